From an optimization exercise on the open Yosys and OpenROAD flow, aimed at small area and a short achievable clock period; shortcuts taken in it are not production practice. The RTL was checked by simulation tests, not by an equivalence proof against the original design. Order is by start time. A run may have started before the one above it ended, and the first run may already hold edits. Not every run is shown, and edits may drop behaviour that the tests do not exercise.

==> design.v <==
module fifo_mem #(
    parameter int DWIDTH = 8,
    parameter int AWIDTH = 4
) (   
    input  wire              clk, wren,
    input  wire [AWIDTH-1:0] waddr, raddr,
    input  wire [DWIDTH-1:0] wdata,
    output wire [DWIDTH-1:0] rdata
);  
    localparam int DEPTH = 1 << AWIDTH;
    reg [DWIDTH-1:0] mem[DEPTH];
    assign rdata = mem[raddr];
    always @(posedge clk) begin
        if (wren) mem[waddr] <= wdata;
    end
endmodule
module sync_fifo #(
    parameter DWIDTH = 32,
    parameter AWIDTH = 5
) (
    input  wire              clk, rstn,
    input  wire              wren, rden,
    input  wire [DWIDTH-1:0] din,
    output wire [DWIDTH-1:0] dout,
    output wire              full,
    output wire              empty
);   
    parameter DEPTH = 1 << AWIDTH;
    reg [AWIDTH-1:0] wptr, rptr;
    wire [AWIDTH-1:0] wptr_nxt, rptr_nxt;
    reg  [AWIDTH:0] pptr;
    wire [AWIDTH:0] pptr_nxt;
    assign empty = pptr == 0;
    assign full = pptr == DEPTH;
    wire do_wr = wren & (~full);
    wire do_rd = rden & (~empty);
    assign pptr_nxt = ~(do_wr^do_rd) ? pptr : (
                        do_wr ? pptr + 1'b1 : pptr - 1'b1);
    always @(posedge clk or negedge rstn) begin
        if (~rstn) begin
            pptr <= 0;
        end else begin
            pptr <= pptr_nxt;
        end
    end
    assign wptr_nxt = wren & (~full) ? wptr + 1'b1 : wptr;
    always @(posedge clk or negedge rstn) begin
        if (~rstn) begin
            wptr <= 0;
        end else begin
            wptr <= wptr_nxt;
        end
    end
    assign rptr_nxt = rden & (!empty) ? rptr + 1'b1 : rptr;
    always @(posedge clk or negedge rstn) begin
        if (~rstn) begin
            rptr <= 0;
        end else begin
            rptr <= rptr_nxt;
        end
    end
    fifo_mem #(
        .DWIDTH(DWIDTH),
        .AWIDTH(AWIDTH)
    ) u_fifomem (
        .clk  (clk),
        .wren (wren & (~full)),
        .waddr(wptr),
        .raddr(rptr),
        .wdata(din),
        .rdata(dout)
    );
endmodule
==> run.sh <==
#!/bin/bash
# synth_recipe.tcl (not shown) runs the flow's synth.tcl, then flattens the netlist and writes it again
# the make line also repeats each setting of config.mk as NAME=value (left out here)
make -C /OpenROAD-flow-scripts/flow DESIGN_CONFIG=/design/flow/config.mk WORK_HOME=/design/flow/orfs CLKGATE_MAP_FILE= SYNTH_SCRIPT=/design/flow/synth_recipe.tcl finish
==> config.mk <==
export PLATFORM = sky130hd
export DESIGN_NAME = sync_fifo
export DESIGN_NICKNAME = sync_fifo
export VERILOG_FILES = /design/flow/design.v
export SDC_FILE = /design/flow/constraint.sdc
export NUM_CORES = 4
export LEC_CHECK = 0
export CAP_MARGIN = 20
export CORE_MARGIN = 2
export CORE_UTILIZATION = 40
export SLEW_MARGIN = 20
==> constraint.sdc <==
create_clock -name core_clock -period 4.0 [get_ports {clk}]
set_input_delay 0.8000 -clock core_clock [delete_from_list [all_inputs] [get_ports {clk}]]
set_output_delay 0.8000 -clock core_clock [all_outputs]
set_load 0.01 [all_outputs]
==> results of run 1 <==
## flip-flops by register name (all words and copies together), names as in the netlist
name / flops
pptr: 6
wptr: 5
u_fifomem.mem: 1024
rptr: 5
## how the worst min path moves through the flow
stage | cells after the start | slack, ns | end
CTS | 1 | 0.52 | pptr[5]
global route | 1 | 0.57 | pptr[5]
detailed placement | 1 | 0.51 | pptr[5]
finish | 1 | 0.52 | pptr[5]
floorplan | 1 | 0.48 | pptr[5]
global placement | 1 | 0.50 | pptr[5]
## cell usage after synthesis, types with 2 or more instances
library cell,instances
mux4_2,128
nand2b_1,2
ha_1,9
mux2i_1,321
o21ai_0,4
inv_1,2
xor2_1,2
nor2b_1,2
nand3_1,2
mux2_4,3
nor2_1,39
buf_1,11
clkbuf_1,47
nand2_1,42
a22o_1,96
o221ai_1,32
a21oi_1,36
and2_1,2
edfxtp_1,1024
xnor2_1,10
or2_2,2
nor3_1,33
nand4_1,2
buf_6,2
dfrtp_1,16
a31oi_1,32
buf_2,50
nand3b_1,2
## layer usage
| metal | GRT usage, % | routed length, um |
|---|---|---|
| met3 | 3.293 | 6497 |
| met5 | 0 | 21 |
| met1 | 27.04 | 42970 |
| met4 | 5.566 | 2445 |
| met2 | 30.67 | 47210 |
## cells by family (layout without fill, tap and decap cells)
family / count (synthesis) / count (layout) / share of synthesized area, %
adders and majority gates: 10 / 10 / 0.3295
DFF: 1040 / 1040 / 77.40
xor gates and xnor gates: 13 / 13 / 0.3295
AOI/OAI and AO/OA: 206 / 206 / 3.898
muxes: 453 / 453 / 15.29
buffers and inverters: 114 / 399 / 1.296
and+or+nand+nor: 132 / 132 / 1.464
## worst max-delay path, delay by kind of cell, from the launching register on
family,cells,cell delay (ns)
flops,1,0.50
mux,1,0.20
buf+inv,4,0.99
compound gates,4,0.73
## area by class of cell
class | count | share of cell area (%)
clock buffers | 110 | 5.466
clock inverters | 74 | 1.778
inverters | 3 | 0.04991
multi-input cells | 814 | 18.94
flip-flops and latches | 1040 | 65.42
well taps | 1298 | 3.409
repair buffers | 212 | 4.943
## per-stage QoR
stage	instance area, sq um	setup TNS [ns]	util, %	hold slack, ns	cells
2_1_floorplan	40250	0	-	0.4817	1968
3_3_place_gp	43640	0	43.70	0.5018	3347
3_5_place_dp	43640	0	43.70	0.5131	3347
4_1_cts	47590	-0.08252	47.66	0.5238	3546
5_1_grt	47630	-0.06354	47.70	0.5748	3551
6_report	47630	0	47.70	0.5222	3551
## cells in the final DEF (no fill, tap or decap), types with 26 or more instances in the layout
| master | count |
|---|---|
| a22o_1 | 96 |
| nor2_4 | 34 |
| mux4_2 | 128 |
| buf_4 | 97 |
| o221ai_1 | 26 |
| edfxtp_1 | 1024 |
| a21oi_1 | 35 |
| mux2i_1 | 317 |
| nand2_1 | 41 |
| clkbuf_16 | 106 |
| nor3_1 | 28 |
## what timing repair did
action	CTS	global route
cloned	7	3
buffers inserted	8	2
endpoints found under the setup margin	32	17
resized for setup	65	26
pin swaps	1	1
==> flow_summary.yaml, run 1 <==
timing:
  slew_violations: 0
  fin_crit_sh_pct: 97.75
  grt_setup_unrepaired: "yes"
  worstMarginPinSlew_ns: 1.095
  max_slew_margin_pct: 26.80
  max_freq_ghz: 0.2557
  worst_slack_ns: 0.08989
  skew_ns: 0.02296
  setup-violations-final: 0
  fin_crit_ns: 3.910
  hold_viol: 0
route:
  detail-route-antenna-nets: 0
  viasPerCell: 5.667
  routed_wl_um: 99150
  drt_pass1_iterations: 5
  drc: 0
  vias: 20120
  routedWlPerCell_um: 27.92
  drt_iter0_markers: 1941
cts:
  cts.clk_slew.worst_paths_ns: 0.06
  ctsHoldBuffers: 0
  tritoncts: "yes"
  root_buffer: "clkbuf_16"
  cts_buffers: 100
  h-tree-depth: 3
  clk-insertion-delay-late_ns: 0.67
  ctsLongestPathBuffers: 3
  clock-sinks: 1040
cells_and_area:
  fin_nets: 2217
  multi_input_area_sq_um: 9020
  regArea_sq_um: 31160
  antennaDiodeCount: 0
  area_delta_synth_final_pct: 18.35
  fillCellCount: 8147
  drive_gt1_share_pct: 23.48
floorplan:
  chipWidth_um: 321.2
  start_util_pct: 40.31
  die_y_um: 321.2
  dieArea_sq_um: 103200
  coreArea_sq_um: 99860
  top_level_ports: 70
  fp-row-count: 116
synthesis:
  synth.distinct_cells: 43
  synth_seq_cells: 1040
  ys_seq_area_share_pct: 77.40
  synth_top_area_share_pct: 76.40
  synth.avg_cell_area_sq_um: 20.45
  synthesis.nets: 2014
  yosys-top-cells-area: "edfxtp_1 (76%), mux2i_1 (8.0%), mux4_2 (7.2%)"
  synth_top_cell_by_area: "edfxtp_1"
  async_flop_share_pct: 1.538
  synth_flop_cell: "edfxtp_1"
  synth_edf_count: 1024
  yosys_warnings: 2
  synth_cells: 1968
  syn-cell-area_sq_um: 40250
run_status:
  status: "no timing/DRC/antenna violations"
setup_path:
  cp-start-kind: "register"
  crit_required_ns: 3.20
  r2r_end: "pptr[5]"
  cp_max_fo: 17
  arrival_ns: 3.11
  crit_slowest_cell: "dfrtp_4"
  r2r_cells: 9
  startpoint: "rptr[1]"
  worst-setup-path-type: "register to output port"
  r2r_setup_slack_ns: 1.16
  crit_chain: "buf_12, buf_16, bufbuf_16, mux2i_1, a22o_1, a21oi_1, a31oi_1, o221ai_1, dlygate4sd2_1"
  cpPeakStageDelay_ns: 0.50
  end_kind: "output port"
  timing.rr.start: "pptr[0]"
  endpoint: "dout[5]"
placement:
  port_buffers: 69
  dp_slack_ns: 0.4184
  dp_hpwl_um: 54980
  routabilityCongestion: 0.7606
hold_path:
  worstHoldStart: "pptr[5]"
  hp-class: "register to register"
grt:
  grt_max_degree: 45
  overflow: 0
  antenna_found_initial: 4
  grt_use_total_pct: 19.15
  grt_pass1_vias: 20560
  grt_first_pass_wirelength_um: 143500
job:
  cap_violations: 0
Power of run 1 is not shown: the default activity estimate is doubtful for this run.
==> run 2: changes to the inputs <==
==> design.v (replaced) <==
module fifo_mem #(
    parameter int DWIDTH = 32,
    parameter int AWIDTH = 5
) (   
    input  wire              clk, wen,
    input  wire [AWIDTH-1:0] waddr, raddr,
    input  wire [DWIDTH-1:0] wdata,
    output wire [DWIDTH-1:0] rdata
);  
    localparam int DEPTH = 1 << AWIDTH;
    reg [DWIDTH-1:0] mem[1:DEPTH-1];
    genvar i;
    generate
        for (i = 1; i < DEPTH; i = i + 1) begin : g_row
            always @(posedge clk) begin
                if (wen && waddr == i) mem[i] <= wdata;
            end
        end
    endgenerate
    wire [DWIDTH-1:0] rows[DEPTH];
    assign rows[0] = mem[DEPTH-1];
    generate
        for (i = 1; i < DEPTH; i = i + 1) begin : g_rd
            assign rows[i] = mem[i];
        end
    endgenerate
    assign rdata = rows[raddr];
endmodule
module sync_fifo #(
    parameter DWIDTH = 32,
    parameter AWIDTH = 5
) (
    input  wire              clk, rstn,
    input  wire              wren, rden,
    input  wire [DWIDTH-1:0] din,
    output wire [DWIDTH-1:0] dout,
    output wire              full,
    output wire              empty
);   
    localparam DEPTH = 1 << AWIDTH;
    reg [AWIDTH:0]   cnt;         
    reg              empty_q;     
    reg              one_q;       
    reg              full_q;      
    reg [AWIDTH-1:0] wptr, rptr;  
    reg [DWIDTH-1:0] head;        
    assign empty = empty_q;
    assign full  = full_q;
    assign dout  = head;
    wire do_wr = wren & ~full_q;
    wire do_rd = rden & ~empty_q;
    wire load_din = empty_q | (one_q & rden);
    wire load_buf = rden & ~empty_q & ~one_q;
    wire wr_buf = do_wr & ~load_din;
    function automatic [AWIDTH-1:0] lfsr_next(input [AWIDTH-1:0] p);
        lfsr_next = {p[AWIDTH-2:0], p[4] ^ p[2]};
    endfunction
    wire [DWIDTH-1:0] buf_rdata;
    fifo_mem #(
        .DWIDTH(DWIDTH),
        .AWIDTH(AWIDTH)
    ) u_fifomem (
        .clk  (clk),
        .wen  (~full_q),
        .waddr(wptr),
        .raddr(rptr),
        .wdata(din),
        .rdata(buf_rdata)
    );
    always @(posedge clk) begin
        if (load_din) head <= din;
        else if (load_buf) head <= buf_rdata;
    end
    wire [AWIDTH:0] cnt_nxt = cnt + {{AWIDTH{1'b0}}, do_wr} - {{AWIDTH{1'b0}}, do_rd};
    always @(posedge clk or negedge rstn) begin
        if (~rstn) begin
            cnt     <= 0;
            empty_q <= 1'b1;
            one_q   <= 1'b0;
            full_q  <= 1'b0;
            wptr    <= 1;
            rptr    <= 1;
        end else begin
            cnt     <= cnt_nxt;
            empty_q <= cnt_nxt == 0;
            one_q   <= cnt_nxt == 1;
            full_q  <= cnt_nxt == DEPTH;
            if (wr_buf) wptr <= lfsr_next(wptr);
            if (load_buf) rptr <= lfsr_next(rptr);
        end
    end
endmodule
==> run 2 against run 1 <==
Still clean. Global-route usage rose by 4.8 points. Sequential cell count increased by 3. Register-to-register slack got worse by 0.55 ns. Routed wire length is 21% higher. Critical path depth fell by 1. Synthesized cell count is 17% higher. Clock skew is 0.00051 ns lower. Core utilization down 0.84 points. Final cell count grew 7.4%. Largest cell class unchanged.
==> flow_summary.yaml, run 2 <==
run_status:
  status: "no timing/DRC/antenna violations"
cells_and_area:
  postLayoutCellArea_sq_um: 45320
  reg_top3: "u_fifomem.mem: 992 flops, head: 32 flops, cnt: 6 flops"
  area_delta_synth_final_pct: 16.01
  finalNonFillerCells: 3814
  layout_commonest_cell: "edfxtp_1"
  final_cell_mix: "edfxtp_1 (1,024), a22oi_1 (257), and3_1 (219)"
  fin_nets: 2499
  drive_gt1_share_pct: 14.45
  largest_register: "u_fifomem.mem"
  largest_reg_flops: 992
  fillCellCount: 8149
route:
  routed-wl-met3_um: 13890
  drt_pass1_iterations: 6
  drt_iter0_markers: 3728
  routedWlPerCell_um: 31.54
  viasPerCell: 6.154
  routed_wl_um: 120300
  detail-route-antenna-nets: 0
  drt-met1-wl_um: 46390
  met2_wirelength_um: 55870
  highest_layer: "met5"
  drc: 0
  vias: 23470
cts:
  cts_buffers: 102
  h-tree-depth: 3
  cts.clk_slew.worst_paths_ns: 0.06
  root_buffer: "clkbuf_16"
  ctsHoldBuffers: 0
  cts-resized-gates: 0
  tritoncts: "yes"
  clk-insertion-delay-late_ns: 0.68
  post_cts_buffers: 0
  clock-sinks: 1043
  ctsLongestPathBuffers: 3
floorplan:
  chipWidth_um: 316.5
  start_util_pct: 40.39
  top_level_ports: 70
  die_y_um: 316.5
  dieArea_sq_um: 100200
  coreArea_sq_um: 96710
  fp-row-count: 114
setup_path:
  r2r_setup_slack_ns: 0.61
  end_kind: "register"
  worst-setup-path-type: "register to register"
  crit_required_ns: 4.50
  cp_max_fo: 21
  arrival_ns: 3.88
  cp-start-kind: "register"
timing:
  finalSetupTns_ns: 0
  grt_setup_unrepaired: "no"
  worstMarginPinSlew_ns: 1.189
  fin_crit_sh_pct: 84.65
  slew_violations: 0
  max_freq_ghz: 0.2953
  fin_crit_ns: 3.386
  setup-violations-final: 0
  hold_viol: 0
  max_slew_margin_pct: 20.57
  skew_ns: 0.02245
  holdWs_ns: 0.1142
synthesis:
  synth_cells: 2295
  synthesis.nets: 2338
  synth_seq_cells: 1043
  synthTopCellsByCount: "edfxtp_1 (1,024), a22oi_1 (257), and3_1 (219), nand2_1 (94), clkbuf_1 (83)"
  synth_top_area_share_pct: 78.72
  synth_flop_cell: "edfxtp_1"
  synth_most_common_cell: "edfxtp_1"
  ys_seq_area_share_pct: 79.95
  yosys-top-cells-area: "edfxtp_1 (79%), a22oi_1 (4.9%), and3_1 (3.5%)"
  syn-cell-area_sq_um: 39060
  async_flop_share_pct: 1.822
  synth_edf_count: 1024
  yosys_warnings: 3
  synth.distinct_cells: 58
  synth.avg_cell_area_sq_um: 17.02
  synth_top_cell_by_area: "edfxtp_1"
placement:
  port_buffers: 69
  dpl.cell_count: 3627
  place_area_sq_um: 42080
  dp_hpwl_um: 67950
  routabilityCongestion: 0.8173
job:
  cap_violations: 0
grt:
  grt_pass1_vias: 23130
  antenna_found_initial: 10
  overflow: 0
  grt_use_total_pct: 23.93
  grt_max_degree: 52
  grt_first_pass_wirelength_um: 168900
hold_path:
  hp-class: "input port to async pin"
==> run 2: cell types whose count changed after synthesis, moves of 41 or more <==
cell       change
mux2i_1      -311
nand3_1       +44
a22oi_1      +257
mux4_2       -128
nand4_1       +60
a22o_1        -94
nand2_1       +52
and3_1       +219
a2111oi_0     +67
o21ai_0       +41
==> run 2: cell families (layout without fill, tap and decap cells) <==
kind of cell	after synthesis	after routing	synth area share, %
XOR/XNOR	6	6	0.1345
adder cells (fa/ha/maj)	7	7	0.2434
flip-flops	1043	1043	79.95
AND/OR/NAND/NOR	607	607	8.591
multiplexers	16	16	0.4292
buffers and inverters	150	388	1.807
AO/OA/AOI/OAI	466	466	8.850
other	0	5	0
==> run 2: path summary, 6_finish.rpt <==
kind | startpoint | end | cells past startpoint
worst max register to register | rptr[3] | head[22] | 8
min in group core_clock | wptr[0] | wptr[0] | 2
worst min-delay path | rstn | one_q | 1
max in group asynchronous | rstn | rptr[2] | 1
worst max-delay path | rptr[3] | head[22] | 8
worst min register to register | wptr[0] | wptr[0] | 2
==> run 2: stage by stage <==
| step | setup slack (ns) | utilization, % |
|---|---|---|
| after global routing | 0.4359 | 46.86 |
| final | 0.6138 | 46.86 |
| after global placement | 0.4524 | 43.52 |
| after detailed placement | 0.4755 | 43.52 |
| after floorplan | 1.257 | - |
| after CTS | 0.6747 | 46.89 |
==> run 2: cell type report <==
class | count | area [sq um] | share of cell area [%]
Inverter | 11 | 41.29 | 0.09111
Antenna cell | 5 | 12.51 | 0.02761
Clock inverter | 54 | 536.8 | 1.184
Sequential cell | 1043 | 31230 | 68.91
Clock buffer | 127 | 2729 | 6.022
Tap cell | 1276 | 1597 | 3.523
Multi-Input combinational cell | 1102 | 7492 | 16.53
Timing Repair Buffer | 196 | 1679 | 3.705
==> run 2: per-layer routing <==
metal  global-route usage (%)  vias up
met5                        0        -
met2                    37.56     1486
met1                    32.48    12020
li1                         -     9706
met3                    6.095      259
met4                    8.437        2
==> run 2: critical path: stages (launching register included) <==
cell and delay (ns):
dfrtp_1 0.72, buf_4 0.39, nand3b_1 0.32, nor2_1 0.88, buf_4 0.37, a22oi_1 0.12
nand3_1 0.12, nor4_1 0.07, o21ai_1 0.20
Power of run 2 is not shown: the default activity estimate is doubtful for this run.
==> run 3: changes to the inputs <==
--- a/design.v
+++ b/design.v
@@ -71,7 +71,10 @@
         if (load_din) head <= din;
         else if (load_buf) head <= buf_rdata;
     end
-    wire [AWIDTH:0] cnt_nxt = cnt + {{AWIDTH{1'b0}}, do_wr} - {{AWIDTH{1'b0}}, do_rd};
+    wire inc = do_wr & ~do_rd;
+    wire dec = do_rd & ~do_wr;
+    wire [AWIDTH:0] cnt_up = cnt + 1'b1;
+    wire [AWIDTH:0] cnt_dn = cnt - 1'b1;
     always @(posedge clk or negedge rstn) begin
         if (~rstn) begin
             cnt     <= 0;
@@ -81,10 +84,17 @@
             wptr    <= 1;
             rptr    <= 1;
         end else begin
-            cnt     <= cnt_nxt;
-            empty_q <= cnt_nxt == 0;
-            one_q   <= cnt_nxt == 1;
-            full_q  <= cnt_nxt == DEPTH;
+            if (inc) begin
+                cnt     <= cnt_up;
+                empty_q <= 1'b0;
+                one_q   <= empty_q;
+                full_q  <= cnt == DEPTH - 1;
+            end else if (dec) begin
+                cnt     <= cnt_dn;
+                empty_q <= one_q;
+                one_q   <= cnt == 2;
+                full_q  <= 1'b0;
+            end
             if (wr_buf) wptr <= lfsr_next(wptr);
             if (load_buf) rptr <= lfsr_next(rptr);
         end
--- a/config.mk
+++ b/config.mk
@@ -8,4 +8,5 @@
 export CAP_MARGIN = 20
 export CORE_MARGIN = 2
 export CORE_UTILIZATION = 40
+export SETUP_SLACK_MARGIN = 2.0
 export SLEW_MARGIN = 20
==> run 3 against run 2 <==
Final cell count is 6.6% higher. Die area is 0.95% lower. Sequential share of layout area fell by 7.1 points. Core utilization is 5.7 points higher. Via count is 11% higher. Register-to-register slack improved by 0.73 ns. Maximum frequency grew 27%. Routed wire length grew 21%. Clock skew increased by 0.023 ns. Synthesized area fell by 0.96%. First-iteration DRC count grew 32%. Synthesized cell count down 2.7%.
==> flow_summary.yaml, run 3 <==
placement:
  dp_slack_ns: 0.6439
  port_buffers: 69
  dp_hpwl_um: 73550
  place_area_sq_um: 42280
  routabilityCongestion: 0.8416
grt:
  antenna_found_initial: 3
  grt_pass1_vias: 24760
  grt_first_pass_wirelength_um: 195700
  grt_use_total_pct: 28.58
  overflow: 0
  grt_max_degree: 34
cells_and_area:
  fin_nets: 2748
  reg_top3: "u_fifomem.mem: 992 flops, head: 32 flops, cnt: 6 flops"
  postLayoutCellArea_sq_um: 50570
  largest_register: "u_fifomem.mem"
  multi_input_area_sq_um: 8937
  layout_commonest_cell: "edfxtp_1"
  regArea_sq_um: 31240
  final_cell_mix: "edfxtp_1 (1,024), a22oi_1 (283), buf_4 (227)"
  fillCellCount: 7420
  largest_reg_flops: 992
  drive_gt1_share_pct: 33.21
  area_delta_synth_final_pct: 30.73
synthesis:
  yosys_warnings: 3
  syn-cell-area_sq_um: 38690
  synth_cells: 2232
  synthTopCellsByCount: "edfxtp_1 (1,024), a22oi_1 (348), and3_1 (97), nand2_1 (90), nor2_1 (82)"
  ys_seq_area_share_pct: 80.72
  synth_top_area_share_pct: 79.48
  synth_seq_cells: 1043
  synth_edf_count: 1024
  synthesis.nets: 2274
  async_flop_share_pct: 1.822
  yosys-top-cells-area: "edfxtp_1 (79%), a22oi_1 (6.8%), and3_1 (1.6%)"
  synth_most_common_cell: "edfxtp_1"
  synth_top_cell_by_area: "edfxtp_1"
  synth.avg_cell_area_sq_um: 17.33
  synth_flop_cell: "edfxtp_1"
  synth.distinct_cells: 60
timing:
  skew_ns: 0.04537
  grt_setup_unrepaired: "yes"
  fin_crit_ns: 2.657
  fin_crit_sh_pct: 66.42
  holdWs_ns: 0.4685
  worstMarginPinSlew_ns: 1.086
  finalSetupTns_ns: 0
  hold_viol: 0
  slew_violations: 0
  max_freq_ghz: 0.3764
  max_slew_margin_pct: 27.36
  worst_slack_ns: 1.343
  setup-violations-final: 0
setup_path:
  crit_required_ns: 4.39
  cp_max_fo: 8
  worst-setup-path-type: "register to register"
  cp-start-kind: "register"
  end_kind: "register"
  arrival_ns: 3.05
cts:
  root_buffer: "clkbuf_16"
  h-tree-depth: 3
  clock-sinks: 1043
  ctsLongestPathBuffers: 3
  ctsHoldBuffers: 0
  tritoncts: "yes"
  clk-insertion-delay-late_ns: 0.71
  cts.clk_slew.worst_paths_ns: 0.07
  cts_buffers: 101
route:
  drt_iter0_markers: 4912
  routed_wl_um: 145900
  routedWlPerCell_um: 35.90
  drt_pass1_iterations: 9
  vias: 26050
  drc: 0
  detail-route-antenna-nets: 0
  viasPerCell: 6.409
job:
  cap_violations: 0
floorplan:
  top_level_ports: 70
  chipWidth_um: 315.0
  coreArea_sq_um: 96280
  start_util_pct: 40.18
  dieArea_sq_um: 99220
  die_y_um: 315.0
  fp-row-count: 114
hold_path:
  hp-class: "register to register"
run_status:
  status: "no timing/DRC/antenna violations"
-- run 3: cell count changes after synthesis, moves of 9 or more --
cell       before  now
a22oi_1       257  348
a21oi_1        17   56
a2111oi_0      67   29
nor2_1         70   82
o21ai_0        45   29
nand2b_1       30    7
clkbuf_1       83   57
buf_2          36   64
o22ai_1         0   11
o21ai_1        22    4
and3_1        219   97
or3_1          10   19
-- run 3: path summary, 6_finish.rpt --
kind	startpoint	end	slack [ns]	cells past startpoint
max in group asynchronous	rstn	rptr[2]	2.58	1
hold reg to reg	cnt[5]	cnt[5]	0.47	1
setup reg to reg	rptr[0]	head[22]	1.34	9
hold / removal	cnt[5]	cnt[5]	0.47	1
min in group asynchronous	rstn	rptr[2]	0.67	1
setup / recovery	rptr[0]	head[22]	1.34	9
-- run 3: metrics by stage --
step,util [%],std cells
finish,52.53,4065
global route,52.52,4062
CTS,50.85,3985
detailed placement,43.91,3582
global placement,43.89,3581
floorplan,-,2232
-- run 3: per-layer routing --
metal | routed length, um | vias to the layer above | global-route usage, %
li1 | - | 10160 | -
met1 | 51140 | 13110 | 37.42
met2 | 66710 | 2292 | 45.00
met3 | 19190 | 500 | 6.183
met4 | 8892 | 0 | 14.70
met5 | 0 | - | 0
-- run 3: layout make-up --
type	count	area share [%]
Clock inverter	64	1.205
Timing Repair Buffer	494	11.00
Inverter	6	0.05443
Tap cell	1276	3.157
Multi-Input combinational cell	1060	17.67
Sequential cell	1043	61.77
Clock buffer	118	5.124
Antenna cell	4	0.01979
-- run 3: critical path: stages (launching register included) --
cell	delay, ns
dfstp_4	0.66
buf_6	0.12
or2_4	0.17
buf_12	0.17
nor2_4	0.08
buf_12	0.16
a2111oi_4	0.30
nand4_1	0.24
nor3_1	0.24
o22ai_1	0.16
-- run 3: timing repair --
action	CTS	global route
pin swaps	158	164
gates resized for setup	425	194
setup buffers	214	73
gates cloned	7	3
endpoints found under the setup margin	986	464
-- run 3: cells by family after synthesis --
logic type               synth area share [%]
multiplexers                           0.4787
buffers and inverters                   1.585
AND/OR/NAND/NOR                         6.863
XOR/XNOR                               0.1359
flip-flops                              80.72
adder cells (fa/ha/maj)                0.2135
AO/OA/AOI/OAI                           10.00
Power of run 3 is not shown: the default activity estimate is doubtful for this run.
==> run 4: changes to the inputs <==
--- a/config.mk
+++ b/config.mk
@@ -7,6 +7,6 @@
 export LEC_CHECK = 0
 export CAP_MARGIN = 20
 export CORE_MARGIN = 2
-export CORE_UTILIZATION = 40
+export CORE_UTILIZATION = 65
 export SETUP_SLACK_MARGIN = 2.0
 export SLEW_MARGIN = 20
==> run 4 against run 3 <==
Count of clock-buffer cells in the layout up 6. Via count increased by 10%. Critical endpoint is now head[30]. Global-route usage rose by 21 points. Critical path type unchanged.
==> flow_summary.yaml, run 4 <==
floorplan:
  chipWidth_um: 248.0
  start_util_pct: 65.67
  die_y_um: 248.0
  dieArea_sq_um: 61490
  coreArea_sq_um: 58910
  top_level_ports: 70
  fp-row-count: 89
timing:
  max_slew_margin_pct: 27.65
  setup-violations-final: 0
  skew_ns: 0.03323
  hold_viol: 0
  max_freq_ghz: 0.3593
  slew_violations: 0
  fin_crit_sh_pct: 69.58
  fin_crit_ns: 2.783
  grt_setup_unrepaired: "yes"
  finalSetupTns_ns: 0
  worstMarginPinSlew_ns: 1.082
synthesis:
  synth_cells: 2232
  synth_seq_cells: 1043
  synth_edf_count: 1024
  synth_top_area_share_pct: 79.48
  synthTopCellsByCount: "edfxtp_1 (1,024), a22oi_1 (348), and3_1 (97), nand2_1 (90), nor2_1 (82)"
  synth.avg_cell_area_sq_um: 17.33
  synth_flop_cell: "edfxtp_1"
  synth.distinct_cells: 60
  synth_most_common_cell: "edfxtp_1"
  ys_seq_area_share_pct: 80.72
  async_flop_share_pct: 1.822
  synth_top_cell_by_area: "edfxtp_1"
  syn-cell-area_sq_um: 38690
  synthesis.nets: 2274
  yosys_warnings: 3
  yosys-top-cells-area: "edfxtp_1 (79%), a22oi_1 (6.8%), and3_1 (1.6%)"
grt:
  grt_use_total_pct: 49.59
  antenna_found_initial: 12
  overflow: 0
  grt_first_pass_wirelength_um: 204000
  grt_max_degree: 34
  grt_pass1_vias: 26810
cells_and_area:
  largest_reg_flops: 992
  fillCellCount: 2389
  fin_nets: 2806
  final_cell_mix: "edfxtp_1 (1,024), a22oi_1 (283), buf_4 (249)"
  reg_top3: "u_fifomem.mem: 992 flops, head: 32 flops, cnt: 6 flops"
  drive_gt1_share_pct: 34.87
  area_delta_synth_final_pct: 30.99
  regArea_sq_um: 31240
  largest_register: "u_fifomem.mem"
  multi_input_area_sq_um: 9052
  layout_commonest_cell: "edfxtp_1"
setup_path:
  cp-start-kind: "register"
  cpPeakStageDelay_ns: 0.44
  worst-setup-path-type: "register to register"
  crit_required_ns: 4.42
  cp_max_fo: 6
  arrival_ns: 3.21
  end_kind: "register"
  crit_chain: "buf_6, buf_12, buf_6, nand3b_1, buf_12, nor2_4, buf_4, buf_4, a22oi_1, nand4_1, nor4_2, o22ai_1"
  crit_buf_inv: 6
  path_delay_family: "simple AND/OR/NAND/NOR gates"
  crit_slowest_cell: "dfrtp_2"
route:
  vias: 28790
  drt_pass1_iterations: 10
  viasPerCell: 7.947
  drc: 0
  routedWlPerCell_um: 43.89
  routed_wl_um: 159000
  detail-route-antenna-nets: 0
  drt_iter0_markers: 6716
cts:
  root_buffer: "clkbuf_16"
  clock-sinks: 1043
  tritoncts: "yes"
  cts_buffers: 100
  h-tree-depth: 3
  cts.clk_slew.worst_paths_ns: 0.08
  ctsHoldBuffers: 0
  ctsLongestPathBuffers: 3
  clk-insertion-delay-late_ns: 0.69
job:
  cap_violations: 0
placement:
  dp_hpwl_um: 70600
  routabilityCongestion: 0.8829
  port_buffers: 69
run_status:
  status: "no timing/DRC/antenna violations"
hold_path:
  hp-class: "register to register"
-- run 4: cell count changes in the layout (fill, tap and decap cells not counted), moves of 7 or more --
| cell | change |
|---|---|
| buf_4 | +22 |
| clkinv_1 | -9 |
| and3_4 | +8 |
| buf_12 | -9 |
| clkbuf_1 | +7 |
| buf_6 | +24 |
| buf_16 | +10 |
| and3_1 | -8 |
-- run 4: final timing paths --
| check | startpoint | end | slack [ns] | cells past startpoint |
|---|---|---|---|---|
| min | cnt[5] | cnt[5] | 0.47 | 1 |
| min reg2reg | cnt[5] | cnt[5] | 0.47 | 1 |
| min in group asynchronous | rstn | rptr[1] | 0.68 | 1 |
| max in group asynchronous | rstn | rptr[3] | 2.57 | 1 |
| max | rptr[2] | head[30] | 1.22 | 12 |
| max reg2reg | rptr[2] | head[30] | 1.22 | 12 |
-- run 4: cell type report --
class	count	area share [%]
Inverter	6	0.05926
Clock inverter	59	1.091
Tap cell	773	1.909
Multi-Input combinational cell	1066	17.86
Clock buffer	124	5.116
Timing Repair Buffer	547	12.29
Antenna cell	4	0.01975
Sequential cell	1043	61.66
-- run 4: cell families (layout without fill, tap and decap cells) --
group / after synthesis / in the layout / synth area share (%)
flip-flops: 1043 / 1043 / 80.72
AO/OA/AOI/OAI: 531 / 531 / 10.00
AND/OR/NAND/NOR: 495 / 506 / 6.863
buffers and inverters: 134 / 736 / 1.585
multiplexers: 17 / 17 / 0.4787
adder cells (fa/ha/maj): 6 / 6 / 0.2135
XOR/XNOR: 6 / 6 / 0.1359
other: 0 / 4 / 0
-- run 4: stage by stage --
stage | hold WS, ns | utilization, % | instances | worst slack [ns] | instance area (sq um)
3_3_place_gp | 0.4551 | 70.42 | 3068 | 0.6537 | 41480
6_report | 0.4699 | 86.02 | 3622 | 1.217 | 50670
3_5_place_dp | 0.4615 | 70.46 | 3069 | 0.6695 | 41500
5_1_grt | 0.4942 | 86.01 | 3618 | 1.261 | 50660
2_1_floorplan | 0.4297 | - | 2232 | 1.620 | 39210
4_1_cts | 0.4723 | 83.73 | 3547 | 1.456 | 49320
-- run 4: timing repair --
action,4_1_cts,5_1_grt
cloned,23,6
setup endpoints to repair,1040,804
pin swaps,200,135
endpoints found under the hold margin,0,0
gates resized for setup,501,141
buffers inserted,272,64
-- run 4: per-layer routing --
metal  up-vias  share of wire, %  track usage [%]
li1      10290                 -                -
met1     13800                30            64.03
met2      3561                41            69.96
met3      1122                19            19.92
met4         8               9.8            32.46
met5         -             0.035            1.113
Power of run 4 is not shown: the default activity estimate is doubtful for this run.
==> run 5: changes to the inputs <==
--- a/design.v
+++ b/design.v
@@ -1,30 +1,27 @@
 module fifo_mem #(
     parameter int DWIDTH = 32,
-    parameter int AWIDTH = 5
+    parameter int NROWS  = 31
 ) (   
-    input  wire              clk, wen,
-    input  wire [AWIDTH-1:0] waddr, raddr,
+    input  wire              clk,
+    input  wire [NROWS-1:0]  wsel, rsel,
     input  wire [DWIDTH-1:0] wdata,
     output wire [DWIDTH-1:0] rdata
 );  
-    localparam int DEPTH = 1 << AWIDTH;
-    reg [DWIDTH-1:0] mem[1:DEPTH-1];
+    reg [DWIDTH-1:0] mem[NROWS];
     genvar i;
     generate
-        for (i = 1; i < DEPTH; i = i + 1) begin : g_row
+        for (i = 0; i < NROWS; i = i + 1) begin : g_row
             always @(posedge clk) begin
-                if (wen && waddr == i) mem[i] <= wdata;
+                if (wsel[i]) mem[i] <= wdata;
             end
         end
     endgenerate
-    wire [DWIDTH-1:0] rows[DEPTH];
-    assign rows[0] = mem[DEPTH-1];
-    generate
-        for (i = 1; i < DEPTH; i = i + 1) begin : g_rd
-            assign rows[i] = mem[i];
-        end
-    endgenerate
-    assign rdata = rows[raddr];
+    reg [DWIDTH-1:0] rd;
+    always @(*) begin
+        rd = '0;
+        for (int k = 0; k < NROWS; k = k + 1) rd = rd | (mem[k] & {DWIDTH{rsel[k]}});
+    end
+    assign rdata = rd;
 endmodule
 module sync_fifo #(
     parameter DWIDTH = 32,
@@ -38,11 +35,14 @@
     output wire              empty
 );   
     localparam DEPTH = 1 << AWIDTH;
+    localparam NROWS = DEPTH - 1;
+    localparam JW = DEPTH / 2;
     reg [AWIDTH:0]   cnt;         
     reg              empty_q;     
     reg              one_q;       
     reg              full_q;      
-    reg [AWIDTH-1:0] wptr, rptr;  
+    reg [AWIDTH-1:0] wptr;        
+    reg [JW-1:0]     rptr;        
     reg [DWIDTH-1:0] head;        
     assign empty = empty_q;
     assign full  = full_q;
@@ -55,15 +55,36 @@
     function automatic [AWIDTH-1:0] lfsr_next(input [AWIDTH-1:0] p);
         lfsr_next = {p[AWIDTH-2:0], p[4] ^ p[2]};
     endfunction
+    function automatic [JW-1:0] john_next(input [JW-1:0] p);
+        john_next = {p[JW-2:0], ~(p[JW-1] & p[JW-2])};
+    endfunction
+    reg [NROWS-1:0] wsel, rsel;
+    always @(*) begin
+        reg [AWIDTH-1:0] ws;
+        ws = 1;
+        for (int k = 0; k < NROWS; k = k + 1) begin
+            wsel[k] = ~full_q & (wptr == ws);
+            ws = lfsr_next(ws);
+        end
+        for (int k = 0; k < NROWS; k = k + 1) begin
+            if (k == 0)
+                rsel[k] = rptr[0] & ~rptr[1];
+            else if (k < JW - 1)
+                rsel[k] = rptr[k] & ~rptr[k+1];
+            else if (k == JW - 1)
+                rsel[k] = rptr[JW-1] & rptr[0];
+            else
+                rsel[k] = ~rptr[k-JW] & rptr[k-JW+1];
+        end
+    end
     wire [DWIDTH-1:0] buf_rdata;
     fifo_mem #(
         .DWIDTH(DWIDTH),
-        .AWIDTH(AWIDTH)
+        .NROWS (NROWS)
     ) u_fifomem (
         .clk  (clk),
-        .wen  (~full_q),
-        .waddr(wptr),
-        .raddr(rptr),
+        .wsel (wsel),
+        .rsel (rsel),
         .wdata(din),
         .rdata(buf_rdata)
     );
@@ -96,7 +117,7 @@
                 full_q  <= 1'b0;
             end
             if (wr_buf) wptr <= lfsr_next(wptr);
-            if (load_buf) rptr <= lfsr_next(rptr);
+            if (load_buf) rptr <= john_next(rptr);
         end
     end
 endmodule
--- a/config.mk
+++ b/config.mk
@@ -7,6 +7,6 @@
 export LEC_CHECK = 0
 export CAP_MARGIN = 20
 export CORE_MARGIN = 2
-export CORE_UTILIZATION = 65
-export SETUP_SLACK_MARGIN = 2.0
+export CORE_UTILIZATION = 60
+export SETUP_SLACK_MARGIN = 1.9
 export SLEW_MARGIN = 20
==> run 5 against run 4 <==
Sequential share of layout area rose by 2.3 points. Register-to-register slack improved by 0.51 ns. Non-clock buffer count fell by 115. Setup slack improved by 0.51 ns. Hold slack improved by 0.0062 ns. First-iteration DRC count fell by 27%. Count of clock-buffer cells in the layout rose by 3. Maximum frequency rose by 22%. Die area rose by 11%. Routed wire length fell by 8.9%. Critical endpoint is now head[3]. Highest routed layer unchanged. Via count fell by 7.3%.
==> flow_summary.yaml, run 5 <==
run_status:
  status: "no timing/DRC/antenna violations"
setup_path:
  path_delay_family: "compound AO/OA/AOI/OAI gates"
  cp_max_fo: 5
  crit_slowest_cell: "dfrtp_4"
  arrival_ns: 2.69
  startpoint: "rptr[5]"
  crit_required_ns: 4.42
  crit_chain: "buf_12, buf_4, nor2b_4, buf_6, a22o_1, a221oi_2, nand4_1, o32a_1"
  timing.rr.start: "rptr[5]"
  cp-start-kind: "register"
  crit_buf_inv: 3
  cpPeakStageDelay_ns: 0.54
  worst-setup-path-type: "register to register"
  end_kind: "register"
cts:
  tritoncts: "yes"
  root_buffer: "clkbuf_16"
  h-tree-depth: 3
  ctsHoldBuffers: 0
  ctsLongestPathBuffers: 3
  clock-sinks: 1054
  clk-insertion-delay-late_ns: 0.67
  cts.clk_slew.worst_paths_ns: 0.06
  cts_buffers: 103
floorplan:
  chipWidth_um: 260.9
  coreArea_sq_um: 65510
  fp-row-count: 94
  dieArea_sq_um: 68060
  start_util_pct: 60.44
  top_level_ports: 70
  die_y_um: 260.9
cells_and_area:
  layout_commonest_cell: "edfxtp_1"
  fin_nets: 2792
  drive_gt1_share_pct: 27.98
  area_delta_synth_final_pct: 24.66
  largest_reg_flops: 992
  largest_register: "u_fifomem.mem"
  reg_top3: "u_fifomem.mem: 992 flops, head: 32 flops, rptr: 16 flops"
  fillCellCount: 3796
  final_cell_mix: "edfxtp_1 (1,024), a22oi_1 (208), inv_1 (207)"
route:
  drt_iter0_markers: 4917
  routedWlPerCell_um: 39.12
  viasPerCell: 7.203
  detail-route-antenna-nets: 0
  drc: 0
  vias: 26680
  drt_pass1_iterations: 6
  routed_wl_um: 144900
synthesis:
  yosys_warnings: 3
  synth_cells: 2357
  async_flop_share_pct: 2.846
  synth_most_common_cell: "edfxtp_1"
  synth_flop_cell: "edfxtp_1"
  synth.avg_cell_area_sq_um: 16.80
  synth_top_cell_by_area: "edfxtp_1"
  ys_seq_area_share_pct: 79.57
  synthesis.nets: 2399
  yosys-top-cells-area: "edfxtp_1 (78%), a22oi_1 (4.5%), inv_1 (2.0%)"
  synthTopCellsByCount: "edfxtp_1 (1,024), a22oi_1 (236), inv_1 (208), o22ai_1 (94), nor2_1 (74)"
  synth_top_area_share_pct: 77.66
  synth_seq_cells: 1054
  synth_edf_count: 1024
  synth.distinct_cells: 50
  syn-cell-area_sq_um: 39590
grt:
  overflow: 0
  grt_use_total_pct: 41.81
  grt_max_degree: 38
  antenna_found_initial: 6
  grt_first_pass_wirelength_um: 191500
  grt_pass1_vias: 24640
placement:
  routabilityCongestion: 0.8293
  dp_hpwl_um: 71760
  port_buffers: 69
timing:
  setup-violations-final: 0
  max_freq_ghz: 0.4399
  worstMarginPinSlew_ns: 1.120
  fin_crit_ns: 2.273
  skew_ns: 0.01960
  finalSetupTns_ns: 0
  grt_setup_unrepaired: "yes"
  max_slew_margin_pct: 25.10
  fin_crit_sh_pct: 56.84
  slew_violations: 0
  hold_viol: 0
hold_path:
  worstHoldStart: "cnt[5]"
  hp-class: "register to register"
job:
  cap_violations: 0
==> run 5: cell types whose count changed in the layout (fill, tap and decap cells not counted), sizes merged, moves of 26 or more <==
| cell | delta |
|---|---|
| a2111oi | -31 |
| a221oi | +65 |
| a22o | +46 |
| a22oi | -112 |
| and3 | -98 |
| buf | -114 |
| inv | +202 |
| nand2 | -39 |
| nor2 | -26 |
| nor2b | +28 |
| o22ai | +82 |
==> run 5: metal layers <==
layer	routed length (um)	GRT usage, %	share of wire (%)
met5	54	0	0.037
met4	9146	21.92	6.3
met3	21980	10.06	15
met2	65320	63.54	45
met1	48400	56.83	33
==> run 5: cell type report <==
cell class	instances	area, sq um	area share, %
Clock buffer	127	2761	5.595
Clock inverter	66	553.0	1.120
Multi-Input combinational cell	951	7785	15.77
Antenna cell	2	5.005	0.01014
Tap cell	864	1081	2.190
Inverter	208	788.3	1.597
Sequential cell	1054	31550	63.92
Timing Repair Buffer	432	4833	9.792
==> run 5: logic make-up after synthesis <==
logic type	after synthesis	synth area share [%]
flops	1054	79.57
simple gates	282	3.612
mux	21	0.5941
compound gates	637	12.19
buf+inv	353	3.745
xor+xnor	4	0.08850
fa+ha+maj	6	0.2086
==> run 5: path summary, 6_finish.rpt <==
check | end | slack, ns | cells past startpoint
min in group asynchronous | cnt[2] | 0.59 | 2
max in group asynchronous | rptr[12] | 2.94 | 2
min reg2reg | cnt[5] | 0.48 | 1
max reg2reg | head[3] | 1.73 | 8
max | head[3] | 1.73 | 8
min | cnt[5] | 0.48 | 1
==> run 5: timing repair <==
item                                    4_1_cts  5_1_grt
pin swaps                                    62       83
gates resized for setup                     339      147
buffers inserted                            163       71
endpoints found under the setup margin      940      259
gates cloned                                  6        6
==> run 5: per-stage QoR <==
| step | utilization (%) | std cells | setup slack, ns | hold slack [ns] | instance area (sq um) |
|---|---|---|---|---|---|
| 3_5_place_dp | 64.31 | 3263 | 0.8813 | 0.4571 | 42130 |
| 4_1_cts | 73.29 | 3625 | 1.704 | 0.4717 | 48010 |
| 5_1_grt | 75.34 | 3703 | 1.696 | 0.4923 | 49360 |
| 6_report | 75.34 | 3704 | 1.727 | 0.4762 | 49360 |
| 3_3_place_gp | 64.27 | 3262 | 0.8584 | 0.4651 | 42100 |
| 2_1_floorplan | - | 2357 | 1.395 | 0.4332 | 39700 |
Power of run 5 is not shown: the default activity estimate is doubtful for this run.
==> run 6: changes to the inputs <==
--- a/design.v
+++ b/design.v
@@ -4,7 +4,8 @@
 ) (   
     input  wire              clk,
     input  wire [NROWS-1:0]  wsel, rsel,
-    input  wire [DWIDTH-1:0] wdata,
+    input  wire              xsel,
+    input  wire [DWIDTH-1:0] wdata, xdata,
     output wire [DWIDTH-1:0] rdata
 );  
     reg [DWIDTH-1:0] mem[NROWS];
@@ -18,7 +19,7 @@
     endgenerate
     reg [DWIDTH-1:0] rd;
     always @(*) begin
-        rd = '0;
+        rd = xdata & {DWIDTH{xsel}};
         for (int k = 0; k < NROWS; k = k + 1) rd = rd | (mem[k] & {DWIDTH{rsel[k]}});
     end
     assign rdata = rd;
@@ -51,6 +52,7 @@
     wire do_rd = rden & ~empty_q;
     wire load_din = empty_q | (one_q & rden);
     wire load_buf = rden & ~empty_q & ~one_q;
+    wire hold = ~load_din & ~load_buf;
     wire wr_buf = do_wr & ~load_din;
     function automatic [AWIDTH-1:0] lfsr_next(input [AWIDTH-1:0] p);
         lfsr_next = {p[AWIDTH-2:0], p[4] ^ p[2]};
@@ -58,7 +60,7 @@
     function automatic [JW-1:0] john_next(input [JW-1:0] p);
         john_next = {p[JW-2:0], ~(p[JW-1] & p[JW-2])};
     endfunction
-    reg [NROWS-1:0] wsel, rsel;
+    reg [NROWS-1:0] wsel, rsel_st, rsel;
     always @(*) begin
         reg [AWIDTH-1:0] ws;
         ws = 1;
@@ -68,13 +70,14 @@
         end
         for (int k = 0; k < NROWS; k = k + 1) begin
             if (k == 0)
-                rsel[k] = rptr[0] & ~rptr[1];
+                rsel_st[k] = rptr[0] & ~rptr[1];
             else if (k < JW - 1)
-                rsel[k] = rptr[k] & ~rptr[k+1];
+                rsel_st[k] = rptr[k] & ~rptr[k+1];
             else if (k == JW - 1)
-                rsel[k] = rptr[JW-1] & rptr[0];
+                rsel_st[k] = rptr[JW-1] & rptr[0];
             else
-                rsel[k] = ~rptr[k-JW] & rptr[k-JW+1];
+                rsel_st[k] = ~rptr[k-JW] & rptr[k-JW+1];
+            rsel[k] = rsel_st[k] & load_buf;
         end
     end
     wire [DWIDTH-1:0] buf_rdata;
@@ -85,12 +88,13 @@
         .clk  (clk),
         .wsel (wsel),
         .rsel (rsel),
+        .xsel (hold),
         .wdata(din),
+        .xdata(head),
         .rdata(buf_rdata)
     );
     always @(posedge clk) begin
-        if (load_din) head <= din;
-        else if (load_buf) head <= buf_rdata;
+        head <= load_din ? din : buf_rdata;
     end
     wire inc = do_wr & ~do_rd;
     wire dec = do_rd & ~do_wr;
--- a/config.mk
+++ b/config.mk
@@ -7,6 +7,6 @@
 export LEC_CHECK = 0
 export CAP_MARGIN = 20
 export CORE_MARGIN = 2
-export CORE_UTILIZATION = 60
-export SETUP_SLACK_MARGIN = 1.9
+export CORE_UTILIZATION = 40
+export SETUP_SLACK_MARGIN = 1.8
 export SLEW_MARGIN = 20
==> run 6 against run 5 <==
Still clean on timing, DRC and antenna. Synthesized cell count up 0.17%. Design area increased by 5.9%. Via count increased by 7.4%. Count of clock-buffer cells in the layout grew 1. Clock skew increased by 0.024 ns. First-iteration DRC count is 3.2% higher. Core utilization decreased by 22 points. Hold slack lost 0.0012 ns. Die area rose by 50%.
==> flow_summary.yaml, run 6 <==
timing:
  finalSetupTns_ns: 0
  skew_ns: 0.04378
  worstMarginPinSlew_ns: 1.159
  grt_setup_unrepaired: "yes"
  max_freq_ghz: 0.3609
  fin_crit_ns: 2.771
  max_slew_margin_pct: 22.49
  hold_viol: 0
  holdWs_ns: 0.4750
  slew_violations: 0
  fin_crit_sh_pct: 69.28
  worst_slack_ns: 1.229
  setup-violations-final: 0
route:
  routed_wl_um: 170100
  vias: 28660
  drt_iter0_markers: 5073
  detail-route-antenna-nets: 0
  viasPerCell: 6.911
  drc: 0
  drt_pass1_iterations: 6
  routedWlPerCell_um: 41.02
cells_and_area:
  drive_gt1_share_pct: 31.99
  layout_commonest_cell: "edfxtp_1"
  final_cell_mix: "edfxtp_1 (992), and3_1 (279), buf_4 (210)"
  fin_nets: 2792
  area_delta_synth_final_pct: 31.08
  largest_register: "u_fifomem.mem"
  largest_reg_flops: 992
  finalNonFillerCells: 4147
  reg_top3: "u_fifomem.mem: 992 flops, head: 32 flops, rptr: 16 flops"
grt:
  top_usage_layer: "met2"
  grt_max_degree: 33
  grt_first_pass_wirelength_um: 225400
  antenna_found_initial: 19
  grt_pass1_vias: 27090
  use_met1_pct: 41.65
  overflow: 0
  use_met2_pct: 48.07
  gr-usage-met3_pct: 9.100
  grt_use_total_pct: 32.22
synthesis:
  synth_top_cell_by_area: "edfxtp_1"
  synth_edf_count: 992
  synth.avg_cell_area_sq_um: 16.88
  synthXorXnorAreaFrac_pct: 0.1099
  synth_cells: 2361
  yosys.area_share.simple_pct: 10.62
  synth_top_family_by_area: "simple AND/OR/NAND/NOR gates"
  yosys-top-cells-area: "edfxtp_1 (75%), and3_1 (5.1%), a22oi_1 (3.6%)"
  yosys_warnings: 3
  ys_seq_area_share_pct: 78.23
  synth_flop_cell: "edfxtp_1"
  synth_most_common_cell: "edfxtp_1"
  synth.distinct_cells: 61
  synth_top_area_share_pct: 74.73
  synthTopCellsByCount: "edfxtp_1 (992), and3_1 (323), a22oi_1 (189), clkbuf_1 (135), a2111oi_0 (127)"
  synthesis.nets: 2403
  synth-compound-area-share_pct: 8.987
  synth_seq_cells: 1054
  synthMuxAreaShare_pct: 0.1413
  syn-cell-area_sq_um: 39860
  async_flop_share_pct: 2.846
  synthAdderAreaFrac_pct: 0.2072
setup_path:
  crit_required_ns: 4.55
  cp-start-kind: "register"
  arrival_ns: 3.32
  path_depth: 7
  cpPeakStageDelay_ns: 0.57
  crit_path_frequent_cell: "a21o_1"
  crit_buf_inv: 2
  startpoint: "one_q"
  cp_max_fo: 29
  worst-setup-path-type: "register to register"
  r2r_cells: 7
  timing.rr.start: "one_q"
  crit_chain: "buf_4, a21o_1, buf_12, a21o_1, a2111oi_4, nand4_1, o32a_1"
  crit_slowest_cell: "dfrtp_4"
  path_delay_family: "compound AO/OA/AOI/OAI gates"
  end_kind: "register"
hold_path:
  hp-class: "register to register"
  worstHoldStart: "cnt[5]"
  min_delay_path_depth: 1
placement:
  routabilityCongestion: 0.8870
  dp_slack_ns: 0.1773
  port_buffers: 69
  dp_hpwl_um: 88400
  dpl.cell_count: 3719
cts:
  clk-insertion-delay-late_ns: 0.70
  h-tree-depth: 3
  ctsLongestPathBuffers: 3
  cts_buffers: 100
  clock-sinks: 1054
  root_buffer: "clkbuf_16"
  cts.clk_slew.worst_paths_ns: 0.06
  tritoncts: "yes"
floorplan:
  fp-row-count: 115
  chipWidth_um: 319.7
  dieArea_sq_um: 102200
  coreArea_sq_um: 98560
  top_level_ports: 70
  die_y_um: 319.7
  start_util_pct: 40.44
job:
  cap_violations: 0
run_status:
  status: "no timing/DRC/antenna violations"
## run 6: final cells by class
cell class	instances	area, sq um
sequential	1054	31230
timing repair buffer	445	4861
clock buffer	128	2731
clock inverter	62	679.4
multi-input combinational	1144	11050
fill	7590	46320
antenna	22	55.05
tap	1287	1610
inverter	5	28.78
## run 6: final timing paths
kind	end	slack, ns
hold / removal	cnt[5]	0.48
setup reg to reg	head[17]	1.23
max in group asynchronous	rptr[8]	3.10
hold reg to reg	cnt[5]	0.48
min in group asynchronous	rptr[14]	0.53
setup / recovery	head[17]	1.23
## run 6: per-stage QoR
stage | cell area [sq um] | util (%)
after global routing | 52200 | 52.96
after detailed placement | 44460 | 45.10
after CTS | 51210 | 51.96
final | 52250 | 53.01
after floorplan | 41400 | -
after global placement | 44440 | 45.09
## run 6: logic make-up after synthesis
kind of cell	count (synthesis)
and+or+nand+nor	677
AOI/OAI and AO/OA	447
DFF	1054
buffers and inverters	167
adders and majority gates	6
xor gates and xnor gates	5
muxes	5
## run 6: what timing repair did
| action | CTS | global route |
|---|---|---|
| cloned | 13 | 5 |
| hold buffers | 0 | 0 |
| buffers inserted | 161 | 37 |
| hold endpoints to repair | 0 | 0 |
| endpoints found under the setup margin | 960 | 256 |
| pin swaps | 108 | 103 |
| resized for setup | 397 | 116 |
## run 6: routing by layer
layer	wire length [um]	share of wire, %	vias up
met5	96	0.056	-
met4	12770	7.5	14
met3	25950	15	684
met2	74100	44	2832
met1	57190	34	14530
li1	-	-	10600
Power of run 6 is not shown: the default activity estimate is doubtful for this run.
==> run 7: changes to the inputs <==
--- a/design.v
+++ b/design.v
@@ -4,8 +4,7 @@
 ) (   
     input  wire              clk,
     input  wire [NROWS-1:0]  wsel, rsel,
-    input  wire              xsel,
-    input  wire [DWIDTH-1:0] wdata, xdata,
+    input  wire [DWIDTH-1:0] wdata,
     output wire [DWIDTH-1:0] rdata
 );  
     reg [DWIDTH-1:0] mem[NROWS];
@@ -19,7 +18,7 @@
     endgenerate
     reg [DWIDTH-1:0] rd;
     always @(*) begin
-        rd = xdata & {DWIDTH{xsel}};
+        rd = '0;
         for (int k = 0; k < NROWS; k = k + 1) rd = rd | (mem[k] & {DWIDTH{rsel[k]}});
     end
     assign rdata = rd;
@@ -60,7 +59,7 @@
     function automatic [JW-1:0] john_next(input [JW-1:0] p);
         john_next = {p[JW-2:0], ~(p[JW-1] & p[JW-2])};
     endfunction
-    reg [NROWS-1:0] wsel, rsel_st, rsel;
+    reg [NROWS-1:0] wsel, rsel;
     always @(*) begin
         reg [AWIDTH-1:0] ws;
         ws = 1;
@@ -70,14 +69,13 @@
         end
         for (int k = 0; k < NROWS; k = k + 1) begin
             if (k == 0)
-                rsel_st[k] = rptr[0] & ~rptr[1];
+                rsel[k] = rptr[0] & ~rptr[1];
             else if (k < JW - 1)
-                rsel_st[k] = rptr[k] & ~rptr[k+1];
+                rsel[k] = rptr[k] & ~rptr[k+1];
             else if (k == JW - 1)
-                rsel_st[k] = rptr[JW-1] & rptr[0];
+                rsel[k] = rptr[JW-1] & rptr[0];
             else
-                rsel_st[k] = ~rptr[k-JW] & rptr[k-JW+1];
-            rsel[k] = rsel_st[k] & load_buf;
+                rsel[k] = ~rptr[k-JW] & rptr[k-JW+1];
         end
     end
     wire [DWIDTH-1:0] buf_rdata;
@@ -88,13 +86,12 @@
         .clk  (clk),
         .wsel (wsel),
         .rsel (rsel),
-        .xsel (hold),
         .wdata(din),
-        .xdata(head),
         .rdata(buf_rdata)
     );
     always @(posedge clk) begin
-        head <= load_din ? din : buf_rdata;
+        head <= (din & {DWIDTH{load_din}}) | (buf_rdata & {DWIDTH{load_buf}})
+              | (head & {DWIDTH{hold}});
     end
     wire inc = do_wr & ~do_rd;
     wire dec = do_rd & ~do_wr;
--- a/config.mk
+++ b/config.mk
@@ -7,6 +7,8 @@
 export LEC_CHECK = 0
 export CAP_MARGIN = 20
 export CORE_MARGIN = 2
-export CORE_UTILIZATION = 40
-export SETUP_SLACK_MARGIN = 1.8
+export CORE_UTILIZATION = 50
+export CTS_CLUSTER_DIAMETER = 80
+export CTS_CLUSTER_SIZE = 30
+export SETUP_SLACK_MARGIN = 1.6
 export SLEW_MARGIN = 20
==> run 7 against run 6 <==
Still clean on timing, DRC and antenna. Clock skew fell by 0.012 ns. Core utilization increased by 4.9 points. Design area fell by 13%. Count of clock-buffer cells in the layout down 66. Maximum frequency is 6.6% higher. Non-clock buffer count down 137. Die area shrank 20%. Sequential share of layout area rose by 8.7 points. Via count fell by 9.7%. Global-route usage grew 3.6 points. Setup slack better by 0.17 ns. Critical path depth unchanged.
==> flow_summary.yaml, run 7 <==
grt:
  grt_pass1_vias: 24180
  grt_use_total_pct: 35.80
  grt_first_pass_wirelength_um: 199600
  grt_max_degree: 34
  antenna_found_initial: 3
  overflow: 0
route:
  viasPerCell: 7.150
  vias: 25870
  drt_iter0_markers: 4821
  routed_wl_um: 148200
  detail-route-antenna-nets: 0
  drt_pass1_iterations: 8
  routedWlPerCell_um: 40.97
  drc: 0
setup_path:
  end_kind: "register"
  r2r_end: "head[4]"
  path_depth: 7
  crit_required_ns: 4.51
  crit_slowest_cell: "dfrtp_4"
  path_delay_family: "simple AND/OR/NAND/NOR gates"
  timing.rr.start: "rptr[4]"
  cpPeakStageDelay_ns: 0.58
  worst-setup-path-type: "register to register"
  r2r_setup_slack_ns: 1.40
  cp_max_fo: 10
  crit_chain: "clkbuf_8, buf_8, and3b_1, a2111oi_1, nand3_1, nor4b_4, o21ai_0"
  r2r_cells: 7
  cp-start-kind: "register"
  startpoint: "rptr[4]"
  arrival_ns: 3.11
  crit_buf_inv: 2
  endpoint: "head[4]"
synthesis:
  syn-cell-area_sq_um: 39800
  ys_seq_area_share_pct: 78.35
  synth_flop_cell: "edfxtp_1"
  synth_cells: 2328
  yosys-top-cells-area: "edfxtp_1 (75%), a22oi_1 (4.9%), nor2b_1 (2.1%)"
  synth_top_cell_by_area: "edfxtp_1"
  synthesis.nets: 2370
  synth_top_area_share_pct: 74.85
  async_flop_share_pct: 2.846
  synthTopCellsByCount: "edfxtp_1 (992), a22oi_1 (260), nor2b_1 (136), o21ai_0 (108), and3b_1 (92)"
  synth_seq_cells: 1054
  synth_edf_count: 992
  synth.avg_cell_area_sq_um: 17.10
  synth_most_common_cell: "edfxtp_1"
  yosys_warnings: 3
  synth.distinct_cells: 68
placement:
  dp_hpwl_um: 81860
  routabilityCongestion: 0.8953
  dp_slack_ns: 0.5325
  port_buffers: 69
  dpl.cell_count: 3423
timing:
  fin_crit_sh_pct: 64.98
  max_freq_ghz: 0.3847
  skew_ns: 0.03215
  grt_setup_unrepaired: "yes"
  finalSetupTns_ns: 0
  fin_crit_ns: 2.599
  setup-violations-final: 0
  max_slew_margin_pct: 26.99
  slew_violations: 0
  worstMarginPinSlew_ns: 1.092
  worst_slack_ns: 1.401
  hold_viol: 0
cts:
  clock-sinks: 1054
  ctsHoldBuffers: 0
  root_buffer: "clkbuf_16"
  h-tree-depth: 2
  cts_buffers: 46
  ctsLongestPathBuffers: 3
  cts.clk_slew.worst_paths_ns: 0.12
  tritoncts: "yes"
  clk-insertion-delay-late_ns: 0.65
cells_and_area:
  fin_nets: 2571
  finalNonFillerCells: 3618
  layout_commonest_cell: "edfxtp_1"
  reg_top3: "u_fifomem.mem: 992 flops, head: 32 flops, rptr: 16 flops"
  final_cell_mix: "edfxtp_1 (992), a22oi_1 (260), buf_4 (176)"
  largest_reg_flops: 992
  fillCellCount: 5988
  largest_register: "u_fifomem.mem"
  area_delta_synth_final_pct: 14.67
  drive_gt1_share_pct: 18.08
hold_path:
  hp-class: "register to register"
floorplan:
  die_y_um: 286.1
  dieArea_sq_um: 81870
  chipWidth_um: 286.1
  fp-row-count: 103
  top_level_ports: 70
  start_util_pct: 50.46
  coreArea_sq_um: 78870
job:
  cap_violations: 0
run_status:
  status: "no timing/DRC/antenna violations"
==> run 7: final cells by class <==
| type | instances | area [sq um] | share of cell area, % |
|---|---|---|---|
| clock inverter | 23 | 261.5 | 0.5730 |
| clock buffer | 62 | 1285 | 2.816 |
| tap | 1050 | 1314 | 2.879 |
| inverter | 17 | 87.58 | 0.1919 |
| timing repair buffer | 308 | 3019 | 6.616 |
| multi-input combinational | 1102 | 8412 | 18.43 |
| antenna | 2 | 5.005 | 0.01097 |
| sequential | 1054 | 31250 | 68.48 |
==> run 7: worst min-delay path by stage <==
stage	from	end	slack [ns]	cells past startpoint
floorplan	cnt[5]	cnt[5]	0.45	1
global placement	head[16]	head[16]	0.47	2
detailed placement	head[28]	head[28]	0.47	2
CTS	head[28]	head[28]	0.50	2
global route	head[25]	head[25]	0.52	2
finish	head[16]	head[16]	0.49	2
==> run 7: repair_timing <==
| action | 4_1_cts | 5_1_grt |
|---|---|---|
| setup endpoints to repair | 212 | 112 |
| gates resized for setup | 85 | 53 |
| setup buffers | 81 | 27 |
| pin swaps | 11 | 16 |
==> run 7: per-stage QoR <==
stage               hold slack [ns]  instance area, sq um  utilization, %
floorplan                    0.4468                 39830               -
global placement             0.4694                 42570           53.97
detailed placement           0.4669                 42570           53.97
CTS                          0.4952                 45290           57.42
global route                 0.5236                 45630           57.86
finish                       0.4922                 45640           57.86
==> run 7: layer usage <==
metal / wire, um / track usage (%) / vias to the layer above
met3: 20570 / 7.727 / 442
li1: - / - / 9909
met5: 13 / 0 / -
met2: 65450 / 53.41 / 2199
met4: 8570 / 17.41 / 2
met1: 53650 / 50.37 / 13320
==> run 7: logic make-up (layout without fill, tap and decap cells) <==
kind of cell	after synthesis	after routing	share of synthesized area, %
flip-flops	1054	1054	78.35
other	0	2	0
AND/OR/NAND/NOR	464	464	7.237
adder cells (fa/ha/maj)	6	6	0.2075
XOR/XNOR	4	4	0.08804
AO/OA/AOI/OAI	622	622	11.97
buffers and inverters	172	410	1.974
multiplexers	6	6	0.1666
==> run 7: tightest hold or removal path, stage by stage (launching register included) <==
cell     delay (ns)
dfxtp_1        0.35
a22oi_1        0.06
o21ai_0        0.06
Power of run 7 is not shown: the default activity estimate is doubtful for this run.
==> run 8: changes to the inputs <==
--- a/config.mk
+++ b/config.mk
@@ -10,5 +10,5 @@
 export CORE_UTILIZATION = 50
 export CTS_CLUSTER_DIAMETER = 80
 export CTS_CLUSTER_SIZE = 30
-export SETUP_SLACK_MARGIN = 1.6
+export SETUP_SLACK_MARGIN = 1.8
 export SLEW_MARGIN = 20
==> run 8 against run 7 <==
Maximum frequency up 13%. Global-route usage rose by 1.2 points. Clock skew is 0.012 ns lower. Critical path depth grew 3. Sequential cell count stayed put.
==> flow_summary.yaml, run 8 <==
timing:
  fin_crit_ns: 2.303
  hold_viol: 0
  grt_setup_unrepaired: "yes"
  setup-violations-final: 0
  max_slew_margin_pct: 23.54
  fin_crit_sh_pct: 57.57
  finalSetupTns_ns: 0
  skew_ns: 0.02050
  slew_violations: 0
  max_freq_ghz: 0.4342
  worstMarginPinSlew_ns: 1.143
route:
  routedWlPerCell_um: 41.28
  detail-route-antenna-nets: 0
  drc: 0
  routed_wl_um: 155000
  vias: 26950
  drt_iter0_markers: 5304
  viasPerCell: 7.175
  drt_pass1_iterations: 9
synthesis:
  ys_seq_area_share_pct: 78.35
  synth_top_area_share_pct: 74.85
  synth_cells: 2328
  synth.avg_cell_area_sq_um: 17.10
  synth_top_cell_by_area: "edfxtp_1"
  yosys_warnings: 3
  synth_edf_count: 992
  synthTopCellsByCount: "edfxtp_1 (992), a22oi_1 (260), nor2b_1 (136), o21ai_0 (108), and3b_1 (92)"
  synth.distinct_cells: 68
  synth_most_common_cell: "edfxtp_1"
  synth_seq_cells: 1054
  synth_flop_cell: "edfxtp_1"
  async_flop_share_pct: 2.846
  yosys-top-cells-area: "edfxtp_1 (75%), a22oi_1 (4.9%), nor2b_1 (2.1%)"
  syn-cell-area_sq_um: 39800
  synthesis.nets: 2370
cells_and_area:
  largest_reg_flops: 992
  fin_nets: 2704
  layout_commonest_cell: "edfxtp_1"
  largest_register: "u_fifomem.mem"
  reg_top3: "u_fifomem.mem: 992 flops, head: 32 flops, rptr: 16 flops"
  finish.utilization_pct: 60.39
  area_delta_synth_final_pct: 19.68
  drive_gt1_share_pct: 24.30
  final_cell_mix: "edfxtp_1 (992), a22oi_1 (253), buf_4 (245)"
cts:
  ctsLongestPathBuffers: 3
  tritoncts: "yes"
  h-tree-depth: 2
  clk-insertion-delay-late_ns: 0.65
  root_buffer: "clkbuf_16"
  clock-sinks: 1054
  ctsHoldBuffers: 0
  cts.clk_slew.worst_paths_ns: 0.11
  cts_buffers: 45
grt:
  overflow: 0
  grt_use_total_pct: 36.96
  grt_pass1_vias: 24640
  antenna_found_initial: 15
  grt_first_pass_wirelength_um: 205700
  grt_max_degree: 34
floorplan:
  dieArea_sq_um: 81870
  top_level_ports: 70
  coreArea_sq_um: 78870
  die_y_um: 286.1
  start_util_pct: 50.46
  fp-row-count: 103
  chipWidth_um: 286.1
setup_path:
  end_kind: "register"
  crit_slowest_cell: "dfstp_2"
  worst-setup-path-type: "register to register"
  arrival_ns: 2.83
  cp-start-kind: "register"
  crit_chain: "buf_6, nand2b_4, ha_4, inv_8, ha_4, a21oi_4, o21ai_2, mux2i_2, o2111ai_2, xor2_1"
  cpPeakStageDelay_ns: 0.56
  cp_max_fo: 6
  crit_required_ns: 4.52
  crit_path_frequent_cell: "ha_4"
placement:
  port_buffers: 69
  dp_hpwl_um: 81800
  routabilityCongestion: 0.8991
job:
  cap_violations: 0
run_status:
  status: "no timing/DRC/antenna violations"
hold_path:
  hp-class: "register to register"
[run 8: cell counts after synthesis]
Identical to the previous run, type by type.
[run 8: per-stage QoR]
step	area, sq um	cells	hold WS (ns)	worst slack [ns]
2_1_floorplan	39870	2328	0.4468	1.353
3_3_place_gp	42630	3430	0.4670	0.6827
3_5_place_dp	42630	3430	0.4663	0.6250
4_1_cts	46560	3684	0.4891	1.657
5_1_grt	47610	3748	0.5188	1.623
6_report	47630	3756	0.4884	1.697
[run 8: logic make-up after synthesis]
kind of cell	count (synthesis)	synth area share, %
AO/OA/AOI/OAI	622	11.97
buffers and inverters	172	1.974
XOR/XNOR	4	0.08804
flip-flops	1054	78.35
adder cells (fa/ha/maj)	6	0.2075
multiplexers	6	0.1666
AND/OR/NAND/NOR	464	7.237
[run 8: worst max-delay path, delay by kind of cell, from the launching register on]
family	cells	cell delay, ns
fa+ha+maj	2	0.44
buf+inv	2	0.16
flops	1	0.56
xor+xnor	1	0.18
compound gates	3	0.43
mux	1	0.27
simple gates	1	0.14
[run 8: what timing repair did]
action	4_1_cts	5_1_grt
cloned	4	2
pin swaps	51	69
setup endpoints to repair	911	295
setup buffers	169	60
resized for setup	219	151
[run 8: final timing paths]
path | start | endpoint | slack [ns] | cells after the start
max | empty_q | cnt[5] | 1.70 | 10
min | head[0] | head[0] | 0.49 | 2
max reg2reg | empty_q | cnt[5] | 1.70 | 10
min reg2reg | head[0] | head[0] | 0.49 | 2
max in group asynchronous | rstn | rptr[6] | 2.94 | 2
min in group asynchronous | rstn | cnt[4] | 0.60 | 2
[run 8: cell type report]
class / instances / area, sq um
inverters: 17 / 105.1
clock buffers: 60 / 1235
well taps: 1050 / 1314
repair buffers: 442 / 4591
fillers: 5742 / 31240
flip-flops and latches: 1054 / 31250
clock inverters: 21 / 236.5
diodes: 10 / 25.02
multi-input cells: 1102 / 8877
[run 8: routing by layer]
layer	global-route usage (%)	part of all wire [%]	up-vias
met5	0	0.028	-
met4	16.99	5.8	6
met3	9.475	14	475
met2	55.65	44	2388
met1	50.95	36	13900
li1	-	-	10190
Power of run 8 is not shown: the default activity estimate is doubtful for this run.
==> run 9: changes to the inputs <==
--- a/design.v
+++ b/design.v
@@ -1,3 +1,57 @@
+module rd_ao222n (
+    input  wire a1, a2, b1, b2, c1, c2,
+    output wire y
+);
+    assign y = ~((a1 & a2) | (b1 & b2) | (c1 & c2));
+endmodule
+module rd_nand2 (
+    input  wire a, b,
+    output wire y
+);
+    assign y = ~(a & b);
+endmodule
+module rd_nand3 (
+    input  wire a, b, c,
+    output wire y
+);
+    assign y = ~(a & b & c);
+endmodule
+module rd_nand4 (
+    input  wire a, b, c, d,
+    output wire y
+);
+    assign y = ~(a & b & c & d);
+endmodule
+module rd_nor3 (
+    input  wire a, b, c,
+    output wire y
+);
+    assign y = ~(a | b | c);
+endmodule
+module rd_nor31 (
+    input  wire [30:0] sel,
+    input  wire [30:0] d,
+    output wire        y
+);
+    wire [10:0] t;
+    wire [2:0]  u;
+    genvar p;
+    generate
+        for (p = 0; p < 10; p = p + 1) begin : g_tri
+            rd_ao222n u_ao (
+                .a1(sel[3*p]),   .a2(d[3*p]),
+                .b1(sel[3*p+1]), .b2(d[3*p+1]),
+                .c1(sel[3*p+2]), .c2(d[3*p+2]),
+                .y (t[p])
+            );
+        end
+    endgenerate
+    rd_nand2 u_last (.a(sel[30]), .b(d[30]), .y(t[10]));
+    rd_nand4 u_n0 (.a(t[0]), .b(t[1]), .c(t[2]), .d(t[3]), .y(u[0]));
+    rd_nand4 u_n1 (.a(t[4]), .b(t[5]), .c(t[6]), .d(t[7]), .y(u[1]));
+    rd_nand3 u_n2 (.a(t[8]), .b(t[9]), .c(t[10]), .y(u[2]));
+    rd_nor3 u_y (.a(u[0]), .b(u[1]), .c(u[2]), .y(y));
+endmodule
 module fifo_mem #(
     parameter int DWIDTH = 32,
     parameter int NROWS  = 31
@@ -5,23 +59,24 @@
     input  wire              clk,
     input  wire [NROWS-1:0]  wsel, rsel,
     input  wire [DWIDTH-1:0] wdata,
-    output wire [DWIDTH-1:0] rdata
+    output wire [DWIDTH-1:0] rdata_n
 );  
     reg [DWIDTH-1:0] mem[NROWS];
-    genvar i;
+    genvar i, j;
     generate
         for (i = 0; i < NROWS; i = i + 1) begin : g_row
             always @(posedge clk) begin
                 if (wsel[i]) mem[i] <= wdata;
             end
         end
+        for (j = 0; j < DWIDTH; j = j + 1) begin : g_bit
+            wire [NROWS-1:0] col;
+            for (i = 0; i < NROWS; i = i + 1) begin : g_col
+                assign col[i] = mem[i][j];
+            end
+            rd_nor31 u_or (.sel(rsel), .d(col), .y(rdata_n[j]));
+        end
     endgenerate
-    reg [DWIDTH-1:0] rd;
-    always @(*) begin
-        rd = '0;
-        for (int k = 0; k < NROWS; k = k + 1) rd = rd | (mem[k] & {DWIDTH{rsel[k]}});
-    end
-    assign rdata = rd;
 endmodule
 module sync_fifo #(
     parameter DWIDTH = 32,
@@ -78,7 +133,7 @@
                 rsel[k] = ~rptr[k-JW] & rptr[k-JW+1];
         end
     end
-    wire [DWIDTH-1:0] buf_rdata;
+    wire [DWIDTH-1:0] buf_rdata_n;   
     fifo_mem #(
         .DWIDTH(DWIDTH),
         .NROWS (NROWS)
@@ -87,10 +142,10 @@
         .wsel (wsel),
         .rsel (rsel),
         .wdata(din),
-        .rdata(buf_rdata)
+        .rdata_n(buf_rdata_n)
     );
     always @(posedge clk) begin
-        head <= (din & {DWIDTH{load_din}}) | (buf_rdata & {DWIDTH{load_buf}})
+        head <= (din & {DWIDTH{load_din}}) | (~buf_rdata_n & {DWIDTH{load_buf}})
               | (head & {DWIDTH{hold}});
     end
     wire inc = do_wr & ~do_rd;
--- a/config.mk
+++ b/config.mk
@@ -8,7 +8,9 @@
 export CAP_MARGIN = 20
 export CORE_MARGIN = 2
 export CORE_UTILIZATION = 50
-export CTS_CLUSTER_DIAMETER = 80
-export CTS_CLUSTER_SIZE = 30
+export CTS_CLUSTER_DIAMETER = 100
+export CTS_CLUSTER_SIZE = 25
 export SETUP_SLACK_MARGIN = 1.8
 export SLEW_MARGIN = 20
+export SYNTH_HIERARCHICAL = 1
+export SYNTH_MINIMUM_KEEP_SIZE = 0
==> run 9 against run 8 <==
Routed wire length is 28% lower. Final cell count fell by 15%. Maximum frequency shrank 6.0%. Synthesized cell count is 21% lower. Synthesized area down 6.4%. Still clean on timing, DRC and antenna. Setup slack worse by 0.15 ns. First-iteration DRC count decreased by 19%. Die area shrank 6.3%. Sequential share of layout area up 5.8 points. Via count decreased by 18%. Clock skew up 0.0021 ns. Global-route usage decreased by 8.5 points.
==> flow_summary.yaml, run 9 <==
setup_path:
  r2r_setup_slack_ns: 1.55
  crit_slowest_cell: "nand4_1"
  timing.rr.start: "rptr[3]"
  r2r_end: "head[16]"
  arrival_ns: 2.96
  end_kind: "register"
  r2r_cells: 8
  cpPeakStageDelay_ns: 0.52
  cp-start-kind: "register"
  crit_required_ns: 4.51
  crit_chain: "nor2b_4, buf_12, a222oi_1, nand4_1, nor3_2, nor2_1, a21oi_1, o21ai_1"
  cp_max_fo: 6
  worst-setup-path-type: "register to register"
cells_and_area:
  layout_commonest_cell: "edfxtp_1"
  fin_nets: 2238
  largest_reg_flops: 992
  fillCellCount: 5401
  largest_register: "u_fifomem.mem"
  area_delta_synth_final_pct: 17.35
  reg_top3: "u_fifomem.mem: 992 flops, head: 32 flops, rptr: 16 flops"
  final_cell_mix: "edfxtp_1 (992), a222oi_1 (320), buf_4 (148)"
  drive_gt1_share_pct: 22.28
timing:
  fin_crit_sh_pct: 61.24
  hold_viol: 0
  fin_crit_ns: 2.450
  max_freq_ghz: 0.4082
  finalSetupTns_ns: 0
  setup-violations-final: 0
  worst_slack_ns: 1.550
  slew_violations: 0
  grt_setup_unrepaired: "yes"
  max_slew_margin_pct: 26.61
  worstMarginPinSlew_ns: 1.097
  skew_ns: 0.02263
job:
  cap_violations: 0
cts:
  ctsLongestPathBuffers: 3
  clock-sinks: 1054
  cts.clk_slew.worst_paths_ns: 0.10
  tritoncts: "yes"
  clk-insertion-delay-late_ns: 0.65
  h-tree-depth: 2
  root_buffer: "clkbuf_16"
  cts_buffers: 48
floorplan:
  fp-row-count: 100
  top_level_ports: 70
  chipWidth_um: 276.9
  start_util_pct: 50.29
  die_y_um: 276.9
  dieArea_sq_um: 76700
  coreArea_sq_um: 74070
synthesis:
  synth_seq_cells: 1054
  synth_top_cell_by_area: "edfxtp_1"
  synthTopCellsByCount: "edfxtp_1 (992), a222oi_1 (320), nor2_1 (69), nand4_1 (65), nand2_1 (49)"
  synth_top_area_share_pct: 79.97
  syn-cell-area_sq_um: 37250
  synth_edf_count: 992
  ys_seq_area_share_pct: 83.72
  synth_top_family_by_area: "compound AO/OA/AOI/OAI gates"
  synth_cells: 1845
  yosys-top-cells-area: "edfxtp_1 (80%), a222oi_1 (8.6%), dfrtp_1 (1.8%)"
  synth-compound-area-share_pct: 10.46
  synth.distinct_cells: 42
  synth_flop_cell: "edfxtp_1"
  synthXorXnorAreaFrac_pct: 0.09405
  synth_most_common_cell: "edfxtp_1"
  yosys_warnings: 9
  synthesis.nets: 1887
  async_flop_share_pct: 2.846
  yosys.area_share.simple_pct: 4.461
  synth.avg_cell_area_sq_um: 20.19
  synthAdderAreaFrac_pct: 0.2217
  synthMuxAreaShare_pct: 0.6852
placement:
  routabilityCongestion: 0.7741
  dp_hpwl_um: 55630
  dp_slack_ns: 0.9307
  port_buffers: 69
route:
  viasPerCell: 6.882
  drc: 0
  vias: 22060
  drt_pass1_iterations: 9
  drt_iter0_markers: 4270
  routed_wl_um: 111500
  detail-route-antenna-nets: 0
  routedWlPerCell_um: 34.80
hold_path:
  worstHoldStart: "head[19]"
  whs_endpoint: "head[19]"
  min_delay_path_depth: 2
  hp-class: "register to register"
grt:
  antenna_found_initial: 3
  grt_max_degree: 36
  grt_use_total_pct: 28.41
  grt_pass1_vias: 21260
  grt_first_pass_wirelength_um: 154900
  overflow: 0
run_status:
  status: "no timing/DRC/antenna violations"
## run 9: cell types whose count changed after synthesis, sizes merged, moves of 39 or more
cell	delta
a221oi	-59
a222oi	+295
a22o	-39
a22oi	-228
and3b	-93
buf	-64
clkbuf	-67
nand4	+42
nor2b	-101
o21ai	-73
## run 9: modules after synthesis (local to each module, per instance), a selection
module / cells inside / copies in the design / flops+latches
rd_ao222n: 1 / 320 / 0
rd_nand2: 1 / 32 / 0
rd_nand4: 1 / 64 / 0
sync_fifo: 373 / 1 / 62
rd_nand3: 1 / 32 / 0
rd_nor3: 1 / 32 / 0
## run 9: worst max-delay path by stage
| stage | endpoint | start |
|---|---|---|
| after floorplan | u_fifomem.mem[15][0] | wptr[1] |
| after global placement | cnt[5] | rden |
| after detailed placement | cnt[5] | rden |
| after CTS | empty | empty_q |
| after global routing | head[20] | rptr[3] |
| final | head[16] | rptr[3] |
## run 9: through the flow
stage / hold WS (ns) / utilization [%] / cells / instance area (sq um)
finish: 0.4830 / 59.01 / 3205 / 43710
global route: 0.5247 / 59.01 / 3204 / 43710
CTS: 0.4884 / 58.70 / 3182 / 43480
detailed placement: 0.4639 / 54.28 / 2945 / 40210
global placement: 0.4585 / 54.28 / 2944 / 40200
floorplan: 0.4647 / - / 1845 / 37400
## run 9: cell families after synthesis
family / count (synthesis)
compound gates: 437
xor+xnor: 4
fa+ha+maj: 6
buf+inv: 26
flops: 1054
mux: 20
simple gates: 298
## run 9: per-layer routing
| layer | global-route usage (%) | vias up | part of all wire (%) |
|---|---|---|---|
| met4 | 10.26 | 2 | 3.8 |
| met5 | 0 | - | 0.012 |
| met1 | 39.21 | 11460 | 38 |
| met2 | 45.66 | 1390 | 47 |
| li1 | - | 8991 | - |
| met3 | 5.298 | 211 | 11 |
## run 9: worst max-delay path, delay by kind of cell (launching register included)
family                 cells  cell delay [ns]
AOI/OAI and AO/OA          3             0.64
buffers and inverters      1             0.16
and+or+nand+nor            4             1.07
DFF                        1             0.44
## run 9: cell type report
class | count | area (sq um) | area share [%]
tap | 969 | 1212 | 2.774
inverter | 2 | 15.01 | 0.03435
clock inverter | 4 | 75.07 | 0.1717
timing repair buffer | 308 | 3117 | 7.130
multi-input combinational | 782 | 6728 | 15.39
clock buffer | 85 | 1340 | 3.066
antenna | 1 | 2.502 | 0.005725
sequential | 1054 | 31220 | 71.43
## run 9: repair_timing
action	in CTS	in global routing
hold buffers	0	0
pin swaps	172	113
gates cloned	23	1
setup buffers	125	21
gates resized for setup	160	42
setup endpoints to repair	658	207
Power of run 9 is not shown: the default activity estimate is doubtful for this run.
==> run 10: changes to the inputs <==
--- a/config.mk
+++ b/config.mk
@@ -10,7 +10,7 @@
 export CORE_UTILIZATION = 50
 export CTS_CLUSTER_DIAMETER = 100
 export CTS_CLUSTER_SIZE = 25
-export SETUP_SLACK_MARGIN = 1.8
+export SETUP_SLACK_MARGIN = 1.95
 export SLEW_MARGIN = 20
 export SYNTH_HIERARCHICAL = 1
 export SYNTH_MINIMUM_KEEP_SIZE = 0
==> run 10 against run 9 <==
Still clean. Synthesized area did not move. Core utilization rose by 0.50 points. First-iteration DRC count up 1.7%. Maximum frequency down 0.26%. Critical path depth increased by 1. Routed wire length is 0.22% higher. Global-route usage is 0.31 points higher. Final cell count about the same. Register-to-register slack about the same. Sequential share of layout area down 0.53 points. Via count decreased by 0.45%. Hold slack better by 0.0023 ns. Critical endpoint is now head[13]. Largest cell class unchanged.
==> flow_summary.yaml, run 10 <==
setup_path:
  cpPeakStageDelay_ns: 0.49
  crit_chain: "nor2b_4, buf_12, buf_16, a222oi_1, nand4_1, nor3_2, nor2_1, a21oi_1, o21ai_0"
  startpoint: "rptr[12]"
  cp-start-kind: "register"
  worst-setup-path-type: "register to register"
  endpoint: "head[13]"
  timing.rr.start: "rptr[12]"
  crit_buf_inv: 2
  path_depth: 9
  r2r_cells: 9
  cp_max_fo: 8
  end_kind: "register"
  crit_required_ns: 4.51
  path_delay_family: "simple AND/OR/NAND/NOR gates"
  arrival_ns: 2.96
  r2r_setup_slack_ns: 1.54
  crit_slowest_cell: "nand4_1"
  r2r_end: "head[13]"
cts:
  cts_buffers: 48
  tritoncts: "yes"
  h-tree-depth: 2
  clock-sinks: 1054
  ctsHoldBuffers: 0
  ctsLongestPathBuffers: 3
  cts.clk_slew.worst_paths_ns: 0.11
  clk-insertion-delay-late_ns: 0.65
  root_buffer: "clkbuf_16"
route:
  drt_pass1_iterations: 7
  viasPerCell: 6.846
  detail-route-antenna-nets: 0
  vias: 21960
  drt_iter0_markers: 4342
  routedWlPerCell_um: 34.85
  routed_wl_um: 111800
  drc: 0
grt:
  top_usage_layer: "met2"
  use_met2_pct: 46.04
  grt_max_degree: 36
  grt_use_total_pct: 28.72
  grt_pass1_vias: 21330
  gr-usage-met3_pct: 5.729
  use_met1_pct: 39.41
  antenna_found_initial: 1
  grt_first_pass_wirelength_um: 156100
  overflow: 0
cells_and_area:
  reg_top3: "u_fifomem.mem: 992 flops, head: 32 flops, rptr: 16 flops"
  final_cell_mix: "edfxtp_1 (992), a222oi_1 (320), buf_4 (132)"
  area_delta_synth_final_pct: 18.33
  largest_reg_flops: 992
  fillCellCount: 5367
  drive_gt1_share_pct: 25.17
  largest_register: "u_fifomem.mem"
  layout_commonest_cell: "edfxtp_1"
  fin_nets: 2240
timing:
  finalSetupTns_ns: 0
  grt_setup_unrepaired: "yes"
  skew_ns: 0.02338
  worstMarginPinSlew_ns: 1.153
  setup-violations-final: 0
  slew_violations: 0
  fin_crit_sh_pct: 61.40
  max_freq_ghz: 0.4072
  max_slew_margin_pct: 22.97
  fin_crit_ns: 2.456
  hold_viol: 0
synthesis:
  syn-cell-area_sq_um: 37250
  synthesis.nets: 1887
  synth_top_cell_by_area: "edfxtp_1"
  ys_seq_area_share_pct: 83.72
  synth_flop_cell: "edfxtp_1"
  synth.avg_cell_area_sq_um: 20.19
  yosys_warnings: 9
  synth_edf_count: 992
  synth.distinct_cells: 42
  synth_cells: 1845
  synthTopCellsByCount: "edfxtp_1 (992), a222oi_1 (320), nor2_1 (69), nand4_1 (65), nand2_1 (49)"
  synth_most_common_cell: "edfxtp_1"
  synth_seq_cells: 1054
  yosys-top-cells-area: "edfxtp_1 (80%), a222oi_1 (8.6%), dfrtp_1 (1.8%)"
  async_flop_share_pct: 2.846
  synth_top_area_share_pct: 79.97
floorplan:
  chipWidth_um: 276.9
  start_util_pct: 50.29
  die_y_um: 276.9
  fp-row-count: 100
  top_level_ports: 70
  dieArea_sq_um: 76700
  coreArea_sq_um: 74070
job:
  cap_violations: 0
hold_path:
  hp-class: "register to register"
placement:
  routabilityCongestion: 0.8078
  dp_hpwl_um: 55720
  port_buffers: 69
run_status:
  status: "no timing/DRC/antenna violations"
## run 10: changes by cell type in the layout (fill, tap and decap cells not counted), sizes merged
| cell | change |
|---|---|
| buf | +15 |
| bufbuf | +1 |
| clkbuf | +8 |
| clkdlybuf4s15 | +19 |
| clkdlybuf4s50 | -1 |
| dlygate4sd2 | -32 |
| inv | -2 |
| nor2 | +1 |
| nor2b | -7 |
## run 10: layout make-up
| cell class | count | area, sq um | share of cell area, % |
|---|---|---|---|
| Clock inverter | 2 | 46.29 | 0.1050 |
| Timing Repair Buffer | 316 | 3485 | 7.906 |
| Antenna cell | 1 | 2.502 | 0.005677 |
| Multi-Input combinational cell | 776 | 6679 | 15.15 |
| Inverter | 2 | 15.01 | 0.03406 |
| Sequential cell | 1054 | 31250 | 70.89 |
| Clock buffer | 87 | 1390 | 3.154 |
| Tap cell | 969 | 1212 | 2.751 |
## run 10: worst min-delay path, stage by stage, from the launching register on
cell and delay, ns:
dfxtp_2 0.34, a22oi_1 0.05, o21ai_1 0.06
## run 10: cell families after synthesis
logic type      after synthesis  share of synthesized area (%)
xor+xnor                      4                        0.09407
mux                          20                         0.6852
buf+inv                      26                         0.3594
simple gates                298                          4.461
compound gates              437                          10.46
fa+ha+maj                     6                         0.2217
flops                      1054                          83.72
## run 10: repair_timing
item,in CTS,in global routing
resized for setup,304,52
pin swaps,214,94
setup buffers,135,10
endpoints found under the setup margin,1031,610
cloned,25,1
## run 10: per-layer routing
layer,vias to the layer above,part of all wire (%)
li1,8987,-
met2,1338,48
met1,11430,37
met5,-,0
met4,0,3.5
met3,199,11
## run 10: per-module statistics from Yosys (local to each module, per instance), a selection
module,cells,times used
sync_fifo,373,1
rd_nand2,1,32
rd_nand4,1,64
rd_nor3,1,32
rd_nand3,1,32
rd_ao222n,1,320
## run 10: how the worst min path moves through the flow
stage,startpoint,to,slack (ns),cells after the start
final,head[5],head[5],0.49,2
after global routing,head[16],head[16],0.52,2
after CTS,head[5],head[5],0.49,2
after detailed placement,head[8],head[8],0.47,2
after global placement,head[10],head[10],0.46,2
after floorplan,rptr[15],rptr[0],0.46,1
## run 10: stage by stage
step                      hold WS, ns  instances  util, %  cell area (sq um)  worst slack, ns
after CTS                      0.4916       3195    59.36              43970            1.627
after global routing           0.5181       3206    59.50              44070            1.454
after detailed placement       0.4678       2946    54.38              40280            1.006
after global placement         0.4593       2945    54.39              40290            1.037
final                          0.4853       3207    59.51              44080            1.544
after floorplan                0.4643       1845        -              37600            1.736
Power of run 10 is not shown: the default activity estimate is doubtful for this run.
==> run 11: changes to the inputs <==
--- a/design.v
+++ b/design.v
@@ -99,9 +99,8 @@
     reg [AWIDTH-1:0] wptr;        
     reg [JW-1:0]     rptr;        
     reg [DWIDTH-1:0] head;        
-    assign empty = empty_q;
-    assign full  = full_q;
-    assign dout  = head;
+    wire empty_nxt, one_nxt, full_nxt;
+    wire [DWIDTH-1:0] head_nxt;
     wire do_wr = wren & ~full_q;
     wire do_rd = rden & ~empty_q;
     wire load_din = empty_q | (one_q & rden);
@@ -144,14 +143,28 @@
         .wdata(din),
         .rdata_n(buf_rdata_n)
     );
+    assign head_nxt = (din & {DWIDTH{load_din}}) | (~buf_rdata_n & {DWIDTH{load_buf}})
+                    | (head & {DWIDTH{hold}});
     always @(posedge clk) begin
-        head <= (din & {DWIDTH{load_din}}) | (~buf_rdata_n & {DWIDTH{load_buf}})
-              | (head & {DWIDTH{hold}});
-    end
+        head <= head_nxt;
+    end
+    fifo_dreg #(.W(DWIDTH)) u_dout (.clk(clk), .d(head_nxt), .q(dout));
+    fifo_areg #(.RV(1'b1)) u_empty (.clk(clk), .rstn(rstn), .d(empty_nxt), .q(empty));
+    fifo_areg #(.RV(1'b0)) u_full (.clk(clk), .rstn(rstn), .d(full_nxt), .q(full));
     wire inc = do_wr & ~do_rd;
     wire dec = do_rd & ~do_wr;
-    wire [AWIDTH:0] cnt_up = cnt + 1'b1;
-    wire [AWIDTH:0] cnt_dn = cnt - 1'b1;
+    wire [AWIDTH:0] cnt_up, cnt_dn;
+    wire cnt_is31, cnt_is2;
+    fifo_cnt_step u_step (
+        .c   (cnt),
+        .up  (cnt_up),
+        .dn  (cnt_dn),
+        .is31(cnt_is31),
+        .is2 (cnt_is2)
+    );
+    assign empty_nxt = inc ? 1'b0 : dec ? one_q : empty_q;
+    assign one_nxt   = inc ? empty_q : dec ? cnt_is2 : one_q;
+    assign full_nxt  = inc ? cnt_is31 : dec ? 1'b0 : full_q;
     always @(posedge clk or negedge rstn) begin
         if (~rstn) begin
             cnt     <= 0;
@@ -161,19 +174,44 @@
             wptr    <= 1;
             rptr    <= 1;
         end else begin
-            if (inc) begin
-                cnt     <= cnt_up;
-                empty_q <= 1'b0;
-                one_q   <= empty_q;
-                full_q  <= cnt == DEPTH - 1;
-            end else if (dec) begin
-                cnt     <= cnt_dn;
-                empty_q <= one_q;
-                one_q   <= cnt == 2;
-                full_q  <= 1'b0;
-            end
+            cnt     <= inc ? cnt_up : dec ? cnt_dn : cnt;
+            empty_q <= empty_nxt;
+            one_q   <= one_nxt;
+            full_q  <= full_nxt;
             if (wr_buf) wptr <= lfsr_next(wptr);
             if (load_buf) rptr <= john_next(rptr);
         end
     end
 endmodule
+module fifo_cnt_step (
+    input  wire [5:0] c,
+    output wire [5:0] up,
+    output wire [5:0] dn,
+    output wire       is31,
+    output wire       is2
+);
+    assign up   = c + 1'b1;
+    assign dn   = c - 1'b1;
+    assign is31 = c == 6'd31;
+    assign is2  = c == 6'd2;
+endmodule
+module fifo_areg #(
+    parameter bit RV = 1'b0
+) (
+    input  wire clk, rstn, d,
+    output reg  q
+);
+    always @(posedge clk or negedge rstn) begin
+        if (~rstn) q <= RV;
+        else q <= d;
+    end
+endmodule
+module fifo_dreg #(
+    parameter int W = 1
+) (
+    input  wire         clk,
+    input  wire [W-1:0] d,
+    output reg  [W-1:0] q
+);
+    always @(posedge clk) q <= d;
+endmodule
--- a/config.mk
+++ b/config.mk
@@ -10,7 +10,7 @@
 export CORE_UTILIZATION = 50
 export CTS_CLUSTER_DIAMETER = 100
 export CTS_CLUSTER_SIZE = 25
-export SETUP_SLACK_MARGIN = 1.95
+export SETUP_SLACK_MARGIN = 1.8
 export SLEW_MARGIN = 20
 export SYNTH_HIERARCHICAL = 1
 export SYNTH_MINIMUM_KEEP_SIZE = 0
==> run 11 against run 10 <==
Sequential cell count grew 34. Count of clock-buffer cells in the layout is the same. Global-route usage grew 2.6 points. Die area grew 1.6%. Register-to-register slack is essentially flat. First-iteration DRC count grew 22%. Synthesized area grew 1.6%. Non-clock buffer count grew 27. Core utilization grew 0.90 points. Maximum frequency shrank 0.33%. Clock skew grew 0.0025 ns.
==> flow_summary.yaml, run 11 <==
run_status:
  status: "no timing/DRC/antenna violations"
route:
  drc: 0
  viasPerCell: 7.146
  routedWlPerCell_um: 38.93
  drt_iter0_markers: 5296
  vias: 23430
  drt_pass1_iterations: 8
  detail-route-antenna-nets: 0
  routed_wl_um: 127600
timing:
  grt_setup_unrepaired: "yes"
  fin_crit_ns: 2.464
  fin_crit_sh_pct: 61.60
  slew_violations: 0
  worstMarginPinSlew_ns: 1.150
  finalSetupTns_ns: 0
  hold_viol: 0
  max_slew_margin_pct: 23.11
  max_freq_ghz: 0.4058
  skew_ns: 0.02587
  setup-violations-final: 0
grt:
  use_met1_pct: 43.83
  grt_max_degree: 35
  gr-usage-met3_pct: 7.640
  grt_pass1_vias: 21690
  grt_first_pass_wirelength_um: 168300
  use_met2_pct: 47.00
  overflow: 0
  grt_use_total_pct: 31.28
  top_usage_layer: "met2"
  antenna_found_initial: 3
floorplan:
  top_level_ports: 70
  dieArea_sq_um: 77920
  fp-row-count: 100
  chipWidth_um: 279.2
  coreArea_sq_um: 74700
  start_util_pct: 50.68
  die_y_um: 279.2
synthesis:
  ys_seq_area_share_pct: 84.21
  synth_top_area_share_pct: 78.69
  syn-cell-area_sq_um: 37850
  synth.avg_cell_area_sq_um: 20.46
  yosys_warnings: 12
  yosys-top-cells-area: "edfxtp_1 (79%), a222oi_1 (8.5%), dfxtp_1 (3.4%)"
  synth.distinct_cells: 35
  synthTopCellsByCount: "edfxtp_1 (992), a222oi_1 (320), nor2_1 (68), dfxtp_1 (64), nand4_1 (64)"
  synth_seq_cells: 1088
  async_flop_share_pct: 2.941
  synthesis.nets: 1891
  synth_edf_count: 992
  synth_most_common_cell: "edfxtp_1"
  synth_flop_cell: "edfxtp_1"
  synth_top_cell_by_area: "edfxtp_1"
  synth_cells: 1850
setup_path:
  end_kind: "register"
  arrival_ns: 3.01
  cp-start-kind: "register"
  crit_required_ns: 4.54
  timing.rr.start: "rptr[4]"
  crit_slowest_cell: "a222oi_1"
  cp_max_fo: 10
  cpPeakStageDelay_ns: 0.63
  crit_chain: "buf_4, nor2b_4, a222oi_1, nand4_1, nor3_2, a21oi_1, o22a_1"
  r2r_cells: 7
  worst-setup-path-type: "register to register"
  r2r_end: "u_dout.q[29]"
  r2r_setup_slack_ns: 1.54
placement:
  dp_hpwl_um: 60360
  port_buffers: 69
  routabilityCongestion: 0.8189
  dpl.cell_count: 2942
cells_and_area:
  layout_commonest_cell: "edfxtp_1"
  area_delta_synth_final_pct: 19.20
  fillCellCount: 5272
  drive_gt1_share_pct: 23.83
  reg_top3: "u_fifomem.mem: 992 flops, head: 32 flops, u_dout.q: 32 flops"
  finalNonFillerCells: 3279
  final_cell_mix: "edfxtp_1 (992), a222oi_1 (320), buf_4 (176)"
  largest_reg_flops: 992
  fin_nets: 2308
  largest_register: "u_fifomem.mem"
cts:
  cts.clk_slew.worst_paths_ns: 0.10
  ctsLongestPathBuffers: 3
  cts_buffers: 49
  tritoncts: "yes"
  h-tree-depth: 2
  clock-sinks: 1088
  clk-insertion-delay-late_ns: 0.67
  root_buffer: "clkbuf_16"
hold_path:
  hp-class: "input port to async pin"
job:
  cap_violations: 0
[run 11: changes by cell type after synthesis, sizes merged, moves of 5 or more]
cell	previous run	this run
a22oi	32	0
clkbuf	17	12
dfxtp	32	64
mux2i	0	8
o21ai	38	8
o22a	0	32
[run 11: area by class of cell]
class	instances	area (sq um)	area share (%)
antenna	2	5.005	0.01109
clock buffer	87	1369	3.034
clock inverter	5	57.56	0.1276
inverter	5	18.77	0.04159
multi-input combinational	780	6914	15.32
sequential	1088	31940	70.78
tap	969	1212	2.687
timing repair buffer	343	3606	7.992
[run 11: per-stage QoR]
step                      hold WS (ns)  setup slack [ns]  utilization (%)  area [sq um]
final                           0.2508             1.536            60.41         45120
after CTS                       0.2573             1.399            59.72         44610
after global routing            0.3019             1.568            60.40         45120
after detailed placement        0.5359             1.393            54.58         40770
after global placement          0.5219             1.419            54.58         40770
after floorplan                 0.4647             1.353                -         37950
[run 11: what timing repair did]
item,CTS,global route
hold buffers,0,0
pin swaps,176,87
gates resized for setup,144,35
hold endpoints to repair,0,0
cloned,41,9
endpoints found under the setup margin,771,314
setup buffers,158,35
[run 11: layer usage]
layer / vias to the layer above / routed length (um)
met2: 1904 / 56600
li1: 9114 / -
met3: 290 / 18450
met5: - / 17
met1: 12120 / 46440
met4: 4 / 6131
[run 11: how the worst max path moves through the flow]
stage / start / end / slack [ns] / cells past startpoint
6_report: rptr[4] / u_dout.q[29] / 1.54 / 7
3_5_place_dp: rden / u_dout.q[0] / 1.39 / 6
4_1_cts: wptr[0] / u_fifomem.mem[20][1] / 1.40 / 3
3_3_place_gp: rden / u_dout.q[30] / 1.42 / 6
2_1_floorplan: wptr[1] / u_fifomem.mem[15][0] / 1.35 / 3
5_1_grt: rptr[6] / u_dout.q[30] / 1.57 / 8
[run 11: cells by family after synthesis]
logic type | after synthesis | synth area share [%]
AO/OA/AOI/OAI | 394 | 9.771
XOR/XNOR | 8 | 0.1851
flip-flops | 1088 | 84.21
adder cells (fa/ha/maj) | 5 | 0.1653
buffers and inverters | 28 | 0.3768
multiplexers | 28 | 0.8859
AND/OR/NAND/NOR | 299 | 4.409
[run 11: modules after synthesis, one instance, submodules excluded, a selection]
module	times used	cell area (sq um)	flops+latches
fifo_cnt_step	1	202.7	0
rd_nor3	32	10.01	0
rd_nand4	64	6.256	0
rd_ao222n	320	10.01	0
rd_nand3	32	5.005	0
rd_nand2	32	3.754	0
sync_fifo	1	2967	62
[run 11: worst max-delay path, delay by kind of cell, from the launching register on]
family | cells | cell delay, ns
DFF | 1 | 0.50
AOI/OAI and AO/OA | 3 | 0.94
and+or+nand+nor | 3 | 0.75
buffers and inverters | 1 | 0.15
Power of run 11 is not shown: the default activity estimate is doubtful for this run.
==> run 12: changes to the inputs <==
--- a/config.mk
+++ b/config.mk
@@ -7,10 +7,11 @@
 export LEC_CHECK = 0
 export CAP_MARGIN = 20
 export CORE_MARGIN = 2
-export CORE_UTILIZATION = 50
+export CORE_UTILIZATION = 55
 export CTS_CLUSTER_DIAMETER = 100
 export CTS_CLUSTER_SIZE = 25
-export SETUP_SLACK_MARGIN = 1.8
+export PLACE_DENSITY = 0.75
+export SETUP_SLACK_MARGIN = 1.9
 export SLEW_MARGIN = 20
 export SYNTH_HIERARCHICAL = 1
 export SYNTH_MINIMUM_KEEP_SIZE = 0
==> run 12 against run 11 <==
Design area shrank 1.4%. Still clean on timing, DRC and antenna. Die area is 9.0% lower. Synthesized area stayed put.
==> flow_summary.yaml, run 12 <==
timing:
  max_freq_ghz: 0.4258
  hold_viol: 0
  fin_crit_sh_pct: 58.72
  worstMarginPinSlew_ns: 1.124
  setup-violations-final: 0
  max_slew_margin_pct: 24.85
  grt_setup_unrepaired: "yes"
  finalSetupTns_ns: 0
  slew_violations: 0
  fin_crit_ns: 2.349
  skew_ns: 0.02242
grt:
  grt_use_total_pct: 30.89
  antenna_found_initial: 3
  grt_first_pass_wirelength_um: 153600
  overflow: 0
  grt_pass1_vias: 21770
  grt_max_degree: 33
setup_path:
  r2r_setup_slack_ns: 1.65
  arrival_ns: 2.86
  r2r_end: "u_dout.q[23]"
  cpPeakStageDelay_ns: 0.51
  crit_required_ns: 4.51
  cp_max_fo: 5
  path_delay_family: "compound AO/OA/AOI/OAI gates"
  cp-start-kind: "register"
  crit_buf_inv: 3
  worst-setup-path-type: "register to register"
  crit_slowest_cell: "a222oi_1"
  timing.rr.start: "rptr[13]"
  crit_path_frequent_cell: "buf_6"
  r2r_cells: 9
  end_kind: "register"
  crit_chain: "buf_6, buf_6, buf_4, nor2b_4, a222oi_1, nand3_1, nor3_4, a21oi_2, o22a_1"
floorplan:
  coreArea_sq_um: 68350
  chipWidth_um: 266.3
  fp-row-count: 96
  start_util_pct: 55.39
  top_level_ports: 70
  dieArea_sq_um: 70940
  die_y_um: 266.3
route:
  drc: 0
  routed_wl_um: 112500
  drt_pass1_iterations: 8
  vias: 22700
  drt_iter0_markers: 5275
  routedWlPerCell_um: 36.10
  detail-route-antenna-nets: 0
  viasPerCell: 7.285
synthesis:
  ys_seq_area_share_pct: 84.21
  synth_top_area_share_pct: 78.69
  synth_top_cell_by_area: "edfxtp_1"
  synth_most_common_cell: "edfxtp_1"
  synth_seq_cells: 1088
  synthesis.nets: 1891
  synthTopCellsByCount: "edfxtp_1 (992), a222oi_1 (320), nor2_1 (68), dfxtp_1 (64), nand4_1 (64)"
  async_flop_share_pct: 2.941
  yosys-top-cells-area: "edfxtp_1 (79%), a222oi_1 (8.5%), dfxtp_1 (3.4%)"
  synth.avg_cell_area_sq_um: 20.46
  synth_flop_cell: "edfxtp_1"
  synth_edf_count: 992
  yosys_warnings: 12
  synth.distinct_cells: 35
  synth_cells: 1850
  syn-cell-area_sq_um: 37850
cts:
  h-tree-depth: 2
  clock-sinks: 1088
  ctsLongestPathBuffers: 3
  root_buffer: "clkbuf_16"
  cts_buffers: 50
  ctsHoldBuffers: 0
  cts.clk_slew.worst_paths_ns: 0.10
  tritoncts: "yes"
  clk-insertion-delay-late_ns: 0.65
run_status:
  status: "no timing/DRC/antenna violations"
placement:
  port_buffers: 69
  dp_hpwl_um: 57730
  place_area_sq_um: 40710
  routabilityCongestion: 0.8435
job:
  cap_violations: 0
cells_and_area:
  drive_gt1_share_pct: 21.83
  final_cell_mix: "edfxtp_1 (992), a222oi_1 (320), buf_4 (120)"
  layout_commonest_cell: "edfxtp_1"
  area_delta_synth_final_pct: 17.51
  fin_nets: 2231
  largest_register: "u_fifomem.mem"
  postLayoutCellArea_sq_um: 44480
  finish.utilization_pct: 65.08
  largest_reg_flops: 992
  reg_top3: "u_fifomem.mem: 992 flops, head: 32 flops, u_dout.q: 32 flops"
hold_path:
  hp-class: "input port to async pin"
-- run 12: cell counts after synthesis --
Identical to the previous run, type by type.
-- run 12: modules after synthesis (local to each module, per instance), a selection --
module / cells inside / times used / flops+latches / area (sq um)
fifo_cnt_step: 27 / 1 / 0 / 202.7
rd_ao222n: 1 / 320 / 0 / 10.01
rd_nand2: 1 / 32 / 0 / 3.754
rd_nand3: 1 / 32 / 0 / 5.005
rd_nand4: 1 / 64 / 0 / 6.256
rd_nor3: 1 / 32 / 0 / 10.01
sync_fifo: 317 / 1 / 62 / 2967
-- run 12: what timing repair did --
item,4_1_cts,5_1_grt
resized for setup,158,52
endpoints found under the hold margin,0,0
pin swaps,222,105
endpoints found under the setup margin,876,522
gates cloned,17,4
buffers inserted,127,23
-- run 12: final cells by class --
class	instances	area, sq um
sequential	1088	31930
clock inverter	6	82.58
timing repair buffer	297	3406
tap	882	1104
antenna	3	7.507
inverter	5	18.77
clock buffer	87	1390
fill	4212	23860
multi-input combinational	748	6545
-- run 12: kinds of logic after synthesis --
kind of cell / Yosys count / share of synthesized area (%)
AOI/OAI and AO/OA: 394 / 9.771
xor gates and xnor gates: 8 / 0.1851
adders and majority gates: 5 / 0.1653
buffers and inverters: 28 / 0.3768
DFF: 1088 / 84.21
muxes: 28 / 0.8859
and+or+nand+nor: 299 / 4.409
-- run 12: worst max-delay path by stage --
stage | start | to | slack (ns) | cells after the start
2_1_floorplan | wptr[0] | u_fifomem.mem[20][0] | 1.44 | 3
3_5_place_dp | rden | rptr[1] | 1.33 | 3
4_1_cts | rptr[12] | head[2] | 1.77 | 7
6_report | rptr[13] | u_dout.q[23] | 1.65 | 9
5_1_grt | rptr[5] | u_dout.q[5] | 1.64 | 8
3_3_place_gp | rden | rptr[1] | 1.33 | 3
-- run 12: routing by layer --
metal	up-vias	global-route usage (%)	routed length [um]
li1	8934	-	-
met1	11280	42.15	37860
met2	2132	45.92	49250
met3	347	9.667	18500
met4	4	14.21	6852
met5	-	0	26
-- run 12: worst reg2reg max path: cells and delay by family (launching register included) --
| kind | cells | cell delay [ns] |
|---|---|---|
| AOI/OAI and AO/OA | 3 | 0.82 |
| and+or+nand+nor | 3 | 0.61 |
| buffers and inverters | 3 | 0.34 |
| DFF | 1 | 0.47 |
-- run 12: through the flow --
stage | setup slack [ns] | std cells | hold slack (ns)
2_1_floorplan | 1.438 | 1850 | 0.4647
3_3_place_gp | 1.335 | 2844 | 0.5258
3_5_place_dp | 1.327 | 2848 | 0.5392
4_1_cts | 1.769 | 3085 | 0.5461
5_1_grt | 1.638 | 3113 | 0.5854
6_report | 1.651 | 3116 | 0.5521
Power of run 12 is not shown: the default activity estimate is doubtful for this run.
==> run 13: changes to the inputs <==
==> design.v (replaced) <==
module rd_ao222n (
    input  wire a1, a2, b1, b2, c1, c2,
    output wire y
);
    assign y = ~((a1 & a2) | (b1 & b2) | (c1 & c2));
endmodule
module rd_ao22n (
    input  wire a1, a2, b1, b2,
    output wire y
);
    assign y = ~((a1 & a2) | (b1 & b2));
endmodule
module rd_nand2 (
    input  wire a, b,
    output wire y
);
    assign y = ~(a & b);
endmodule
module rd_nand3 (
    input  wire a, b, c,
    output wire y
);
    assign y = ~(a & b & c);
endmodule
module rd_nand4 (
    input  wire a, b, c, d,
    output wire y
);
    assign y = ~(a & b & c & d);
endmodule
module rd_or31 (
    input  wire [30:0] sel,
    input  wire [30:0] d,
    output wire [2:0]  y
);
    wire [10:0] t;
    genvar p;
    generate
        for (p = 0; p < 10; p = p + 1) begin : g_tri
            rd_ao222n u_ao (
                .a1(sel[3*p]),   .a2(d[3*p]),
                .b1(sel[3*p+1]), .b2(d[3*p+1]),
                .c1(sel[3*p+2]), .c2(d[3*p+2]),
                .y (t[p])
            );
        end
    endgenerate
    rd_nand2 u_last (.a(sel[30]), .b(d[30]), .y(t[10]));
    rd_nand4 u_n0 (.a(t[0]), .b(t[1]), .c(t[2]), .d(t[3]), .y(y[0]));
    rd_nand4 u_n1 (.a(t[4]), .b(t[5]), .c(t[6]), .d(t[7]), .y(y[1]));
    rd_nand3 u_n2 (.a(t[8]), .b(t[9]), .c(t[10]), .y(y[2]));
endmodule
module fifo_mem #(
    parameter int DWIDTH = 32,
    parameter int NROWS  = 31
) (   
    input  wire              clk,
    input  wire [NROWS-1:0]  wsel, rsel,
    input  wire [DWIDTH-1:0] wdata,
    output wire [DWIDTH-1:0] rpart0, rpart1, rpart2
);  
    reg [DWIDTH-1:0] mem[NROWS];
    genvar i, j;
    generate
        for (i = 0; i < NROWS; i = i + 1) begin : g_row
            always @(posedge clk) begin
                if (wsel[i]) mem[i] <= wdata;
            end
        end
        for (j = 0; j < DWIDTH; j = j + 1) begin : g_bit
            wire [NROWS-1:0] col;
            for (i = 0; i < NROWS; i = i + 1) begin : g_col
                assign col[i] = mem[i][j];
            end
            rd_or31 u_or (.sel(rsel), .d(col), .y({rpart2[j], rpart1[j], rpart0[j]}));
        end
    endgenerate
endmodule
module sync_fifo #(
    parameter DWIDTH = 32,
    parameter AWIDTH = 5
) (
    input  wire              clk, rstn,
    input  wire              wren, rden,
    input  wire [DWIDTH-1:0] din,
    output wire [DWIDTH-1:0] dout,
    output wire              full,
    output wire              empty
);   
    localparam DEPTH = 1 << AWIDTH;
    localparam NROWS = DEPTH - 1;
    localparam JW = DEPTH / 2;
    reg [AWIDTH:0]   cnt;         
    reg              empty_q;     
    reg              one_q;       
    reg              full_q;      
    reg [JW-1:0]     wptr;        
    reg [NROWS-1:0]  rsel;        
    reg [DWIDTH-1:0] head;        
    wire do_wr = wren & ~full_q;
    wire do_rd = rden & ~empty_q;
    wire load_din = empty_q | (one_q & rden);
    wire load_buf = rden & ~empty_q & ~one_q;
    wire hold = ~load_din & ~load_buf;
    wire wr_buf = do_wr & ~load_din;
    function automatic [JW-1:0] john_next(input [JW-1:0] p);
        john_next = {p[JW-2:0], ~(p[JW-1] & p[JW-2])};
    endfunction
    reg [NROWS-1:0] wsel;
    always @(*) begin
        for (int k = 0; k < NROWS; k = k + 1) begin
            if (k < JW - 1)
                wsel[k] = ~full_q & wptr[k] & ~wptr[k+1];
            else if (k == JW - 1)
                wsel[k] = ~full_q & wptr[JW-1] & wptr[0];
            else
                wsel[k] = ~full_q & ~wptr[k-JW] & wptr[k-JW+1];
        end
    end
    wire [DWIDTH-1:0] rpart0, rpart1, rpart2;
    fifo_mem #(
        .DWIDTH(DWIDTH),
        .NROWS (NROWS)
    ) u_fifomem (
        .clk   (clk),
        .wsel  (wsel),
        .rsel  (rsel),
        .wdata (din),
        .rpart0(rpart0),
        .rpart1(rpart1),
        .rpart2(rpart2)
    );
    wire [DWIDTH-1:0] head_nxt, hx, hy;
    genvar j;
    generate
        for (j = 0; j < DWIDTH; j = j + 1) begin : g_head
            rd_ao222n u_x (
                .a1(load_buf), .a2(rpart0[j]),
                .b1(load_buf), .b2(rpart1[j]),
                .c1(load_buf), .c2(rpart2[j]),
                .y (hx[j])
            );
            rd_ao22n u_y (.a1(load_din), .a2(din[j]), .b1(hold), .b2(head[j]), .y(hy[j]));
            rd_nand2 u_h (.a(hx[j]), .b(hy[j]), .y(head_nxt[j]));
        end
    endgenerate
    always @(posedge clk) begin
        head <= head_nxt;
    end
    wire inc = do_wr & ~do_rd;
    wire dec = do_rd & ~do_wr;
    wire [AWIDTH:0] cnt_up, cnt_dn;
    wire cnt_is31, cnt_is2;
    fifo_cnt_step u_step (
        .c   (cnt),
        .up  (cnt_up),
        .dn  (cnt_dn),
        .is31(cnt_is31),
        .is2 (cnt_is2)
    );
    wire empty_nxt = inc ? 1'b0 : dec ? one_q : empty_q;
    wire one_nxt   = inc ? empty_q : dec ? cnt_is2 : one_q;
    wire full_nxt  = inc ? cnt_is31 : dec ? 1'b0 : full_q;
    always @(posedge clk or negedge rstn) begin
        if (~rstn) begin
            cnt     <= 0;
            empty_q <= 1'b1;
            one_q   <= 1'b0;
            full_q  <= 1'b0;
            wptr    <= 1;
            rsel    <= 1;
        end else begin
            cnt     <= inc ? cnt_up : dec ? cnt_dn : cnt;
            empty_q <= empty_nxt;
            one_q   <= one_nxt;
            full_q  <= full_nxt;
            if (wr_buf) wptr <= john_next(wptr);
            if (load_buf) rsel <= {rsel[NROWS-2:0], rsel[NROWS-1]};
        end
    end
    fifo_dreg #(.W(DWIDTH)) u_dout (.clk(clk), .d(head_nxt), .q(dout));
    fifo_areg #(.RV(1'b1)) u_empty (.clk(clk), .rstn(rstn), .d(empty_nxt), .q(empty));
    fifo_areg #(.RV(1'b0)) u_full (.clk(clk), .rstn(rstn), .d(full_nxt), .q(full));
endmodule
module fifo_cnt_step (
    input  wire [5:0] c,
    output wire [5:0] up,
    output wire [5:0] dn,
    output wire       is31,
    output wire       is2
);
    assign up   = c + 1'b1;
    assign dn   = c - 1'b1;
    assign is31 = c == 6'd31;
    assign is2  = c == 6'd2;
endmodule
module fifo_areg #(
    parameter bit RV = 1'b0
) (
    input  wire clk, rstn, d,
    output reg  q
);
    always @(posedge clk or negedge rstn) begin
        if (~rstn) q <= RV;
        else q <= d;
    end
endmodule
module fifo_dreg #(
    parameter int W = 1
) (
    input  wire         clk,
    input  wire [W-1:0] d,
    output reg  [W-1:0] q
);
    always @(posedge clk) q <= d;
endmodule
--- a/config.mk
+++ b/config.mk
@@ -7,10 +7,9 @@
 export LEC_CHECK = 0
 export CAP_MARGIN = 20
 export CORE_MARGIN = 2
-export CORE_UTILIZATION = 55
+export CORE_UTILIZATION = 50
 export CTS_CLUSTER_DIAMETER = 100
 export CTS_CLUSTER_SIZE = 25
-export PLACE_DENSITY = 0.75
 export SETUP_SLACK_MARGIN = 1.9
 export SLEW_MARGIN = 20
 export SYNTH_HIERARCHICAL = 1
==> run 13 against run 12 <==
Setup slack better by 0.11 ns. Register-to-register slack gained 0.11 ns. Hold slack got worse by 0.34 ns. First-iteration DRC count down 28%. Critical path type unchanged. Sequential share of layout area up 2.5 points. Count of clock-buffer cells in the layout grew 6. Design area shrank 1.2%. Sequential cell count rose by 26. Critical path depth is 3 lower. Maximum frequency increased by 5.0%. Non-clock buffer count fell by 83. Global-route usage decreased by 6.1 points.
==> flow_summary.yaml, run 13 <==
cts:
  cts_buffers: 50
  cts.clk_slew.worst_paths_ns: 0.10
  ctsLongestPathBuffers: 3
  clock-sinks: 1114
  h-tree-depth: 2
  root_buffer: "clkbuf_16"
  clk-insertion-delay-late_ns: 0.65
  tritoncts: "yes"
setup_path:
  cp-start-kind: "register"
  end_kind: "register"
  crit_required_ns: 4.52
  arrival_ns: 2.75
  cp_max_fo: 7
  cpPeakStageDelay_ns: 0.58
  crit_chain: "buf_12, buf_4, a222oi_1, nand4_1, a222oi_1, nand2_1"
  path_delay_family: "compound AO/OA/AOI/OAI gates"
  worst-setup-path-type: "register to register"
  crit_slowest_cell: "dfrtp_4"
  crit_path_frequent_cell: "a222oi_1"
  crit_buf_inv: 2
run_status:
  status: "no timing/DRC/antenna violations"
timing:
  finalSetupTns_ns: 0
  hold_viol: 0
  fin_crit_sh_pct: 55.94
  worstMarginPinSlew_ns: 0.7769
  max_freq_ghz: 0.4469
  fin_crit_ns: 2.238
  skew_ns: 0.02520
  max_slew_margin_pct: 48.21
  holdWs_ns: 0.2127
  slew_violations: 0
  setup-violations-final: 0
  grt_setup_unrepaired: "yes"
synthesis:
  synth.distinct_cells: 38
  ys_seq_area_share_pct: 83.98
  synthTopCellsByCount: "edfxtp_1 (992), a222oi_1 (352), nand2_1 (73), dfxtp_1 (64), nand4_1 (64)"
  synth.avg_cell_area_sq_um: 21.30
  synth_top_area_share_pct: 76.91
  synth_flop_cell: "edfxtp_1"
  async_flop_share_pct: 5.206
  yosys_warnings: 12
  syn-cell-area_sq_um: 38730
  yosys-top-cells-area: "edfxtp_1 (77%), a222oi_1 (9.1%), dfrtp_1 (3.5%)"
  synth_most_common_cell: "edfxtp_1"
  synth_cells: 1818
  synth_top_cell_by_area: "edfxtp_1"
  synthesis.nets: 1860
  synth_seq_cells: 1114
  synth_edf_count: 992
route:
  detail-route-antenna-nets: 0
  routed_wl_um: 101100
  viasPerCell: 6.656
  drc: 0
  vias: 21030
  drt_pass1_iterations: 7
  drt_iter0_markers: 3810
  routedWlPerCell_um: 32.01
placement:
  place_area_sq_um: 41440
  routabilityCongestion: 0.7697
  dp_hpwl_um: 53270
  port_buffers: 69
cells_and_area:
  antennaDiodeCount: 0
  layout_commonest_cell: "edfxtp_1"
  area_delta_synth_final_pct: 13.44
  fillCellCount: 5781
  reg_top3: "u_fifomem.mem: 992 flops, head: 32 flops, u_dout.q: 32 flops"
  regArea_sq_um: 32620
  final_cell_mix: "edfxtp_1 (992), a222oi_1 (352), buf_4 (87)"
  drive_gt1_share_pct: 19.48
  fin_nets: 2120
  postLayoutCellArea_sq_um: 43940
  largest_reg_flops: 992
  largest_register: "u_fifomem.mem"
  multi_input_area_sq_um: 6409
floorplan:
  dieArea_sq_um: 79710
  coreArea_sq_um: 77080
  chipWidth_um: 282.3
  start_util_pct: 50.25
  top_level_ports: 70
  die_y_um: 282.3
  fp-row-count: 102
grt:
  overflow: 0
  grt_pass1_vias: 20350
  antenna_found_initial: 2
  grt_use_total_pct: 24.78
  grt_first_pass_wirelength_um: 141700
  grt_max_degree: 64
hold_path:
  hp-class: "input port to async pin"
job:
  cap_violations: 0
==> run 13: changes by cell type after synthesis, moves of 24 or more <==
cell	before	now
nor2_1	68	19
nor2b_1	35	0
a222oi_1	320	352
a22oi_2	0	32
nor3_2	33	1
o22a_1	32	0
a21oi_1	32	1
mux2_4	8	39
dfrtp_1	28	54
nand2_1	49	73
==> run 13: kinds of logic after synthesis <==
kind of cell             after synthesis  share of synthesized area, %
AO/OA/AOI/OAI                        395                         10.31
adder cells (fa/ha/maj)                6                        0.1938
flip-flops                          1114                         83.98
AND/OR/NAND/NOR                      225                         3.079
multiplexers                          54                         1.922
buffers and inverters                 16                        0.3359
XOR/XNOR                               8                        0.1809
==> run 13: repair_timing <==
action / 4_1_cts / 5_1_grt
hold endpoints to repair: 0 / 0
pin swaps: 28 / 83
setup buffers: 36 / 30
gates resized for setup: 144 / 62
gates cloned: 5 / 5
hold buffers: 0 / 0
setup endpoints to repair: 840 / 308
==> run 13: through the flow <==
step	util [%]	worst slack, ns	instances
after floorplan	-	1.424	1818
after global placement	53.79	1.166	2990
after detailed placement	53.76	1.142	2990
after CTS	56.49	1.879	3125
after global routing	57.00	1.750	3160
final	57.00	1.762	3160
==> run 13: layer usage <==
metal | routed length (um) | vias to the layer above | GRT usage, %
met3 | 8979 | 112 | 3.155
met4 | 1810 | 2 | 5.440
met5 | 13 | - | 0
li1 | - | 8788 | -
met1 | 41060 | 11060 | 36.03
met2 | 49280 | 1071 | 40.53
==> run 13: worst paths after layout <==
| path | to | start | slack [ns] | cells after the start |
|---|---|---|---|---|
| max in group asynchronous | rsel[0] | rstn | 2.93 | 2 |
| worst min register to register | u_dout.q[1] | head[1] | 0.46 | 2 |
| worst max register to register | u_dout.q[29] | rsel[11] | 1.76 | 6 |
| worst min-delay path | cnt[4] | rstn | 0.21 | 1 |
| worst max-delay path | u_dout.q[29] | rsel[11] | 1.76 | 6 |
| min in group core_clock | u_dout.q[1] | head[1] | 0.46 | 2 |
==> run 13: layout make-up <==
cell class | count | share of cell area [%]
multi-input combinational | 692 | 14.59
clock buffer | 93 | 3.360
clock inverter | 1 | 0.03702
sequential | 1114 | 74.24
timing repair buffer | 214 | 4.753
tap | 1040 | 2.962
inverter | 6 | 0.06265
==> run 13: per-module statistics from Yosys (local to each module, per instance), a selection <==
| module | cells inside | area (sq um) | copies in the design | flip-flops and latches |
|---|---|---|---|---|
| fifo_cnt_step | 27 | 202.7 | 1 | 0 |
| rd_ao222n | 1 | 10.01 | 352 | 0 |
| rd_ao22n | 1 | 12.51 | 32 | 0 |
| rd_nand2 | 1 | 3.754 | 64 | 0 |
| rd_nand3 | 1 | 5.005 | 32 | 0 |
| rd_nand4 | 1 | 6.256 | 64 | 0 |
| sync_fifo | 221 | 3324 | 1 | 88 |
Power of run 13 is not shown: the default activity estimate is doubtful for this run.
==> run 14: changes to the inputs <==
--- a/config.mk
+++ b/config.mk
@@ -7,9 +7,10 @@
 export LEC_CHECK = 0
 export CAP_MARGIN = 20
 export CORE_MARGIN = 2
-export CORE_UTILIZATION = 50
+export CORE_UTILIZATION = 60
 export CTS_CLUSTER_DIAMETER = 100
 export CTS_CLUSTER_SIZE = 25
+export PLACE_DENSITY = 0.8
 export SETUP_SLACK_MARGIN = 1.9
 export SLEW_MARGIN = 20
 export SYNTH_HIERARCHICAL = 1
==> run 14 against run 13 <==
Still clean. Sequential share of layout area increased by 0.18 points. Global-route usage increased by 3.5 points. First-iteration DRC count increased by 32%. Hold slack improved by 0.040 ns. Highest routed layer unchanged. Critical endpoint is now u_dout.q[10]. Final cell count decreased by 5.7%. Critical path type unchanged.
==> flow_summary.yaml, run 14 <==
setup_path:
  crit_required_ns: 4.52
  path_depth: 6
  end_kind: "register"
  worst-setup-path-type: "register to register"
  crit_slowest_cell: "dfrtp_4"
  crit_chain: "buf_6, buf_16, a222oi_1, nand4_1, a222oi_1, nand2_1"
  cp-start-kind: "register"
  cpPeakStageDelay_ns: 0.56
  arrival_ns: 2.70
  r2r_setup_slack_ns: 1.82
  crit_path_frequent_cell: "a222oi_1"
  r2r_cells: 6
  cp_max_fo: 17
  path_delay_family: "compound AO/OA/AOI/OAI gates"
  crit_buf_inv: 2
synthesis:
  yosys-top-cells-area: "edfxtp_1 (77%), a222oi_1 (9.1%), dfrtp_1 (3.5%)"
  synth_edf_count: 992
  synthesis.nets: 1860
  synth_top_area_share_pct: 76.91
  syn-cell-area_sq_um: 38730
  synthTopCellsByCount: "edfxtp_1 (992), a222oi_1 (352), nand2_1 (73), dfxtp_1 (64), nand4_1 (64)"
  synth_top_cell_by_area: "edfxtp_1"
  synth.avg_cell_area_sq_um: 21.30
  async_flop_share_pct: 5.206
  synth_cells: 1818
  ys_seq_area_share_pct: 83.98
  synth_flop_cell: "edfxtp_1"
  synth_most_common_cell: "edfxtp_1"
  yosys_warnings: 12
  synth_seq_cells: 1114
  synth.distinct_cells: 38
cts:
  cts_buffers: 50
  clk-insertion-delay-late_ns: 0.64
  clock-sinks: 1114
  h-tree-depth: 2
  tritoncts: "yes"
  cts.clk_slew.worst_paths_ns: 0.10
  root_buffer: "clkbuf_16"
  ctsLongestPathBuffers: 3
  ctsHoldBuffers: 0
job:
  cap_violations: 0
floorplan:
  dieArea_sq_um: 66600
  coreArea_sq_um: 64120
  fp-row-count: 93
  top_level_ports: 70
  chipWidth_um: 258.1
  die_y_um: 258.1
  start_util_pct: 60.41
route:
  vias: 22060
  routedWlPerCell_um: 33.66
  drc: 0
  viasPerCell: 7.405
  drt_iter0_markers: 5031
  drt_pass1_iterations: 10
  detail-route-antenna-nets: 0
  routed_wl_um: 100300
grt:
  antenna_found_initial: 5
  grt_use_total_pct: 28.29
  grt_first_pass_wirelength_um: 137800
  overflow: 0
  grt_max_degree: 43
  grt_pass1_vias: 21070
timing:
  setup-violations-final: 0
  finalSetupTns_ns: 0
  holdWs_ns: 0.2525
  max_freq_ghz: 0.4597
  fin_crit_sh_pct: 54.38
  max_slew_margin_pct: 28.83
  hold_viol: 0
  grt_setup_unrepaired: "yes"
  slew_violations: 0
  skew_ns: 0.03004
  worstMarginPinSlew_ns: 1.066
  fin_crit_ns: 2.175
cells_and_area:
  drive_gt1_share_pct: 18.65
  area_delta_synth_final_pct: 13.03
  fin_nets: 2124
  largest_register: "u_fifomem.mem"
  reg_top3: "u_fifomem.mem: 992 flops, head: 32 flops, u_dout.q: 32 flops"
  fillCellCount: 3747
  largest_reg_flops: 992
  final_cell_mix: "edfxtp_1 (992), a222oi_1 (352), buf_4 (88)"
  layout_commonest_cell: "edfxtp_1"
placement:
  port_buffers: 69
  dp_hpwl_um: 50980
  routabilityCongestion: 0.8490
run_status:
  status: "no timing/DRC/antenna violations"
hold_path:
  hp-class: "input port to async pin"
## run 14: cell counts after synthesis
Identical to the previous run, type by type.
## run 14: final cells by class
class	count	area, sq um	share of cell area, %
clock buffers	92	1473	3.364
multi-input cells	694	6416	14.66
well taps	855	1070	2.443
flip-flops and latches	1114	32580	74.42
repair buffers	216	2197	5.018
inverters	6	25.02	0.05716
clock inverters	1	16.27	0.03715
diodes	1	2.502	0.005716
## run 14: cells by family after synthesis
group           share of synthesized area (%)
compound gates                          10.31
fa+ha+maj                              0.1938
xor+xnor                               0.1809
mux                                     1.922
buf+inv                                0.3359
simple gates                            3.079
flops                                   83.98
## run 14: per-module statistics from Yosys, one instance, submodules excluded, excerpt
module,copies in the design,flip-flops and latches,cells inside
rd_nand4,64,0,1
rd_nand3,32,0,1
rd_ao222n,352,0,1
sync_fifo,1,88,221
rd_ao22n,32,0,1
fifo_cnt_step,1,0,27
rd_nand2,64,0,1
## run 14: path summary, 6_finish.rpt
kind / startpoint / endpoint
setup / recovery: rsel[20] / u_dout.q[10]
hold / removal: rstn / cnt[0]
setup reg to reg: rsel[20] / u_dout.q[10]
hold reg to reg: head[14] / u_dout.q[14]
max in group asynchronous: rstn / rsel[0]
min in group core_clock: head[14] / u_dout.q[14]
## run 14: metal layers
layer / wire (um) / share of wire, % / vias to the layer above / global-route usage [%]
li1: - / - / 8786 / -
met1: 33780 / 34 / 11090 / 38.66
met2: 49020 / 49 / 1939 / 46.27
met3: 13580 / 14 / 243 / 5.143
met4: 3880 / 3.9 / 4 / 10.45
met5: 23 / 0.023 / - / 0
## run 14: timing repair
action	in CTS	in global routing
setup buffers	32	40
pin swaps	22	75
resized for setup	104	53
cloned	6	9
setup endpoints to repair	909	166
## run 14: through the flow
step	utilization [%]	setup WS, ns	cells	instance area (sq um)
detailed placement	64.25	0.9563	2798	41200
global placement	64.25	1.046	2798	41200
finish	68.28	1.825	2979	43780
CTS	67.41	1.676	2929	43220
floorplan	-	1.424	1818	38840
global route	68.28	1.797	2978	43780
## run 14: worst reg2reg max path: cells and delay by family (launching register included)
kind | cells | cell delay (ns)
buffers and inverters | 2 | 0.35
AND/OR/NAND/NOR | 2 | 0.43
flip-flops | 1 | 0.56
AO/OA/AOI/OAI | 2 | 0.71
Power of run 14 is not shown: the default activity estimate is doubtful for this run.
==> run 15: changes to the inputs <==
--- a/design.v
+++ b/design.v
@@ -9,6 +9,12 @@
     output wire y
 );
     assign y = ~((a1 & a2) | (b1 & b2));
+endmodule
+module rd_o31ai (
+    input  wire a1, a2, a3, b1,
+    output wire y
+);
+    assign y = ~((a1 | a2 | a3) & b1);
 endmodule
 module rd_nand2 (
     input  wire a, b,
@@ -134,11 +140,8 @@
     genvar j;
     generate
         for (j = 0; j < DWIDTH; j = j + 1) begin : g_head
-            rd_ao222n u_x (
-                .a1(load_buf), .a2(rpart0[j]),
-                .b1(load_buf), .b2(rpart1[j]),
-                .c1(load_buf), .c2(rpart2[j]),
-                .y (hx[j])
+            rd_o31ai u_x (
+                .a1(rpart0[j]), .a2(rpart1[j]), .a3(rpart2[j]), .b1(load_buf), .y(hx[j])
             );
             rd_ao22n u_y (.a1(load_din), .a2(din[j]), .b1(hold), .b2(head[j]), .y(hy[j]));
             rd_nand2 u_h (.a(hx[j]), .b(hy[j]), .y(head_nxt[j]));
--- a/config.mk
+++ b/config.mk
@@ -7,11 +7,11 @@
 export LEC_CHECK = 0
 export CAP_MARGIN = 20
 export CORE_MARGIN = 2
-export CORE_UTILIZATION = 60
+export CORE_UTILIZATION = 55
 export CTS_CLUSTER_DIAMETER = 100
 export CTS_CLUSTER_SIZE = 25
-export PLACE_DENSITY = 0.8
-export SETUP_SLACK_MARGIN = 1.9
+export PLACE_DENSITY = 0.75
+export SETUP_SLACK_MARGIN = 1.95
 export SLEW_MARGIN = 20
 export SYNTH_HIERARCHICAL = 1
 export SYNTH_MINIMUM_KEEP_SIZE = 0
==> run 15 against run 14 <==
Still clean on timing, DRC and antenna. Core utilization decreased by 5.6 points. Register-to-register slack about the same. Maximum frequency shrank 0.68%. Critical path type unchanged.
==> flow_summary.yaml, run 15 <==
synthesis:
  ys_seq_area_share_pct: 83.80
  async_flop_share_pct: 5.206
  synth_most_common_cell: "edfxtp_1"
  synth_top_area_share_pct: 76.75
  yosys-top-cells-area: "edfxtp_1 (77%), a222oi_1 (8.3%), dfrtp_1 (3.5%)"
  synth_flop_cell: "edfxtp_1"
  synthesis.nets: 1860
  synth.distinct_cells: 39
  yosys_warnings: 12
  synth.avg_cell_area_sq_um: 21.35
  syn-cell-area_sq_um: 38810
  synthTopCellsByCount: "edfxtp_1 (992), a222oi_1 (320), nand2_1 (73), dfxtp_1 (64), nand4_1 (64)"
  synth_seq_cells: 1114
  synth_edf_count: 992
  synth_cells: 1818
  synth_top_cell_by_area: "edfxtp_1"
floorplan:
  fp-row-count: 97
  dieArea_sq_um: 72710
  top_level_ports: 70
  chipWidth_um: 269.6
  die_y_um: 269.6
  start_util_pct: 55.52
  coreArea_sq_um: 69910
cells_and_area:
  reg_top3: "u_fifomem.mem: 992 flops, head: 32 flops, u_dout.q: 32 flops"
  largest_register: "u_fifomem.mem"
  fin_nets: 2117
  largest_reg_flops: 992
  drive_gt1_share_pct: 21.21
  final_cell_mix: "edfxtp_1 (992), a222oi_1 (320), buf_4 (87)"
  layout_commonest_cell: "edfxtp_1"
  area_delta_synth_final_pct: 12.96
  antennaDiodeCount: 0
hold_path:
  hp-class: "input port to async pin"
route:
  detail-route-antenna-nets: 0
  routed-wl-met3_um: 12190
  vias: 21550
  routed_wl_um: 100100
  drc: 0
  met2_wirelength_um: 47290
  drt_pass1_iterations: 9
  drt-met1-wl_um: 36700
  viasPerCell: 7.048
  routedWlPerCell_um: 32.74
  drt_iter0_markers: 4842
  highest_layer: "met4"
setup_path:
  r2r_cells: 5
  arrival_ns: 2.71
  timing.rr.start: "rsel[21]"
  path_delay_family: "compound AO/OA/AOI/OAI gates"
  cp-start-kind: "register"
  crit_required_ns: 4.52
  crit_buf_inv: 1
  cpPeakStageDelay_ns: 0.51
  startpoint: "rsel[21]"
  endpoint: "head[7]"
  r2r_setup_slack_ns: 1.81
  r2r_end: "head[7]"
  crit_slowest_cell: "nand4_1"
  crit_chain: "buf_12, a222oi_1, nand4_1, o31ai_2, nand2_1"
  cp_max_fo: 12
  worst-setup-path-type: "register to register"
  end_kind: "register"
  path_depth: 5
cts:
  cts.clk_slew.worst_paths_ns: 0.10
  ctsLongestPathBuffers: 3
  h-tree-depth: 2
  clk-insertion-delay-late_ns: 0.65
  tritoncts: "yes"
  root_buffer: "clkbuf_16"
  clock-sinks: 1114
  cts_buffers: 50
timing:
  hold_viol: 0
  setup-violations-final: 0
  grt_setup_unrepaired: "yes"
  finalSetupTns_ns: 0
  max_slew_margin_pct: 33.34
  fin_crit_ns: 2.190
  fin_crit_sh_pct: 54.75
  skew_ns: 0.02469
  slew_violations: 0
  max_freq_ghz: 0.4566
  worstMarginPinSlew_ns: 0.9998
grt:
  antenna_found_initial: 1
  overflow: 0
  grt_first_pass_wirelength_um: 143200
  grt_pass1_vias: 20620
  grt_max_degree: 43
  grt_use_total_pct: 27.01
placement:
  port_buffers: 69
  routabilityCongestion: 0.7912
  dp_hpwl_um: 53840
job:
  cap_violations: 0
run_status:
  status: "no timing/DRC/antenna violations"
## run 15: final cells by class
cell class,count,area (sq um)
well taps,940,1176
multi-input cells,695,6530
inverters,6,25.02
clock buffers,93,1498
flip-flops and latches,1114,32610
repair buffers,208,1997
clock inverters,1,8.758
fillers,4678,26060
## run 15: worst reg2reg max path: cells and delay by family, from the launching register on
family          cells  cell delay (ns)
simple gates        2             0.62
flops               1             0.45
buf+inv             1             0.16
compound gates      2             0.84
## run 15: per-stage QoR
step,hold slack (ns),utilization [%],worst slack [ns],cells,area [sq um]
3_3_place_gp,0.4392,59.30,1.313,2895,41450
2_1_floorplan,0.4292,-,1.619,1818,39050
4_1_cts,0.2922,62.68,1.881,3052,43820
6_report,0.2918,62.72,1.810,3057,43840
5_1_grt,0.3385,62.72,1.800,3057,43840
3_5_place_dp,0.4478,59.28,1.251,2895,41440
## run 15: logic make-up (layout without fill, tap and decap cells)
kind of cell,count (synthesis),in the layout,synth area share (%)
flip-flops,1114,1114,83.80
AO/OA/AOI/OAI,395,395,10.50
AND/OR/NAND/NOR,225,232,3.072
multiplexers,54,54,1.918
buffers and inverters,16,308,0.3353
XOR/XNOR,8,8,0.1805
adder cells (fa/ha/maj),6,6,0.1934
## run 15: Yosys stat by module (local to each module, per instance), excerpt
module | cells inside | cell area (sq um) | flip-flops and latches | times used
fifo_cnt_step | 27 | 202.7 | 0 | 1
rd_ao222n | 1 | 10.01 | 0 | 320
rd_ao22n | 1 | 12.51 | 0 | 32
rd_nand2 | 1 | 3.754 | 0 | 64
rd_nand3 | 1 | 5.005 | 0 | 32
rd_nand4 | 1 | 6.256 | 0 | 64
rd_o31ai | 1 | 12.51 | 0 | 32
sync_fifo | 221 | 3324 | 88 | 1
## run 15: worst min-delay path by stage
stage | end | cells past startpoint | slack [ns] | from
2_1_floorplan | head[0] | 2 | 0.43 | head[0]
3_3_place_gp | head[15] | 2 | 0.44 | head[15]
3_5_place_dp | head[8] | 2 | 0.45 | head[8]
4_1_cts | cnt[3] | 1 | 0.29 | rstn
5_1_grt | cnt[3] | 1 | 0.34 | rstn
6_report | cnt[3] | 1 | 0.29 | rstn
## run 15: repair_timing
| action | 4_1_cts | 5_1_grt |
|---|---|---|
| gates resized for setup | 183 | 32 |
| pin swaps | 56 | 63 |
| gates cloned | 10 | 1 |
| endpoints found under the setup margin | 852 | 218 |
| setup buffers | 53 | 4 |
| hold buffers | 0 | 0 |
## run 15: per-layer routing
layer  global-route usage [%]  vias up
li1                         -     8716
met1                    38.61    10970
met2                    43.07     1667
met3                    3.723      195
met4                    9.898        0
met5                        0        -
Power of run 15 is not shown: the default activity estimate is doubtful for this run.
==> run 16: changes to the inputs <==
--- a/design.v
+++ b/design.v
@@ -181,7 +181,7 @@
             if (load_buf) rsel <= {rsel[NROWS-2:0], rsel[NROWS-1]};
         end
     end
-    fifo_dreg #(.W(DWIDTH)) u_dout (.clk(clk), .d(head_nxt), .q(dout));
+    assign dout = head;
     fifo_areg #(.RV(1'b1)) u_empty (.clk(clk), .rstn(rstn), .d(empty_nxt), .q(empty));
     fifo_areg #(.RV(1'b0)) u_full (.clk(clk), .rstn(rstn), .d(full_nxt), .q(full));
 endmodule
@@ -208,12 +208,3 @@
         else q <= d;
     end
 endmodule
-module fifo_dreg #(
-    parameter int W = 1
-) (
-    input  wire         clk,
-    input  wire [W-1:0] d,
-    output reg  [W-1:0] q
-);
-    always @(posedge clk) q <= d;
-endmodule
--- a/config.mk
+++ b/config.mk
@@ -7,10 +7,10 @@
 export LEC_CHECK = 0
 export CAP_MARGIN = 20
 export CORE_MARGIN = 2
-export CORE_UTILIZATION = 55
+export CORE_UTILIZATION = 60
 export CTS_CLUSTER_DIAMETER = 100
 export CTS_CLUSTER_SIZE = 25
-export PLACE_DENSITY = 0.75
+export PLACE_DENSITY = 0.8
 export SETUP_SLACK_MARGIN = 1.95
 export SLEW_MARGIN = 20
 export SYNTH_HIERARCHICAL = 1
==> run 16 against run 15 <==
Hold slack got worse by 0.080 ns. Sequential share of layout area increased by 0.39 points. Register-to-register slack improved by 0.12 ns. First-iteration DRC count increased by 7.1%. Synthesized area decreased by 1.6%.
==> flow_summary.yaml, run 16 <==
setup_path:
  end_kind: "register"
  cp-start-kind: "register"
  r2r_end: "head[31]"
  worst-setup-path-type: "register to register"
  r2r_cells: 5
  arrival_ns: 2.60
  cp_max_fo: 13
  crit_required_ns: 4.53
  timing.rr.start: "rsel[6]"
  r2r_setup_slack_ns: 1.93
route:
  routed_wl_um: 98770
  drc: 0
  detail-route-antenna-nets: 0
  routedWlPerCell_um: 33.78
  drt_pass1_iterations: 7
  vias: 21540
  viasPerCell: 7.366
  drt_iter0_markers: 5185
synthesis:
  synth_top_area_share_pct: 78.03
  synthTopCellsByCount: "edfxtp_1 (992), a222oi_1 (320), nand2_1 (73), nand4_1 (64), dfrtp_1 (54)"
  synthMuxAreaShare_pct: 1.950
  yosys.area_share.simple_pct: 3.133
  yosys_warnings: 11
  synth_seq_cells: 1082
  synth.avg_cell_area_sq_um: 21.37
  synth_cells: 1786
  yosys-top-cells-area: "edfxtp_1 (78%), a222oi_1 (8.4%), dfrtp_1 (3.5%)"
  ys_seq_area_share_pct: 83.52
  synth_top_family_by_area: "compound AO/OA/AOI/OAI gates"
  synth_flop_cell: "edfxtp_1"
  synthAdderAreaFrac_pct: 0.1967
  synth_top_cell_by_area: "edfxtp_1"
  synth_most_common_cell: "edfxtp_1"
  async_flop_share_pct: 5.360
  synthesis.nets: 1828
  synth.distinct_cells: 38
  synth-compound-area-share_pct: 10.67
  syn-cell-area_sq_um: 38180
  synthXorXnorAreaFrac_pct: 0.1835
  synth_edf_count: 992
cells_and_area:
  area_delta_synth_final_pct: 12.24
  largest_register: "u_fifomem.mem"
  drive_gt1_share_pct: 22.57
  antennaDiodeCount: 0
  layout_commonest_cell: "edfxtp_1"
  reg_top3: "u_fifomem.mem: 992 flops, head: 32 flops, rsel: 31 flops"
  largest_reg_flops: 992
  final_cell_mix: "edfxtp_1 (992), a222oi_1 (320), buf_4 (107)"
  finalNonFillerCells: 2924
  postLayoutCellArea_sq_um: 42850
  finish.utilization_pct: 68.05
  fin_nets: 2079
cts:
  cts.clk_slew.worst_paths_ns: 0.11
  tritoncts: "yes"
  clk-insertion-delay-late_ns: 0.65
  ctsLongestPathBuffers: 3
  cts_buffers: 49
  h-tree-depth: 2
  ctsHoldBuffers: 0
  clock-sinks: 1082
  root_buffer: "clkbuf_16"
timing:
  skew_ns: 0.02853
  max_slew_margin_pct: 28.11
  fin_crit_sh_pct: 51.79
  setup-violations-final: 0
  slew_violations: 0
  finalSetupTns_ns: 0
  grt_setup_unrepaired: "yes"
  max_freq_ghz: 0.4827
  hold_viol: 0
  worstMarginPinSlew_ns: 1.075
  fin_crit_ns: 2.072
grt:
  overflow: 0
  grt_use_total_pct: 29.74
  grt_max_degree: 37
  grt_first_pass_wirelength_um: 142300
  antenna_found_initial: 0
  grt_pass1_vias: 21420
placement:
  routabilityCongestion: 0.8229
  dpl.cell_count: 2758
  dp_hpwl_um: 54360
  place_area_sq_um: 40650
  port_buffers: 69
floorplan:
  start_util_pct: 60.63
  dieArea_sq_um: 65660
  fp-row-count: 92
  coreArea_sq_um: 62970
  chipWidth_um: 256.2
  top_level_ports: 70
  die_y_um: 256.2
job:
  cap_violations: 0
hold_path:
  hp-class: "input port to async pin"
run_status:
  status: "no timing/DRC/antenna violations"
==> run 16: cell types whose count changed in the layout (fill, tap and decap cells not counted), moves of 5 or more <==
| cell | before | now |
|---|---|---|
| dfxtp_1 | 47 | 0 |
| buf_4 | 87 | 107 |
| dfrtp_2 | 20 | 4 |
| dfrtp_4 | 6 | 22 |
| buf_6 | 32 | 18 |
| dfxtp_2 | 13 | 24 |
| buf_2 | 30 | 38 |
| buf_12 | 14 | 8 |
| clkdlybuf4s15_1 | 5 | 0 |
| nor2_4 | 23 | 18 |
==> run 16: metrics by stage <==
step / setup WS, ns / hold slack, ns
floorplan: 1.619 / 0.4750
global placement: 1.152 / 0.4975
detailed placement: 1.116 / 0.4872
CTS: 1.903 / 0.2175
global route: 1.884 / 0.2426
finish: 1.928 / 0.2116
==> run 16: metal layers <==
layer | GRT usage [%] | wire length [um] | vias up
met4 | 12.78 | 4728 | 0
met5 | 0 | 0 | -
met1 | 38.88 | 33100 | 10790
met3 | 5.971 | 12700 | 290
li1 | - | - | 8576
met2 | 49.20 | 48240 | 1884
==> run 16: cells by family after synthesis <==
family	after synthesis
compound gates	395
xor+xnor	8
fa+ha+maj	6
buf+inv	16
flops	1082
mux	54
simple gates	225
==> run 16: worst max-delay path, cell delays in order (launching register included) <==
cell	delay, ns
dfrtp_4	0.62
buf_4	0.25
a222oi_1	0.46
nand4_1	0.28
o31ai_2	0.27
nand2_1	0.08
==> run 16: final cells by class <==
type                            instances  area, sq um
Tap cell                              846         1059
Sequential cell                      1082        32040
Inverter                                6        25.02
Fill cell                            3747        20120
Timing Repair Buffer                  208         1804
Clock inverter                          2        28.78
Clock buffer                           90         1423
Multi-Input combinational cell        690         6472
==> run 16: worst max path at each step <==
| stage | to | slack (ns) | startpoint |
|---|---|---|---|
| 3_5_place_dp | rsel[1] | 1.12 | rden |
| 6_report | head[31] | 1.93 | rsel[6] |
| 5_1_grt | empty | 1.88 | u_empty.q |
| 3_3_place_gp | rsel[1] | 1.15 | rden |
| 2_1_floorplan | u_fifomem.mem[23][0] | 1.62 | full_q |
| 4_1_cts | empty | 1.90 | u_empty.q |
==> run 16: repair_timing <==
item | 4_1_cts | 5_1_grt
setup buffers | 47 | 24
gates cloned | 2 | 1
pin swaps | 26 | 22
gates resized for setup | 217 | 23
endpoints found under the setup margin | 833 | 152
==> run 16: per-module statistics from Yosys (local to each module, per instance), excerpt <==
module | flops+latches | cells | times used
rd_nand2 | 0 | 1 | 64
rd_ao22n | 0 | 1 | 32
sync_fifo | 88 | 221 | 1
rd_nand4 | 0 | 1 | 64
rd_o31ai | 0 | 1 | 32
rd_nand3 | 0 | 1 | 32
fifo_cnt_step | 0 | 27 | 1
rd_ao222n | 0 | 1 | 320
Power of run 16 is not shown: the default activity estimate is doubtful for this run.
==> run 17: changes to the inputs <==
--- a/design.v
+++ b/design.v
@@ -182,8 +182,8 @@
         end
     end
     assign dout = head;
-    fifo_areg #(.RV(1'b1)) u_empty (.clk(clk), .rstn(rstn), .d(empty_nxt), .q(empty));
-    fifo_areg #(.RV(1'b0)) u_full (.clk(clk), .rstn(rstn), .d(full_nxt), .q(full));
+    assign empty = empty_q;
+    assign full  = full_q;
 endmodule
 module fifo_cnt_step (
     input  wire [5:0] c,
@@ -197,14 +197,3 @@
     assign is31 = c == 6'd31;
     assign is2  = c == 6'd2;
 endmodule
-module fifo_areg #(
-    parameter bit RV = 1'b0
-) (
-    input  wire clk, rstn, d,
-    output reg  q
-);
-    always @(posedge clk or negedge rstn) begin
-        if (~rstn) q <= RV;
-        else q <= d;
-    end
-endmodule
==> run 17 against run 16 <==
Hold slack improved by 0.061 ns. Register-to-register slack hardly changed. Design area is 0.46% lower. Maximum frequency shrank 5.6%. Routed wire length rose by 3.5%. Die area is 0.55% lower. Non-clock buffer count down 12. Sequential share of layout area up 0.17 points. Core utilization down 0.19 points. Clock skew is 0.020 ns higher. Synthesized cell count decreased by 0.17%. Highest routed layer unchanged.
==> flow_summary.yaml, run 17 <==
route:
  viasPerCell: 7.479
  vias: 21770
  detail-route-antenna-nets: 0
  drc: 0
  routedWlPerCell_um: 35.14
  drt_iter0_markers: 5278
  drt_pass1_iterations: 13
  routed_wl_um: 102300
cells_and_area:
  final_cell_mix: "edfxtp_1 (992), a222oi_1 (320), buf_4 (84)"
  area_delta_synth_final_pct: 12.35
  finish.utilization_pct: 67.86
  multi_input_area_sq_um: 6341
  largest_reg_flops: 992
  largest_register: "u_fifomem.mem"
  fillCellCount: 3843
  reg_top3: "u_fifomem.mem: 992 flops, head: 32 flops, rsel: 31 flops"
  fin_nets: 2061
  layout_commonest_cell: "edfxtp_1"
  postLayoutCellArea_sq_um: 42650
  finalNonFillerCells: 2910
  drive_gt1_share_pct: 21.25
  regArea_sq_um: 31960
placement:
  place_area_sq_um: 40570
  port_buffers: 69
  dp_hpwl_um: 55390
  routabilityCongestion: 0.8516
  dpl.cell_count: 2760
timing:
  max_slew_margin_pct: 26.71
  finalSetupTns_ns: 0
  fin_crit_ns: 2.196
  setup-violations-final: 0
  skew_ns: 0.04868
  hold_viol: 0
  slew_violations: 0
  max_freq_ghz: 0.4555
  grt_setup_unrepaired: "yes"
  worstMarginPinSlew_ns: 1.096
  fin_crit_sh_pct: 54.89
hold_path:
  hp-class: "input port to async pin"
setup_path:
  arrival_ns: 1.40
  cp-start-kind: "register"
  crit_slowest_cell: "dfrtp_4"
  cpPeakStageDelay_ns: 0.49
  crit_required_ns: 3.20
  crit_chain: "buf_4, clkbuf_2"
  end_kind: "output port"
  worst-setup-path-type: "register to output port"
  cp_max_fo: 2
floorplan:
  top_level_ports: 70
  dieArea_sq_um: 65300
  chipWidth_um: 255.5
  fp-row-count: 92
  coreArea_sq_um: 62850
  die_y_um: 255.5
  start_util_pct: 60.40
cts:
  ctsLongestPathBuffers: 3
  cts_buffers: 49
  root_buffer: "clkbuf_16"
  clock-sinks: 1080
  h-tree-depth: 2
  tritoncts: "yes"
  cts.clk_slew.worst_paths_ns: 0.10
  clk-insertion-delay-late_ns: 0.65
synthesis:
  synth.distinct_cells: 36
  yosys-top-cells-area: "edfxtp_1 (78%), a222oi_1 (8.4%), dfrtp_1 (3.5%)"
  syn-cell-area_sq_um: 37960
  synthTopCellsByCount: "edfxtp_1 (992), a222oi_1 (320), nand2_1 (75), nand4_1 (64), dfrtp_1 (53)"
  synth_top_cell_by_area: "edfxtp_1"
  synth.avg_cell_area_sq_um: 21.29
  synthesis.nets: 1824
  synth_cells: 1783
  synth_flop_cell: "edfxtp_1"
  synth_edf_count: 992
  synth_top_area_share_pct: 78.47
  yosys_warnings: 9
  ys_seq_area_share_pct: 83.85
  synth_seq_cells: 1080
  async_flop_share_pct: 5.185
  synth_most_common_cell: "edfxtp_1"
grt:
  overflow: 0
  antenna_found_initial: 2
  grt_pass1_vias: 21270
  grt_use_total_pct: 30.71
  grt_max_degree: 64
  grt_first_pass_wirelength_um: 144700
run_status:
  status: "no timing/DRC/antenna violations"
job:
  cap_violations: 0
[run 17: cell types whose count changed after synthesis, moves of 2 or more]
cell	previous run	this run
mux2_2	7	35
mux2_4	39	11
buf_6	2	5
nand2_1	73	75
buf_12	3	0
[run 17: stage by stage]
stage               setup WS [ns]  hold WS, ns
floorplan                   1.561       0.4750
global placement            1.423       0.4862
detailed placement          1.360       0.4825
CTS                         1.702       0.2827
global route                1.780       0.3262
finish                      1.804       0.2729
[run 17: cell type report]
| cell class | instances | area share [%] |
|---|---|---|
| tap | 846 | 2.482 |
| antenna | 3 | 0.01760 |
| sequential | 1080 | 74.94 |
| timing repair buffer | 196 | 4.254 |
| multi-input combinational | 689 | 14.87 |
| clock buffer | 90 | 3.335 |
| clock inverter | 2 | 0.06747 |
| inverter | 4 | 0.04107 |
[run 17: timing repair]
action | in CTS | in global routing
pin swaps | 17 | 15
endpoints found under the setup margin | 611 | 355
gates cloned | 0 | 1
resized for setup | 190 | 37
buffers inserted | 35 | 19
hold buffers | 0 | 0
hold endpoints to repair | 0 | 0
[run 17: path summary, 6_finish.rpt]
kind                       startpoint        to  slack (ns)  cells past startpoint
min in group core_clock      head[16]  head[16]        0.48                      2
hold reg to reg              head[16]  head[16]        0.48                      2
setup / recovery               full_q      full        1.80                      2
max in group asynchronous        rstn   rsel[0]        2.81                      2
setup reg to reg             rsel[10]   head[6]        1.92                      5
hold / removal                   rstn  rsel[13]        0.27                      1
[run 17: per-module statistics from Yosys (local to each module, per instance), excerpt]
module	cells inside	times used	cell area, sq um
rd_ao222n	1	320	10.01
fifo_cnt_step	27	1	206.4
rd_nand2	1	64	3.754
sync_fifo	220	1	3164
rd_nand3	1	32	5.005
rd_nand4	1	64	6.256
rd_ao22n	1	32	12.51
rd_o31ai	1	32	12.51
[run 17: cell families (layout without fill, tap and decap cells)]
logic type / after synthesis / count (layout) / share of synthesized area (%)
AO/OA/AOI/OAI: 396 / 396 / 10.74
XOR/XNOR: 8 / 8 / 0.1846
adder cells (fa/ha/maj): 5 / 5 / 0.1648
buffers and inverters: 15 / 292 / 0.2571
flip-flops: 1080 / 1080 / 83.85
multiplexers: 53 / 53 / 1.658
other: 0 / 3 / 0
AND/OR/NAND/NOR: 226 / 227 / 3.138
[run 17: per-layer routing]
| metal | up-vias | track usage [%] | part of all wire (%) |
|---|---|---|---|
| met4 | 0 | 10.59 | 3.0 |
| met5 | - | 0 | 0 |
| li1 | 8555 | - | - |
| met3 | 221 | 8.695 | 16 |
| met2 | 2042 | 47.32 | 47 |
| met1 | 10950 | 42.84 | 34 |
[run 17: worst max-delay path: cells and delay by family, from the launching register on]
kind	cells	cell delay [ns]
buffers and inverters	2	0.28
DFF	1	0.49
Power of run 17 is not shown: the default activity estimate is doubtful for this run.
==> run 18: changes to the inputs <==
--- a/config.mk
+++ b/config.mk
@@ -7,10 +7,10 @@
 export LEC_CHECK = 0
 export CAP_MARGIN = 20
 export CORE_MARGIN = 2
-export CORE_UTILIZATION = 60
+export CORE_UTILIZATION = 65
 export CTS_CLUSTER_DIAMETER = 100
 export CTS_CLUSTER_SIZE = 25
-export PLACE_DENSITY = 0.8
+export PLACE_DENSITY = 0.85
 export SETUP_SLACK_MARGIN = 1.95
 export SLEW_MARGIN = 20
 export SYNTH_HIERARCHICAL = 1
==> run 18 against run 17 <==
Still clean. Clock skew down 0.030 ns. Critical path depth unchanged. Design area down 0.26%. Hold slack worse by 0.11 ns. Final cell count down 2.2%. Non-clock buffer count up 17. Die area down 7.6%. Largest cell class unchanged. Highest routed layer is now met5.
==> flow_summary.yaml, run 18 <==
timing:
  max_slew_margin_pct: 20.18
  hold_viol: 0
  fin_crit_sh_pct: 52.59
  finalSetupTns_ns: 0
  setup-violations-final: 0
  skew_ns: 0.01915
  fin_crit_ns: 2.104
  slew_violations: 0
  worstMarginPinSlew_ns: 1.194
  max_freq_ghz: 0.4754
  grt_setup_unrepaired: "yes"
grt:
  overflow: 0
  grt_max_degree: 64
  grt_first_pass_wirelength_um: 149600
  antenna_found_initial: 4
  grt_pass1_vias: 22030
  grt_use_total_pct: 35.11
run_status:
  status: "no timing/DRC/antenna violations"
route:
  drc: 0
  drt_iter0_markers: 5864
  drt_pass1_iterations: 9
  viasPerCell: 7.875
  routed_wl_um: 107500
  routedWlPerCell_um: 37.77
  detail-route-antenna-nets: 0
  vias: 22400
synthesis:
  synth_seq_cells: 1080
  yosys-top-cells-area: "edfxtp_1 (78%), a222oi_1 (8.4%), dfrtp_1 (3.5%)"
  async_flop_share_pct: 5.185
  yosys_warnings: 9
  synth.avg_cell_area_sq_um: 21.29
  syn-cell-area_sq_um: 37960
  synth_most_common_cell: "edfxtp_1"
  synthesis.nets: 1824
  synthTopCellsByCount: "edfxtp_1 (992), a222oi_1 (320), nand2_1 (75), nand4_1 (64), dfrtp_1 (53)"
  synth_edf_count: 992
  ys_seq_area_share_pct: 83.85
  synth.distinct_cells: 36
  synth_cells: 1783
  synth_flop_cell: "edfxtp_1"
  synth_top_cell_by_area: "edfxtp_1"
  synth_top_area_share_pct: 78.47
setup_path:
  worst-setup-path-type: "register to output port"
  startpoint: "full_q"
  crit_chain: "buf_6, buf_6"
  timing.rr.start: "rsel[3]"
  crit_required_ns: 3.20
  path_delay_family: "flip-flops"
  crit_buf_inv: 2
  crit_slowest_cell: "dfrtp_2"
  end_kind: "output port"
  cp_max_fo: 2
  cpPeakStageDelay_ns: 0.43
  arrival_ns: 1.30
  cp-start-kind: "register"
  crit_path_frequent_cell: "buf_6"
cells_and_area:
  largest_register: "u_fifomem.mem"
  layout_commonest_cell: "edfxtp_1"
  fin_nets: 2078
  area_delta_synth_final_pct: 12.05
  reg_top3: "u_fifomem.mem: 992 flops, head: 32 flops, rsel: 31 flops"
  largest_reg_flops: 992
  drive_gt1_share_pct: 22.29
  final_cell_mix: "edfxtp_1 (992), a222oi_1 (320), buf_4 (111)"
cts:
  cts_buffers: 49
  ctsLongestPathBuffers: 3
  h-tree-depth: 2
  clk-insertion-delay-late_ns: 0.64
  clock-sinks: 1080
  root_buffer: "clkbuf_16"
  tritoncts: "yes"
  ctsHoldBuffers: 0
  cts.clk_slew.worst_paths_ns: 0.10
floorplan:
  die_y_um: 245.7
  dieArea_sq_um: 60360
  coreArea_sq_um: 57700
  fp-row-count: 88
  start_util_pct: 65.80
  top_level_ports: 70
  chipWidth_um: 245.7
placement:
  port_buffers: 69
  routabilityCongestion: 0.8070
  dp_hpwl_um: 55470
hold_path:
  hp-class: "input port to async pin"
job:
  cap_violations: 0
[run 18: cell counts after synthesis]
Identical to the previous run, type by type.
[run 18: path summary, 6_finish.rpt]
check / cells after the start / end / slack, ns
worst max-delay path: 2 / full / 1.90
worst min-delay path: 1 / cnt[1] / 0.16
worst max register to register: 5 / head[6] / 1.92
worst min register to register: 2 / head[5] / 0.47
max in group asynchronous: 2 / rsel[10] / 2.85
min in group core_clock: 2 / head[5] / 0.47
[run 18: cell type report]
class                      count  area [sq um]
fill                        3049         15160
tap                          765         957.2
inverter                       4         15.01
clock inverter                 3         36.28
timing repair buffer         213          1804
clock buffer                  88          1415
multi-input combinational    689          6335
antenna                        3         7.507
sequential                  1080         31970
[run 18: cell families after synthesis]
| kind of cell | synth area share (%) |
|---|---|
| flip-flops | 83.85 |
| AO/OA/AOI/OAI | 10.74 |
| AND/OR/NAND/NOR | 3.138 |
| multiplexers | 1.658 |
| buffers and inverters | 0.2571 |
| XOR/XNOR | 0.1846 |
| adder cells (fa/ha/maj) | 0.1648 |
[run 18: metal layers]
layer | track usage (%) | wire length [um] | share of wire (%)
met1 | 46.66 | 33550 | 31
met2 | 53.99 | 50260 | 47
met3 | 9.462 | 17450 | 16
met4 | 18.50 | 6186 | 5.8
met5 | 0 | 13 | 0.012
[run 18: stage by stage]
step	utilization, %	area [sq um]	worst slack, ns	hold slack, ns	std cells
finish	73.73	42540	1.896	0.1643	2845
CTS	73.38	42340	1.460	0.1688	2814
floorplan	-	38200	1.561	0.4750	1783
global route	73.72	42530	1.876	0.2045	2843
detailed placement	69.92	40340	1.317	0.4909	2675
global placement	69.92	40340	1.407	0.4801	2675
[run 18: what timing repair did]
action | 4_1_cts | 5_1_grt
endpoints found under the setup margin | 551 | 102
pin swaps | 22 | 26
gates cloned | 1 | 1
setup buffers | 47 | 27
resized for setup | 196 | 40
[run 18: Yosys stat by module (local to each module, per instance), excerpt]
| module | flops+latches | times used | cells | cell area (sq um) |
|---|---|---|---|---|
| rd_ao22n | 0 | 32 | 1 | 12.51 |
| fifo_cnt_step | 0 | 1 | 27 | 206.4 |
| rd_nand2 | 0 | 64 | 1 | 3.754 |
| sync_fifo | 88 | 1 | 220 | 3164 |
| rd_nand3 | 0 | 32 | 1 | 5.005 |
| rd_o31ai | 0 | 32 | 1 | 12.51 |
| rd_ao222n | 0 | 320 | 1 | 10.01 |
| rd_nand4 | 0 | 64 | 1 | 6.256 |
Power of run 18 is not shown: the default activity estimate is doubtful for this run.
==> run 19: changes to the inputs <==
--- a/design.v
+++ b/design.v
@@ -100,13 +100,15 @@
     reg              empty_q;     
     reg              one_q;       
     reg              full_q;      
+    reg              nempty_q;    
+    reg              nfull_q;     
     reg [JW-1:0]     wptr;        
     reg [NROWS-1:0]  rsel;        
     reg [DWIDTH-1:0] head;        
-    wire do_wr = wren & ~full_q;
-    wire do_rd = rden & ~empty_q;
-    wire load_din = empty_q | (one_q & rden);
-    wire load_buf = rden & ~empty_q & ~one_q;
+    wire do_wr = wren & nfull_q;
+    wire do_rd = rden & nempty_q;
+    wire load_din = ~nempty_q | (one_q & rden);
+    wire load_buf = rden & nempty_q & ~one_q;
     wire hold = ~load_din & ~load_buf;
     wire wr_buf = do_wr & ~load_din;
     function automatic [JW-1:0] john_next(input [JW-1:0] p);
@@ -116,11 +118,11 @@
     always @(*) begin
         for (int k = 0; k < NROWS; k = k + 1) begin
             if (k < JW - 1)
-                wsel[k] = ~full_q & wptr[k] & ~wptr[k+1];
+                wsel[k] = nfull_q & wptr[k] & ~wptr[k+1];
             else if (k == JW - 1)
-                wsel[k] = ~full_q & wptr[JW-1] & wptr[0];
+                wsel[k] = nfull_q & wptr[JW-1] & wptr[0];
             else
-                wsel[k] = ~full_q & ~wptr[k-JW] & wptr[k-JW+1];
+                wsel[k] = nfull_q & ~wptr[k-JW] & wptr[k-JW+1];
         end
     end
     wire [DWIDTH-1:0] rpart0, rpart1, rpart2;
@@ -161,15 +163,17 @@
         .is31(cnt_is31),
         .is2 (cnt_is2)
     );
-    wire empty_nxt = inc ? 1'b0 : dec ? one_q : empty_q;
-    wire one_nxt   = inc ? empty_q : dec ? cnt_is2 : one_q;
-    wire full_nxt  = inc ? cnt_is31 : dec ? 1'b0 : full_q;
+    wire empty_nxt = inc ? 1'b0 : dec ? one_q : ~nempty_q;
+    wire one_nxt   = inc ? ~nempty_q : dec ? cnt_is2 : one_q;
+    wire full_nxt  = inc ? cnt_is31 : dec ? 1'b0 : ~nfull_q;
     always @(posedge clk or negedge rstn) begin
         if (~rstn) begin
             cnt     <= 0;
             empty_q <= 1'b1;
             one_q   <= 1'b0;
             full_q  <= 1'b0;
+            nempty_q <= 1'b0;
+            nfull_q <= 1'b1;
             wptr    <= 1;
             rsel    <= 1;
         end else begin
@@ -177,6 +181,8 @@
             empty_q <= empty_nxt;
             one_q   <= one_nxt;
             full_q  <= full_nxt;
+            nempty_q <= ~empty_nxt;
+            nfull_q <= ~full_nxt;
             if (wr_buf) wptr <= john_next(wptr);
             if (load_buf) rsel <= {rsel[NROWS-2:0], rsel[NROWS-1]};
         end
--- a/config.mk
+++ b/config.mk
@@ -7,10 +7,10 @@
 export LEC_CHECK = 0
 export CAP_MARGIN = 20
 export CORE_MARGIN = 2
-export CORE_UTILIZATION = 65
+export CORE_UTILIZATION = 60
 export CTS_CLUSTER_DIAMETER = 100
 export CTS_CLUSTER_SIZE = 25
-export PLACE_DENSITY = 0.85
+export PLACE_DENSITY = 0.8
 export SETUP_SLACK_MARGIN = 1.95
 export SLEW_MARGIN = 20
 export SYNTH_HIERARCHICAL = 1
==> run 19 against run 18 <==
Still clean on timing, DRC and antenna. Sequential share of layout area up 0.26 points. Maximum frequency decreased by 0.71%. Critical path depth grew 4. Critical endpoint is now head[23]. Design area down 0.18%. Hold slack worse by 0.088 ns. Non-clock buffer count decreased by 24.
==> flow_summary.yaml, run 19 <==
route:
  detail-route-antenna-nets: 0
  vias: 21940
  drt_pass1_iterations: 9
  routed_wl_um: 104200
  routedWlPerCell_um: 35.88
  drc: 0
  viasPerCell: 7.558
  drt_iter0_markers: 5191
synthesis:
  synth_edf_count: 992
  synth_cells: 1781
  syn-cell-area_sq_um: 38000
  yosys-top-cells-area: "edfxtp_1 (78%), a222oi_1 (8.4%), dfrtp_1 (3.6%)"
  synth_top_area_share_pct: 78.39
  synth_seq_cells: 1082
  synthTopCellsByCount: "edfxtp_1 (992), a222oi_1 (320), nand2_1 (78), nand4_1 (64), dfrtp_1 (54)"
  synth.distinct_cells: 37
  yosys_warnings: 9
  async_flop_share_pct: 5.360
  synth_flop_cell: "edfxtp_1"
  ys_seq_area_share_pct: 83.91
  synth_most_common_cell: "edfxtp_1"
  synth.avg_cell_area_sq_um: 21.34
  synth_top_cell_by_area: "edfxtp_1"
  synthesis.nets: 1820
cts:
  clock-sinks: 1082
  root_buffer: "clkbuf_16"
  h-tree-depth: 2
  cts_buffers: 49
  tritoncts: "yes"
  ctsLongestPathBuffers: 3
  clk-insertion-delay-late_ns: 0.63
  cts.clk_slew.worst_paths_ns: 0.10
setup_path:
  r2r_setup_slack_ns: 1.88
  cpPeakStageDelay_ns: 0.53
  cp_max_fo: 17
  crit_slowest_cell: "a222oi_1"
  path_delay_family: "compound AO/OA/AOI/OAI gates"
  crit_required_ns: 4.52
  crit_path_frequent_cell: "buf_4"
  worst-setup-path-type: "register to register"
  crit_buf_inv: 2
  crit_chain: "buf_4, buf_4, a222oi_1, nand4_1, o31ai_2, nand2_1"
  end_kind: "register"
  cp-start-kind: "register"
  arrival_ns: 2.64
timing:
  worstMarginPinSlew_ns: 1.083
  max_freq_ghz: 0.4720
  grt_setup_unrepaired: "yes"
  setup-violations-final: 0
  fin_crit_sh_pct: 52.97
  hold_viol: 0
  skew_ns: 0.02831
  max_slew_margin_pct: 27.56
  fin_crit_ns: 2.119
  finalSetupTns_ns: 0
  slew_violations: 0
cells_and_area:
  final_cell_mix: "edfxtp_1 (992), a222oi_1 (320), buf_4 (91)"
  fin_nets: 2054
  drive_gt1_share_pct: 21.50
  area_delta_synth_final_pct: 11.74
  largest_reg_flops: 992
  fillCellCount: 3801
  regArea_sq_um: 32020
  reg_top3: "u_fifomem.mem: 992 flops, head: 32 flops, rsel: 31 flops"
  largest_register: "u_fifomem.mem"
  multi_input_area_sq_um: 6256
  layout_commonest_cell: "edfxtp_1"
hold_path:
  hp-class: "input port to async pin"
grt:
  antenna_found_initial: 0
  grt_max_degree: 46
  grt_use_total_pct: 31.33
  overflow: 0
  grt_first_pass_wirelength_um: 147500
  grt_pass1_vias: 21530
run_status:
  status: "no timing/DRC/antenna violations"
floorplan:
  chipWidth_um: 255.7
  fp-row-count: 92
  start_util_pct: 60.46
  coreArea_sq_um: 62850
  die_y_um: 255.7
  top_level_ports: 70
  dieArea_sq_um: 65360
placement:
  port_buffers: 69
  routabilityCongestion: 0.8124
  dp_hpwl_um: 53870
job:
  cap_violations: 0
==> run 19: cell types whose count changed after synthesis, sizes merged, moves of 3 or more <==
cell    previous run  this run
nor3b             16         2
and3b              1        14
nand2b            10         0
o21ai              9         0
mux2i              7         0
o221a              0         6
or3                1         7
clkbuf             5         2
inv                4         7
nand2             76        79
xnor2              3         6
==> run 19: per-layer routing <==
layer / vias up / routed length [um] / track usage [%] / part of all wire (%)
met5: - / 0 / 0 / 0
met4: 0 / 4906 / 13.03 / 4.7
met3: 302 / 16180 / 8.130 / 16
met2: 2091 / 48910 / 49.46 / 47
met1: 10990 / 34170 / 42.12 / 33
li1: 8554 / - / - / -
==> run 19: stage by stage <==
step                hold WS [ns]  util [%]  instance area (sq um)  instances  worst slack, ns
global route             0.08803     67.56                  42460       2902            1.906
floorplan                 0.4977         -                  38070       1781            1.645
detailed placement        0.4844     64.06                  40260       2741            1.263
CTS                      0.07500     67.24                  42260       2875            1.742
finish                   0.07614     67.56                  42460       2903            1.881
global placement          0.4845     64.05                  40260       2741            1.360
==> run 19: logic make-up (layout without fill, tap and decap cells) <==
family | Yosys count | in the layout | share of synthesized area [%]
muxes | 47 | 47 | 1.491
AOI/OAI and AO/OA | 395 | 395 | 10.83
adders and majority gates | 3 | 3 | 0.09879
other | 0 | 1 | 0
and+or+nand+nor | 227 | 231 | 3.128
buffers and inverters | 17 | 288 | 0.2700
DFF | 1082 | 1082 | 83.91
xor gates and xnor gates | 10 | 10 | 0.2799
==> run 19: repair_timing <==
item | in CTS | in global routing
setup buffers | 37 | 27
gates resized for setup | 214 | 31
endpoints found under the setup margin | 1011 | 487
hold buffers | 0 | 0
pin swaps | 18 | 30
gates cloned | 5 | 0
==> run 19: cell type report <==
class / instances / share of cell area [%]
clock buffer: 90 / 3.350
tap: 846 / 2.493
sequential: 1082 / 75.41
timing repair buffer: 189 / 3.875
inverter: 7 / 0.06777
clock inverter: 2 / 0.06777
multi-input combinational: 686 / 14.73
antenna: 1 / 0.005893
==> run 19: worst paths after layout <==
kind / from / end / depth (start not counted)
max: rsel[21] / head[23] / 6
min in group core_clock: head[3] / head[3] / 2
min reg2reg: head[3] / head[3] / 2
min: rstn / rsel[16] / 1
max in group asynchronous: rstn / rsel[3] / 2
max reg2reg: rsel[21] / head[23] / 6
==> run 19: worst register-to-register path: stages, from the launching register on <==
cell,delay (ns)
dfrtp_2,0.41
buf_4,0.23
buf_4,0.23
a222oi_1,0.53
nand4_1,0.27
o31ai_2,0.26
nand2_1,0.09
==> run 19: Yosys stat by module, one instance, submodules excluded, excerpt <==
module         flip-flops and latches  cells inside
fifo_cnt_step                       0            27
rd_ao222n                           0             1
rd_ao22n                            0             1
rd_nand2                            0             1
rd_nand3                            0             1
rd_nand4                            0             1
rd_o31ai                            0             1
sync_fifo                          90           218
Power of run 19 is not shown: the default activity estimate is doubtful for this run.
==> run 20: changes to the inputs <==
--- a/config.mk
+++ b/config.mk
@@ -7,10 +7,10 @@
 export LEC_CHECK = 0
 export CAP_MARGIN = 20
 export CORE_MARGIN = 2
-export CORE_UTILIZATION = 60
+export CORE_UTILIZATION = 65
 export CTS_CLUSTER_DIAMETER = 100
 export CTS_CLUSTER_SIZE = 25
-export PLACE_DENSITY = 0.8
+export PLACE_DENSITY = 0.85
 export SETUP_SLACK_MARGIN = 1.95
 export SLEW_MARGIN = 20
 export SYNTH_HIERARCHICAL = 1
==> run 20 against run 19 <==
Critical path depth down 5. Clock skew about the same. Register-to-register slack worse by 0.17 ns. Final cell count down 2.3%. Sequential share of layout area up 0.084 points. Via count up 2.8%. Synthesized cell count unchanged. Count of clock-buffer cells in the layout unchanged. Die area down 7.6%. Design area about the same.
==> flow_summary.yaml, run 20 <==
synthesis:
  synth_edf_count: 992
  synth.avg_cell_area_sq_um: 21.34
  synth.distinct_cells: 37
  yosys-top-cells-area: "edfxtp_1 (78%), a222oi_1 (8.4%), dfrtp_1 (3.6%)"
  synth_most_common_cell: "edfxtp_1"
  synth_flop_cell: "edfxtp_1"
  synth_top_area_share_pct: 78.39
  synth_seq_cells: 1082
  async_flop_share_pct: 5.360
  ys_seq_area_share_pct: 83.91
  synth_cells: 1781
  synthTopCellsByCount: "edfxtp_1 (992), a222oi_1 (320), nand2_1 (78), nand4_1 (64), dfrtp_1 (54)"
  synth_top_cell_by_area: "edfxtp_1"
  synthesis.nets: 1820
  syn-cell-area_sq_um: 38000
  yosys_warnings: 9
route:
  routedWlPerCell_um: 37.58
  vias: 22550
  drt_iter0_markers: 5993
  detail-route-antenna-nets: 0
  drc: 0
  routed_wl_um: 106600
  drt_pass1_iterations: 9
  viasPerCell: 7.948
setup_path:
  path_depth: 1
  crit_required_ns: 4.27
  cp_max_fo: 32
  path_delay_family: "simple AND/OR/NAND/NOR gates"
  crit_slowest_cell: "and3b_2"
  worst-setup-path-type: "register to register"
  r2r_cells: 1
  end_kind: "register"
  crit_buf_inv: 0
  cpPeakStageDelay_ns: 1.05
  crit_chain: "and3b_2"
  arrival_ns: 2.55
  cp-start-kind: "register"
cts:
  clk-insertion-delay-late_ns: 0.65
  cts_buffers: 49
  root_buffer: "clkbuf_16"
  h-tree-depth: 2
  ctsLongestPathBuffers: 3
  cts.clk_slew.worst_paths_ns: 0.10
  clock-sinks: 1082
  tritoncts: "yes"
  ctsHoldBuffers: 0
grt:
  grt_pass1_vias: 21770
  grt_max_degree: 64
  grt_use_total_pct: 34.64
  antenna_found_initial: 2
  grt_first_pass_wirelength_um: 147800
  overflow: 0
placement:
  port_buffers: 69
  dp_hpwl_um: 55500
  dp_slack_ns: 1.314
  place_area_sq_um: 40120
  routabilityCongestion: 0.8052
timing:
  setup-violations-final: 0
  finalSetupTns_ns: 0
  hold_viol: 0
  worstMarginPinSlew_ns: 1.202
  worst_slack_ns: 1.716
  fin_crit_sh_pct: 57.11
  fin_crit_ns: 2.284
  max_freq_ghz: 0.4378
  max_slew_margin_pct: 19.88
  grt_setup_unrepaired: "yes"
  slew_violations: 0
  skew_ns: 0.02814
floorplan:
  die_y_um: 245.8
  top_level_ports: 70
  start_util_pct: 65.87
  dieArea_sq_um: 60410
  coreArea_sq_um: 57700
  chipWidth_um: 245.8
  fp-row-count: 88
cells_and_area:
  largest_register: "u_fifomem.mem"
  area_delta_synth_final_pct: 11.64
  final_cell_mix: "edfxtp_1 (992), a222oi_1 (320), buf_4 (103)"
  postLayoutCellArea_sq_um: 42420
  fin_nets: 2070
  drive_gt1_share_pct: 22.25
  reg_top3: "u_fifomem.mem: 992 flops, head: 32 flops, rsel: 31 flops"
  largest_reg_flops: 992
  layout_commonest_cell: "edfxtp_1"
  antennaDiodeCount: 0
  finish.utilization_pct: 73.53
job:
  cap_violations: 0
run_status:
  status: "no timing/DRC/antenna violations"
hold_path:
  hp-class: "input port to async pin"
==> run 20: layout make-up <==
type                       instances  area [sq um]
clock buffer                      90          1423
clock inverter                     2         28.78
fill                            3079         15270
inverter                           7         26.28
multi-input combinational        683          6186
sequential                      1082         32030
tap                              765         957.2
timing repair buffer             208          1777
==> run 20: final timing paths <==
check                               from             endpoint  slack, ns
worst max-delay path             nfull_q  u_fifomem.mem[6][9]       1.72
worst min-delay path                rstn             rsel[18]       0.27
worst max register to register   nfull_q  u_fifomem.mem[6][9]       1.72
worst min register to register  head[25]             head[25]       0.48
max in group asynchronous           rstn             rsel[15]       2.69
min in group core_clock         head[25]             head[25]       0.48
==> run 20: per-stage QoR <==
step | hold WS [ns] | cells
finish | 0.2689 | 2837
global route | 0.3184 | 2837
detailed placement | 0.4881 | 2656
floorplan | 0.4977 | 1781
global placement | 0.4798 | 2656
CTS | 0.2834 | 2802
==> run 20: repair_timing <==
action,in CTS,in global routing
pin swaps,28,23
setup endpoints to repair,958,474
gates resized for setup,215,28
cloned,1,1
setup buffers,53,31
==> run 20: kinds of logic after synthesis <==
| kind of cell | Yosys count | synth area share [%] |
|---|---|---|
| flops | 1082 | 83.91 |
| fa+ha+maj | 3 | 0.09879 |
| xor+xnor | 10 | 0.2799 |
| buf+inv | 17 | 0.2700 |
| simple gates | 227 | 3.128 |
| compound gates | 395 | 10.83 |
| mux | 47 | 1.491 |
==> run 20: modules after synthesis, one instance, submodules excluded, a selection <==
module,area (sq um),flops+latches,cells
rd_nand4,6.256,0,1
fifo_cnt_step,202.7,0,27
rd_nand3,5.005,0,1
rd_ao222n,10.01,0,1
rd_nand2,3.754,0,1
rd_ao22n,12.51,0,1
rd_o31ai,12.51,0,1
sync_fifo,3206,90,218
==> run 20: metal layers <==
layer	wire [um]	vias up	track usage (%)	part of all wire, %
met2	50100	2504	55.15	47
met1	33380	11030	45.87	31
li1	-	8577	-	-
met5	0	-	0	0
met3	17260	440	8.054	16
met4	5888	0	16.54	5.5
Power of run 20 is not shown: the default activity estimate is doubtful for this run.
==> run 21: changes to the inputs <==
--- a/config.mk
+++ b/config.mk
@@ -11,7 +11,7 @@
 export CTS_CLUSTER_DIAMETER = 100
 export CTS_CLUSTER_SIZE = 25
 export PLACE_DENSITY = 0.85
-export SETUP_SLACK_MARGIN = 1.95
+export SETUP_SLACK_MARGIN = 2.05
 export SLEW_MARGIN = 20
 export SYNTH_HIERARCHICAL = 1
 export SYNTH_MINIMUM_KEEP_SIZE = 0
==> run 21 against run 20 <==
Maximum frequency rose by 6.8%. Synthesized area did not move. Hold slack improved by 0.080 ns. Sequential cell count did not move. Setup slack improved by 0.15 ns. Sequential share of layout area fell by 1.5 points. Still clean. Critical endpoint is now head[8]. Die area did not move. Non-clock buffer count rose by 41. Highest routed layer is now met5. Count of clock-buffer cells in the layout fell by 2. Routed wire length rose by 9.2%.
==> flow_summary.yaml, run 21 <==
run_status:
  status: "no timing/DRC/antenna violations"
hold_path:
  hp-class: "input port to async pin"
timing:
  max_slew_margin_pct: 18.58
  setup-violations-final: 0
  worst_slack_ns: 1.862
  hold_viol: 0
  max_freq_ghz: 0.4677
  slew_violations: 0
  skew_ns: 0.02336
  worstMarginPinSlew_ns: 1.218
  finalSetupTns_ns: 0
  fin_crit_sh_pct: 53.45
  grt_setup_unrepaired: "yes"
  fin_crit_ns: 2.138
setup_path:
  end_kind: "register"
  arrival_ns: 2.66
  cp-start-kind: "register"
  r2r_setup_slack_ns: 1.86
  worst-setup-path-type: "register to register"
  crit_required_ns: 4.52
  cp_max_fo: 26
route:
  drt_pass1_iterations: 10
  detail-route-antenna-nets: 0
  vias: 23620
  viasPerCell: 8.179
  routedWlPerCell_um: 40.31
  routed_wl_um: 116400
  drc: 0
  drt_iter0_markers: 6354
grt:
  grt_first_pass_wirelength_um: 155500
  overflow: 0
  grt_use_total_pct: 36.63
  grt_pass1_vias: 22730
  antenna_found_initial: 6
  grt_max_degree: 59
cells_and_area:
  drive_gt1_share_pct: 24.10
  fillCellCount: 2931
  finalNonFillerCells: 2888
  largest_register: "u_fifomem.mem"
  area_delta_synth_final_pct: 14.00
  layout_commonest_cell: "edfxtp_1"
  largest_reg_flops: 992
  fin_nets: 2115
  final_cell_mix: "edfxtp_1 (992), a222oi_1 (320), buf_4 (109)"
  reg_top3: "u_fifomem.mem: 992 flops, head: 32 flops, rsel: 31 flops"
cts:
  root_buffer: "clkbuf_16"
  h-tree-depth: 2
  tritoncts: "yes"
  cts_buffers: 49
  cts.clk_slew.worst_paths_ns: 0.11
  ctsLongestPathBuffers: 3
  clock-sinks: 1082
  clk-insertion-delay-late_ns: 0.65
  ctsHoldBuffers: 0
synthesis:
  synth_flop_cell: "edfxtp_1"
  synth_seq_cells: 1082
  synth_edf_count: 992
  synth_most_common_cell: "edfxtp_1"
  synth.distinct_cells: 37
  synth_top_area_share_pct: 78.39
  ys_seq_area_share_pct: 83.91
  synth_top_cell_by_area: "edfxtp_1"
  synth_cells: 1781
  yosys-top-cells-area: "edfxtp_1 (78%), a222oi_1 (8.4%), dfrtp_1 (3.6%)"
  syn-cell-area_sq_um: 38000
  synth.avg_cell_area_sq_um: 21.34
  yosys_warnings: 9
  synthTopCellsByCount: "edfxtp_1 (992), a222oi_1 (320), nand2_1 (78), nand4_1 (64), dfrtp_1 (54)"
  async_flop_share_pct: 5.360
  synthesis.nets: 1820
floorplan:
  start_util_pct: 65.87
  chipWidth_um: 245.8
  die_y_um: 245.8
  coreArea_sq_um: 57700
  fp-row-count: 88
  top_level_ports: 70
  dieArea_sq_um: 60410
job:
  cap_violations: 0
placement:
  port_buffers: 69
  dpl.cell_count: 2662
  dp_hpwl_um: 55840
  dp_slack_ns: 1.269
  routabilityCongestion: 0.8361
## run 21: cell counts after synthesis
No cell type changed its count.
## run 21: path summary, 6_finish.rpt
check | startpoint | end | depth (start not counted)
worst max-delay path | rsel[8] | head[8] | 5
worst min-delay path | rstn | rsel[13] | 2
worst max register to register | rsel[8] | head[8] | 5
worst min register to register | head[5] | head[5] | 2
max in group asynchronous | rstn | rsel[10] | 2
min in group core_clock | head[5] | head[5] | 2
## run 21: what timing repair did
item,in CTS,in global routing
gates resized for setup,298,48
setup endpoints to repair,1030,832
setup buffers,75,41
hold endpoints to repair,0,0
pin swaps,38,125
cloned,5,6
## run 21: through the flow
| step | cell area, sq um | util, % | hold WS, ns |
|---|---|---|---|
| 2_1_floorplan | 38140 | - | 0.4977 |
| 3_3_place_gp | 40150 | 69.59 | 0.4773 |
| 3_5_place_dp | 40210 | 69.70 | 0.4727 |
| 4_1_cts | 42650 | 73.92 | 0.3578 |
| 5_1_grt | 43310 | 75.06 | 0.4093 |
| 6_report | 43320 | 75.09 | 0.3486 |
## run 21: cell type report
| cell class | count | area (sq um) | share of cell area (%) |
|---|---|---|---|
| Timing Repair Buffer | 249 | 2585 | 5.967 |
| Antenna cell | 7 | 17.52 | 0.04043 |
| Inverter | 7 | 28.78 | 0.06643 |
| Multi-Input combinational cell | 687 | 6267 | 14.47 |
| Clock buffer | 88 | 1383 | 3.191 |
| Sequential cell | 1082 | 32050 | 73.98 |
| Clock inverter | 3 | 33.78 | 0.07798 |
| Tap cell | 765 | 957.2 | 2.209 |
## run 21: cells by family after synthesis
family                     after synthesis  share of synthesized area [%]
AOI/OAI and AO/OA                      395                          10.83
muxes                                   47                          1.491
adders and majority gates                3                        0.09879
buffers and inverters                   17                         0.2700
DFF                                   1082                          83.91
and+or+nand+nor                        227                          3.128
xor gates and xnor gates                10                         0.2799
## run 21: per-module statistics from Yosys, one instance, submodules excluded, a selection
| module | times used | area (sq um) | cells |
|---|---|---|---|
| rd_nand3 | 32 | 5.005 | 1 |
| rd_nand4 | 64 | 6.256 | 1 |
| sync_fifo | 1 | 3206 | 218 |
| fifo_cnt_step | 1 | 202.7 | 27 |
| rd_ao22n | 32 | 12.51 | 1 |
| rd_o31ai | 32 | 12.51 | 1 |
| rd_ao222n | 320 | 10.01 | 1 |
## run 21: critical path: stages, from the launching register on
cell      delay, ns
dfrtp_2        0.47
buf_8          0.24
a222oi_1       0.46
nand4_1        0.32
o31ai_2        0.37
nand2_1        0.13
## run 21: layer usage
layer | vias up | part of all wire [%] | GRT usage [%]
met3 | 637 | 17 | 10.89
met4 | 2 | 7.3 | 19.30
met1 | 11440 | 30 | 48.06
met2 | 2844 | 45 | 56.18
li1 | 8696 | - | -
met5 | - | 0.010 | 0
Power of run 21 is not shown: the default activity estimate is doubtful for this run.

-- re-timing with driven ports --
In the flow no input, the clock included, has a driving cell. The finished layouts below were timed again as built, in two steps. Step 1: set_driving_cell puts a clkbuf_16 on clk and a buf_2 on each other input, an assumption about the parent block. Step 2, shift: input delay + t, output delay - t, t = (earliest + latest rising clock arrival at the registers) / 2. This alone moves slack from input paths to output paths. a / b / c = ideal ports / drivers / drivers and shift; a / b = the first two.
| run | shift t [ns] | setup slack, ns | latest minus earliest clock arrival (ns) | worst register clock-pin slew, ns | cell pins on the clock port's net |
|---|---|---|---|---|---|
| run 1 | 0.722 | 0.090 / 0.025 / 0.747 | 0.028 / 0.029 | 0.07 / 0.07 | 1 |
| run 2 | 0.736 | 0.614 / 0.614 / 0.404 | 0.026 / 0.026 | 0.07 / 0.07 | 1 |
| run 3 | 0.759 | 1.343 / 1.343 / 1.245 | 0.050 / 0.050 | 0.07 / 0.07 | 1 |
| run 4 | 0.747 | 1.217 / 1.217 / 1.145 | 0.037 / 0.036 | 0.08 / 0.08 | 1 |
| run 5 | 0.728 | 1.727 / 1.725 / 1.390 | 0.024 / 0.024 | 0.07 / 0.07 | 1 |
| run 6 | 0.740 | 1.229 / 1.229 / 0.639 | 0.054 / 0.053 | 0.07 / 0.07 | 1 |
| run 7 | 0.701 | 1.401 / 1.401 / 0.837 | 0.037 / 0.038 | 0.12 / 0.12 | 1 |
| run 8 | 0.706 | 1.697 / 1.697 / 1.051 | 0.022 / 0.022 | 0.12 / 0.12 | 1 |
| run 9 | 0.702 | 1.550 / 1.550 / 1.172 | 0.027 / 0.027 | 0.10 / 0.10 | 1 |
| run 10 | 0.703 | 1.544 / 1.544 / 1.122 | 0.030 / 0.030 | 0.11 / 0.11 | 1 |
| run 11 | 0.719 | 1.536 / 1.536 / 1.323 | 0.029 / 0.030 | 0.10 / 0.10 | 1 |
| run 12 | 0.698 | 1.651 / 1.651 / 1.313 | 0.027 / 0.027 | 0.11 / 0.11 | 1 |
| run 13 | 0.706 | 1.762 / 1.762 / 1.260 | 0.026 / 0.026 | 0.11 / 0.11 | 1 |
| run 14 | 0.692 | 1.825 / 1.825 / 1.359 | 0.036 / 0.036 | 0.10 / 0.10 | 1 |
| run 15 | 0.706 | 1.810 / 1.810 / 1.569 | 0.025 / 0.026 | 0.10 / 0.10 | 1 |
| run 16 | 0.695 | 1.928 / 1.871 / 1.276 | 0.029 / 0.029 | 0.11 / 0.11 | 1 |
| run 17 | 0.696 | 1.804 / 1.739 / 1.318 | 0.049 / 0.049 | 0.10 / 0.10 | 1 |
| run 18 | 0.701 | 1.896 / 1.831 / 1.412 | 0.022 / 0.022 | 0.11 / 0.11 | 1 |
| run 19 | 0.680 | 1.881 / 1.869 / 1.327 | 0.028 / 0.028 | 0.10 / 0.10 | 1 |
| run 20 | 0.698 | 1.716 / 1.716 / 1.582 | 0.033 / 0.034 | 0.11 / 0.11 | 1 |
| run 21 | 0.702 | 1.862 / 1.862 / 1.311 | 0.024 / 0.024 | 0.11 / 0.11 | 1 |
After both steps setup and hold are still met in every run listed. The setup slack of run 16, which loses most, moves by -0.057 ns with the drivers and by -0.652 ns with both steps.
